What follows belongs to an exercise in optimizing a design on an open flow for small area; a production flow would make more cautious choices.
In this exercise RTL edits were held to simulation tests only and were not proved equivalent to the original.
Order is by start time. A run may have started before the one above it ended, and the first run may already hold edits.
Some runs may be left out. An edit can pass the tests and still lose a function that they never use.
The clock port is modelled as an ideal driver; clocking choices that lean on that would not hold on a real chip.
Power and IR drop assume default switching activity.

==> design.v <==
module HastiBus(input clk, input reset,
    input [31:0] io_master_haddr,
    input  io_master_hwrite,
    input [2:0] io_master_hsize,
    input [2:0] io_master_hburst,
    input [3:0] io_master_hprot,
    input [1:0] io_master_htrans,
    input  io_master_hmastlock,
    input [31:0] io_master_hwdata,
    output[31:0] io_master_hrdata,
    output io_master_hready,
    output io_master_hresp,
    output[31:0] io_slaves_1_haddr,
    output io_slaves_1_hwrite,
    output[2:0] io_slaves_1_hsize,
    output[2:0] io_slaves_1_hburst,
    output[3:0] io_slaves_1_hprot,
    output[1:0] io_slaves_1_htrans,
    output io_slaves_1_hmastlock,
    output[31:0] io_slaves_1_hwdata,
    input [31:0] io_slaves_1_hrdata,
    output io_slaves_1_hsel,
    output io_slaves_1_hreadyin,
    input  io_slaves_1_hreadyout,
    input  io_slaves_1_hresp,
    output[31:0] io_slaves_0_haddr,
    output io_slaves_0_hwrite,
    output[2:0] io_slaves_0_hsize,
    output[2:0] io_slaves_0_hburst,
    output[3:0] io_slaves_0_hprot,
    output[1:0] io_slaves_0_htrans,
    output io_slaves_0_hmastlock,
    output[31:0] io_slaves_0_hwdata,
    input [31:0] io_slaves_0_hrdata,
    output io_slaves_0_hsel,
    output io_slaves_0_hreadyin,
    input  io_slaves_0_hreadyout,
    input  io_slaves_0_hresp
);
  wire T0;
  reg  skb_valid;
  wire T47;
  wire T1;
  wire T2;
  wire T3;
  wire T4;
  wire T5;
  wire T6;
  wire[1:0] T7;
  wire[1:0] T8;
  wire T9;
  wire T10;
  wire[1:0] master_htrans;
  reg [1:0] skb_htrans;
  wire[1:0] T11;
  wire T12;
  wire T13;
  wire[3:0] T14;
  wire[31:0] master_haddr;
  reg [31:0] skb_haddr;
  wire[31:0] T15;
  wire T16;
  wire T17;
  wire T18;
  wire[3:0] T19;
  wire T20;
  wire T21;
  wire T22;
  wire T23;
  reg  R24;
  wire T48;
  wire T25;
  reg  R26;
  wire T49;
  wire T27;
  wire master_hready;
  wire T28;
  wire T29;
  wire T30;
  wire T31;
  wire T32;
  wire[31:0] master_hwdata;
  wire master_hmastlock;
  reg  skb_hmastlock;
  wire T33;
  wire[3:0] master_hprot;
  reg [3:0] skb_hprot;
  wire[3:0] T34;
  wire[2:0] master_hburst;
  reg [2:0] skb_hburst;
  wire[2:0] T35;
  wire[2:0] master_hsize;
  reg [2:0] skb_hsize;
  wire[2:0] T36;
  wire master_hwrite;
  reg  skb_hwrite;
  wire T37;
  wire T38;
  wire T39;
  wire T40;
  wire T41;
  wire T42;
  wire T43;
  wire[31:0] T44;
  wire[31:0] T45;
  wire[31:0] T46;
  assign io_slaves_0_hreadyin = T0;
  assign T0 = skb_valid | io_master_hready;
  assign T47 = reset ? 1'h0 : T1;
  assign T1 = master_hready ? T2 : skb_valid;
  assign T2 = T23 & T3;
  assign T3 = T20 | T4;
  assign T4 = T6 & T5;
  assign T5 = io_slaves_1_hreadyout ^ 1'h1;
  assign T6 = T7[1];
  assign T7 = T16 ? 2'h1 : T8;
  assign T8 = T9 ? 2'h2 : 2'h0;
  assign T9 = T13 & T10;
  assign T10 = master_htrans != 2'h0;
  assign master_htrans = skb_valid ? skb_htrans : io_master_htrans;
  assign T11 = T12 ? io_master_htrans : skb_htrans;
  assign T12 = master_hready & T2;
  assign T13 = T14 == 4'h0;
  assign T14 = master_haddr[31:28];
  assign master_haddr = skb_valid ? skb_haddr : io_master_haddr;
  assign T15 = T12 ? io_master_haddr : skb_haddr;
  assign T16 = T18 & T17;
  assign T17 = master_htrans != 2'h0;
  assign T18 = T19 == 4'h2;
  assign T19 = master_haddr[31:28];
  assign T20 = T22 & T21;
  assign T21 = io_slaves_0_hreadyout ^ 1'h1;
  assign T22 = T7[0];
  assign T23 = R26 | R24;
  assign T48 = reset ? 1'h0 : T25;
  assign T25 = master_hready ? T6 : R24;
  assign T49 = reset ? 1'h0 : T27;
  assign T27 = master_hready ? T22 : R26;
  assign master_hready = T31 | T28;
  assign T28 = T30 | T29;
  assign T29 = R24 ? io_slaves_1_hreadyout : 1'h0;
  assign T30 = R26 ? io_slaves_0_hreadyout : 1'h0;
  assign T31 = T32 == 1'h0;
  assign T32 = R26 | R24;
  assign io_slaves_0_hsel = T22;
  assign io_slaves_0_hwdata = master_hwdata;
  assign master_hwdata = io_master_hwdata;
  assign io_slaves_0_hmastlock = master_hmastlock;
  assign master_hmastlock = skb_valid ? skb_hmastlock : io_master_hmastlock;
  assign T33 = T12 ? io_master_hmastlock : skb_hmastlock;
  assign io_slaves_0_htrans = master_htrans;
  assign io_slaves_0_hprot = master_hprot;
  assign master_hprot = skb_valid ? skb_hprot : io_master_hprot;
  assign T34 = T12 ? io_master_hprot : skb_hprot;
  assign io_slaves_0_hburst = master_hburst;
  assign master_hburst = skb_valid ? skb_hburst : io_master_hburst;
  assign T35 = T12 ? io_master_hburst : skb_hburst;
  assign io_slaves_0_hsize = master_hsize;
  assign master_hsize = skb_valid ? skb_hsize : io_master_hsize;
  assign T36 = T12 ? io_master_hsize : skb_hsize;
  assign io_slaves_0_hwrite = master_hwrite;
  assign master_hwrite = skb_valid ? skb_hwrite : io_master_hwrite;
  assign T37 = T12 ? io_master_hwrite : skb_hwrite;
  assign io_slaves_0_haddr = master_haddr;
  assign io_slaves_1_hreadyin = T38;
  assign T38 = skb_valid | io_master_hready;
  assign io_slaves_1_hsel = T6;
  assign io_slaves_1_hwdata = master_hwdata;
  assign io_slaves_1_hmastlock = master_hmastlock;
  assign io_slaves_1_htrans = master_htrans;
  assign io_slaves_1_hprot = master_hprot;
  assign io_slaves_1_hburst = master_hburst;
  assign io_slaves_1_hsize = master_hsize;
  assign io_slaves_1_hwrite = master_hwrite;
  assign io_slaves_1_haddr = master_haddr;
  assign io_master_hresp = T39;
  assign T39 = T41 | T40;
  assign T40 = R24 ? io_slaves_1_hresp : 1'h0;
  assign T41 = R26 ? io_slaves_0_hresp : 1'h0;
  assign io_master_hready = T42;
  assign T42 = T43 & master_hready;
  assign T43 = skb_valid ^ 1'h1;
  assign io_master_hrdata = T44;
  assign T44 = T46 | T45;
  assign T45 = R24 ? io_slaves_1_hrdata : 32'h0;
  assign T46 = R26 ? io_slaves_0_hrdata : 32'h0;
  always @(posedge clk) begin
    if(reset) begin
      skb_valid <= 1'h0;
    end else if(master_hready) begin
      skb_valid <= T2;
    end
    if(T12) begin
      skb_htrans <= io_master_htrans;
    end
    if(T12) begin
      skb_haddr <= io_master_haddr;
    end
    if(reset) begin
      R24 <= 1'h0;
    end else if(master_hready) begin
      R24 <= T6;
    end
    if(reset) begin
      R26 <= 1'h0;
    end else if(master_hready) begin
      R26 <= T22;
    end
    if(T12) begin
      skb_hmastlock <= io_master_hmastlock;
    end
    if(T12) begin
      skb_hprot <= io_master_hprot;
    end
    if(T12) begin
      skb_hburst <= io_master_hburst;
    end
    if(T12) begin
      skb_hsize <= io_master_hsize;
    end
    if(T12) begin
      skb_hwrite <= io_master_hwrite;
    end
  end
endmodule
module HastiSlaveMux(input clk, input reset,
    input [31:0] io_ins_2_haddr,
    input  io_ins_2_hwrite,
    input [2:0] io_ins_2_hsize,
    input [2:0] io_ins_2_hburst,
    input [3:0] io_ins_2_hprot,
    input [1:0] io_ins_2_htrans,
    input  io_ins_2_hmastlock,
    input [31:0] io_ins_2_hwdata,
    output[31:0] io_ins_2_hrdata,
    input  io_ins_2_hsel,
    input  io_ins_2_hreadyin,
    output io_ins_2_hreadyout,
    output io_ins_2_hresp,
    input [31:0] io_ins_1_haddr,
    input  io_ins_1_hwrite,
    input [2:0] io_ins_1_hsize,
    input [2:0] io_ins_1_hburst,
    input [3:0] io_ins_1_hprot,
    input [1:0] io_ins_1_htrans,
    input  io_ins_1_hmastlock,
    input [31:0] io_ins_1_hwdata,
    output[31:0] io_ins_1_hrdata,
    input  io_ins_1_hsel,
    input  io_ins_1_hreadyin,
    output io_ins_1_hreadyout,
    output io_ins_1_hresp,
    input [31:0] io_ins_0_haddr,
    input  io_ins_0_hwrite,
    input [2:0] io_ins_0_hsize,
    input [2:0] io_ins_0_hburst,
    input [3:0] io_ins_0_hprot,
    input [1:0] io_ins_0_htrans,
    input  io_ins_0_hmastlock,
    input [31:0] io_ins_0_hwdata,
    output[31:0] io_ins_0_hrdata,
    input  io_ins_0_hsel,
    input  io_ins_0_hreadyin,
    output io_ins_0_hreadyout,
    output io_ins_0_hresp,
    output[31:0] io_out_haddr,
    output io_out_hwrite,
    output[2:0] io_out_hsize,
    output[2:0] io_out_hburst,
    output[3:0] io_out_hprot,
    output[1:0] io_out_htrans,
    output io_out_hmastlock,
    output[31:0] io_out_hwdata,
    input [31:0] io_out_hrdata,
    output io_out_hsel,
    output io_out_hreadyin,
    input  io_out_hreadyout,
    input  io_out_hresp
);
  wire T0;
  wire T1;
  wire[2:0] T2;
  wire[2:0] T3;
  wire[2:0] T4;
  wire requests_2;
  reg  R5;
  wire T168;
  wire T6;
  wire T7;
  wire T8;
  wire T9;
  wire T10;
  wire T11;
  wire T12;
  wire T13;
  wire T14;
  wire requests_1;
  reg  R15;
  wire T169;
  wire T16;
  wire T17;
  wire T18;
  wire T19;
  wire T20;
  wire T21;
  wire T22;
  wire T23;
  wire T24;
  wire T25;
  wire requests_0;
  reg  R26;
  wire T170;
  wire T27;
  wire T28;
  wire T29;
  wire T30;
  wire T31;
  wire T32;
  wire T33;
  wire T34;
  wire T35;
  wire T36;
  wire T37;
  wire[31:0] T38;
  wire[31:0] T39;
  reg  R40;
  wire T171;
  wire T41;
  wire[31:0] T42;
  wire[31:0] T43;
  reg  R44;
  wire T172;
  wire T45;
  wire[31:0] T46;
  reg  R47;
  wire T173;
  wire T48;
  wire T49;
  wire T50;
  wire T51;
  reg  R52;
  wire T53;
  wire T54;
  wire T55;
  wire T56;
  wire T57;
  reg  R58;
  wire T59;
  wire T60;
  wire T61;
  wire T62;
  reg  R63;
  wire T64;
  wire T65;
  wire[1:0] T66;
  wire[1:0] T67;
  wire[1:0] T68;
  reg [1:0] R69;
  wire[1:0] T70;
  wire[1:0] T71;
  wire[1:0] T72;
  wire[1:0] T73;
  reg [1:0] R74;
  wire[1:0] T75;
  wire[1:0] T76;
  wire[1:0] T77;
  reg [1:0] R78;
  wire[1:0] T79;
  wire[3:0] T80;
  wire[3:0] T81;
  wire[3:0] T82;
  reg [3:0] R83;
  wire[3:0] T84;
  wire[3:0] T85;
  wire[3:0] T86;
  wire[3:0] T87;
  reg [3:0] R88;
  wire[3:0] T89;
  wire[3:0] T90;
  wire[3:0] T91;
  reg [3:0] R92;
  wire[3:0] T93;
  wire[2:0] T94;
  wire[2:0] T95;
  wire[2:0] T96;
  reg [2:0] R97;
  wire[2:0] T98;
  wire[2:0] T99;
  wire[2:0] T100;
  wire[2:0] T101;
  reg [2:0] R102;
  wire[2:0] T103;
  wire[2:0] T104;
  wire[2:0] T105;
  reg [2:0] R106;
  wire[2:0] T107;
  wire[2:0] T108;
  wire[2:0] T109;
  wire[2:0] T110;
  reg [2:0] R111;
  wire[2:0] T112;
  wire[2:0] T113;
  wire[2:0] T114;
  wire[2:0] T115;
  reg [2:0] R116;
  wire[2:0] T117;
  wire[2:0] T118;
  wire[2:0] T119;
  reg [2:0] R120;
  wire[2:0] T121;
  wire T122;
  wire T123;
  wire T124;
  reg  R125;
  wire T126;
  wire T127;
  wire T128;
  wire T129;
  reg  R130;
  wire T131;
  wire T132;
  wire T133;
  reg  R134;
  wire T135;
  wire[31:0] T136;
  wire[31:0] T137;
  wire[31:0] T138;
  reg [31:0] R139;
  wire[31:0] T140;
  wire[31:0] T141;
  wire[31:0] T142;
  wire[31:0] T143;
  reg [31:0] R144;
  wire[31:0] T145;
  wire[31:0] T146;
  wire[31:0] T147;
  reg [31:0] R148;
  wire[31:0] T149;
  wire T150;
  wire T151;
  wire T152;
  wire T153;
  wire[31:0] T154;
  wire[31:0] T155;
  wire[31:0] T174;
  wire T156;
  wire T157;
  wire T158;
  wire T159;
  wire[31:0] T160;
  wire[31:0] T161;
  wire[31:0] T175;
  wire T162;
  wire T163;
  wire T164;
  wire T165;
  wire[31:0] T166;
  wire[31:0] T167;
  wire[31:0] T176;
  assign io_out_hreadyin = io_out_hreadyout;
  assign io_out_hsel = T0;
  assign T0 = T37 | T1;
  assign T1 = T2[2];
  assign T2 = requests_0 ? 3'h1 : T3;
  assign T3 = requests_1 ? 3'h2 : T4;
  assign T4 = requests_2 ? 3'h4 : 3'h0;
  assign requests_2 = T14 | R5;
  assign T168 = reset ? 1'h0 : T6;
  assign T6 = T10 ? T9 : T7;
  assign T7 = T8 ? 1'h0 : R5;
  assign T8 = io_out_hreadyout & T1;
  assign T9 = io_ins_2_hsel & io_ins_2_hreadyin;
  assign T10 = io_out_hreadyout & T11;
  assign T11 = T13 & T12;
  assign T12 = R5 ^ 1'h1;
  assign T13 = T1 ^ 1'h1;
  assign T14 = io_ins_2_hsel & io_ins_2_hreadyin;
  assign requests_1 = T25 | R15;
  assign T169 = reset ? 1'h0 : T16;
  assign T16 = T21 ? T20 : T17;
  assign T17 = T18 ? 1'h0 : R15;
  assign T18 = io_out_hreadyout & T19;
  assign T19 = T2[1];
  assign T20 = io_ins_1_hsel & io_ins_1_hreadyin;
  assign T21 = io_out_hreadyout & T22;
  assign T22 = T24 & T23;
  assign T23 = R15 ^ 1'h1;
  assign T24 = T19 ^ 1'h1;
  assign T25 = io_ins_1_hsel & io_ins_1_hreadyin;
  assign requests_0 = T36 | R26;
  assign T170 = reset ? 1'h0 : T27;
  assign T27 = T32 ? T31 : T28;
  assign T28 = T29 ? 1'h0 : R26;
  assign T29 = io_out_hreadyout & T30;
  assign T30 = T2[0];
  assign T31 = io_ins_0_hsel & io_ins_0_hreadyin;
  assign T32 = io_out_hreadyout & T33;
  assign T33 = T35 & T34;
  assign T34 = R26 ^ 1'h1;
  assign T35 = T30 ^ 1'h1;
  assign T36 = io_ins_0_hsel & io_ins_0_hreadyin;
  assign T37 = T30 | T19;
  assign io_out_hwdata = T38;
  assign T38 = T42 | T39;
  assign T39 = R40 ? io_ins_2_hwdata : 32'h0;
  assign T171 = reset ? 1'h1 : T41;
  assign T41 = io_out_hreadyout ? T1 : R40;
  assign T42 = T46 | T43;
  assign T43 = R44 ? io_ins_1_hwdata : 32'h0;
  assign T172 = reset ? 1'h1 : T45;
  assign T45 = io_out_hreadyout ? T19 : R44;
  assign T46 = R47 ? io_ins_0_hwdata : 32'h0;
  assign T173 = reset ? 1'h1 : T48;
  assign T48 = io_out_hreadyout ? T30 : R47;
  assign io_out_hmastlock = T49;
  assign T49 = T55 | T50;
  assign T50 = T1 ? T51 : 1'h0;
  assign T51 = R5 ? R52 : io_ins_2_hmastlock;
  assign T53 = T54 ? io_ins_2_hmastlock : R52;
  assign T54 = T10 & T9;
  assign T55 = T61 | T56;
  assign T56 = T19 ? T57 : 1'h0;
  assign T57 = R15 ? R58 : io_ins_1_hmastlock;
  assign T59 = T60 ? io_ins_1_hmastlock : R58;
  assign T60 = T21 & T20;
  assign T61 = T30 ? T62 : 1'h0;
  assign T62 = R26 ? R63 : io_ins_0_hmastlock;
  assign T64 = T65 ? io_ins_0_hmastlock : R63;
  assign T65 = T32 & T31;
  assign io_out_htrans = T66;
  assign T66 = T71 | T67;
  assign T67 = T1 ? T68 : 2'h0;
  assign T68 = R5 ? R69 : io_ins_2_htrans;
  assign T70 = T54 ? io_ins_2_htrans : R69;
  assign T71 = T76 | T72;
  assign T72 = T19 ? T73 : 2'h0;
  assign T73 = R15 ? R74 : io_ins_1_htrans;
  assign T75 = T60 ? io_ins_1_htrans : R74;
  assign T76 = T30 ? T77 : 2'h0;
  assign T77 = R26 ? R78 : io_ins_0_htrans;
  assign T79 = T65 ? io_ins_0_htrans : R78;
  assign io_out_hprot = T80;
  assign T80 = T85 | T81;
  assign T81 = T1 ? T82 : 4'h0;
  assign T82 = R5 ? R83 : io_ins_2_hprot;
  assign T84 = T54 ? io_ins_2_hprot : R83;
  assign T85 = T90 | T86;
  assign T86 = T19 ? T87 : 4'h0;
  assign T87 = R15 ? R88 : io_ins_1_hprot;
  assign T89 = T60 ? io_ins_1_hprot : R88;
  assign T90 = T30 ? T91 : 4'h0;
  assign T91 = R26 ? R92 : io_ins_0_hprot;
  assign T93 = T65 ? io_ins_0_hprot : R92;
  assign io_out_hburst = T94;
  assign T94 = T99 | T95;
  assign T95 = T1 ? T96 : 3'h0;
  assign T96 = R5 ? R97 : io_ins_2_hburst;
  assign T98 = T54 ? io_ins_2_hburst : R97;
  assign T99 = T104 | T100;
  assign T100 = T19 ? T101 : 3'h0;
  assign T101 = R15 ? R102 : io_ins_1_hburst;
  assign T103 = T60 ? io_ins_1_hburst : R102;
  assign T104 = T30 ? T105 : 3'h0;
  assign T105 = R26 ? R106 : io_ins_0_hburst;
  assign T107 = T65 ? io_ins_0_hburst : R106;
  assign io_out_hsize = T108;
  assign T108 = T113 | T109;
  assign T109 = T1 ? T110 : 3'h0;
  assign T110 = R5 ? R111 : io_ins_2_hsize;
  assign T112 = T54 ? io_ins_2_hsize : R111;
  assign T113 = T118 | T114;
  assign T114 = T19 ? T115 : 3'h0;
  assign T115 = R15 ? R116 : io_ins_1_hsize;
  assign T117 = T60 ? io_ins_1_hsize : R116;
  assign T118 = T30 ? T119 : 3'h0;
  assign T119 = R26 ? R120 : io_ins_0_hsize;
  assign T121 = T65 ? io_ins_0_hsize : R120;
  assign io_out_hwrite = T122;
  assign T122 = T127 | T123;
  assign T123 = T1 ? T124 : 1'h0;
  assign T124 = R5 ? R125 : io_ins_2_hwrite;
  assign T126 = T54 ? io_ins_2_hwrite : R125;
  assign T127 = T132 | T128;
  assign T128 = T19 ? T129 : 1'h0;
  assign T129 = R15 ? R130 : io_ins_1_hwrite;
  assign T131 = T60 ? io_ins_1_hwrite : R130;
  assign T132 = T30 ? T133 : 1'h0;
  assign T133 = R26 ? R134 : io_ins_0_hwrite;
  assign T135 = T65 ? io_ins_0_hwrite : R134;
  assign io_out_haddr = T136;
  assign T136 = T141 | T137;
  assign T137 = T1 ? T138 : 32'h0;
  assign T138 = R5 ? R139 : io_ins_2_haddr;
  assign T140 = T54 ? io_ins_2_haddr : R139;
  assign T141 = T146 | T142;
  assign T142 = T19 ? T143 : 32'h0;
  assign T143 = R15 ? R144 : io_ins_1_haddr;
  assign T145 = T60 ? io_ins_1_haddr : R144;
  assign T146 = T30 ? T147 : 32'h0;
  assign T147 = R26 ? R148 : io_ins_0_haddr;
  assign T149 = T65 ? io_ins_0_haddr : R148;
  assign io_ins_0_hresp = T150;
  assign T150 = R47 & io_out_hresp;
  assign io_ins_0_hreadyout = T151;
  assign T151 = io_out_hreadyout & T152;
  assign T152 = T153 | R47;
  assign T153 = R26 ^ 1'h1;
  assign io_ins_0_hrdata = T154;
  assign T154 = T155 & io_out_hrdata;
  assign T155 = 32'h0 - T174;
  assign T174 = {31'h0, R47};
  assign io_ins_1_hresp = T156;
  assign T156 = R44 & io_out_hresp;
  assign io_ins_1_hreadyout = T157;
  assign T157 = io_out_hreadyout & T158;
  assign T158 = T159 | R44;
  assign T159 = R15 ^ 1'h1;
  assign io_ins_1_hrdata = T160;
  assign T160 = T161 & io_out_hrdata;
  assign T161 = 32'h0 - T175;
  assign T175 = {31'h0, R44};
  assign io_ins_2_hresp = T162;
  assign T162 = R40 & io_out_hresp;
  assign io_ins_2_hreadyout = T163;
  assign T163 = io_out_hreadyout & T164;
  assign T164 = T165 | R40;
  assign T165 = R5 ^ 1'h1;
  assign io_ins_2_hrdata = T166;
  assign T166 = T167 & io_out_hrdata;
  assign T167 = 32'h0 - T176;
  assign T176 = {31'h0, R40};
  always @(posedge clk) begin
    if(reset) begin
      R5 <= 1'h0;
    end else if(T10) begin
      R5 <= T9;
    end else if(T8) begin
      R5 <= 1'h0;
    end
    if(reset) begin
      R15 <= 1'h0;
    end else if(T21) begin
      R15 <= T20;
    end else if(T18) begin
      R15 <= 1'h0;
    end
    if(reset) begin
      R26 <= 1'h0;
    end else if(T32) begin
      R26 <= T31;
    end else if(T29) begin
      R26 <= 1'h0;
    end
    if(reset) begin
      R40 <= 1'h1;
    end else if(io_out_hreadyout) begin
      R40 <= T1;
    end
    if(reset) begin
      R44 <= 1'h1;
    end else if(io_out_hreadyout) begin
      R44 <= T19;
    end
    if(reset) begin
      R47 <= 1'h1;
    end else if(io_out_hreadyout) begin
      R47 <= T30;
    end
    if(T54) begin
      R52 <= io_ins_2_hmastlock;
    end
    if(T60) begin
      R58 <= io_ins_1_hmastlock;
    end
    if(T65) begin
      R63 <= io_ins_0_hmastlock;
    end
    if(T54) begin
      R69 <= io_ins_2_htrans;
    end
    if(T60) begin
      R74 <= io_ins_1_htrans;
    end
    if(T65) begin
      R78 <= io_ins_0_htrans;
    end
    if(T54) begin
      R83 <= io_ins_2_hprot;
    end
    if(T60) begin
      R88 <= io_ins_1_hprot;
    end
    if(T65) begin
      R92 <= io_ins_0_hprot;
    end
    if(T54) begin
      R97 <= io_ins_2_hburst;
    end
    if(T60) begin
      R102 <= io_ins_1_hburst;
    end
    if(T65) begin
      R106 <= io_ins_0_hburst;
    end
    if(T54) begin
      R111 <= io_ins_2_hsize;
    end
    if(T60) begin
      R116 <= io_ins_1_hsize;
    end
    if(T65) begin
      R120 <= io_ins_0_hsize;
    end
    if(T54) begin
      R125 <= io_ins_2_hwrite;
    end
    if(T60) begin
      R130 <= io_ins_1_hwrite;
    end
    if(T65) begin
      R134 <= io_ins_0_hwrite;
    end
    if(T54) begin
      R139 <= io_ins_2_haddr;
    end
    if(T60) begin
      R144 <= io_ins_1_haddr;
    end
    if(T65) begin
      R148 <= io_ins_0_haddr;
    end
  end
endmodule
module HastiXbar(input clk, input reset,
    input [31:0] io_masters_2_haddr,
    input  io_masters_2_hwrite,
    input [2:0] io_masters_2_hsize,
    input [2:0] io_masters_2_hburst,
    input [3:0] io_masters_2_hprot,
    input [1:0] io_masters_2_htrans,
    input  io_masters_2_hmastlock,
    input [31:0] io_masters_2_hwdata,
    output[31:0] io_masters_2_hrdata,
    output io_masters_2_hready,
    output io_masters_2_hresp,
    input [31:0] io_masters_1_haddr,
    input  io_masters_1_hwrite,
    input [2:0] io_masters_1_hsize,
    input [2:0] io_masters_1_hburst,
    input [3:0] io_masters_1_hprot,
    input [1:0] io_masters_1_htrans,
    input  io_masters_1_hmastlock,
    input [31:0] io_masters_1_hwdata,
    output[31:0] io_masters_1_hrdata,
    output io_masters_1_hready,
    output io_masters_1_hresp,
    input [31:0] io_masters_0_haddr,
    input  io_masters_0_hwrite,
    input [2:0] io_masters_0_hsize,
    input [2:0] io_masters_0_hburst,
    input [3:0] io_masters_0_hprot,
    input [1:0] io_masters_0_htrans,
    input  io_masters_0_hmastlock,
    input [31:0] io_masters_0_hwdata,
    output[31:0] io_masters_0_hrdata,
    output io_masters_0_hready,
    output io_masters_0_hresp,
    output[31:0] io_slaves_1_haddr,
    output io_slaves_1_hwrite,
    output[2:0] io_slaves_1_hsize,
    output[2:0] io_slaves_1_hburst,
    output[3:0] io_slaves_1_hprot,
    output[1:0] io_slaves_1_htrans,
    output io_slaves_1_hmastlock,
    output[31:0] io_slaves_1_hwdata,
    input [31:0] io_slaves_1_hrdata,
    output io_slaves_1_hsel,
    output io_slaves_1_hreadyin,
    input  io_slaves_1_hreadyout,
    input  io_slaves_1_hresp,
    output[31:0] io_slaves_0_haddr,
    output io_slaves_0_hwrite,
    output[2:0] io_slaves_0_hsize,
    output[2:0] io_slaves_0_hburst,
    output[3:0] io_slaves_0_hprot,
    output[1:0] io_slaves_0_htrans,
    output io_slaves_0_hmastlock,
    output[31:0] io_slaves_0_hwdata,
    input [31:0] io_slaves_0_hrdata,
    output io_slaves_0_hsel,
    output io_slaves_0_hreadyin,
    input  io_slaves_0_hreadyout,
    input  io_slaves_0_hresp
);
  wire[31:0] HastiBus_io_master_hrdata;
  wire HastiBus_io_master_hready;
  wire HastiBus_io_master_hresp;
  wire[31:0] HastiBus_io_slaves_1_haddr;
  wire HastiBus_io_slaves_1_hwrite;
  wire[2:0] HastiBus_io_slaves_1_hsize;
  wire[2:0] HastiBus_io_slaves_1_hburst;
  wire[3:0] HastiBus_io_slaves_1_hprot;
  wire[1:0] HastiBus_io_slaves_1_htrans;
  wire HastiBus_io_slaves_1_hmastlock;
  wire[31:0] HastiBus_io_slaves_1_hwdata;
  wire HastiBus_io_slaves_1_hsel;
  wire HastiBus_io_slaves_1_hreadyin;
  wire[31:0] HastiBus_io_slaves_0_haddr;
  wire HastiBus_io_slaves_0_hwrite;
  wire[2:0] HastiBus_io_slaves_0_hsize;
  wire[2:0] HastiBus_io_slaves_0_hburst;
  wire[3:0] HastiBus_io_slaves_0_hprot;
  wire[1:0] HastiBus_io_slaves_0_htrans;
  wire HastiBus_io_slaves_0_hmastlock;
  wire[31:0] HastiBus_io_slaves_0_hwdata;
  wire HastiBus_io_slaves_0_hsel;
  wire HastiBus_io_slaves_0_hreadyin;
  wire[31:0] HastiBus_1_io_master_hrdata;
  wire HastiBus_1_io_master_hready;
  wire HastiBus_1_io_master_hresp;
  wire[31:0] HastiBus_1_io_slaves_1_haddr;
  wire HastiBus_1_io_slaves_1_hwrite;
  wire[2:0] HastiBus_1_io_slaves_1_hsize;
  wire[2:0] HastiBus_1_io_slaves_1_hburst;
  wire[3:0] HastiBus_1_io_slaves_1_hprot;
  wire[1:0] HastiBus_1_io_slaves_1_htrans;
  wire HastiBus_1_io_slaves_1_hmastlock;
  wire[31:0] HastiBus_1_io_slaves_1_hwdata;
  wire HastiBus_1_io_slaves_1_hsel;
  wire HastiBus_1_io_slaves_1_hreadyin;
  wire[31:0] HastiBus_1_io_slaves_0_haddr;
  wire HastiBus_1_io_slaves_0_hwrite;
  wire[2:0] HastiBus_1_io_slaves_0_hsize;
  wire[2:0] HastiBus_1_io_slaves_0_hburst;
  wire[3:0] HastiBus_1_io_slaves_0_hprot;
  wire[1:0] HastiBus_1_io_slaves_0_htrans;
  wire HastiBus_1_io_slaves_0_hmastlock;
  wire[31:0] HastiBus_1_io_slaves_0_hwdata;
  wire HastiBus_1_io_slaves_0_hsel;
  wire HastiBus_1_io_slaves_0_hreadyin;
  wire[31:0] HastiBus_2_io_master_hrdata;
  wire HastiBus_2_io_master_hready;
  wire HastiBus_2_io_master_hresp;
  wire[31:0] HastiBus_2_io_slaves_1_haddr;
  wire HastiBus_2_io_slaves_1_hwrite;
  wire[2:0] HastiBus_2_io_slaves_1_hsize;
  wire[2:0] HastiBus_2_io_slaves_1_hburst;
  wire[3:0] HastiBus_2_io_slaves_1_hprot;
  wire[1:0] HastiBus_2_io_slaves_1_htrans;
  wire HastiBus_2_io_slaves_1_hmastlock;
  wire[31:0] HastiBus_2_io_slaves_1_hwdata;
  wire HastiBus_2_io_slaves_1_hsel;
  wire HastiBus_2_io_slaves_1_hreadyin;
  wire[31:0] HastiBus_2_io_slaves_0_haddr;
  wire HastiBus_2_io_slaves_0_hwrite;
  wire[2:0] HastiBus_2_io_slaves_0_hsize;
  wire[2:0] HastiBus_2_io_slaves_0_hburst;
  wire[3:0] HastiBus_2_io_slaves_0_hprot;
  wire[1:0] HastiBus_2_io_slaves_0_htrans;
  wire HastiBus_2_io_slaves_0_hmastlock;
  wire[31:0] HastiBus_2_io_slaves_0_hwdata;
  wire HastiBus_2_io_slaves_0_hsel;
  wire HastiBus_2_io_slaves_0_hreadyin;
  wire[31:0] HastiSlaveMux_io_ins_2_hrdata;
  wire HastiSlaveMux_io_ins_2_hreadyout;
  wire HastiSlaveMux_io_ins_2_hresp;
  wire[31:0] HastiSlaveMux_io_ins_1_hrdata;
  wire HastiSlaveMux_io_ins_1_hreadyout;
  wire HastiSlaveMux_io_ins_1_hresp;
  wire[31:0] HastiSlaveMux_io_ins_0_hrdata;
  wire HastiSlaveMux_io_ins_0_hreadyout;
  wire HastiSlaveMux_io_ins_0_hresp;
  wire[31:0] HastiSlaveMux_io_out_haddr;
  wire HastiSlaveMux_io_out_hwrite;
  wire[2:0] HastiSlaveMux_io_out_hsize;
  wire[2:0] HastiSlaveMux_io_out_hburst;
  wire[3:0] HastiSlaveMux_io_out_hprot;
  wire[1:0] HastiSlaveMux_io_out_htrans;
  wire HastiSlaveMux_io_out_hmastlock;
  wire[31:0] HastiSlaveMux_io_out_hwdata;
  wire HastiSlaveMux_io_out_hsel;
  wire HastiSlaveMux_io_out_hreadyin;
  wire[31:0] HastiSlaveMux_1_io_ins_2_hrdata;
  wire HastiSlaveMux_1_io_ins_2_hreadyout;
  wire HastiSlaveMux_1_io_ins_2_hresp;
  wire[31:0] HastiSlaveMux_1_io_ins_1_hrdata;
  wire HastiSlaveMux_1_io_ins_1_hreadyout;
  wire HastiSlaveMux_1_io_ins_1_hresp;
  wire[31:0] HastiSlaveMux_1_io_ins_0_hrdata;
  wire HastiSlaveMux_1_io_ins_0_hreadyout;
  wire HastiSlaveMux_1_io_ins_0_hresp;
  wire[31:0] HastiSlaveMux_1_io_out_haddr;
  wire HastiSlaveMux_1_io_out_hwrite;
  wire[2:0] HastiSlaveMux_1_io_out_hsize;
  wire[2:0] HastiSlaveMux_1_io_out_hburst;
  wire[3:0] HastiSlaveMux_1_io_out_hprot;
  wire[1:0] HastiSlaveMux_1_io_out_htrans;
  wire HastiSlaveMux_1_io_out_hmastlock;
  wire[31:0] HastiSlaveMux_1_io_out_hwdata;
  wire HastiSlaveMux_1_io_out_hsel;
  wire HastiSlaveMux_1_io_out_hreadyin;
  assign io_slaves_0_hreadyin = HastiSlaveMux_io_out_hreadyin;
  assign io_slaves_0_hsel = HastiSlaveMux_io_out_hsel;
  assign io_slaves_0_hwdata = HastiSlaveMux_io_out_hwdata;
  assign io_slaves_0_hmastlock = HastiSlaveMux_io_out_hmastlock;
  assign io_slaves_0_htrans = HastiSlaveMux_io_out_htrans;
  assign io_slaves_0_hprot = HastiSlaveMux_io_out_hprot;
  assign io_slaves_0_hburst = HastiSlaveMux_io_out_hburst;
  assign io_slaves_0_hsize = HastiSlaveMux_io_out_hsize;
  assign io_slaves_0_hwrite = HastiSlaveMux_io_out_hwrite;
  assign io_slaves_0_haddr = HastiSlaveMux_io_out_haddr;
  assign io_slaves_1_hreadyin = HastiSlaveMux_1_io_out_hreadyin;
  assign io_slaves_1_hsel = HastiSlaveMux_1_io_out_hsel;
  assign io_slaves_1_hwdata = HastiSlaveMux_1_io_out_hwdata;
  assign io_slaves_1_hmastlock = HastiSlaveMux_1_io_out_hmastlock;
  assign io_slaves_1_htrans = HastiSlaveMux_1_io_out_htrans;
  assign io_slaves_1_hprot = HastiSlaveMux_1_io_out_hprot;
  assign io_slaves_1_hburst = HastiSlaveMux_1_io_out_hburst;
  assign io_slaves_1_hsize = HastiSlaveMux_1_io_out_hsize;
  assign io_slaves_1_hwrite = HastiSlaveMux_1_io_out_hwrite;
  assign io_slaves_1_haddr = HastiSlaveMux_1_io_out_haddr;
  assign io_masters_0_hresp = HastiBus_io_master_hresp;
  assign io_masters_0_hready = HastiBus_io_master_hready;
  assign io_masters_0_hrdata = HastiBus_io_master_hrdata;
  assign io_masters_1_hresp = HastiBus_1_io_master_hresp;
  assign io_masters_1_hready = HastiBus_1_io_master_hready;
  assign io_masters_1_hrdata = HastiBus_1_io_master_hrdata;
  assign io_masters_2_hresp = HastiBus_2_io_master_hresp;
  assign io_masters_2_hready = HastiBus_2_io_master_hready;
  assign io_masters_2_hrdata = HastiBus_2_io_master_hrdata;
  HastiBus HastiBus(.clk(clk), .reset(reset),
       .io_master_haddr( io_masters_0_haddr ),
       .io_master_hwrite( io_masters_0_hwrite ),
       .io_master_hsize( io_masters_0_hsize ),
       .io_master_hburst( io_masters_0_hburst ),
       .io_master_hprot( io_masters_0_hprot ),
       .io_master_htrans( io_masters_0_htrans ),
       .io_master_hmastlock( io_masters_0_hmastlock ),
       .io_master_hwdata( io_masters_0_hwdata ),
       .io_master_hrdata( HastiBus_io_master_hrdata ),
       .io_master_hready( HastiBus_io_master_hready ),
       .io_master_hresp( HastiBus_io_master_hresp ),
       .io_slaves_1_haddr( HastiBus_io_slaves_1_haddr ),
       .io_slaves_1_hwrite( HastiBus_io_slaves_1_hwrite ),
       .io_slaves_1_hsize( HastiBus_io_slaves_1_hsize ),
       .io_slaves_1_hburst( HastiBus_io_slaves_1_hburst ),
       .io_slaves_1_hprot( HastiBus_io_slaves_1_hprot ),
       .io_slaves_1_htrans( HastiBus_io_slaves_1_htrans ),
       .io_slaves_1_hmastlock( HastiBus_io_slaves_1_hmastlock ),
       .io_slaves_1_hwdata( HastiBus_io_slaves_1_hwdata ),
       .io_slaves_1_hrdata( HastiSlaveMux_1_io_ins_0_hrdata ),
       .io_slaves_1_hsel( HastiBus_io_slaves_1_hsel ),
       .io_slaves_1_hreadyin( HastiBus_io_slaves_1_hreadyin ),
       .io_slaves_1_hreadyout( HastiSlaveMux_1_io_ins_0_hreadyout ),
       .io_slaves_1_hresp( HastiSlaveMux_1_io_ins_0_hresp ),
       .io_slaves_0_haddr( HastiBus_io_slaves_0_haddr ),
       .io_slaves_0_hwrite( HastiBus_io_slaves_0_hwrite ),
       .io_slaves_0_hsize( HastiBus_io_slaves_0_hsize ),
       .io_slaves_0_hburst( HastiBus_io_slaves_0_hburst ),
       .io_slaves_0_hprot( HastiBus_io_slaves_0_hprot ),
       .io_slaves_0_htrans( HastiBus_io_slaves_0_htrans ),
       .io_slaves_0_hmastlock( HastiBus_io_slaves_0_hmastlock ),
       .io_slaves_0_hwdata( HastiBus_io_slaves_0_hwdata ),
       .io_slaves_0_hrdata( HastiSlaveMux_io_ins_0_hrdata ),
       .io_slaves_0_hsel( HastiBus_io_slaves_0_hsel ),
       .io_slaves_0_hreadyin( HastiBus_io_slaves_0_hreadyin ),
       .io_slaves_0_hreadyout( HastiSlaveMux_io_ins_0_hreadyout ),
       .io_slaves_0_hresp( HastiSlaveMux_io_ins_0_hresp )
  );
  HastiBus HastiBus_1(.clk(clk), .reset(reset),
       .io_master_haddr( io_masters_1_haddr ),
       .io_master_hwrite( io_masters_1_hwrite ),
       .io_master_hsize( io_masters_1_hsize ),
       .io_master_hburst( io_masters_1_hburst ),
       .io_master_hprot( io_masters_1_hprot ),
       .io_master_htrans( io_masters_1_htrans ),
       .io_master_hmastlock( io_masters_1_hmastlock ),
       .io_master_hwdata( io_masters_1_hwdata ),
       .io_master_hrdata( HastiBus_1_io_master_hrdata ),
       .io_master_hready( HastiBus_1_io_master_hready ),
       .io_master_hresp( HastiBus_1_io_master_hresp ),
       .io_slaves_1_haddr( HastiBus_1_io_slaves_1_haddr ),
       .io_slaves_1_hwrite( HastiBus_1_io_slaves_1_hwrite ),
       .io_slaves_1_hsize( HastiBus_1_io_slaves_1_hsize ),
       .io_slaves_1_hburst( HastiBus_1_io_slaves_1_hburst ),
       .io_slaves_1_hprot( HastiBus_1_io_slaves_1_hprot ),
       .io_slaves_1_htrans( HastiBus_1_io_slaves_1_htrans ),
       .io_slaves_1_hmastlock( HastiBus_1_io_slaves_1_hmastlock ),
       .io_slaves_1_hwdata( HastiBus_1_io_slaves_1_hwdata ),
       .io_slaves_1_hrdata( HastiSlaveMux_1_io_ins_1_hrdata ),
       .io_slaves_1_hsel( HastiBus_1_io_slaves_1_hsel ),
       .io_slaves_1_hreadyin( HastiBus_1_io_slaves_1_hreadyin ),
       .io_slaves_1_hreadyout( HastiSlaveMux_1_io_ins_1_hreadyout ),
       .io_slaves_1_hresp( HastiSlaveMux_1_io_ins_1_hresp ),
       .io_slaves_0_haddr( HastiBus_1_io_slaves_0_haddr ),
       .io_slaves_0_hwrite( HastiBus_1_io_slaves_0_hwrite ),
       .io_slaves_0_hsize( HastiBus_1_io_slaves_0_hsize ),
       .io_slaves_0_hburst( HastiBus_1_io_slaves_0_hburst ),
       .io_slaves_0_hprot( HastiBus_1_io_slaves_0_hprot ),
       .io_slaves_0_htrans( HastiBus_1_io_slaves_0_htrans ),
       .io_slaves_0_hmastlock( HastiBus_1_io_slaves_0_hmastlock ),
       .io_slaves_0_hwdata( HastiBus_1_io_slaves_0_hwdata ),
       .io_slaves_0_hrdata( HastiSlaveMux_io_ins_1_hrdata ),
       .io_slaves_0_hsel( HastiBus_1_io_slaves_0_hsel ),
       .io_slaves_0_hreadyin( HastiBus_1_io_slaves_0_hreadyin ),
       .io_slaves_0_hreadyout( HastiSlaveMux_io_ins_1_hreadyout ),
       .io_slaves_0_hresp( HastiSlaveMux_io_ins_1_hresp )
  );
  HastiBus HastiBus_2(.clk(clk), .reset(reset),
       .io_master_haddr( io_masters_2_haddr ),
       .io_master_hwrite( io_masters_2_hwrite ),
       .io_master_hsize( io_masters_2_hsize ),
       .io_master_hburst( io_masters_2_hburst ),
       .io_master_hprot( io_masters_2_hprot ),
       .io_master_htrans( io_masters_2_htrans ),
       .io_master_hmastlock( io_masters_2_hmastlock ),
       .io_master_hwdata( io_masters_2_hwdata ),
       .io_master_hrdata( HastiBus_2_io_master_hrdata ),
       .io_master_hready( HastiBus_2_io_master_hready ),
       .io_master_hresp( HastiBus_2_io_master_hresp ),
       .io_slaves_1_haddr( HastiBus_2_io_slaves_1_haddr ),
       .io_slaves_1_hwrite( HastiBus_2_io_slaves_1_hwrite ),
       .io_slaves_1_hsize( HastiBus_2_io_slaves_1_hsize ),
       .io_slaves_1_hburst( HastiBus_2_io_slaves_1_hburst ),
       .io_slaves_1_hprot( HastiBus_2_io_slaves_1_hprot ),
       .io_slaves_1_htrans( HastiBus_2_io_slaves_1_htrans ),
       .io_slaves_1_hmastlock( HastiBus_2_io_slaves_1_hmastlock ),
       .io_slaves_1_hwdata( HastiBus_2_io_slaves_1_hwdata ),
       .io_slaves_1_hrdata( HastiSlaveMux_1_io_ins_2_hrdata ),
       .io_slaves_1_hsel( HastiBus_2_io_slaves_1_hsel ),
       .io_slaves_1_hreadyin( HastiBus_2_io_slaves_1_hreadyin ),
       .io_slaves_1_hreadyout( HastiSlaveMux_1_io_ins_2_hreadyout ),
       .io_slaves_1_hresp( HastiSlaveMux_1_io_ins_2_hresp ),
       .io_slaves_0_haddr( HastiBus_2_io_slaves_0_haddr ),
       .io_slaves_0_hwrite( HastiBus_2_io_slaves_0_hwrite ),
       .io_slaves_0_hsize( HastiBus_2_io_slaves_0_hsize ),
       .io_slaves_0_hburst( HastiBus_2_io_slaves_0_hburst ),
       .io_slaves_0_hprot( HastiBus_2_io_slaves_0_hprot ),
       .io_slaves_0_htrans( HastiBus_2_io_slaves_0_htrans ),
       .io_slaves_0_hmastlock( HastiBus_2_io_slaves_0_hmastlock ),
       .io_slaves_0_hwdata( HastiBus_2_io_slaves_0_hwdata ),
       .io_slaves_0_hrdata( HastiSlaveMux_io_ins_2_hrdata ),
       .io_slaves_0_hsel( HastiBus_2_io_slaves_0_hsel ),
       .io_slaves_0_hreadyin( HastiBus_2_io_slaves_0_hreadyin ),
       .io_slaves_0_hreadyout( HastiSlaveMux_io_ins_2_hreadyout ),
       .io_slaves_0_hresp( HastiSlaveMux_io_ins_2_hresp )
  );
  HastiSlaveMux HastiSlaveMux(.clk(clk), .reset(reset),
       .io_ins_2_haddr( HastiBus_2_io_slaves_0_haddr ),
       .io_ins_2_hwrite( HastiBus_2_io_slaves_0_hwrite ),
       .io_ins_2_hsize( HastiBus_2_io_slaves_0_hsize ),
       .io_ins_2_hburst( HastiBus_2_io_slaves_0_hburst ),
       .io_ins_2_hprot( HastiBus_2_io_slaves_0_hprot ),
       .io_ins_2_htrans( HastiBus_2_io_slaves_0_htrans ),
       .io_ins_2_hmastlock( HastiBus_2_io_slaves_0_hmastlock ),
       .io_ins_2_hwdata( HastiBus_2_io_slaves_0_hwdata ),
       .io_ins_2_hrdata( HastiSlaveMux_io_ins_2_hrdata ),
       .io_ins_2_hsel( HastiBus_2_io_slaves_0_hsel ),
       .io_ins_2_hreadyin( HastiBus_2_io_slaves_0_hreadyin ),
       .io_ins_2_hreadyout( HastiSlaveMux_io_ins_2_hreadyout ),
       .io_ins_2_hresp( HastiSlaveMux_io_ins_2_hresp ),
       .io_ins_1_haddr( HastiBus_1_io_slaves_0_haddr ),
       .io_ins_1_hwrite( HastiBus_1_io_slaves_0_hwrite ),
       .io_ins_1_hsize( HastiBus_1_io_slaves_0_hsize ),
       .io_ins_1_hburst( HastiBus_1_io_slaves_0_hburst ),
       .io_ins_1_hprot( HastiBus_1_io_slaves_0_hprot ),
       .io_ins_1_htrans( HastiBus_1_io_slaves_0_htrans ),
       .io_ins_1_hmastlock( HastiBus_1_io_slaves_0_hmastlock ),
       .io_ins_1_hwdata( HastiBus_1_io_slaves_0_hwdata ),
       .io_ins_1_hrdata( HastiSlaveMux_io_ins_1_hrdata ),
       .io_ins_1_hsel( HastiBus_1_io_slaves_0_hsel ),
       .io_ins_1_hreadyin( HastiBus_1_io_slaves_0_hreadyin ),
       .io_ins_1_hreadyout( HastiSlaveMux_io_ins_1_hreadyout ),
       .io_ins_1_hresp( HastiSlaveMux_io_ins_1_hresp ),
       .io_ins_0_haddr( HastiBus_io_slaves_0_haddr ),
       .io_ins_0_hwrite( HastiBus_io_slaves_0_hwrite ),
       .io_ins_0_hsize( HastiBus_io_slaves_0_hsize ),
       .io_ins_0_hburst( HastiBus_io_slaves_0_hburst ),
       .io_ins_0_hprot( HastiBus_io_slaves_0_hprot ),
       .io_ins_0_htrans( HastiBus_io_slaves_0_htrans ),
       .io_ins_0_hmastlock( HastiBus_io_slaves_0_hmastlock ),
       .io_ins_0_hwdata( HastiBus_io_slaves_0_hwdata ),
       .io_ins_0_hrdata( HastiSlaveMux_io_ins_0_hrdata ),
       .io_ins_0_hsel( HastiBus_io_slaves_0_hsel ),
       .io_ins_0_hreadyin( HastiBus_io_slaves_0_hreadyin ),
       .io_ins_0_hreadyout( HastiSlaveMux_io_ins_0_hreadyout ),
       .io_ins_0_hresp( HastiSlaveMux_io_ins_0_hresp ),
       .io_out_haddr( HastiSlaveMux_io_out_haddr ),
       .io_out_hwrite( HastiSlaveMux_io_out_hwrite ),
       .io_out_hsize( HastiSlaveMux_io_out_hsize ),
       .io_out_hburst( HastiSlaveMux_io_out_hburst ),
       .io_out_hprot( HastiSlaveMux_io_out_hprot ),
       .io_out_htrans( HastiSlaveMux_io_out_htrans ),
       .io_out_hmastlock( HastiSlaveMux_io_out_hmastlock ),
       .io_out_hwdata( HastiSlaveMux_io_out_hwdata ),
       .io_out_hrdata( io_slaves_0_hrdata ),
       .io_out_hsel( HastiSlaveMux_io_out_hsel ),
       .io_out_hreadyin( HastiSlaveMux_io_out_hreadyin ),
       .io_out_hreadyout( io_slaves_0_hreadyout ),
       .io_out_hresp( io_slaves_0_hresp )
  );
  HastiSlaveMux HastiSlaveMux_1(.clk(clk), .reset(reset),
       .io_ins_2_haddr( HastiBus_2_io_slaves_1_haddr ),
       .io_ins_2_hwrite( HastiBus_2_io_slaves_1_hwrite ),
       .io_ins_2_hsize( HastiBus_2_io_slaves_1_hsize ),
       .io_ins_2_hburst( HastiBus_2_io_slaves_1_hburst ),
       .io_ins_2_hprot( HastiBus_2_io_slaves_1_hprot ),
       .io_ins_2_htrans( HastiBus_2_io_slaves_1_htrans ),
       .io_ins_2_hmastlock( HastiBus_2_io_slaves_1_hmastlock ),
       .io_ins_2_hwdata( HastiBus_2_io_slaves_1_hwdata ),
       .io_ins_2_hrdata( HastiSlaveMux_1_io_ins_2_hrdata ),
       .io_ins_2_hsel( HastiBus_2_io_slaves_1_hsel ),
       .io_ins_2_hreadyin( HastiBus_2_io_slaves_1_hreadyin ),
       .io_ins_2_hreadyout( HastiSlaveMux_1_io_ins_2_hreadyout ),
       .io_ins_2_hresp( HastiSlaveMux_1_io_ins_2_hresp ),
       .io_ins_1_haddr( HastiBus_1_io_slaves_1_haddr ),
       .io_ins_1_hwrite( HastiBus_1_io_slaves_1_hwrite ),
       .io_ins_1_hsize( HastiBus_1_io_slaves_1_hsize ),
       .io_ins_1_hburst( HastiBus_1_io_slaves_1_hburst ),
       .io_ins_1_hprot( HastiBus_1_io_slaves_1_hprot ),
       .io_ins_1_htrans( HastiBus_1_io_slaves_1_htrans ),
       .io_ins_1_hmastlock( HastiBus_1_io_slaves_1_hmastlock ),
       .io_ins_1_hwdata( HastiBus_1_io_slaves_1_hwdata ),
       .io_ins_1_hrdata( HastiSlaveMux_1_io_ins_1_hrdata ),
       .io_ins_1_hsel( HastiBus_1_io_slaves_1_hsel ),
       .io_ins_1_hreadyin( HastiBus_1_io_slaves_1_hreadyin ),
       .io_ins_1_hreadyout( HastiSlaveMux_1_io_ins_1_hreadyout ),
       .io_ins_1_hresp( HastiSlaveMux_1_io_ins_1_hresp ),
       .io_ins_0_haddr( HastiBus_io_slaves_1_haddr ),
       .io_ins_0_hwrite( HastiBus_io_slaves_1_hwrite ),
       .io_ins_0_hsize( HastiBus_io_slaves_1_hsize ),
       .io_ins_0_hburst( HastiBus_io_slaves_1_hburst ),
       .io_ins_0_hprot( HastiBus_io_slaves_1_hprot ),
       .io_ins_0_htrans( HastiBus_io_slaves_1_htrans ),
       .io_ins_0_hmastlock( HastiBus_io_slaves_1_hmastlock ),
       .io_ins_0_hwdata( HastiBus_io_slaves_1_hwdata ),
       .io_ins_0_hrdata( HastiSlaveMux_1_io_ins_0_hrdata ),
       .io_ins_0_hsel( HastiBus_io_slaves_1_hsel ),
       .io_ins_0_hreadyin( HastiBus_io_slaves_1_hreadyin ),
       .io_ins_0_hreadyout( HastiSlaveMux_1_io_ins_0_hreadyout ),
       .io_ins_0_hresp( HastiSlaveMux_1_io_ins_0_hresp ),
       .io_out_haddr( HastiSlaveMux_1_io_out_haddr ),
       .io_out_hwrite( HastiSlaveMux_1_io_out_hwrite ),
       .io_out_hsize( HastiSlaveMux_1_io_out_hsize ),
       .io_out_hburst( HastiSlaveMux_1_io_out_hburst ),
       .io_out_hprot( HastiSlaveMux_1_io_out_hprot ),
       .io_out_htrans( HastiSlaveMux_1_io_out_htrans ),
       .io_out_hmastlock( HastiSlaveMux_1_io_out_hmastlock ),
       .io_out_hwdata( HastiSlaveMux_1_io_out_hwdata ),
       .io_out_hrdata( io_slaves_1_hrdata ),
       .io_out_hsel( HastiSlaveMux_1_io_out_hsel ),
       .io_out_hreadyin( HastiSlaveMux_1_io_out_hreadyin ),
       .io_out_hreadyout( io_slaves_1_hreadyout ),
       .io_out_hresp( io_slaves_1_hresp )
  );
endmodule
module Ahbmli(input clk, input reset,
    input [31:0] io_jtag_haddr,
    input  io_jtag_hwrite,
    input [2:0] io_jtag_hsize,
    input [2:0] io_jtag_hburst,
    input [3:0] io_jtag_hprot,
    input [1:0] io_jtag_htrans,
    input  io_jtag_hmastlock,
    input [31:0] io_jtag_hwdata,
    output[31:0] io_jtag_hrdata,
    output io_jtag_hready,
    output io_jtag_hresp,
    input [31:0] io_dmem_haddr,
    input  io_dmem_hwrite,
    input [2:0] io_dmem_hsize,
    input [2:0] io_dmem_hburst,
    input [3:0] io_dmem_hprot,
    input [1:0] io_dmem_htrans,
    input  io_dmem_hmastlock,
    input [31:0] io_dmem_hwdata,
    output[31:0] io_dmem_hrdata,
    output io_dmem_hready,
    output io_dmem_hresp,
    input [31:0] io_imem_haddr,
    input  io_imem_hwrite,
    input [2:0] io_imem_hsize,
    input [2:0] io_imem_hburst,
    input [3:0] io_imem_hprot,
    input [1:0] io_imem_htrans,
    input  io_imem_hmastlock,
    input [31:0] io_imem_hwdata,
    output[31:0] io_imem_hrdata,
    output io_imem_hready,
    output io_imem_hresp,
    output[31:0] io_datamem_haddr,
    output io_datamem_hwrite,
    output[2:0] io_datamem_hsize,
    output[2:0] io_datamem_hburst,
    output[3:0] io_datamem_hprot,
    output[1:0] io_datamem_htrans,
    output io_datamem_hmastlock,
    output[31:0] io_datamem_hwdata,
    input [31:0] io_datamem_hrdata,
    output io_datamem_hsel,
    output io_datamem_hreadyin,
    input  io_datamem_hreadyout,
    input  io_datamem_hresp,
    output[31:0] io_codemem_haddr,
    output io_codemem_hwrite,
    output[2:0] io_codemem_hsize,
    output[2:0] io_codemem_hburst,
    output[3:0] io_codemem_hprot,
    output[1:0] io_codemem_htrans,
    output io_codemem_hmastlock,
    output[31:0] io_codemem_hwdata,
    input [31:0] io_codemem_hrdata,
    output io_codemem_hsel,
    output io_codemem_hreadyin,
    input  io_codemem_hreadyout,
    input  io_codemem_hresp
);
  wire[31:0] xbar_io_masters_2_hrdata;
  wire xbar_io_masters_2_hready;
  wire xbar_io_masters_2_hresp;
  wire[31:0] xbar_io_masters_1_hrdata;
  wire xbar_io_masters_1_hready;
  wire xbar_io_masters_1_hresp;
  wire[31:0] xbar_io_masters_0_hrdata;
  wire xbar_io_masters_0_hready;
  wire xbar_io_masters_0_hresp;
  wire[31:0] xbar_io_slaves_1_haddr;
  wire xbar_io_slaves_1_hwrite;
  wire[2:0] xbar_io_slaves_1_hsize;
  wire[2:0] xbar_io_slaves_1_hburst;
  wire[3:0] xbar_io_slaves_1_hprot;
  wire[1:0] xbar_io_slaves_1_htrans;
  wire xbar_io_slaves_1_hmastlock;
  wire[31:0] xbar_io_slaves_1_hwdata;
  wire xbar_io_slaves_1_hsel;
  wire xbar_io_slaves_1_hreadyin;
  wire[31:0] xbar_io_slaves_0_haddr;
  wire xbar_io_slaves_0_hwrite;
  wire[2:0] xbar_io_slaves_0_hsize;
  wire[2:0] xbar_io_slaves_0_hburst;
  wire[3:0] xbar_io_slaves_0_hprot;
  wire[1:0] xbar_io_slaves_0_htrans;
  wire xbar_io_slaves_0_hmastlock;
  wire[31:0] xbar_io_slaves_0_hwdata;
  wire xbar_io_slaves_0_hsel;
  wire xbar_io_slaves_0_hreadyin;
  assign io_codemem_hreadyin = xbar_io_slaves_1_hreadyin;
  assign io_codemem_hsel = xbar_io_slaves_1_hsel;
  assign io_codemem_hwdata = xbar_io_slaves_1_hwdata;
  assign io_codemem_hmastlock = xbar_io_slaves_1_hmastlock;
  assign io_codemem_htrans = xbar_io_slaves_1_htrans;
  assign io_codemem_hprot = xbar_io_slaves_1_hprot;
  assign io_codemem_hburst = xbar_io_slaves_1_hburst;
  assign io_codemem_hsize = xbar_io_slaves_1_hsize;
  assign io_codemem_hwrite = xbar_io_slaves_1_hwrite;
  assign io_codemem_haddr = xbar_io_slaves_1_haddr;
  assign io_datamem_hreadyin = xbar_io_slaves_0_hreadyin;
  assign io_datamem_hsel = xbar_io_slaves_0_hsel;
  assign io_datamem_hwdata = xbar_io_slaves_0_hwdata;
  assign io_datamem_hmastlock = xbar_io_slaves_0_hmastlock;
  assign io_datamem_htrans = xbar_io_slaves_0_htrans;
  assign io_datamem_hprot = xbar_io_slaves_0_hprot;
  assign io_datamem_hburst = xbar_io_slaves_0_hburst;
  assign io_datamem_hsize = xbar_io_slaves_0_hsize;
  assign io_datamem_hwrite = xbar_io_slaves_0_hwrite;
  assign io_datamem_haddr = xbar_io_slaves_0_haddr;
  assign io_imem_hresp = xbar_io_masters_2_hresp;
  assign io_imem_hready = xbar_io_masters_2_hready;
  assign io_imem_hrdata = xbar_io_masters_2_hrdata;
  assign io_dmem_hresp = xbar_io_masters_1_hresp;
  assign io_dmem_hready = xbar_io_masters_1_hready;
  assign io_dmem_hrdata = xbar_io_masters_1_hrdata;
  assign io_jtag_hresp = xbar_io_masters_0_hresp;
  assign io_jtag_hready = xbar_io_masters_0_hready;
  assign io_jtag_hrdata = xbar_io_masters_0_hrdata;
  HastiXbar xbar(.clk(clk), .reset(reset),
       .io_masters_2_haddr( io_imem_haddr ),
       .io_masters_2_hwrite( io_imem_hwrite ),
       .io_masters_2_hsize( io_imem_hsize ),
       .io_masters_2_hburst( io_imem_hburst ),
       .io_masters_2_hprot( io_imem_hprot ),
       .io_masters_2_htrans( io_imem_htrans ),
       .io_masters_2_hmastlock( io_imem_hmastlock ),
       .io_masters_2_hwdata( io_imem_hwdata ),
       .io_masters_2_hrdata( xbar_io_masters_2_hrdata ),
       .io_masters_2_hready( xbar_io_masters_2_hready ),
       .io_masters_2_hresp( xbar_io_masters_2_hresp ),
       .io_masters_1_haddr( io_dmem_haddr ),
       .io_masters_1_hwrite( io_dmem_hwrite ),
       .io_masters_1_hsize( io_dmem_hsize ),
       .io_masters_1_hburst( io_dmem_hburst ),
       .io_masters_1_hprot( io_dmem_hprot ),
       .io_masters_1_htrans( io_dmem_htrans ),
       .io_masters_1_hmastlock( io_dmem_hmastlock ),
       .io_masters_1_hwdata( io_dmem_hwdata ),
       .io_masters_1_hrdata( xbar_io_masters_1_hrdata ),
       .io_masters_1_hready( xbar_io_masters_1_hready ),
       .io_masters_1_hresp( xbar_io_masters_1_hresp ),
       .io_masters_0_haddr( io_jtag_haddr ),
       .io_masters_0_hwrite( io_jtag_hwrite ),
       .io_masters_0_hsize( io_jtag_hsize ),
       .io_masters_0_hburst( io_jtag_hburst ),
       .io_masters_0_hprot( io_jtag_hprot ),
       .io_masters_0_htrans( io_jtag_htrans ),
       .io_masters_0_hmastlock( io_jtag_hmastlock ),
       .io_masters_0_hwdata( io_jtag_hwdata ),
       .io_masters_0_hrdata( xbar_io_masters_0_hrdata ),
       .io_masters_0_hready( xbar_io_masters_0_hready ),
       .io_masters_0_hresp( xbar_io_masters_0_hresp ),
       .io_slaves_1_haddr( xbar_io_slaves_1_haddr ),
       .io_slaves_1_hwrite( xbar_io_slaves_1_hwrite ),
       .io_slaves_1_hsize( xbar_io_slaves_1_hsize ),
       .io_slaves_1_hburst( xbar_io_slaves_1_hburst ),
       .io_slaves_1_hprot( xbar_io_slaves_1_hprot ),
       .io_slaves_1_htrans( xbar_io_slaves_1_htrans ),
       .io_slaves_1_hmastlock( xbar_io_slaves_1_hmastlock ),
       .io_slaves_1_hwdata( xbar_io_slaves_1_hwdata ),
       .io_slaves_1_hrdata( io_codemem_hrdata ),
       .io_slaves_1_hsel( xbar_io_slaves_1_hsel ),
       .io_slaves_1_hreadyin( xbar_io_slaves_1_hreadyin ),
       .io_slaves_1_hreadyout( io_codemem_hreadyout ),
       .io_slaves_1_hresp( io_codemem_hresp ),
       .io_slaves_0_haddr( xbar_io_slaves_0_haddr ),
       .io_slaves_0_hwrite( xbar_io_slaves_0_hwrite ),
       .io_slaves_0_hsize( xbar_io_slaves_0_hsize ),
       .io_slaves_0_hburst( xbar_io_slaves_0_hburst ),
       .io_slaves_0_hprot( xbar_io_slaves_0_hprot ),
       .io_slaves_0_htrans( xbar_io_slaves_0_htrans ),
       .io_slaves_0_hmastlock( xbar_io_slaves_0_hmastlock ),
       .io_slaves_0_hwdata( xbar_io_slaves_0_hwdata ),
       .io_slaves_0_hrdata( io_datamem_hrdata ),
       .io_slaves_0_hsel( xbar_io_slaves_0_hsel ),
       .io_slaves_0_hreadyin( xbar_io_slaves_0_hreadyin ),
       .io_slaves_0_hreadyout( io_datamem_hreadyout ),
       .io_slaves_0_hresp( io_datamem_hresp )
  );
endmodule
==> run.sh <==
#!/bin/bash
# synth_recipe.tcl (not shown) runs the flow's synth.tcl, then flattens the netlist and writes it again
# the make line also repeats each setting of config.mk as NAME=value (left out here)
make -C /OpenROAD-flow-scripts/flow DESIGN_CONFIG=/design/flow/config.mk WORK_HOME=/design/flow/orfs CLKGATE_MAP_FILE= SYNTH_SCRIPT=/design/flow/synth_recipe.tcl finish
==> config.mk <==
export PLATFORM = sky130hd
export DESIGN_NAME = Ahbmli
export DESIGN_NICKNAME = Ahbmli
export VERILOG_FILES = /design/flow/design.v
export SDC_FILE = /design/flow/constraint.sdc
export NUM_CORES = 4
export LEC_CHECK = 0
export CAP_MARGIN = 20
export CORE_MARGIN = 2
export CORE_UTILIZATION = 40
export SLEW_MARGIN = 20
==> constraint.sdc <==
create_clock -name core_clock -period 8.0 [get_ports {clk}]
set_input_delay 1.6000 -clock core_clock [delete_from_list [all_inputs] [get_ports {clk}]]
set_output_delay 1.6000 -clock core_clock [all_outputs]
set_load 0.01 [all_outputs]
==> results of run 1 <==
==> power groups by stage <==
stage / sequential, W / combinational [W] / clock (W)
after floorplan: 0.00258 / 0.000283 / 0
after global placement: 0.00260 / 0.000672 / 0
after detailed placement: 0.00260 / 0.000680 / 0
final: 0.00256 / 0.000688 / 0.00226
after global routing: 0.00256 / 0.000733 / 0.00240
after CTS: 0.00256 / 0.000684 / 0.00231
==> path summary, 6_finish.rpt <==
path,startpoint,cells after the start,endpoint
worst max-delay path,io_datamem_hreadyout,9,io_codemem_haddr[26]
worst min-delay path,xbar.HastiSlaveMux_1.R26,2,xbar.HastiSlaveMux_1.R26
worst max register to register,xbar.HastiBus.skb_valid,7,xbar.HastiSlaveMux.R144[12]
worst min register to register,xbar.HastiSlaveMux_1.R26,2,xbar.HastiSlaveMux_1.R26
==> cell type report <==
cell class                 instances  share of cell area (%)
clock buffer                      57                    4.05
tap                              696                    2.90
multi-input combinational       1142                    26.4
antenna                           13                   0.108
sequential                       435                    43.0
timing repair buffer             599                    19.8
clock inverter                    27                    1.19
inverter                         204                    2.55
==> cell usage after synthesis (all sizes together), types with 4 or more instances <==
master / number / area (um2)
nand3: 10 / 50.1
nand2b: 4 / 25.0
or2: 4 / 25.0
and2: 6 / 37.5
buf: 39 / 305
inv: 204 / 766
a222oi: 64 / 641
a22o: 99 / 867
a2111oi: 4 / 110
o21ai: 11 / 70.1
clkbuf: 124 / 465
mux2: 8 / 90.1
o211ai: 6 / 45.0
mux2i: 135 / 1360
a21oi: 186 / 931
a22oi: 87 / 653
nand2: 23 / 86.3
dfxtp: 21 / 420
nor2: 273 / 1020
edfxtp: 414 / 12400
o221ai: 85 / 1160
nor3: 10 / 55.1
==> layer usage <==
| layer | vias up | global-route usage (%) | routed length (um) | share of wire [%] |
|---|---|---|---|---|
| li1 | 8133 | - | - | - |
| met1 | 8863 | 38.5 | 35600 | 40 |
| met2 | 812 | 49.6 | 42000 | 48 |
| met3 | 164 | 6.39 | 6510 | 7.4 |
| met4 | 26 | 13.0 | 3740 | 4.2 |
| met5 | - | 0 | 176 | 0.20 |
==> cells by family (layout without fill, tap and decap cells) <==
group                  count (synthesis)  in the layout  synth area share [%]
muxes                                143            143                  6.61
and+or+nand+nor                      342            342                  6.39
buffers and inverters                367            887                  7.01
AOI/OAI and AO/OA                    565            565                  21.3
DFF                                  435            435                  58.7
other                                  1            105                0.0171
==> worst min-delay path: cells and delay by family (launching register included) <==
family	cells	cell delay [ps]
DFF	1	340
buffers and inverters	1	60
and+or+nand+nor	1	40
==> per-stage QoR <==
| step | instance area [um2] | utilization [%] | power [W] | setup slack (ps) |
|---|---|---|---|---|
| finish | 30000 | 55.5 | 0.00551 | 893 |
| global route | 30000 | 55.5 | 0.00569 | 707 |
| CTS | 30000 | 55.4 | 0.00555 | 887 |
| detailed placement | 28400 | 52.5 | 0.00328 | 898 |
| global placement | 28400 | 52.5 | 0.00327 | 1010 |
| floorplan | 22300 | - | 0.00286 | 70.4 |
==> impl_results.rst, run 1 <==
.. list-table::
   :header-rows: 1

   * - Metric
     - Value
   * - Element type at the critical path end
     - primary output
   * - Post-route minimum period
     - 7110 ps
   * - RSZ-0062 raised after global routing
     - false
   * - Total length of routed wires
     - 88,000 um
   * - Multi-input combinational cell area
     - 0.00792 mm2
   * - Total net switching power
     - 0.00128 W
   * - Power share of the combinational group
     - 12.5%
   * - Number of violations reported at the end of detailed-routing iteration 0
     - 1,792
   * - Post-cts gate resize count
     - 0
   * - Clk network pwr share
     - 41.1%
   * - Final Skew
     - 21.6 ps
   * - Most common library cell in the layout ignoring fill and taps
     - clkdlybuf4s50_1
   * - CTS tree
     - yes
   * - Flop and latch count out of synthesis
     - 435
   * - Type of the most critical hold path
     - reg -> reg
   * - Clock latency of the later-clocked register in the worst-skew pair
     - 580 ps
   * - Number of port buffers
     - 565
   * - Synth unique cells
     - 59
   * - Routed wire length per instance
     - 27.7 um
   * - Full die area
     - 0.0567 mm2
   * - Number of antenna violations at the first check in global routing
     - 25
   * - Number of max-slew violations in the final report
     - 0
   * - Slowest cell on the critical path
     - clkdlybuf4s50_1
   * - Average cell area after synthesis
     - 11.8 um2
   * - Slowest stage delay, CP
     - 710 ps
   * - Async set-or-reset flop fraction in the synthesized netlist
     - 0%
   * - Startpoint type of the worst setup path
     - input port
   * - Warnings from Yosys
     - 2
   * - Required time reported for the critical path endpoint
     - 6400 ps
   * - Number of failing setup endpoints in the final timing report
     - 0
   * - Commonest cells after routing, fill and taps aside
     - clkdlybuf4s50_1 (565), edfxtp_1 (414), nor2_1 (272), inv_1 (202), a21oi_1 (185)
   * - Core Rows
     - 85
   * - Non-filler instance count after layout
     - 3,173
   * - Clock-pin slew on the worst setup and hold paths
     - 60 ps
   * - Count of boundary I/O pins
     - 566
   * - Number of iterations in the first detailed-routing pass
     - 8
   * - Initial core utilization
     - 40.6%
   * - CP Data Arrival Time
     - 5510 ps
   * - Net total in the final layout
     - 2,733
   * - Remaining antenna violation count after routing
     - 0
   * - Detailed-route DRC error count
     - 0
   * - Top FF cell, synth
     - edfxtp_1
   * - Max transition margin
     - 24.1%
   * - Cell class contributing the biggest share of worst-path delay
     - buffers and inverters
   * - Run status
     - complete, no violations
   * - Worst ir drop on vdd
     - 0.168 mV
   * - Crit Path Category
     - in -> out
   * - First-pass GRT wire length
     - 124,000 um
   * - Upper clock frequency limit
     - 141 MHz
   * - Pwr dens
     - 184 mW/mm2
   * - Number of global-route vias before repair
     - 17,800
   * - Register Area
     - 0.0129 mm2
   * - Buffer depth of the longest clock path
     - 3
   * - RD Place Congestion
     - 0.949
   * - Hold-fix buffer count after cts
     - 0
   * - Chip Width
     - 238 um
   * - Pin count of the biggest net entering global routing
     - 96
   * - Sequential power share
     - 46.4%
   * - Gate count of the mapped netlist
     - 1,853
   * - GRT Overall Usage
     - 30.1%
   * - CTS sink count
     - 435
   * - R2r setup slk
     - 4070 ps
   * - Die Span Y
     - 238 um
   * - Final hold viol count
     - 0
   * - Setup TNS
     - 0 ps
   * - Postcts setup bufs
     - 0
   * - Final critical-path share of the clock period
     - 88.8%
   * - Share of layout cells above drive strength 1
     - 8.69%
   * - Max Fanout on Critical Path
     - 23
   * - Cell-internal power
     - 0.00423 W
   * - Fraction of the yosys area taken by sequential cells
     - 58.7%
   * - Number of max-cap violations
     - 0
   * - Tightest Pin Transition
     - 1130 ps
   * - Final HPWL from detailed placement
     - 63,600 um
   * - Sum of buffers and inverters on the critical path
     - 4
   * - Post-Synthesis Cell Area
     - 0.0219 mm2
   * - Static leakage
     - 10.6 nW
   * - Number of clock buffers inserted by TritonCTS
     - 47
   * - Max H-tree Level
     - 2
   * - EDFF count, synth
     - 414
   * - Overflow after GRT
     - 0
   * - Switching power share of the total
     - 23.2%
   * - Number of instances in the placed design
     - 3,076
   * - Fill cell total of the finished layout
     - 4,666
   * - Via total after detailed routing
     - 18,000
   * - Cells traversed along the worst timing path
     - clkdlybuf4s50_1, o211a_1, o31a_2, buf_4, a2111oi_4, o21ai_4, buf_4, o221ai_2, clkdlybuf4s50_1
   * - Hold WS
     - 482 ps
   * - Vias per Instance
     - 5.67
   * - Area added between synthesis and finish
     - 36.9%
   * - Floorplan core area
     - 0.0540 mm2
   * - Clock root buffer master
     - clkbuf_16
==> run 2, diff against run 1 <==
==> design.v (replaced) <==
module Ahbmli(input clk, input reset,
    input [31:0] io_jtag_haddr,
    input  io_jtag_hwrite,
    input [2:0] io_jtag_hsize,
    input [2:0] io_jtag_hburst,
    input [3:0] io_jtag_hprot,
    input [1:0] io_jtag_htrans,
    input  io_jtag_hmastlock,
    input [31:0] io_jtag_hwdata,
    output[31:0] io_jtag_hrdata,
    output io_jtag_hready,
    output io_jtag_hresp,
    input [31:0] io_dmem_haddr,
    input  io_dmem_hwrite,
    input [2:0] io_dmem_hsize,
    input [2:0] io_dmem_hburst,
    input [3:0] io_dmem_hprot,
    input [1:0] io_dmem_htrans,
    input  io_dmem_hmastlock,
    input [31:0] io_dmem_hwdata,
    output[31:0] io_dmem_hrdata,
    output io_dmem_hready,
    output io_dmem_hresp,
    input [31:0] io_imem_haddr,
    input  io_imem_hwrite,
    input [2:0] io_imem_hsize,
    input [2:0] io_imem_hburst,
    input [3:0] io_imem_hprot,
    input [1:0] io_imem_htrans,
    input  io_imem_hmastlock,
    input [31:0] io_imem_hwdata,
    output[31:0] io_imem_hrdata,
    output io_imem_hready,
    output io_imem_hresp,
    output[31:0] io_datamem_haddr,
    output io_datamem_hwrite,
    output[2:0] io_datamem_hsize,
    output[2:0] io_datamem_hburst,
    output[3:0] io_datamem_hprot,
    output[1:0] io_datamem_htrans,
    output io_datamem_hmastlock,
    output[31:0] io_datamem_hwdata,
    input [31:0] io_datamem_hrdata,
    output io_datamem_hsel,
    output io_datamem_hreadyin,
    input  io_datamem_hreadyout,
    input  io_datamem_hresp,
    output[31:0] io_codemem_haddr,
    output io_codemem_hwrite,
    output[2:0] io_codemem_hsize,
    output[2:0] io_codemem_hburst,
    output[3:0] io_codemem_hprot,
    output[1:0] io_codemem_htrans,
    output io_codemem_hmastlock,
    output[31:0] io_codemem_hwdata,
    input [31:0] io_codemem_hrdata,
    output io_codemem_hsel,
    output io_codemem_hreadyin,
    input  io_codemem_hreadyout,
    input  io_codemem_hresp
);
  wire [42:0] in0 = {io_jtag_hmastlock, io_jtag_hprot, io_jtag_hburst, io_jtag_hsize,
                     io_jtag_hwrite, io_jtag_htrans, io_jtag_haddr[29], io_jtag_haddr[27:0]};
  wire [42:0] in1 = {io_dmem_hmastlock, io_dmem_hprot, io_dmem_hburst, io_dmem_hsize,
                     io_dmem_hwrite, io_dmem_htrans, io_dmem_haddr[29], io_dmem_haddr[27:0]};
  wire [42:0] in2 = {io_imem_hmastlock, io_imem_hprot, io_imem_hburst, io_imem_hsize,
                     io_imem_hwrite, io_imem_htrans, io_imem_haddr[29], io_imem_haddr[27:0]};
  wire in0_act = io_jtag_htrans != 2'h0;
  wire in1_act = io_dmem_htrans != 2'h0;
  wire in2_act = io_imem_htrans != 2'h0;
  wire in0_t0 = in0_act & (io_jtag_haddr[31:28] == 4'h2);
  wire in0_t1 = in0_act & (io_jtag_haddr[31:28] == 4'h0);
  wire in1_t0 = in1_act & (io_dmem_haddr[31:28] == 4'h2);
  wire in1_t1 = in1_act & (io_dmem_haddr[31:28] == 4'h0);
  wire in2_t0 = in2_act & (io_imem_haddr[31:28] == 4'h2);
  wire in2_t1 = in2_act & (io_imem_haddr[31:28] == 4'h0);
  reg skb0, skb1, skb2;           
  reg dp00, dp01, dp02;           
  reg dp10, dp11, dp12;           
  reg [42:0] S0, S1, S2;          
  reg h01, h02, h11, h12;         
  reg o00, o01, o02, o10, o11, o12;  
  wire t00 = skb0 ? S0[28] : in0_t0;    
  wire t01 = skb1 ? S1[28] : in1_t0;
  wire t02 = skb2 ? S2[28] : in2_t0;
  wire t10 = skb0 ? ~S0[28] : in0_t1;    
  wire t11 = skb1 ? ~S1[28] : in1_t1;
  wire t12 = skb2 ? ~S2[28] : in2_t1;
  wire r00 = io_datamem_hreadyout;
  wire r01 = io_datamem_hreadyout & (~h01 | o01);
  wire r02 = io_datamem_hreadyout & (~h02 | o02);
  wire r10 = io_codemem_hreadyout;
  wire r11 = io_codemem_hreadyout & (~h11 | o11);
  wire r12 = io_codemem_hreadyout & (~h12 | o12);
  wire mh0 = ~(dp00 | dp10) | (dp00 & r00) | (dp10 & r10);
  wire mh1 = ~(dp01 | dp11) | (dp01 & r01) | (dp11 & r11);
  wire mh2 = ~(dp02 | dp12) | (dp02 & r02) | (dp12 & r12);
  wire full0 = (dp00 | dp10) & ((t00 & ~r00) | (t10 & ~r10));
  wire full1 = (dp01 | dp11) & ((t01 & ~r01) | (t11 & ~r11));
  wire full2 = (dp02 | dp12) & ((t02 & ~r02) | (t12 & ~r12));
  wire ld0 = mh0 & full0;    
  wire ld1 = mh1 & full1;
  wire ld2 = mh2 & full2;
  wire hri0 = skb0 | mh0;    
  wire hri1 = skb1 | mh1;
  wire hri2 = skb2 | mh2;
  assign io_jtag_hready = ~skb0 & mh0;
  assign io_dmem_hready = ~skb1 & mh1;
  assign io_imem_hready = ~skb2 & mh2;
  assign io_jtag_hresp = (dp00 & o00 & io_datamem_hresp) | (dp10 & o10 & io_codemem_hresp);
  assign io_dmem_hresp = (dp01 & o01 & io_datamem_hresp) | (dp11 & o11 & io_codemem_hresp);
  assign io_imem_hresp = (dp02 & o02 & io_datamem_hresp) | (dp12 & o12 & io_codemem_hresp);
  assign io_jtag_hrdata = ({32{dp00 & o00}} & io_datamem_hrdata) | ({32{dp10 & o10}} & io_codemem_hrdata);
  assign io_dmem_hrdata = ({32{dp01 & o01}} & io_datamem_hrdata) | ({32{dp11 & o11}} & io_codemem_hrdata);
  assign io_imem_hrdata = ({32{dp02 & o02}} & io_datamem_hrdata) | ({32{dp12 & o12}} & io_codemem_hrdata);
  wire q00 = t00 & hri0;     
  wire q01 = t01 & hri1;
  wire q02 = t02 & hri2;
  wire q10 = t10 & hri0;
  wire q11 = t11 & hri1;
  wire q12 = t12 & hri2;
  wire g00 = q00;                           
  wire g01 = ~q00 & (q01 | h01);
  wire g02 = ~q00 & ~(q01 | h01) & (q02 | h02);
  wire g10 = q10;
  wire g11 = ~q10 & (q11 | h11);
  wire g12 = ~q10 & ~(q11 | h11) & (q12 | h12);
  wire k01 = io_datamem_hreadyout & ~g01 & ~h01 & q01;
  wire k02 = io_datamem_hreadyout & ~g02 & ~h02 & q02;
  wire k11 = io_codemem_hreadyout & ~g11 & ~h11 & q11;
  wire k12 = io_codemem_hreadyout & ~g12 & ~h12 & q12;
  assign io_datamem_hsel = q00 | q01 | h01 | q02 | h02;
  assign io_codemem_hsel = q10 | q11 | h11 | q12 | h12;
  assign io_datamem_hreadyin = io_datamem_hreadyout;
  assign io_codemem_hreadyin = io_codemem_hreadyout;
  wire [42:0] e0 = skb0 ? S0 : in0;
  wire [42:0] e1 = (skb1 | h01 | h11) ? S1 : in1;
  wire [42:0] e2 = (skb2 | h02 | h12) ? S2 : in2;
  wire [42:0] w0 = g00 ? e0 : (g01 ? e1 : e2);
  wire [42:0] w1 = g10 ? e0 : (g11 ? e1 : e2);
  assign io_datamem_haddr = {4'h2, w0[27:0]};
  assign io_datamem_htrans = w0[30:29];
  assign io_datamem_hwrite = w0[31];
  assign io_datamem_hsize = w0[34:32];
  assign io_datamem_hburst = w0[37:35];
  assign io_datamem_hprot = w0[41:38];
  assign io_datamem_hmastlock = w0[42];
  assign io_codemem_haddr = {4'h0, w1[27:0]};
  assign io_codemem_htrans = w1[30:29];
  assign io_codemem_hwrite = w1[31];
  assign io_codemem_hsize = w1[34:32];
  assign io_codemem_hburst = w1[37:35];
  assign io_codemem_hprot = w1[41:38];
  assign io_codemem_hmastlock = w1[42];
  assign io_datamem_hwdata = ({32{o00}} & io_jtag_hwdata) | ({32{o01}} & io_dmem_hwdata) | ({32{o02}} & io_imem_hwdata);
  assign io_codemem_hwdata = ({32{o10}} & io_jtag_hwdata) | ({32{o11}} & io_dmem_hwdata) | ({32{o12}} & io_imem_hwdata);
  always @(posedge clk) begin
    if (reset) begin
      skb0 <= 1'b0; dp00 <= 1'b0; dp10 <= 1'b0;
    end else if (mh0) begin
      skb0 <= full0; dp00 <= t00; dp10 <= t10;
    end
    if (reset) begin
      skb1 <= 1'b0; dp01 <= 1'b0; dp11 <= 1'b0;
    end else if (mh1) begin
      skb1 <= full1; dp01 <= t01; dp11 <= t11;
    end
    if (reset) begin
      skb2 <= 1'b0; dp02 <= 1'b0; dp12 <= 1'b0;
    end else if (mh2) begin
      skb2 <= full2; dp02 <= t02; dp12 <= t12;
    end
    if (reset) begin
      h01 <= 1'b0; h02 <= 1'b0;
      o00 <= 1'b1; o01 <= 1'b1; o02 <= 1'b1;
    end else if (io_datamem_hreadyout) begin
      h01 <= k01 | (h01 & ~g01);
      h02 <= k02 | (h02 & ~g02);
      o00 <= g00; o01 <= g01; o02 <= g02;
    end
    if (reset) begin
      h11 <= 1'b0; h12 <= 1'b0;
      o10 <= 1'b1; o11 <= 1'b1; o12 <= 1'b1;
    end else if (io_codemem_hreadyout) begin
      h11 <= k11 | (h11 & ~g11);
      h12 <= k12 | (h12 & ~g12);
      o10 <= g10; o11 <= g11; o12 <= g12;
    end
    S0 <= e0;
    S1 <= e1;
    S2 <= e2;
  end
endmodule
==> run 2 against run 1 <==
Net effect: area after synthesis shrank 58%; synthesized cell count decreased by 43%; the run now fails in 3_2_place_iop.
==> impl_results.rst, run 2 <==
.. list-table::
   :header-rows: 1

   * - Metric
     - Value
   * - Warnings from Yosys
     - 1 (-1)
   * - Initial core utilization
     - 40.8% (+0.26 points)
   * - Area contributors post-synth
     - dfxtp_1 (31%), mux2_2 (15%), a22o_1 (9.4%)
   * - Cell with the most instances after synthesis
     - dfxtp_1
   * - Post-Synthesis Cell Area
     - 0.00924 mm2 (-58%)
   * - EDFF count, synth
     - 3 (-99%)
   * - Run status
     - did not finish
   * - Chip Width
     - 156 um (-34%)
   * - Synth unique cells
     - 55 (-6.8%)
   * - Commonest cells post-synth
     - dfxtp_1 (145), mux2_2 (126), a21oi_1 (103)
   * - Gate count of the mapped netlist
     - 1,059 (-43%)
   * - Top FF cell, synth
     - dfxtp_1
   * - Leading area contributor after synthesis
     - dfxtp_1
   * - Fraction of the yosys area taken by sequential cells
     - 32.4% (-26 points)
   * - Flop and latch count out of synthesis
     - 148 (-66%)
   * - Async set-or-reset flop fraction in the synthesized netlist
     - 0% (unchanged)
   * - Average cell area after synthesis
     - 8.73 um2 (-26%)
   * - Die Span Y
     - 156 um (-34%)
   * - Core Rows
     - 55 (-35%)
   * - Error that halted the flow
     - [ERROR PPL-0024] Number of IO pins (566) exceeds maximum number of available positions (558). Increase the die perimeter from 624.04um to 769.76um.
   * - Portion of synthesized cell area occupied by the leading cell type
     - 31.4% (-25 points)
   * - Stage where the flow stopped
     - 3_2_place_iop
-- run 2: changes by cell type after synthesis, moves of 86 or more --
cell | before | now
inv_1 | 203 | 69
edfxtp_1 | 414 | 3
mux2_2 | 8 | 126
dfxtp_1 | 21 | 145
a22oi_1 | 87 | 1
mux2i_1 | 133 | 44
nor2_1 | 273 | 56
-- run 2: cell families after synthesis --
kind of cell    after synthesis  synth area share [%]
mux                         170                  20.1
other cells                   2                0.0813
buf+inv                     190                  8.83
simple gates                156                  7.43
flops                       148                  32.4
compound gates              393                  31.2
==> run 3, diff against run 2 <==
--- a/design.v
+++ b/design.v
@@ -80,12 +80,12 @@
   reg [42:0] S0, S1, S2;          
   reg h01, h02, h11, h12;         
   reg o00, o01, o02, o10, o11, o12;  
-  wire t00 = skb0 ? S0[28] : in0_t0;    
-  wire t01 = skb1 ? S1[28] : in1_t0;
-  wire t02 = skb2 ? S2[28] : in2_t0;
-  wire t10 = skb0 ? ~S0[28] : in0_t1;    
-  wire t11 = skb1 ? ~S1[28] : in1_t1;
-  wire t12 = skb2 ? ~S2[28] : in2_t1;
+  wire t00 = skb0 ? dp00 : in0_t0;    
+  wire t01 = skb1 ? dp01 : in1_t0;
+  wire t02 = skb2 ? dp02 : in2_t0;
+  wire t10 = skb0 ? dp10 : in0_t1;    
+  wire t11 = skb1 ? dp11 : in1_t1;
+  wire t12 = skb2 ? dp12 : in2_t1;
   wire r00 = io_datamem_hreadyout;
   wire r01 = io_datamem_hreadyout & (~h01 | o01);
   wire r02 = io_datamem_hreadyout & (~h02 | o02);
==> flow/run.sh (new file) <==
#!/bin/bash
# Standard ORFS layout, except that the port buffers are the smallest buffer
# cell (buf_1) rather than the one buffer_ports picks by default.
set -euo pipefail
export BUFFER_PORTS_ARGS="-buffer_cell sky130_fd_sc_hd__buf_1"
bash standard.sh > make.log 2>&1
==> standard.sh (new file) <==
#!/bin/bash
# synth_recipe.tcl (not shown) runs the flow's synth.tcl, then flattens the netlist and writes it again
# the make line also repeats each setting of config.mk as NAME=value (left out here)
make -C /OpenROAD-flow-scripts/flow DESIGN_CONFIG=/design/flow/config.mk WORK_HOME=/design/flow/orfs CLKGATE_MAP_FILE= SYNTH_SCRIPT=/design/flow/synth_recipe.tcl "${@:-finish}"
removed: run.sh
==> run 3 against run 2 <==
Net effect: the flow again stops in 3_2_place_iop; area after synthesis down 4.3%; synthesized cell count down 1.6%.
==> impl_results.rst, run 3 <==
.. list-table::
   :header-rows: 1

   * - Metric
     - Value
   * - Commonest cells post-synth
     - dfxtp_1 (145), inv_1 (113), a22o_1 (100)
   * - Portion of synthesized cell area occupied by the leading cell type
     - 32.8% (+1.4 points)
   * - Error that halted the flow
     - [ERROR PPL-0024] Number of IO pins (566) exceeds maximum number of available positions (544). Increase the die perimeter from 610.76um to 769.76um.
   * - Gate count of the mapped netlist
     - 1,042 (-1.6%)
   * - Die Span Y
     - 153 um (-2.1%)
   * - Chip Width
     - 153 um (-2.1%)
   * - Average cell area after synthesis
     - 8.49 um2 (-2.8%)
   * - Synth unique cells
     - 51 (-7.3%)
   * - Run status
     - did not finish
   * - Top FF cell, synth
     - dfxtp_1
   * - Post-Synthesis Cell Area
     - 0.00884 mm2 (-4.3%)
   * - Warnings from Yosys
     - 1 (unchanged)
   * - Stage where the flow stopped
     - 3_2_place_iop
   * - Async set-or-reset flop fraction in the synthesized netlist
     - 0% (unchanged)
   * - EDFF count, synth
     - 0 (-3)
   * - Flop and latch count out of synthesis
     - 145 (-2.0%)
   * - Area contributors post-synth
     - dfxtp_1 (33%), mux2_2 (11%), a22o_1 (9.9%)
   * - Core Rows
     - 54 (-1.8%)
   * - Leading area contributor after synthesis
     - dfxtp_1
   * - Fraction of the yosys area taken by sequential cells
     - 32.8% (+0.44 points)
   * - Initial core utilization
     - 40.6% (-0.17 points)
   * - Cell with the most instances after synthesis
     - dfxtp_1
==> run 3: cell families after synthesis <==
| logic type | Yosys count | share of synthesized area (%) |
|---|---|---|
| compound gates | 402 | 33.5 |
| buf+inv | 229 | 11.0 |
| flops | 145 | 32.8 |
| mux | 127 | 15.6 |
| other cells | 2 | 0.0849 |
| simple gates | 137 | 7.03 |
==> run 4, diff against run 3 <==
==> run.sh (new file) <==
#!/bin/bash
# synth_recipe.tcl (not shown) runs the flow's synth.tcl, then flattens the netlist and writes it again
# the make line also repeats each setting of config.mk as NAME=value (left out here)
make -C /OpenROAD-flow-scripts/flow DESIGN_CONFIG=/design/flow/config.mk WORK_HOME=/design/flow/orfs CLKGATE_MAP_FILE= SYNTH_SCRIPT=/design/flow/synth_recipe.tcl finish
--- a/config.mk
+++ b/config.mk
@@ -6,6 +6,7 @@
 export NUM_CORES = 4
 export LEC_CHECK = 0
 export CAP_MARGIN = 20
-export CORE_MARGIN = 2
-export CORE_UTILIZATION = 40
+export CORE_AREA = 2 2 258 98
+export DIE_AREA = 0 0 260 100
+export PLACE_DENSITY = 0.72
 export SLEW_MARGIN = 20
removed: flow/run.sh
removed: standard.sh
==> run 4 against run 3 <==
Net effect: now clean on timing, DRC and antenna; area after synthesis unchanged; synthesized cell count is the same.
==> impl_results.rst, run 4 <==
.. list-table::
   :header-rows: 1

   * - Metric
     - Value
   * - Pwr dens
     - 143 mW/mm2
   * - CTS sink count
     - 145
   * - Hold Crit Depth
     - 1
   * - Final hold viol count
     - 0
   * - Top layer used by detailed routing
     - met4
   * - Number of max-cap violations
     - 0
   * - Multi-input combinational cell area
     - 0.00503 mm2
   * - Commonest cells after routing, fill and taps aside
     - clkdlybuf4s50_1 (557), dfxtp_1 (144), inv_1 (113), a22o_1 (100), nor2_1 (95)
   * - Crit Path Category
     - in -> out
   * - Async set-or-reset flop fraction in the synthesized netlist
     - 0% (unchanged)
   * - Floorplan core area
     - 0.0243 mm2
   * - Post-cts gate resize count
     - 0
   * - Routed wire length per instance
     - 22.0 um
   * - Leading area contributor after synthesis
     - dfxtp_1
   * - Top FF cell, synth
     - dfxtp_1
   * - Reg2Reg Capture Point
     - o12
   * - Register Area
     - 0.00290 mm2
   * - Worst ir drop on vdd
     - 0.103 mV
   * - Number of violations reported at the end of detailed-routing iteration 0
     - 1,305
   * - Vias per Instance
     - 5.66
   * - Overflow after GRT
     - 0
   * - Number of antenna violations at the first check in global routing
     - 3
   * - Number of iterations in the first detailed-routing pass
     - 9
   * - Max H-tree Level
     - 4
   * - Length in cells of the worst reg-to-reg path
     - 6
   * - Cell with the most instances after synthesis
     - dfxtp_1
   * - Chip Width
     - 260 um (+70%)
   * - CP Data Arrival Time
     - 4930 ps
   * - Area added between synthesis and finish
     - 71.2%
   * - CTS tree
     - yes
   * - Max Fanout on Critical Path
     - 49
   * - EDFF count, synth
     - 0 (unchanged)
   * - Detailed-route DRC error count
     - 0
   * - Area contributors post-synth
     - dfxtp_1 (33%), mux2_2 (11%), a22o_1 (9.9%)
   * - Number of port buffers
     - 557
   * - Static leakage
     - 5.79 nW
   * - Number of failing setup endpoints in the final timing report
     - 0
   * - Largest regs
     - S0: 42 flops, S1: 42 flops, S2: 42 flops
   * - Worst reg2reg startpoint
     - skb0
   * - First-pass GRT wire length
     - 60,400 um
   * - Required time reported for the critical path endpoint
     - 6400 ps
   * - Net total in the final layout
     - 1,835
   * - Critical path capture point
     - io_codemem_hprot[3]
   * - Share of layout cells above drive strength 1
     - 10.1%
   * - Full die area
     - 0.0260 mm2
   * - Warnings from Yosys
     - 1 (unchanged)
   * - Clock latency of the later-clocked register in the worst-skew pair
     - 420 ps
   * - Fill cell total of the finished layout
     - 2,038
   * - RD Place Congestion
     - 0.929
   * - Synth unique cells
     - 51 (unchanged)
   * - Core Rows
     - 35 (-35%)
   * - Launching element of the worst setup path
     - io_datamem_hreadyout
   * - Average cell area after synthesis
     - 8.49 um2 (unchanged)
   * - Sum of routed wire segments on met1
     - 17,800 um
   * - Placement Cell Area
     - 0.0145 mm2
   * - Final HPWL from detailed placement
     - 31,000 um
   * - Total length of routed wires
     - 41,300 um
   * - Most common library cell in the layout ignoring fill and taps
     - clkdlybuf4s50_1
   * - Flop and latch count out of synthesis
     - 145 (unchanged)
   * - Postcts setup bufs
     - 0
   * - Run status
     - complete, no violations
   * - Initial core utilization
     - 36.4% (-4.3 points)
   * - Number of global-route vias before repair
     - 9,904
   * - Tightest Pin Transition
     - 1120 ps
   * - Element type at the critical path end
     - primary output
   * - R2r setup slk
     - 5370 ps
   * - Pin count of the biggest net entering global routing
     - 52
   * - Met2 layer wire length in the routed design
     - 20,100 um
   * - RSZ-0062 raised after global routing
     - false
   * - Number of max-slew violations in the final report
     - 0
   * - Startpoint type of the worst setup path
     - input port
   * - Clock-pin slew on the worst setup and hold paths
     - 60 ps
   * - Commonest cells post-synth
     - dfxtp_1 (145), inv_1 (113), a22o_1 (100)
   * - Fraction of the yosys area taken by sequential cells
     - 32.8% (unchanged)
   * - Hold-fix buffer count after cts
     - 0
   * - Die Span Y
     - 100 um (-35%)
   * - Clock root buffer master
     - clkbuf_16
   * - Gate count of the mapped netlist
     - 1,042 (unchanged)
   * - Detailed-routed wire length on met3
     - 2700 um
   * - Post-Synthesis Cell Area
     - 0.00884 mm2 (unchanged)
   * - Number of clock buffers inserted by TritonCTS
     - 17
   * - Setup TNS
     - 0 ps
   * - Via total after detailed routing
     - 10,600
   * - Post-Layout Inst Area
     - 0.0151 mm2
   * - Final Skew
     - 16.5 ps
   * - Count of boundary I/O pins
     - 566
   * - Portion of synthesized cell area occupied by the leading cell type
     - 32.8% (unchanged)
   * - Type of the most critical hold path
     - reg -> reg
   * - Buffer depth of the longest clock path
     - 2
   * - Final critical-path share of the clock period
     - 81.7%
   * - Upper clock frequency limit
     - 153 MHz
   * - GRT Overall Usage
     - 29.7%
   * - Post-route minimum period
     - 6530 ps
   * - Max transition margin
     - 25.6%
   * - Remaining antenna violation count after routing
     - 0
==> run 4: worst min-delay path by stage <==
stage,startpoint,to,slack [ps]
final,S2[30],S2[30],480
after global routing,S2[23],S2[23],500
after detailed placement,S0[32],S0[32],470
after global placement,S0[23],S0[23],460
after CTS,S2[30],S2[30],490
after floorplan,S0[42],S0[42],450
==> run 4: per-layer routing <==
layer / track usage [%] / vias to the layer above
li1: - / 4875
met1: 39.9 / 5187
met2: 51.3 / 520
met3: 3.48 / 56
met4: 6.63 / 0
met5: 0 / -
==> run 4: logic make-up (layout without fill, tap and decap cells) <==
kind of cell           Yosys count  count (layout)  synth area share, %
multiplexers                   127             127                 15.6
flip-flops                     145             145                 32.8
other                            2              11               0.0849
buffers and inverters          229             725                 11.0
AND/OR/NAND/NOR                137             137                 7.03
AO/OA/AOI/OAI                  402             402                 33.5
==> run 4: stage by stage <==
stage	hold slack [ps]	cells	setup slack [ps]	utilization [%]	power [W]
after floorplan	448	1048	3570	-	0.00103
after global placement	460	1842	1680	59.7	0.00141
after detailed placement	474	1844	1530	59.8	0.00142
after CTS	488	1876	1500	62.1	0.00217
after global routing	505	1878	1260	62.3	0.00225
final	484	1880	1470	62.3	0.00217
==> run 4: cell type report <==
type,count,share of cell area [%]
Timing Repair Buffer,580,38.3
Tap cell,333,2.75
Inverter,113,2.80
Antenna cell,3,0.0496
Multi-Input combinational cell,674,33.3
Clock buffer,19,2.93
Clock inverter,13,0.777
Sequential cell,145,19.2
==> run 4: power breakdown <==
part	internal [W]	switching, W
registers	0.000764	0.0000137
logic	0.000357	0.000275
clock network	0.000417	0.000342
==> run 4: worst max-delay path, stage by stage <==
cell,delay (ps)
clkdlybuf4s50_1,740
a22oi_2,390
o21a_1,210
o31a_2,730
buf_12,300
o21ai_0,140
o22ai_1,170
clkdlybuf4s50_1,590
==> run 5, diff against run 4 <==
==> flow/run.sh (new file) <==
#!/bin/bash
# Layout flow: the standard synthesis, its combinational logic mapped again
# for area (flip-flops untouched), then the standard ORFS layout with the
# smallest buffer cell (buf_1) on the ports.
set -euo pipefail
HERE=$(pwd)
RES=$HERE/orfs/results/$FLOW_PLATFORM/Ahbmli/base
export BUFFER_PORTS_ARGS="-buffer_cell sky130_fd_sc_hd__buf_1"

bash standard.sh synth > make_synth.log 2>&1

cp $RES/1_2_yosys.v $HERE/1_2_yosys.std.v
export RS_LIB=$FLOW_HOME/platforms/$FLOW_PLATFORM/lib/sky130_fd_sc_hd__tt_025C_1v80.lib
export RS_IN=$HERE/1_2_yosys.std.v RS_OUT=$HERE/1_2_yosys.rs.v RS_TOP=$FLOW_TOP
export RS_SCRIPT=$HERE/flow/area.abc
yosys -c $HERE/flow/resynth.tcl > resynth.log 2>&1
cp $RS_OUT $RES/1_2_yosys.v
rm -f $RES/1_synth.odb $RES/1_synth.sdc

bash standard.sh > make.log 2>&1
==> flow/area.abc (new file) <==
strash; dch -f; amap -F 5; stime -p
==> flow/resynth.tcl (new file) <==
# Re-map the combinational logic of the standard synthesis netlist for area.
# The flip-flops are kept as they are (same instances, names and cells); only
# the gates between them are mapped again with an area-oriented ABC script.
set lib $::env(RS_LIB)
yosys read_liberty -ignore_miss_func $lib
yosys blackbox sky130_fd_sc_hd__dfxtp_1 sky130_fd_sc_hd__conb_1
yosys read_verilog $::env(RS_IN)
yosys hierarchy -top $::env(RS_TOP)
yosys flatten
yosys opt -purge
# drop the cell models; the cells ABC maps to are then library blackboxes
yosys hierarchy -top $::env(RS_TOP)
yosys delete sky130_fd_sc_hd__dfxtp_1 sky130_fd_sc_hd__conb_1
yosys read_liberty -lib $lib
set dont {}
foreach c {*probe* *lpflow* *clkbuf* *clkinv* *dlygate* *dlymetal* *clkdlybuf* *bleeder* *dfxbp* *sdf* *edf*} {
  lappend dont -dont_use $c
}
yosys abc -liberty $lib {*}$dont -script $::env(RS_SCRIPT)
yosys opt_clean -purge
yosys hilomap -singleton -hicell sky130_fd_sc_hd__conb_1 HI -locell sky130_fd_sc_hd__conb_1 LO
yosys splitnets
yosys opt_clean -purge
yosys check -assert -mapped
yosys tee -o $::env(RS_OUT).stat stat -liberty $lib
# left out here: hide names made inside functions
yosys write_verilog -noattr -nohex -nodec $::env(RS_OUT)
==> standard.sh (new file) <==
#!/bin/bash
# synth_recipe.tcl (not shown) runs the flow's synth.tcl, then flattens the netlist and writes it again
# the make line also repeats each setting of config.mk as NAME=value (left out here)
make -C /OpenROAD-flow-scripts/flow DESIGN_CONFIG=/design/flow/config.mk WORK_HOME=/design/flow/orfs CLKGATE_MAP_FILE= SYNTH_SCRIPT=/design/flow/synth_recipe.tcl "${@:-finish}"
--- a/config.mk
+++ b/config.mk
@@ -6,7 +6,7 @@
 export NUM_CORES = 4
 export LEC_CHECK = 0
 export CAP_MARGIN = 20
-export CORE_AREA = 2 2 258 98
-export DIE_AREA = 0 0 260 100
-export PLACE_DENSITY = 0.72
+export CORE_AREA = 2 2 278 108
+export DIE_AREA = 0 0 280 110
+export PLACE_DENSITY = 0.6
 export SLEW_MARGIN = 20
removed: run.sh
==> run 5 against run 4 <==
Net effect: wire length up 0.61%; critical endpoint is now io_codemem_hsize[2]; largest cell class is now multi-input gates; critical path type unchanged; clock skew hardly changed; final cell count rose by 2.9%.
==> impl_results.rst, run 5 <==
.. list-table::
   :header-rows: 1

   * - Metric
     - Value
   * - Run status
     - complete, no violations
   * - Number of port buffers
     - 557 (unchanged)
   * - Non-filler instance count after layout
     - 1,935 (+2.9%)
   * - Postcts setup bufs
     - 0 (unchanged)
   * - Net total in the final layout
     - 1,839 (+0.22%)
   * - Cells traversed along the worst timing path
     - buf_1, inv_1, nor2_1, nand2_1, o21ai_0, nor2_1, nor2_1, o21ai_0, nand3_2, clkinv_1, buf_4, o221ai_1, o21ai_0, buf_1
   * - R2r setup slk
     - 5100 ps (-270 ps)
   * - Final Skew
     - 16.4 ps (-0.0890 ps)
   * - Startpoint type of the worst setup path
     - input port
   * - Warnings from Yosys
     - 1 (unchanged)
   * - Number of failing setup endpoints in the final timing report
     - 0 (unchanged)
   * - Buffer depth of the longest clock path
     - 2 (unchanged)
   * - Cell class contributing the biggest share of worst-path delay
     - buffers and inverters
   * - Final core occ
     - 38.8% (-23 points)
   * - Die Span Y
     - 110 um (+10%)
   * - Register Area
     - 0.00290 mm2 (unchanged)
   * - Fill cell total of the finished layout
     - 3,041 (+49%)
   * - Initial core utilization
     - 26.8% (-9.6 points)
   * - Number of max-cap violations
     - 0 (unchanged)
   * - CP Data Arrival Time
     - 4340 ps (-590 ps)
   * - Count of boundary I/O pins
     - 566 (unchanged)
   * - Max H-tree Level
     - 4 (unchanged)
   * - Post-cts gate resize count
     - 0 (unchanged)
   * - Number of clock buffers inserted by TritonCTS
     - 17 (unchanged)
   * - Max transition margin
     - 45.3% (+20 points)
   * - Upper clock frequency limit
     - 168 MHz (+9.9%)
   * - Busiest layer in global routing
     - met2
   * - RSZ-0062 raised after global routing
     - false
   * - Element type at the critical path end
     - primary output
   * - Number of max-slew violations in the final report
     - 0 (unchanged)
   * - Clock-pin slew on the worst setup and hold paths
     - 60 ps (about the same)
   * - Crit Path Category
     - in -> out
   * - Number of instances in the placed design
     - 1,896 (+2.8%)
   * - Floorplan core area
     - 0.0285 mm2 (+17%)
   * - Clock latency of the later-clocked register in the worst-skew pair
     - 440 ps (+20 ps)
   * - Routed wire length per instance
     - 21.5 um (-2.3%)
   * - Global routing usage on met2
     - 39.6% (-12 points)
   * - Number of iterations in the first detailed-routing pass
     - 17 (+8)
   * - Static leakage
     - 4.20 nW (-27%)
   * - GRT Overall Usage
     - 24.8% (-4.9 points)
   * - Setup TNS
     - 0 ps (unchanged)
   * - Final hold viol count
     - 0 (unchanged)
   * - Post-Synthesis Cell Area
     - 0.00763 mm2 (-14%)
   * - Final critical-path share of the clock period
     - 74.3% (-7.4 points)
   * - First-pass GRT wire length
     - 57,600 um (-4.6%)
   * - Required time reported for the critical path endpoint
     - 6400 ps (about the same)
   * - Hold-fix buffer count after cts
     - 0 (unchanged)
   * - Overflow after GRT
     - 0 (unchanged)
   * - Slowest cell on the critical path
     - buf_4
   * - Commonest cells after routing, fill and taps aside
     - buf_1 (557), o22ai_1 (208), inv_1 (177), dfxtp_1 (144), o22a_1 (85)
   * - Hold WS
     - 475 ps (-9.33 ps)
   * - Share of layout cells above drive strength 1
     - 4.13% (-6.0 points)
   * - Type of the most critical hold path
     - reg -> reg
   * - Pin count of the biggest net entering global routing
     - 74 (+42%)
   * - Slowest stage delay, CP
     - 420 ps (-320 ps)
   * - Number of global-route vias before repair
     - 9,233 (-6.8%)
   * - Via total after detailed routing
     - 11,000 (+3.3%)
   * - Core Rows
     - 38 (+8.6%)
   * - Final HPWL from detailed placement
     - 29,700 um (-4.4%)
   * - Most common library cell in the layout ignoring fill and taps
     - buf_1
   * - Vias per Instance
     - 5.68 (+0.35%)
   * - RD Place Congestion
     - 0.929 (unchanged)
   * - Gate count of the mapped netlist
     - 928 (-11%)
   * - Met1 Use GR
     - 31.1% (-8.8 points)
   * - CTS sink count
     - 145 (unchanged)
   * - Remaining antenna violation count after routing
     - 0 (unchanged)
   * - Number of violations reported at the end of detailed-routing iteration 0
     - 1,626 (+25%)
   * - Average cell area after synthesis
     - 8.22 um2 (-3.1%)
   * - Largest regs
     - S0: 42 flops, S1: 42 flops, S2: 42 flops
   * - CTS tree
     - yes
   * - Detailed-route DRC error count
     - 0 (unchanged)
   * - Max Fanout on Critical Path
     - 36 (-27%)
   * - Met3 Resource Use GR
     - 8.09% (+4.6 points)
   * - Tightest Pin Transition
     - 821 ps (-295 ps)
   * - Area added between synthesis and finish
     - 44.8%
   * - Chip Width
     - 280 um (+7.7%)
   * - Post-route minimum period
     - 5940 ps (-590 ps)
   * - Full die area
     - 0.0308 mm2 (+18%)
   * - Pwr dens
     - 247 mW/mm2 (+72%)
   * - Number of antenna violations at the first check in global routing
     - 10 (+7)
   * - Clock root buffer master
     - clkbuf_16
   * - Multi-input combinational cell area
     - 0.00411 mm2 (-18%)
   * - Worst ir drop on vdd
     - 0.144 mV (+40%)
   * - Total length of routed wires
     - 41,600 um (+0.61%)
   * - Sum of buffers and inverters on the critical path
     - 5 (+2)
-- run 5: final timing paths --
kind | end | startpoint | depth (start not counted)
hold reg to reg | S0[13] | S0[13] | 2
setup / recovery | io_codemem_hsize[2] | io_datamem_hreadyout | 14
hold / removal | S0[13] | S0[13] | 2
setup reg to reg | h01 | skb0 | 7
-- run 5: final cells by class --
cell class	instances	area share, %
tap	380	4.30
timing repair buffer	582	20.6
clock buffer	17	3.85
inverter	180	6.11
sequential	145	26.3
multi-input combinational	609	37.2
clock inverter	15	1.51
antenna	7	0.159
-- run 5: routing by layer --
| metal | vias to the layer above | share of wire [%] |
|---|---|---|
| met5 | - | 0.091 |
| met4 | 6 | 3.1 |
| met3 | 107 | 11 |
| met2 | 721 | 47 |
| met1 | 5187 | 39 |
| li1 | 4967 | - |
-- run 5: per-stage QoR --
| step | instance area, um2 | setup slack [ps] | power [W] |
|---|---|---|---|
| floorplan | 7650 | 560 | 0.00151 |
| global placement | 10400 | 1660 | 0.00193 |
| finish | 11100 | 2060 | 0.00273 |
| CTS | 11000 | 1520 | 0.00273 |
| detailed placement | 10400 | 1530 | 0.00193 |
| global route | 11000 | 1790 | 0.00288 |
-- run 5: worst reg2reg max path: cells and delay by family, from the launching register on --
kind	cells	cell delay, ps
AOI/OAI and AO/OA	3	800
buffers and inverters	1	630
DFF	1	340
and+or+nand+nor	3	1020
-- run 5: report_power, final --
group	switching (W)	internal (W)
logic	0.000671	0.000385
registers	0.0000381	0.000838
clock network	0.000355	0.000444
==> run 6, diff against run 5 <==
--- a/flow/run.sh
+++ b/flow/run.sh
@@ -1,11 +1,13 @@
 #!/bin/bash
 # Layout flow: the standard synthesis, its combinational logic mapped again
 # for area (flip-flops untouched), then the standard ORFS layout with the
-# smallest buffer cell (buf_1) on the ports.
+# smallest buffer cell (buf_1) on the ports and a clock tree of fewer,
+# smaller buffers without dummy loads.
 set -euo pipefail
 HERE=$(pwd)
 RES=$HERE/orfs/results/$FLOW_PLATFORM/Ahbmli/base
 export BUFFER_PORTS_ARGS="-buffer_cell sky130_fd_sc_hd__buf_1"
+export CTS_ARGS="-sink_clustering_enable -repair_clock_nets -root_buf sky130_fd_sc_hd__clkbuf_8 -buf_list sky130_fd_sc_hd__clkbuf_8 -dont_use_dummy_load -sink_clustering_size 40 -sink_clustering_max_diameter 120"
 
 bash standard.sh synth > make_synth.log 2>&1
 
==> run 6 against run 5 <==
Net effect: critical endpoint unchanged; synthesized cell count stayed put; still clean; clock-buffer cell count stayed put; worst hold slack better by 2.8 ps; wire length is 0.54% lower; worst setup slack worse by 84 ps; area after synthesis stayed put; largest power group unchanged; via count is 0.48% lower; combinational power hardly changed; critical path type unchanged.
==> impl_results.rst, run 6 <==
.. list-table::
   :header-rows: 1

   * - Metric
     - Value
   * - Run status
     - complete, no violations
   * - GRT Overall Usage
     - 24.8% (-0.047 points)
   * - Number of max-cap violations
     - 0 (unchanged)
   * - Number of clock buffers inserted by TritonCTS
     - 17 (unchanged)
   * - Static leakage
     - 4.03 nW (-4.0%)
   * - Crit Path Category
     - in -> out
   * - Chip Width
     - 280 um (unchanged)
   * - Register Area
     - 0.00290 mm2 (unchanged)
   * - Number of failing setup endpoints in the final timing report
     - 0 (unchanged)
   * - Post-route minimum period
     - 6030 ps (+84.3 ps)
   * - Clock root buffer master
     - clkbuf_8
   * - Upper clock frequency limit
     - 166 MHz (-1.4%)
   * - Fill cell total of the finished layout
     - 3,084 (+1.4%)
   * - Smallest setup slack after layout
     - 1970 ps (-84.3 ps)
   * - Share of layout cells above drive strength 1
     - 3.20% (-0.94 points)
   * - Count of boundary I/O pins
     - 566 (unchanged)
   * - Clk network pwr share
     - 18.4% (-11 points)
   * - Vias per Instance
     - 5.69 (+0.24%)
   * - First-pass GRT wire length
     - 57,500 um (-0.22%)
   * - Element type at the critical path end
     - primary output
   * - Length in cells of the worst reg-to-reg path
     - 7 (unchanged)
   * - Number of antenna violations at the first check in global routing
     - 10 (unchanged)
   * - Worst hold path startpoint
     - S0[38]
   * - Number of violations reported at the end of detailed-routing iteration 0
     - 1,685 (+3.6%)
   * - Number of instances in the placed design
     - 1,896 (unchanged)
   * - Hold EP
     - S0[38]
   * - Final Skew
     - 32.8 ps (+16.4 ps)
   * - Max Fanout on Critical Path
     - 36 (unchanged)
   * - Commonest cells after routing, fill and taps aside
     - buf_1 (557), o22ai_1 (208), inv_1 (177), dfxtp_1 (144), o22a_1 (85)
   * - Final HPWL from detailed placement
     - 29,700 um (unchanged)
   * - Largest regs
     - S0: 42 flops, S1: 42 flops, S2: 42 flops
   * - Sequential power share
     - 37.0% (+4.9 points)
   * - Pin count of the biggest net entering global routing
     - 74 (unchanged)
   * - Post-cts gate resize count
     - 0 (unchanged)
   * - Total length of routed wires
     - 41,300 um (-0.54%)
   * - Setup TNS
     - 0 ps (unchanged)
   * - Postcts setup bufs
     - 0 (unchanged)
   * - Post-Synthesis Cell Area
     - 0.00763 mm2 (unchanged)
   * - Switching power share of the total
     - 40.4% (+1.4 points)
   * - Number of port buffers
     - 557 (unchanged)
   * - Reg2Reg Capture Point
     - h01
   * - Worst reg2reg startpoint
     - skb0
   * - CP Data Arrival Time
     - 4430 ps (+90 ps)
   * - Final hold viol count
     - 0 (unchanged)
   * - Worst ir drop on vdd
     - 0.112 mV (-22%)
   * - Hold Crit Depth
     - 2 (unchanged)
   * - CTS sink count
     - 145 (unchanged)
   * - Hold WS
     - 477 ps (+2.83 ps)
   * - Die Span Y
     - 110 um (unchanged)
   * - Launching element of the worst setup path
     - io_datamem_hreadyout
   * - R2r setup slk
     - 5100 ps (about the same)
   * - Number of global-route vias before repair
     - 9,251 (+0.19%)
   * - Gate count of the mapped netlist
     - 928 (unchanged)
   * - Via total after detailed routing
     - 10,900 (-0.48%)
   * - RD Place Congestion
     - 0.929 (unchanged)
   * - Max H-tree Level
     - 4 (unchanged)
   * - Net total in the final layout
     - 1,839 (unchanged)
   * - Startpoint type of the worst setup path
     - input port
   * - Number of max-slew violations in the final report
     - 0 (unchanged)
   * - Required time reported for the critical path endpoint
     - 6400 ps (about the same)
   * - Routed wire length per instance
     - 21.5 um (+0.18%)
   * - Average cell area after synthesis
     - 8.22 um2 (unchanged)
   * - Type of the most critical hold path
     - reg -> reg
   * - Most common library cell in the layout ignoring fill and taps
     - buf_1
   * - Remaining antenna violation count after routing
     - 0 (unchanged)
   * - Clock latency of the later-clocked register in the worst-skew pair
     - 480 ps (+40 ps)
   * - Detailed-route DRC error count
     - 0 (unchanged)
   * - Cell-internal power
     - 0.00141 W (-15%)
   * - Area added between synthesis and finish
     - 40.2%
   * - Tightest Pin Transition
     - 846 ps (+25.7 ps)
   * - Pwr dens
     - 221 mW/mm2 (-10%)
   * - Clock-pin slew on the worst setup and hold paths
     - 60 ps (about the same)
   * - Final critical-path share of the clock period
     - 75.3% (+1.1 points)
   * - Total net switching power
     - 0.000956 W (-10%)
   * - Hold-fix buffer count after cts
     - 0 (unchanged)
   * - Non-filler instance count after layout
     - 1,921 (-0.72%)
   * - Number of iterations in the first detailed-routing pass
     - 14 (-3)
   * - Floorplan core area
     - 0.0285 mm2 (unchanged)
   * - Setup slack at placement
     - 1530 ps (unchanged)
   * - Max transition margin
     - 43.6% (-1.7 points)
   * - Final core occ
     - 37.6% (-1.2 points)
   * - Full die area
     - 0.0308 mm2 (unchanged)
   * - RSZ-0062 raised after global routing
     - false
   * - Warnings from Yosys
     - 1 (unchanged)
   * - CTS tree
     - yes
   * - Initial core utilization
     - 26.8% (unchanged)
   * - Core Rows
     - 38 (unchanged)
   * - Power share of the combinational group
     - 44.6% (+6.0 points)
   * - Multi-input combinational cell area
     - 0.00411 mm2 (unchanged)
   * - Buffer depth of the longest clock path
     - 2 (unchanged)
   * - Overflow after GRT
     - 0 (unchanged)
==> run 6: power by group through the flow <==
stage	Sequential, W	Combinational (W)	Clock (W)
detailed placement	0.000891	0.00104	0
global placement	0.000888	0.00104	0
CTS	0.000876	0.00104	0.000447
finish	0.000876	0.00105	0.000436
floorplan	0.000899	0.000613	0
global route	0.000887	0.00114	0.000475
==> run 6: metal layers <==
metal | vias to the layer above | GRT usage, % | share of wire [%]
li1 | 4946 | - | -
met1 | 5215 | 30.9 | 40
met2 | 650 | 39.2 | 46
met3 | 118 | 8.47 | 10
met4 | 6 | 10.9 | 3.4
met5 | - | 0 | 0.092
==> run 6: worst max path at each step <==
stage / slack (ps) / depth (start not counted) / end
final: 1970 / 14 / io_codemem_hsize[2]
after global routing: 1790 / 14 / io_codemem_hsize[2]
after CTS: 1510 / 14 / io_datamem_htrans[0]
after detailed placement: 1530 / 14 / io_datamem_htrans[0]
after global placement: 1660 / 14 / io_datamem_htrans[0]
after floorplan: 560 / 6 / io_datamem_haddr[10]
==> run 6: stage by stage <==
step	instance area (um2)	total power (W)
finish	10700	0.00237
global route	10700	0.00250
CTS	10700	0.00237
detailed placement	10400	0.00193
global placement	10400	0.00193
floorplan	7650	0.00151
==> run 6: final cells by class <==
| class | instances | area share [%] |
|---|---|---|
| well taps | 380 | 4.45 |
| multi-input cells | 609 | 38.4 |
| inverters | 180 | 6.32 |
| flip-flops and latches | 145 | 27.2 |
| clock buffers | 17 | 2.19 |
| diodes | 8 | 0.187 |
| repair buffers | 582 | 21.3 |
==> run 6: critical path, stage by stage <==
cell,delay [ps]
buf_1,250
inv_1,120
nor2_1,180
nand2_1,60
o21ai_0,140
nor2_1,100
nor2_1,170
o21ai_0,140
nand3_2,120
clkinv_1,340
buf_4,430
o221ai_1,410
o21ai_0,160
buf_1,170
==> run 7, diff against run 6 <==
--- a/design.v
+++ b/design.v
@@ -87,17 +87,17 @@
   wire t11 = skb1 ? dp11 : in1_t1;
   wire t12 = skb2 ? dp12 : in2_t1;
   wire r00 = io_datamem_hreadyout;
-  wire r01 = io_datamem_hreadyout & (~h01 | o01);
-  wire r02 = io_datamem_hreadyout & (~h02 | o02);
+  wire r01 = io_datamem_hreadyout & ~h01;
+  wire r02 = io_datamem_hreadyout & ~h02;
   wire r10 = io_codemem_hreadyout;
-  wire r11 = io_codemem_hreadyout & (~h11 | o11);
-  wire r12 = io_codemem_hreadyout & (~h12 | o12);
+  wire r11 = io_codemem_hreadyout & ~h11;
+  wire r12 = io_codemem_hreadyout & ~h12;
   wire mh0 = ~(dp00 | dp10) | (dp00 & r00) | (dp10 & r10);
   wire mh1 = ~(dp01 | dp11) | (dp01 & r01) | (dp11 & r11);
   wire mh2 = ~(dp02 | dp12) | (dp02 & r02) | (dp12 & r12);
-  wire full0 = (dp00 | dp10) & ((t00 & ~r00) | (t10 & ~r10));
-  wire full1 = (dp01 | dp11) & ((t01 & ~r01) | (t11 & ~r11));
-  wire full2 = (dp02 | dp12) & ((t02 & ~r02) | (t12 & ~r12));
+  wire full0 = ~skb0 & (dp00 | dp10) & ((in0_t0 & ~r00) | (in0_t1 & ~r10));
+  wire full1 = ~skb1 & (dp01 | dp11) & ((in1_t0 & ~r01) | (in1_t1 & ~r11));
+  wire full2 = ~skb2 & (dp02 | dp12) & ((in2_t0 & ~r02) | (in2_t1 & ~r12));
   wire ld0 = mh0 & full0;    
   wire ld1 = mh1 & full1;
   wire ld2 = mh2 & full2;
--- a/flow/run.sh
+++ b/flow/run.sh
@@ -1,13 +1,17 @@
 #!/bin/bash
 # Layout flow: the standard synthesis, its combinational logic mapped again
-# for area (flip-flops untouched), then the standard ORFS layout with the
-# smallest buffer cell (buf_1) on the ports and a clock tree of fewer,
-# smaller buffers without dummy loads.
+# for area (flip-flops untouched), then the standard ORFS layout with
+#  - the smallest buffer cell (buf_1) on the ports,
+#  - the constant outputs sharing one tie cell per value,
+#  - a clock tree of clkbuf_8 without dummy loads, each clock buffer then
+#    sized down as far as the flip-flop clock-pin slew allows.
 set -euo pipefail
 HERE=$(pwd)
 RES=$HERE/orfs/results/$FLOW_PLATFORM/Ahbmli/base
 export BUFFER_PORTS_ARGS="-buffer_cell sky130_fd_sc_hd__buf_1"
+export SKIP_REPAIR_TIE_FANOUT=1
 export CTS_ARGS="-sink_clustering_enable -repair_clock_nets -root_buf sky130_fd_sc_hd__clkbuf_8 -buf_list sky130_fd_sc_hd__clkbuf_8 -dont_use_dummy_load -sink_clustering_size 40 -sink_clustering_max_diameter 120"
+export POST_CTS_TCL=$HERE/flow/clock_downsize.tcl
 
 bash standard.sh synth > make_synth.log 2>&1
 
==> flow/clock_downsize.tcl (new file) <==
set limit 0.110
set sizes {sky130_fd_sc_hd__clkbuf_1 sky130_fd_sc_hd__clkbuf_2 sky130_fd_sc_hd__clkbuf_4 sky130_fd_sc_hd__clkbuf_8 sky130_fd_sc_hd__clkbuf_16}

proc clk_worst_slew {} {
  set mx 0
  foreach p [get_pins -of_objects [all_registers] -filter "name==CLK"] {
    set s [get_property $p slew_max]
    if { $s > $mx } { set mx $s }
  }
  return $mx
}

estimate_parasitics -placement
puts "clock_downsize: worst clock slew before [clk_worst_slew]"
foreach c [get_cells clkbuf_*] {
  set name [get_full_name $c]
  set orig [get_property $c ref_name]
  set oi [lsearch $sizes $orig]
  if { $oi < 0 } { continue }
  for { set i 0 } { $i < $oi } { incr i } {
    replace_cell $c [lindex $sizes $i]
    estimate_parasitics -placement
    if { [clk_worst_slew] <= $limit } { break }
    replace_cell $c $orig
    estimate_parasitics -placement
  }
  puts "clock_downsize: $name $orig -> [get_property $c ref_name]"
}
puts "clock_downsize: worst clock slew after [clk_worst_slew]"
--- a/config.mk
+++ b/config.mk
@@ -5,8 +5,8 @@
 export SDC_FILE = /design/flow/constraint.sdc
 export NUM_CORES = 4
 export LEC_CHECK = 0
-export CAP_MARGIN = 20
+export CAP_MARGIN = 0
 export CORE_AREA = 2 2 278 108
 export DIE_AREA = 0 0 280 110
 export PLACE_DENSITY = 0.6
-export SLEW_MARGIN = 20
+export SLEW_MARGIN = 0
==> run 7 against run 6 <==
Net effect: total power is 32% lower; largest cell class unchanged; sequential share of layout area increased by 0.39 points; die area unchanged; final area down 1.4%; critical path depth down 2; wire length increased by 1.8%; clock skew is 18 ps higher; combinational power fell by 57%; via count fell by 1.4%; first-iteration DRC count down 1.7%; clock power shrank 15%.
==> impl_results.rst, run 7 <==
.. list-table::
   :header-rows: 1

   * - Metric
     - Value
   * - Pwr dens
     - 152 mW/mm2 (-31%)
   * - Number of failing setup endpoints in the final timing report
     - 0 (unchanged)
   * - Number of max-slew violations in the final report
     - 0 (unchanged)
   * - Most common library cell in the layout ignoring fill and taps
     - buf_1
   * - Remaining antenna violation count after routing
     - 0 (unchanged)
   * - Area added between synthesis and finish
     - 38.9%
   * - RD Place Congestion
     - 0.901 (-3.0%)
   * - Die Span Y
     - 110 um (unchanged)
   * - Largest regs
     - S0: 42 flops, S1: 42 flops, S2: 42 flops
   * - CP Data Arrival Time
     - 4590 ps (+160 ps)
   * - Pin count of the biggest net entering global routing
     - 58 (-22%)
   * - Post-Synthesis Cell Area
     - 0.00759 mm2 (-0.52%)
   * - Gate count of the mapped netlist
     - 932 (+0.43%)
   * - Average cell area after synthesis
     - 8.14 um2 (-0.95%)
   * - Critical path capture point
     - io_codemem_haddr[12]
   * - Startpoint type of the worst setup path
     - input port
   * - Cells traversed along the worst timing path
     - buf_1, inv_1, nor2_1, a221oi_1, nor2_1, nand3b_1, nand2_2, buf_4, inv_2, o22ai_1, a21oi_1, buf_1
   * - Via total after detailed routing
     - 10,800 (-1.4%)
   * - Number of max-cap violations
     - 0 (unchanged)
   * - Final critical-path share of the clock period
     - 77.3% (+2.0 points)
   * - Full die area
     - 0.0308 mm2 (unchanged)
   * - Sum of buffers and inverters on the critical path
     - 5 (unchanged)
   * - Vias per Instance
     - 5.62 (-1.2%)
   * - RSZ-0062 raised after global routing
     - false
   * - Clock latency of the later-clocked register in the worst-skew pair
     - 730 ps (+250 ps)
   * - Routed wire length per instance
     - 21.9 um (+2.0%)
   * - Crit Path Category
     - in -> out
   * - Static leakage
     - 4.05 nW (+0.47%)
   * - Commonest cells after routing, fill and taps aside
     - buf_1 (557), o22ai_1 (187), inv_1 (150), dfxtp_1 (144), a22o_1 (124)
   * - Number of antenna violations at the first check in global routing
     - 8 (-2)
   * - Number of port buffers
     - 557 (unchanged)
   * - Core Rows
     - 38 (unchanged)
   * - Final hold viol count
     - 0 (unchanged)
   * - R2r setup slk
     - 4460 ps (-640 ps)
   * - Max transition margin
     - 24.5% (-19 points)
   * - Length in cells of the worst reg-to-reg path
     - 5 (-2)
   * - Fill cell total of the finished layout
     - 3,137 (+1.7%)
   * - Floorplan core area
     - 0.0285 mm2 (unchanged)
   * - Tightest Pin Transition
     - 1130 ps (+286 ps)
   * - Post-route minimum period
     - 6190 ps (+158 ps)
   * - Cell class contributing the biggest share of worst-path delay
     - buffers and inverters
   * - Slowest stage delay, CP
     - 750 ps (+320 ps)
   * - Worst reg2reg startpoint
     - skb0
   * - Warnings from Yosys
     - 1 (unchanged)
   * - Run status
     - complete, no violations
   * - CTS tree
     - yes
   * - Number of iterations in the first detailed-routing pass
     - 12 (-2)
   * - Number of global-route vias before repair
     - 9,166 (-0.92%)
   * - Final Skew
     - 50.5 ps (+17.7 ps)
   * - Overflow after GRT
     - 0 (unchanged)
   * - Net total in the final layout
     - 1,834 (-0.27%)
   * - Smallest setup slack after layout
     - 1810 ps (-158 ps)
   * - Initial core utilization
     - 26.6% (-0.14 points)
   * - Total length of routed wires
     - 42,100 um (+1.8%)
   * - Slowest cell on the critical path
     - inv_2
   * - Setup TNS
     - 0 ps (unchanged)
   * - Final HPWL from detailed placement
     - 30,600 um (+3.2%)
   * - Detailed-route DRC error count
     - 0 (unchanged)
   * - Number of cells on the critical path
     - 12 (-2)
   * - Clock-pin slew on the worst setup and hold paths
     - 90 ps (+30 ps)
   * - Setup slack at placement
     - 1970 ps (+433 ps)
   * - Type of the most critical hold path
     - reg -> reg
   * - Launching element of the worst setup path
     - io_codemem_hreadyout
   * - Chip Width
     - 280 um (unchanged)
   * - Max Fanout on Critical Path
     - 46 (+28%)
   * - GRT Overall Usage
     - 24.6% (-0.14 points)
   * - Count of boundary I/O pins
     - 566 (unchanged)
   * - Reg2Reg Capture Point
     - o00
   * - First-pass GRT wire length
     - 57,500 um (about the same)
   * - Worst ir drop on vdd
     - 0.0669 mV (-40%)
   * - Upper clock frequency limit
     - 162 MHz (-2.6%)
   * - Number of violations reported at the end of detailed-routing iteration 0
     - 1,656 (-1.7%)
   * - CTS sink count
     - 145 (unchanged)
   * - Required time reported for the critical path endpoint
     - 6400 ps (about the same)
   * - Element type at the critical path end
     - primary output
   * - Share of layout cells above drive strength 1
     - 3.14% (-0.055 points)
run 7: stage by stage:
stage	util (%)	hold slack [ps]	instances	total power [W]	area, um2
3_3_place_gp	36.3	491	1891	0.00124	10300
5_1_grt	37.0	529	1913	0.00168	10500
3_5_place_dp	36.3	483	1891	0.00124	10300
6_report	37.0	507	1917	0.00160	10500
2_1_floorplan	-	462	932	0.00103	7590
run 7: per-layer routing:
metal / global-route usage, % / up-vias / wire [um]
met2: 40.3 / 651 / 20200
met1: 31.4 / 5107 / 16600
met3: 5.61 / 97 / 3770
met4: 11.0 / 4 / 1440
li1: - / 4918 / -
met5: 0 / - / 23
run 7: cell type report:
type                            instances  area, um2  area share, %
Multi-Input combinational cell        632       4130           39.2
Sequential cell                       145       2900           27.5
Timing Repair Buffer                  579       2260           21.4
Inverter                              155        582           5.52
Tap cell                              380        475           4.51
Clock buffer                           17        173           1.64
Antenna cell                            9       22.5          0.214
run 7: how the worst min path moves through the flow:
stage / startpoint / endpoint / cells past startpoint
2_1_floorplan: S1[1] / S1[1] / 1
3_3_place_gp: S1[25] / S1[25] / 1
3_5_place_dp: S2[8] / S2[8] / 1
5_1_grt: S2[6] / S2[6] / 1
6_report: S2[25] / S2[25] / 1
run 7: report_power, final:
group / leakage [nW] / total [W] / switching [W] / internal [W]
logic: 2.73 / 0.000447 / 0.000283 / 0.000165
clock network: 0.0981 / 0.000369 / 0.000235 / 0.000134
registers: 1.22 / 0.000781 / 0.0000174 / 0.000764
==> run 8, diff against run 7 <==
--- a/flow/run.sh
+++ b/flow/run.sh
@@ -1,7 +1,7 @@
 #!/bin/bash
 # Layout flow: the standard synthesis, its combinational logic mapped again
 # for area (flip-flops untouched), then the standard ORFS layout with
-#  - the smallest buffer cell (buf_1) on the ports,
+#  - the smallest buffer cell (buf_1) on the ports, pins one track apart,
 #  - the constant outputs sharing one tie cell per value,
 #  - a clock tree of clkbuf_8 without dummy loads, each clock buffer then
 #    sized down as far as the flip-flop clock-pin slew allows.
@@ -10,6 +10,7 @@
 RES=$HERE/orfs/results/$FLOW_PLATFORM/Ahbmli/base
 export BUFFER_PORTS_ARGS="-buffer_cell sky130_fd_sc_hd__buf_1"
 export SKIP_REPAIR_TIE_FANOUT=1
+export PLACE_PINS_ARGS="-min_distance 1 -min_distance_in_tracks"
 export CTS_ARGS="-sink_clustering_enable -repair_clock_nets -root_buf sky130_fd_sc_hd__clkbuf_8 -buf_list sky130_fd_sc_hd__clkbuf_8 -dont_use_dummy_load -sink_clustering_size 40 -sink_clustering_max_diameter 120"
 export POST_CTS_TCL=$HERE/flow/clock_downsize.tcl
 
--- a/config.mk
+++ b/config.mk
@@ -6,7 +6,7 @@
 export NUM_CORES = 4
 export LEC_CHECK = 0
 export CAP_MARGIN = 0
-export CORE_AREA = 2 2 278 108
-export DIE_AREA = 0 0 280 110
+export CORE_AREA = 2 2 158 158
+export DIE_AREA = 0 0 160 160
 export PLACE_DENSITY = 0.6
 export SLEW_MARGIN = 0
==> run 8 against run 7 <==
Net effect: largest power group unchanged; largest cell class unchanged; global-route usage up 1.3 points; total power down 0.51%; critical endpoint is now io_datamem_hburst[2]; highest routed layer unchanged; combinational power down 3%; still clean.
==> impl_results.rst, run 8 <==
.. list-table::
   :header-rows: 1

   * - Metric
     - Value
   * - Type of the most critical hold path
     - reg -> reg
   * - CTS tree
     - yes
   * - Number of port buffers
     - 557 (unchanged)
   * - Die Span Y
     - 160 um (+45%)
   * - Chip Width
     - 160 um (-43%)
   * - Number of violations reported at the end of detailed-routing iteration 0
     - 1,423 (-14%)
   * - Number of iterations in the first detailed-routing pass
     - 14 (+2)
   * - Sequential power share
     - 48.9% (about the same)
   * - Most common library cell in the layout ignoring fill and taps
     - buf_1
   * - Detailed-route DRC error count
     - 0 (unchanged)
   * - Number of max-slew violations in the final report
     - 0 (unchanged)
   * - Remaining antenna violation count after routing
     - 0 (unchanged)
   * - Initial core utilization
     - 31.5% (+4.8 points)
   * - Clk network pwr share
     - 23.8% (+0.7 points)
   * - Final Skew
     - 33.9 ps (-16.6 ps)
   * - Full die area
     - 0.0256 mm2 (-17%)
   * - Average cell area after synthesis
     - 8.14 um2 (unchanged)
   * - Overflow after GRT
     - 0 (unchanged)
   * - Final HPWL from detailed placement
     - 24,900 um (-19%)
   * - CP Data Arrival Time
     - 4440 ps (-150 ps)
   * - Number of global-route vias before repair
     - 9,811 (+7.0%)
   * - CTS sink count
     - 145 (unchanged)
   * - Run status
     - complete, no violations
   * - Pwr dens
     - 152 mW/mm2 (+0.37%)
   * - Number of instances in the placed design
     - 1,834 (-3.0%)
   * - Max transition margin
     - 14.5% (-10 points)
   * - Final critical-path share of the clock period
     - 75.5% (-1.8 points)
   * - Cells traversed along the worst timing path
     - buf_1, inv_1, o22ai_1, nor2_1, nor2_1, o211ai_1, nor2b_1, inv_1, o21ai_0, inv_2, buf_4, nor2_1, a21oi_1, buf_1
   * - Post-Synthesis Cell Area
     - 0.00759 mm2 (unchanged)
   * - Count of boundary I/O pins
     - 566 (unchanged)
   * - Setup TNS
     - 0 ps (unchanged)
   * - Total net switching power
     - 0.000522 W (-2.5%)
   * - Area added between synthesis and finish
     - 37.7%
   * - Clock-pin slew on the worst setup and hold paths
     - 70 ps (-20 ps)
   * - Gate count of the mapped netlist
     - 932 (unchanged)
   * - Cell-internal power
     - 0.00107 W (+0.48%)
   * - Static leakage
     - 4.05 nW (about the same)
   * - Total length of routed wires
     - 35,600 um (-15%)
   * - Number of failing setup endpoints in the final timing report
     - 0 (unchanged)
   * - Element type at the critical path end
     - primary output
   * - Worst ir drop on vdd
     - 0.0664 mV (-0.76%)
   * - Final hold viol count
     - 0 (unchanged)
   * - Startpoint type of the worst setup path
     - input port
   * - Post-route minimum period
     - 6040 ps (-143 ps)
   * - Clock latency of the later-clocked register in the worst-skew pair
     - 550 ps (-180 ps)
   * - GRT Overall Usage
     - 26.0% (+1.3 points)
   * - Warnings from Yosys
     - 1 (unchanged)
   * - Max Fanout on Critical Path
     - 51 (+11%)
   * - Vias per Instance
     - 5.74 (+2.2%)
   * - Commonest cells after routing, fill and taps aside
     - buf_1 (557), o22ai_1 (187), inv_1 (150), dfxtp_1 (144), a22o_1 (124)
   * - Slowest cell on the critical path
     - inv_2
   * - Core Rows
     - 57 (+50%)
   * - RSZ-0062 raised after global routing
     - false
   * - RD Place Congestion
     - 0.939 (+4.3%)
   * - Floorplan core area
     - 0.0241 mm2 (-15%)
   * - Switching power share of the total
     - 32.8% (-0.67 points)
   * - Power share of the combinational group
     - 27.3% (-0.7 points)
   * - CP most frequent cell
     - nor2_1
   * - Largest regs
     - S0: 42 flops, S1: 42 flops, S2: 42 flops
   * - Required time reported for the critical path endpoint
     - 6400 ps (about the same)
   * - Crit Path Category
     - in -> out
   * - Via total after detailed routing
     - 10,600 (-1.3%)
   * - Number of max-cap violations
     - 0 (unchanged)
   * - Tightest Pin Transition
     - 1280 ps (+147 ps)
   * - Upper clock frequency limit
     - 166 MHz (+2.4%)
   * - Pin count of the biggest net entering global routing
     - 52 (-10%)
   * - Routed wire length per instance
     - 19.2 um (-12%)
   * - Net total in the final layout
     - 1,833 (-0.055%)
   * - Slowest stage delay, CP
     - 680 ps (-70 ps)
   * - Non-filler instance count after layout
     - 1,852 (-3.4%)
   * - Number of antenna violations at the first check in global routing
     - 2 (-6)
   * - Share of layout cells above drive strength 1
     - 3.08% (-0.063 points)
   * - First-pass GRT wire length
     - 53,800 um (-6.5%)
run 8: power groups by stage:
stage                     Sequential (W)  Clock (W)  Combinational [W]
final                           0.000777   0.000379           0.000434
after global routing            0.000781   0.000420           0.000473
after detailed placement        0.000792          0           0.000426
after global placement          0.000792          0           0.000424
after floorplan                 0.000806          0           0.000225
run 8: path summary, 6_finish.rpt:
check / from / endpoint / slack, ps / cells past startpoint
setup reg to reg: skb0 / o02 / 5080 / 8
hold / removal: S2[34] / S2[34] / 500 / 1
hold reg to reg: S2[34] / S2[34] / 500 / 1
setup / recovery: io_codemem_hreadyout / io_datamem_hburst[2] / 1960 / 14
run 8: critical path: cells and delay by family:
family                 cells  cell delay, ps
buffers and inverters      6            1850
AO/OA/AOI/OAI              4             580
AND/OR/NAND/NOR            4             350
run 8: area by class of cell:
cell class | instances | area (um2)
Sequential cell | 145 | 2900
Antenna cell | 1 | 2.50
Timing Repair Buffer | 578 | 2250
Inverter | 155 | 582
Multi-Input combinational cell | 632 | 4130
Clock buffer | 17 | 178
Fill cell | 2535 | 13700
Tap cell | 324 | 405
run 8: stage by stage:
stage / util (%) / instance area, um2 / hold slack (ps) / total power, W / setup WS [ps]
global route: 43.3 / 10400 / 524 / 0.00167 / 1630
detailed placement: 42.6 / 10300 / 479 / 0.00122 / 1980
finish: 43.4 / 10500 / 504 / 0.00159 / 1960
floorplan: - / 7590 / 462 / 0.00103 / 939
global placement: 42.6 / 10300 / 476 / 0.00122 / 2050
run 8: routing by layer:
metal	global-route usage [%]	vias to the layer above	part of all wire (%)
met3	10.1	99	13
li1	-	4933	-
met4	10.6	2	3.3
met2	40.1	785	43
met1	32.5	4819	41
met5	0.758	-	0.031
==> run 9, diff against run 8 <==
--- a/config.mk
+++ b/config.mk
@@ -6,7 +6,7 @@
 export NUM_CORES = 4
 export LEC_CHECK = 0
 export CAP_MARGIN = 0
-export CORE_AREA = 2 2 158 158
-export DIE_AREA = 0 0 160 160
-export PLACE_DENSITY = 0.6
+export CORE_AREA = 2 2 123 123
+export DIE_AREA = 0 0 125 125
+export PLACE_DENSITY = 0.75
 export SLEW_MARGIN = 0
==> run 9 against run 8 <==
Net effect: critical endpoint is now io_codemem_haddr[12]; fmax decreased by 7.1%; sequential share of layout area increased by 0.41 points; still clean; worst setup slack got worse by 460 ps; largest power group unchanged; utilization increased by 28 points; via count increased by 2.4%.
==> impl_results.rst, run 9 <==
.. list-table::
   :header-rows: 1

   * - Metric
     - Value
   * - Post-Synthesis Cell Area
     - 0.00759 mm2 (unchanged)
   * - Max transition margin
     - 13.9% (-0.58 points)
   * - Final Skew
     - 45.4 ps (+11.6 ps)
   * - Share of layout cells above drive strength 1
     - 2.69% (-0.39 points)
   * - Startpoint type of the worst setup path
     - register
   * - Type of the most critical hold path
     - reg -> reg
   * - Die Span Y
     - 125 um (-22%)
   * - GRT Overall Usage
     - 41.1% (+15 points)
   * - Setup TNS
     - 0 ps (unchanged)
   * - Slowest cell on the critical path
     - inv_2
   * - Via total after detailed routing
     - 10,900 (+2.4%)
   * - RD Place Congestion
     - 1.02 (+9.0%)
   * - Final critical-path share of the clock period
     - 81.3% (+5.7 points)
   * - Static leakage
     - 4.05 nW (about the same)
   * - Clock latency of the later-clocked register in the worst-skew pair
     - 1300 ps (+750 ps)
   * - Largest regs
     - S0: 42 flops, S1: 42 flops, S2: 42 flops
   * - Number of failing setup endpoints in the final timing report
     - 0 (unchanged)
   * - Gate count of the mapped netlist
     - 932 (unchanged)
   * - Full die area
     - 0.0156 mm2 (-39%)
   * - Routed wire length per instance
     - 20.1 um (+4.5%)
   * - Element type at the critical path end
     - primary output
   * - Count of boundary I/O pins
     - 566 (unchanged)
   * - Number of max-cap violations
     - 0 (unchanged)
   * - Number of antenna violations at the first check in global routing
     - 5 (+3)
   * - Overflow after GRT
     - 0 (unchanged)
   * - Max Fanout on Critical Path
     - 62 (+22%)
   * - Warnings from Yosys
     - 1 (unchanged)
   * - Final HPWL from detailed placement
     - 23,700 um (-4.7%)
   * - Run status
     - complete, no violations
   * - Final hold viol count
     - 0 (unchanged)
   * - Remaining antenna violation count after routing
     - 0 (unchanged)
   * - Non-filler instance count after layout
     - 1,714 (-7.5%)
   * - Area added between synthesis and finish
     - 35.7%
   * - Slowest stage delay, CP
     - 820 ps (+140 ps)
   * - CTS sink count
     - 145 (unchanged)
   * - Pin count of the biggest net entering global routing
     - 63 (+21%)
   * - Cells traversed along the worst timing path
     - inv_1, buf_4, o21ai_0, inv_2, buf_4, nor2_1, a21oi_1, buf_1
   * - Required time reported for the critical path endpoint
     - 6400 ps (about the same)
   * - CTS tree
     - yes
   * - Final core occ
     - 71.4% (+28 points)
   * - Detailed-route DRC error count
     - 0 (unchanged)
   * - Post-route minimum period
     - 6500 ps (+459 ps)
   * - First-pass GRT wire length
     - 51,900 um (-3.5%)
   * - Vias per Instance
     - 6.36 (+11%)
   * - CP most frequent cell
     - buf_4
   * - CP Data Arrival Time
     - 4900 ps (+460 ps)
   * - Chip Width
     - 125 um (-22%)
   * - Number of iterations in the first detailed-routing pass
     - 20 (+6)
   * - Clock-pin slew on the worst setup and hold paths
     - 90 ps (+20 ps)
   * - Fill cell total of the finished layout
     - 1,251 (-51%)
   * - RSZ-0062 raised after global routing
     - false
   * - Number of instances in the placed design
     - 1,691 (-7.8%)
   * - Tightest Pin Transition
     - 1290 ps (+8.74 ps)
   * - Initial core utilization
     - 52.6% (+21 points)
   * - Most common library cell in the layout ignoring fill and taps
     - buf_1
   * - Number of max-slew violations in the final report
     - 0 (unchanged)
   * - Number of port buffers
     - 557 (unchanged)
   * - Total length of routed wires
     - 34,500 um (-3.3%)
   * - Crit Path Category
     - reg -> out
   * - Floorplan core area
     - 0.0144 mm2 (-40%)
   * - Worst ir drop on vdd
     - 0.146 mV (+120%)
   * - Commonest cells after routing, fill and taps aside
     - buf_1 (557), o22ai_1 (187), inv_1 (153), dfxtp_1 (144), a22o_1 (124)
   * - Net total in the final layout
     - 1,830 (-0.16%)
   * - Number of global-route vias before repair
     - 9,374 (-4.5%)
   * - Core Rows
     - 44 (-23%)
   * - Pwr dens
     - 156 mW/mm2 (+2.8%)
   * - Average cell area after synthesis
     - 8.14 um2 (unchanged)
   * - Upper clock frequency limit
     - 154 MHz (-7.1%)
   * - Number of violations reported at the end of detailed-routing iteration 0
     - 1,729 (+22%)
-- run 9: final cells by class --
class / instances / area (um2) / area share [%]
multi-input cells: 632 / 4130 / 40.1
flip-flops and latches: 145 / 2900 / 28.2
repair buffers: 575 / 2230 / 21.6
inverters: 155 / 582 / 5.65
well taps: 184 / 230 / 2.24
clock buffers: 17 / 211 / 2.05
diodes: 6 / 15.0 / 0.146
-- run 9: metal layers --
layer | part of all wire [%] | vias up | wire length [um] | GRT usage (%)
met4 | 6.5 | 4 | 2240 | 22.6
met1 | 36 | 4902 | 12500 | 52.3
met5 | 0.14 | - | 49 | 0
li1 | - | 4923 | - | -
met2 | 42 | 876 | 14500 | 58.5
met3 | 15 | 191 | 5220 | 17.8
-- run 9: per-stage QoR --
stage	power, W	worst slack [ps]	instance area (um2)	hold WS, ps
3_3_place_gp	0.00121	1970	10100	478
3_5_place_dp	0.00121	1960	10100	479
2_1_floorplan	0.00103	939	7590	462
5_1_grt	0.00168	1070	10300	481
6_report	0.00161	1500	10300	504
-- run 9: path summary, 6_finish.rpt --
path	depth (start not counted)	start	end	slack (ps)
setup reg to reg	8	skb0	o02	4510
setup / recovery	8	skb0	io_codemem_haddr[12]	1500
hold reg to reg	1	S1[25]	S1[25]	500
hold / removal	1	S1[25]	S1[25]	500
-- run 9: worst max-delay path: cells and delay by family, from the launching register on --
family                 cells  cell delay, ps
and+or+nand+nor            1              80
buffers and inverters      5            2570
AOI/OAI and AO/OA          2             340
DFF                        1             630
-- run 9: power breakdown --
part | total [W] | internal (W) | switching [W]
sequential | 0.000777 | 0.000764 | 0.0000130
clock | 0.000399 | 0.000169 | 0.000229
combinational | 0.000435 | 0.000165 | 0.000270
total | 0.00161 | 0.00110 | 0.000513
==> run 10, diff against run 9 <==
--- a/design.v
+++ b/design.v
@@ -136,8 +136,8 @@
   wire [42:0] e0 = skb0 ? S0 : in0;
   wire [42:0] e1 = (skb1 | h01 | h11) ? S1 : in1;
   wire [42:0] e2 = (skb2 | h02 | h12) ? S2 : in2;
-  wire [42:0] w0 = g00 ? e0 : (g01 ? e1 : e2);
-  wire [42:0] w1 = g10 ? e0 : (g11 ? e1 : e2);
+  wire [42:0] w0 = ({43{g00}} & e0) | ({43{g01}} & e1) | ({43{g02}} & e2);
+  wire [42:0] w1 = ({43{g10}} & e0) | ({43{g11}} & e1) | ({43{g12}} & e2);
   assign io_datamem_haddr = {4'h2, w0[27:0]};
   assign io_datamem_htrans = w0[30:29];
   assign io_datamem_hwrite = w0[31];
--- a/config.mk
+++ b/config.mk
@@ -6,7 +6,7 @@
 export NUM_CORES = 4
 export LEC_CHECK = 0
 export CAP_MARGIN = 0
-export CORE_AREA = 2 2 123 123
-export DIE_AREA = 0 0 125 125
-export PLACE_DENSITY = 0.75
+export CORE_AREA = 2 2 158 158
+export DIE_AREA = 0 0 160 160
+export PLACE_DENSITY = 0.6
 export SLEW_MARGIN = 0
==> run 10 against run 9 <==
Net effect: still clean; fmax increased by 2.7%; utilization fell by 29 points; final cell count grew 2.9%; synthesized cell count decreased by 9.5%; clock-buffer cell count is the same; wire length is 2.2% higher; die area up 64%; sequential share of layout area is 0.11 points lower; critical path depth is 4 higher; clock skew decreased by 22 ps; total power fell by 0.32%; register-to-register slack improved by 90 ps; critical path type is now in -> out; largest power group unchanged.
==> impl_results.rst, run 10 <==
.. list-table::
   :header-rows: 1

   * - Metric
     - Value
   * - Run status
     - complete, no violations
   * - Clock-pin slew on the worst setup and hold paths
     - 80 ps (about the same)
   * - Post-route minimum period
     - 6330 ps (-172 ps)
   * - Clk network pwr share
     - 22.0% (-2.7 points)
   * - Crit Path Category
     - in -> out
   * - Via total after detailed routing
     - 10,300 (-5.4%)
   * - Power share of the combinational group
     - 29.4% (+2.4 points)
   * - Number of failing setup endpoints in the final timing report
     - 0 (unchanged)
   * - Number of violations reported at the end of detailed-routing iteration 0
     - 1,927 (+11%)
   * - Upper clock frequency limit
     - 158 MHz (+2.7%)
   * - Static leakage
     - 4.56 nW (+13%)
   * - Pwr dens
     - 155 mW/mm2 (-0.72%)
   * - Warnings from Yosys
     - 1 (unchanged)
   * - First-pass GRT wire length
     - 52,200 um (+0.54%)
   * - Clock latency of the later-clocked register in the worst-skew pair
     - 510 ps (-790 ps)
   * - Number of max-slew violations in the final report
     - 0 (unchanged)
   * - Placement Cell Area
     - 0.0102 mm2 (+1.1%)
   * - Gate count of the mapped netlist
     - 843 (-9.5%)
   * - Number of port buffers
     - 557 (unchanged)
   * - Max Fanout on Critical Path
     - 43 (-31%)
   * - Number of antenna violations at the first check in global routing
     - 3 (-2)
   * - Final HPWL from detailed placement
     - 24,300 um (+2.7%)
   * - Area added between synthesis and finish
     - 38.2%
   * - Final critical-path share of the clock period
     - 79.1% (-2.1 points)
   * - Element type at the critical path end
     - primary output
   * - Switching power share of the total
     - 34.3% (+2.5 points)
   * - Final Skew
     - 23.7 ps (-21.7 ps)
   * - CTS sink count
     - 145 (unchanged)
   * - Post-Synthesis Cell Area
     - 0.00748 mm2 (-1.5%)
   * - Full die area
     - 0.0256 mm2 (+64%)
   * - Share of layout cells above drive strength 1
     - 3.20% (+0.51 points)
   * - Vias per Instance
     - 5.85 (-8.0%)
   * - Overflow after GRT
     - 0 (unchanged)
   * - CTS tree
     - yes
   * - Worst ir drop on vdd
     - 0.0838 mV (-43%)
   * - Net total in the final layout
     - 1,742 (-4.8%)
   * - Total net switching power
     - 0.000551 W (+7.4%)
   * - Initial core utilization
     - 31.0% (-22 points)
   * - Hold Crit Depth
     - 1 (unchanged)
   * - Max transition margin
     - 15.0% (+1.1 points)
   * - Remaining antenna violation count after routing
     - 0 (unchanged)
   * - Setup slack at placement
     - 1730 ps (-227 ps)
   * - Detailed-route DRC error count
     - 0 (unchanged)
   * - Final hold viol count
     - 0 (unchanged)
   * - Cell-internal power
     - 0.00105 W (-3.9%)
   * - Length in cells of the worst reg-to-reg path
     - 7 (-1)
   * - Tightest Pin Transition
     - 1270 ps (-16.4 ps)
   * - Startpoint type of the worst setup path
     - input port
   * - Sequential power share
     - 48.6% (+0.4 points)
   * - Die Span Y
     - 160 um (+28%)
   * - Required time reported for the critical path endpoint
     - 6400 ps (about the same)
   * - Number of global-route vias before repair
     - 9,515 (+1.5%)
   * - RD Place Congestion
     - 0.953 (-6.9%)
   * - Most common library cell in the layout ignoring fill and taps
     - buf_1
   * - Count of boundary I/O pins
     - 566 (unchanged)
   * - Largest regs
     - S0: 42 flops, S1: 42 flops, S2: 42 flops
   * - GRT Overall Usage
     - 25.4% (-16 points)
   * - Pin count of the biggest net entering global routing
     - 48 (-24%)
   * - Routed wire length per instance
     - 20.0 um (-0.61%)
   * - Number of iterations in the first detailed-routing pass
     - 26 (+30%)
   * - Chip Width
     - 160 um (+28%)
   * - Average cell area after synthesis
     - 8.87 um2 (+9.0%)
   * - Floorplan core area
     - 0.0241 mm2 (+67%)
   * - RSZ-0062 raised after global routing
     - false
   * - Total length of routed wires
     - 35,200 um (+2.2%)
   * - Core Rows
     - 57 (+30%)
   * - Number of max-cap violations
     - 0 (unchanged)
   * - Commonest cells after routing, fill and taps aside
     - buf_1 (557), inv_1 (237), a222oi_1 (149), dfxtp_1 (144), a22o_1 (124)
   * - CP Data Arrival Time
     - 4730 ps (-170 ps)
   * - Post-Layout Inst Area
     - 0.0103 mm2 (+0.40%)
   * - Setup TNS
     - 0 ps (unchanged)
   * - Type of the most critical hold path
     - reg -> reg
   * - Smallest setup slack after layout
     - 1670 ps (+172 ps)
## run 10: metal layers
layer  global-route usage [%]  share of wire (%)  vias to the layer above  routed length, um
met1                     31.1                 39                     4753              13900
li1                         -                  -                     4637                  -
met3                     8.96                 13                       79               4700
met2                     41.6                 45                      839              15800
met5                        0                  0                        -                  0
met4                     8.27                2.4                        0                857
## run 10: power by group through the flow
stage	logic [W]	clock network (W)	registers [W]
final	0.000473	0.000353	0.000780
after global routing	0.000508	0.000395	0.000784
after detailed placement	0.000461	0	0.000796
after global placement	0.000460	0	0.000796
after floorplan	0.000247	0	0.000805
## run 10: final timing paths
check	from	slack, ps	endpoint
worst max-delay path	io_jtag_htrans[0]	1670	io_datamem_haddr[21]
worst min-delay path	S2[36]	500	S2[36]
worst min register to register	S2[36]	500	S2[36]
worst max register to register	skb0	4600	o02
## run 10: final cells by class
type / instances / area, um2
Tap cell: 324 / 405
Timing Repair Buffer: 576 / 2230
Antenna cell: 3 / 7.51
Inverter: 238 / 893
Clock buffer: 17 / 153
Fill cell: 2557 / 13800
Multi-Input combinational cell: 460 / 3740
Sequential cell: 145 / 2900
## run 10: per-stage QoR
| stage | total power [W] | util [%] | cells | hold slack (ps) |
|---|---|---|---|---|
| after floorplan | 0.00105 | - | 843 | 459 |
| after global placement | 0.00126 | 42.2 | 1743 | 479 |
| after detailed placement | 0.00126 | 42.2 | 1743 | 477 |
| after global routing | 0.00169 | 42.9 | 1761 | 521 |
| final | 0.00161 | 42.9 | 1763 | 502 |
## run 10: critical path: stages
cell and delay, ps:
buf_1 70, inv_1 50, a2111oi_0 730, buf_4 240, nand3_1 160, o21ai_4 280, buf_4 500, nor3_2 70
buf_4 330, a222oi_1 440, inv_1 90, buf_1 140
==> run 11, diff against run 10 <==
--- a/design.v
+++ b/design.v
@@ -77,7 +77,7 @@
   reg skb0, skb1, skb2;           
   reg dp00, dp01, dp02;           
   reg dp10, dp11, dp12;           
-  reg [42:0] S0, S1, S2;          
+  reg [42:0] Sn0, Sn1, Sn2;       
   reg h01, h02, h11, h12;         
   reg o00, o01, o02, o10, o11, o12;  
   wire t00 = skb0 ? dp00 : in0_t0;    
@@ -133,11 +133,24 @@
   assign io_codemem_hsel = q10 | q11 | h11 | q12 | h12;
   assign io_datamem_hreadyin = io_datamem_hreadyout;
   assign io_codemem_hreadyin = io_codemem_hreadyout;
-  wire [42:0] e0 = skb0 ? S0 : in0;
-  wire [42:0] e1 = (skb1 | h01 | h11) ? S1 : in1;
-  wire [42:0] e2 = (skb2 | h02 | h12) ? S2 : in2;
-  wire [42:0] w0 = ({43{g00}} & e0) | ({43{g01}} & e1) | ({43{g02}} & e2);
-  wire [42:0] w1 = ({43{g10}} & e0) | ({43{g11}} & e1) | ({43{g12}} & e2);
+  wire sel0 = skb0;
+  wire sel1 = skb1 | h01 | h11;
+  wire sel2 = skb2 | h02 | h12;
+  wire [42:0] ne0, ne1, ne2, w0, w1;
+  assign ne0[28] = 1'b1; assign ne1[28] = 1'b1; assign ne2[28] = 1'b1;
+  assign w0[28] = 1'b1; assign w1[28] = 1'b1;
+  genvar i;
+  generate
+    for (i = 0; i < 43; i = i + 1) begin : bits
+      if (i != 28) begin : used
+        Ahbmli_ebit ebit_0 (.s(sel0), .a(Sn0[i]), .b(in0[i]), .y(ne0[i]));
+        Ahbmli_ebit ebit_1 (.s(sel1), .a(Sn1[i]), .b(in1[i]), .y(ne1[i]));
+        Ahbmli_ebit ebit_2 (.s(sel2), .a(Sn2[i]), .b(in2[i]), .y(ne2[i]));
+        Ahbmli_wbit wbit_0 (.g0(g00), .g1(g01), .g2(g02), .n0(ne0[i]), .n1(ne1[i]), .n2(ne2[i]), .y(w0[i]));
+        Ahbmli_wbit wbit_1 (.g0(g10), .g1(g11), .g2(g12), .n0(ne0[i]), .n1(ne1[i]), .n2(ne2[i]), .y(w1[i]));
+      end
+    end
+  endgenerate
   assign io_datamem_haddr = {4'h2, w0[27:0]};
   assign io_datamem_htrans = w0[30:29];
   assign io_datamem_hwrite = w0[31];
@@ -186,8 +199,14 @@
       h12 <= k12 | (h12 & ~g12);
       o10 <= g10; o11 <= g11; o12 <= g12;
     end
-    S0 <= e0;
-    S1 <= e1;
-    S2 <= e2;
+    Sn0 <= ne0;
+    Sn1 <= ne1;
+    Sn2 <= ne2;
   end
 endmodule
+module Ahbmli_ebit(input s, input a, input b, output y);
+  assign y = s ? a : ~b;
+endmodule
+module Ahbmli_wbit(input g0, input g1, input g2, input n0, input n1, input n2, output y);
+  assign y = ~((g0 & n0) | (g1 & n1) | (g2 & n2));
+endmodule
==> flow/run.sh (replaced) <==
#!/bin/bash
# Layout flow:
#  1. the standard synthesis (standard.sh synth), unchanged;
#  3. the combinational logic outside the hand-mapped cells mapped again for
#     area (resynth.tcl; flip-flops untouched);
#  4. the standard ORFS layout with the smallest buffer cell (buf_1) on the
#     ports, the constant outputs sharing one tie cell
#     per value, and a clock tree of clkbuf_8 without dummy loads, each clock
#     buffer then sized down as far as the clock-pin slew allows.
set -euo pipefail
HERE=$(pwd)
RES=$HERE/orfs/results/$FLOW_PLATFORM/Ahbmli/base
export BUFFER_PORTS_ARGS="-buffer_cell sky130_fd_sc_hd__buf_1"
export SKIP_REPAIR_TIE_FANOUT=1

export CTS_ARGS="-sink_clustering_enable -repair_clock_nets -root_buf sky130_fd_sc_hd__clkbuf_8 -buf_list sky130_fd_sc_hd__clkbuf_8 -dont_use_dummy_load -sink_clustering_size 40 -sink_clustering_max_diameter 120"
export POST_CTS_TCL=$HERE/flow/clock_downsize.tcl

bash standard.sh synth > make_synth.log 2>&1
cp $RES/1_2_yosys.v $HERE/1_2_yosys.std.v

SRC=$HERE/1_2_yosys.std.v
if HANDMAP_V=$HERE/flow/handmap.v make -C $FLOW_HOME DESIGN_CONFIG=$HERE/config.mk \
     WORK_HOME=$HERE/orfs_h CLKGATE_MAP_FILE= SYNTH_SCRIPT=$HERE/flow/hier_synth.tcl \
     SYNTH_HIERARCHICAL=1 SYNTH_KEEP_MODULES="Ahbmli_ebit Ahbmli_wbit" synth \
     > make_hier_synth.log 2>&1; then
  HV=$HERE/orfs_h/results/$FLOW_PLATFORM/Ahbmli/base/1_2_yosys.v
  grep -E '^ *sky130_fd_sc_hd__d' $SRC | awk '{print $1, $2}' | sort > flops.std.txt
  grep -E '^ *sky130_fd_sc_hd__d' $HV | awk '{print $1, $2}' | sort > flops.hier.txt
  if cmp -s flops.std.txt flops.hier.txt; then
    cp $HV $HERE/1_2_yosys.hier.v
    SRC=$HERE/1_2_yosys.hier.v
  fi
fi
echo "resynth input: $SRC" > resynth_input.txt

export RS_LIB=$FLOW_HOME/platforms/$FLOW_PLATFORM/lib/sky130_fd_sc_hd__tt_025C_1v80.lib
export RS_IN=$SRC RS_OUT=$HERE/1_2_yosys.rs.v RS_TOP=$FLOW_TOP
export RS_SCRIPT=$HERE/flow/area.abc
yosys -c $HERE/flow/resynth.tcl > resynth.log 2>&1
cp $RS_OUT $RES/1_2_yosys.v
rm -f $RES/1_synth.odb $RES/1_synth.sdc

bash standard.sh > make.log 2>&1
==> flow/handmap.v (new file) <==
// Hand-mapped cells for the two per-bit modules of the design.
// ebit: y = s ? a : ~b, as o2bb2ai (Y = (!B1 & !B2) | (A1_N & A2_N)).
module Ahbmli_ebit(input s, input a, input b, output y);
  sky130_fd_sc_hd__o2bb2ai_1 hm_ebit (.A1_N(s), .A2_N(a), .B1(s), .B2(b), .Y(y));
endmodule
// wbit: y = ~((g0 & n0) | (g1 & n1) | (g2 & n2)), as a222oi.
module Ahbmli_wbit(input g0, input g1, input g2, input n0, input n1, input n2, output y);
  sky130_fd_sc_hd__a222oi_1 hm_wbit (.A1(g0), .A2(n0), .B1(g1), .B2(n1), .C1(g2), .C2(n2), .Y(y));
endmodule
==> flow/hier_synth.tcl (new file) <==
# The standard synthesis (synth_recipe.tcl) with the per-bit modules kept as
# hierarchy and replaced by hand-mapped cells before flattening.
proc synth {args} { yosys synth -nofsm -noshare {*}$args }
source $::env(SCRIPTS_DIR)/synth.tcl
delete Ahbmli_ebit Ahbmli_wbit
read_verilog $::env(HANDMAP_V)
hierarchy -top $::env(DESIGN_NAME)
# left out here: clear keep_hierarchy, flatten, clean up, hide names made inside functions, write 1_2_yosys.v
--- a/flow/resynth.tcl
+++ b/flow/resynth.tcl
@@ -6,11 +6,13 @@
 yosys blackbox sky130_fd_sc_hd__dfxtp_1 sky130_fd_sc_hd__conb_1
 yosys read_verilog $::env(RS_IN)
 yosys hierarchy -top $::env(RS_TOP)
+# hand-mapped cells (named hm_*) are kept as they are
+yosys setattr -set keep_hierarchy 1 c:*hm_*
 yosys flatten
 yosys opt -purge
 # drop the cell models; the cells ABC maps to are then library blackboxes
 yosys hierarchy -top $::env(RS_TOP)
-yosys delete sky130_fd_sc_hd__dfxtp_1 sky130_fd_sc_hd__conb_1
+yosys delete sky130_fd_sc_hd__*
 yosys read_liberty -lib $lib
 set dont {}
 foreach c {*probe* *lpflow* *clkbuf* *clkinv* *dlygate* *dlymetal* *clkdlybuf* *bleeder* *dfxbp* *sdf* *edf*} {
--- a/config.mk
+++ b/config.mk
@@ -6,7 +6,7 @@
 export NUM_CORES = 4
 export LEC_CHECK = 0
 export CAP_MARGIN = 0
-export CORE_AREA = 2 2 158 158
-export DIE_AREA = 0 0 160 160
+export CORE_AREA = 2 2 278 108
+export DIE_AREA = 0 0 280 110
 export PLACE_DENSITY = 0.6
 export SLEW_MARGIN = 0
==> run 11 against run 10 <==
Net effect: first-iteration DRC count up 16%; sequential power down 0.9%; combinational power down 23%; register-to-register slack better by 190 ps; critical path depth unchanged; die area up 20%; sequential cell count unchanged; final area down 1.9%; clock skew up 16 ps; sequential share of layout area up 0.56 points; largest power group unchanged.
==> impl_results.rst, run 11 <==
.. list-table::
   :header-rows: 1

   * - Metric
     - Value
   * - Number of instances in the placed design
     - 1,711 (-1.8%)
   * - Warnings from Yosys
     - 1 (unchanged)
   * - Vias per Instance
     - 5.65 (-3.4%)
   * - Switching power share of the total
     - 32.2% (-2.1 points)
   * - Floorplan core area
     - 0.0285 mm2 (+18%)
   * - Gate count of the mapped netlist
     - 755 (-10%)
   * - Pwr dens
     - 149 mW/mm2 (-4.0%)
   * - Sum of routed wire segments on met1
     - 15,200 um (+9.7%)
   * - Final core occ
     - 35.6% (-7.3 points)
   * - Chip Width
     - 280 um (+75%)
   * - Fill cell total of the finished layout
     - 3,084 (+21%)
   * - Element type at the critical path end
     - primary output
   * - Number of failing setup endpoints in the final timing report
     - 0 (unchanged)
   * - Clk network pwr share
     - 24.8% (+2.8 points)
   * - Slowest stage delay, CP
     - 670 ps (-60 ps)
   * - Die Span Y
     - 110 um (-31%)
   * - CTS tree
     - yes
   * - Remaining antenna violation count after routing
     - 0 (unchanged)
   * - Number of max-cap violations
     - 0 (unchanged)
   * - Met2 layer wire length in the routed design
     - 17,000 um (+7.5%)
   * - Area added between synthesis and finish
     - 41.6%
   * - Tightest Pin Transition
     - 1190 ps (-80.3 ps)
   * - Most common library cell in the layout ignoring fill and taps
     - buf_1
   * - Final critical-path share of the clock period
     - 81.7% (+2.6 points)
   * - CTS sink count
     - 145 (unchanged)
   * - GRT Overall Usage
     - 21.9% (-3.5 points)
   * - Final hold viol count
     - 0 (unchanged)
   * - Setup TNS
     - 0 ps (unchanged)
   * - Full die area
     - 0.0308 mm2 (+20%)
   * - Number of global-route vias before repair
     - 8,008 (-16%)
   * - Run status
     - complete, no violations
   * - Power share of the combinational group
     - 24.1% (-5.3 points)
   * - CP Data Arrival Time
     - 4940 ps (+210 ps)
   * - Worst ir drop on vdd
     - 0.0773 mV (-7.8%)
   * - Final HPWL from detailed placement
     - 28,200 um (+16%)
   * - Sequential power share
     - 51.1% (+2.5 points)
   * - Number of violations reported at the end of detailed-routing iteration 0
     - 2,231 (+16%)
   * - Via total after detailed routing
     - 9,808 (-4.9%)
   * - Number of max-slew violations in the final report
     - 0 (unchanged)
   * - Number of iterations in the first detailed-routing pass
     - 16 (-38%)
   * - RSZ-0062 raised after global routing
     - false
   * - Final Skew
     - 39.6 ps (+15.9 ps)
   * - Routed wire length per instance
     - 21.7 um (+8.4%)
   * - Detailed-routed wire length on met3
     - 4410 um (-6.3%)
   * - Detailed-route DRC error count
     - 0 (unchanged)
   * - Max transition margin
     - 20.3% (+5.4 points)
   * - Non-filler instance count after layout
     - 1,736 (-1.5%)
   * - Initial core utilization
     - 25.1% (-5.9 points)
   * - Number of port buffers
     - 557 (unchanged)
   * - Core Rows
     - 38 (-33%)
   * - Sum of buffers and inverters on the critical path
     - 7 (unchanged)
   * - RD Place Congestion
     - 1.01 (+5.4%)
   * - Launching element of the worst setup path
     - io_datamem_hreadyout
   * - Cell-internal power
     - 0.00103 W (-2.8%)
   * - Net total in the final layout
     - 1,654 (-5.1%)
   * - R2r setup slk
     - 4790 ps (+190 ps)
   * - Static leakage
     - 3.37 nW (-26%)
   * - First-pass GRT wire length
     - 51,200 um (-1.9%)
   * - Clock-pin slew on the worst setup and hold paths
     - 80 ps (about the same)
   * - Slowest cell on the critical path
     - nor3_2
   * - Total length of routed wires
     - 37,600 um (+6.8%)
   * - Commonest cells after routing, fill and taps aside
     - buf_1 (557), inv_1 (151), a222oi_1 (148), dfxtp_1 (144), o2bb2ai_1 (126)
   * - Crit Path Category
     - in -> out
   * - CP most frequent cell
     - inv_1
   * - Worst reg2reg startpoint
     - dp00
   * - Upper clock frequency limit
     - 153 MHz (-3.2%)
   * - Total net switching power
     - 0.000486 W (-12%)
   * - Post-Synthesis Cell Area
     - 0.00716 mm2 (-4.3%)
   * - Clock latency of the later-clocked register in the worst-skew pair
     - 720 ps (+210 ps)
   * - Number of antenna violations at the first check in global routing
     - 10 (+7)
   * - Hold WS
     - 488 ps (-13.6 ps)
   * - Count of boundary I/O pins
     - 566 (unchanged)
   * - Top layer used by detailed routing
     - met5
   * - Post-route minimum period
     - 6540 ps (+206 ps)
   * - Critical path capture point
     - io_codemem_haddr[25]
   * - Number of cells on the critical path
     - 12 (unchanged)
   * - Length in cells of the worst reg-to-reg path
     - 9 (+2)
   * - Largest regs
     - Sn0: 42 flops, Sn1: 42 flops, Sn2: 42 flops
   * - Startpoint type of the worst setup path
     - input port
   * - Share of layout cells above drive strength 1
     - 3.26% (+0.061 points)
   * - Reg2Reg Capture Point
     - o11
   * - Average cell area after synthesis
     - 9.48 um2 (+6.9%)
   * - Pin count of the biggest net entering global routing
     - 85 (+77%)
   * - Overflow after GRT
     - 0 (unchanged)
   * - Required time reported for the critical path endpoint
     - 6400 ps (about the same)
   * - Max Fanout on Critical Path
     - 46 (+7.0%)
   * - Type of the most critical hold path
     - reg -> reg
   * - Cells traversed along the worst timing path
     - buf_1, inv_1, o21ai_0, o21ai_0, inv_1, a22oi_1, inv_1, buf_4, nor3_2, buf_4, a222oi_1, buf_1
   * - Cell class contributing the biggest share of worst-path delay
     - buffers and inverters
## run 11: worst min-delay path by stage
stage,slack (ps),from,cells after the start,endpoint
final,490,o10,1,o10
after global routing,510,o10,1,o10
after detailed placement,470,o10,1,o10
after global placement,460,o10,1,o10
after floorplan,460,Sn0[0],1,Sn0[0]
## run 11: stage by stage
stage | power [W] | instance area (um2) | worst slack (ps)
final | 0.00151 | 10100 | 1460
after global routing | 0.00158 | 10100 | 1190
after detailed placement | 0.00114 | 9940 | 1560
after global placement | 0.00114 | 9940 | 1670
after floorplan | 0.000965 | 7170 | 658
## run 11: power by group through the flow
stage	clock network, W	registers, W	logic, W
final	0.000375	0.000773	0.000364
after global routing	0.000415	0.000776	0.000390
after detailed placement	0	0.000789	0.000351
after global placement	0	0.000789	0.000352
after floorplan	0	0.000802	0.000163
## run 11: layer usage
metal	GRT usage, %	vias to the layer above
met5	4.49	-
met4	8.02	4
met3	7.88	91
met2	32.2	666
met1	28.9	4577
li1	-	4470
## run 11: final cells by class
class	instances	area (um2)	area share, %
inverters	151	567	5.59
well taps	380	475	4.69
clock buffers	17	181	1.79
repair buffers	576	2230	22.0
diodes	8	20.0	0.197
flip-flops and latches	145	2900	28.6
multi-input cells	459	3760	37.1
## run 11: worst reg2reg max path: cells and delay by family, from the launching register on
family                 cells  cell delay (ps)
AND/OR/NAND/NOR            1              990
AO/OA/AOI/OAI              4             1130
buffers and inverters      4              670
flip-flops                 1              340

## afterwards: timing with drivers on the ports
How much do the figures lean on ideal ports? The routed layouts below were timed once more, with nothing changed but the port constraints. Step 1: set_driving_cell puts a clkbuf_16 on clk and a buf_2 on each other input, an assumption about the parent block. Step 2 moves the port delays by t, midway between the first and last clock arrival at a register: inputs arrive t later, outputs are due t later. That takes back most of the time a late clock gives input paths. Three values: no drivers, after step 1, after step 2; two values: the first two.
run	t (ns)	setup WS [ns]	worst setup path after step 2	latest minus earliest clock arrival (ns)
run 1	0.630	0.893 / 0.840 / 0.840	input to output	0.021 / 0.022
run 4	0.439	1.467 / 1.429 / 1.429	input to output	0.018 / 0.019
run 5	0.475	2.058 / 2.031 / 2.031	input to output	0.016 / 0.017
run 6	0.498	1.973 / 1.947 / 1.947	input to output	0.041 / 0.041
run 7	0.740	1.815 / 1.792 / 1.792	input to output	0.052 / 0.051
run 8	0.569	1.958 / 1.934 / 1.934	input to output	0.037 / 0.037
run 9	1.317	1.499 / 1.457 / 1.825	input to output	0.049 / 0.049
run 10	0.542	1.670 / 1.643 / 1.643	input to output	0.035 / 0.035
run 11	0.734	1.464 / 1.442 / 1.442	input to output	0.041 / 0.041
After both steps every run listed still meets setup and hold. For run 1, which loses most, drivers alone change the setup slack by -0.053 ns; drivers and shift together by -0.053 ns.
